Source: an optimization exercise on an open RTL-to-GDS flow (aim: small area and a short achievable clock period). Production flows keep margins and buffers that such runs may drop.
Only simulation tests tie the RTL to the original design; equivalence was not proved.
Order is by start time. A run may have started before the one above it ended, and the first run may already hold edits.
The series may have gaps, and a smaller design here may also do less where the tests do not look.
Power figures rest on the tool's default switching activity, not on a simulated workload.

File: run.sh
#!/bin/bash
# synth_recipe.tcl (not shown) runs the flow's synth.tcl, then flattens the netlist and writes it again
# the make line also repeats each setting of config.mk as NAME=value (left out here)
make -C /OpenROAD-flow-scripts/flow DESIGN_CONFIG=/design/flow/config.mk WORK_HOME=/design/flow/orfs CLKGATE_MAP_FILE= SYNTH_SCRIPT=/design/flow/synth_recipe.tcl finish
File: config.mk
export PLATFORM = sky130hd
export DESIGN_NAME = lru_cache_4way
export DESIGN_NICKNAME = lru_cache_4way
export VERILOG_FILES = /design/flow/design.v
export SDC_FILE = /design/flow/constraint.sdc
export NUM_CORES = 4
export LEC_CHECK = 0
export CAP_MARGIN = 20
export CORE_MARGIN = 2
export CORE_UTILIZATION = 40
export SLEW_MARGIN = 20
File: constraint.sdc
create_clock -name core_clock -period 5.6 [get_ports {clk}]
set_input_delay 1.1200 -clock core_clock [delete_from_list [all_inputs] [get_ports {clk}]]
set_output_delay 1.1200 -clock core_clock [all_outputs]
set_load 0.01 [all_outputs]
File: design.v
module lru_cache_4way #(
    parameter DEPTH       = 32,     
    parameter WAYS        = 4,      
    parameter TAG_BITS    = 31,
    parameter BLOCK_SIZE  = 8
)(
    input  logic clk,
    input  logic rst_n,
    input  logic wr_en,
    input  logic rd_en,
    input  logic [31:0] addr,               
    input  logic [BLOCK_SIZE-1:0] data_in,
    output logic [BLOCK_SIZE-1:0] data_out,
    output logic [BLOCK_SIZE-1:0] data_evicted,
    output logic                  data_evict_en
);
    localparam NUM_SETS   = DEPTH / WAYS;
    localparam INDEX_BITS = $clog2(NUM_SETS);
    localparam WAY_BITS   = $clog2(WAYS);
    logic [TAG_BITS-1:0]   line_tag   [DEPTH-1:0];
    logic [BLOCK_SIZE-1:0] line_value [DEPTH-1:0];
    logic                  line_valid [DEPTH-1:0];
    logic [WAY_BITS-1:0]   line_lru   [DEPTH-1:0];   
    logic [TAG_BITS-1:0]   addr_tag;
    logic [INDEX_BITS-1:0] addr_index;
    assign addr_index = addr[0 +: INDEX_BITS];
    assign addr_tag   = addr[31 -: TAG_BITS];
    logic [TAG_BITS-1:0]   set_tag   [WAYS-1:0];
    logic [BLOCK_SIZE-1:0] set_value [WAYS-1:0];
    logic                  set_valid [WAYS-1:0];
    logic [WAY_BITS-1:0]   set_lru   [WAYS-1:0];
    always_comb begin
        for (int w = 0; w < WAYS; w++) begin
            set_tag[w]   = '0;
            set_value[w] = '0;
            set_valid[w] = 1'b0;
            set_lru[w]   = '0;
            for (int s = 0; s < NUM_SETS; s++) begin
                if (addr_index == s[INDEX_BITS-1:0]) begin
                    set_tag[w]   = line_tag[s * WAYS + w];
                    set_value[w] = line_value[s * WAYS + w];
                    set_valid[w] = line_valid[s * WAYS + w];
                    set_lru[w]   = line_lru[s * WAYS + w];
                end
            end
        end
    end
    logic hit;
    logic [WAY_BITS-1:0] hit_way;
    logic [WAY_BITS-1:0] lru_way_comb;
    logic [BLOCK_SIZE-1:0] data_out_comb;
    logic [BLOCK_SIZE-1:0] data_evicted_comb;
    logic data_evict_en_comb;
    always_comb begin
        hit = 1'b0;
        hit_way = '0;
        for (int i = 0; i < WAYS; i++) begin
            if (set_valid[i] && set_tag[i] == addr_tag) begin
                hit = 1'b1;
                hit_way = i[WAY_BITS-1:0];
            end
        end
    end
    always_comb begin
        lru_way_comb = '0;
        for (int i = 1; i < WAYS; i++) begin
            if (set_lru[i] > set_lru[lru_way_comb])
                lru_way_comb = i[WAY_BITS-1:0];
        end
    end
    always_comb begin
        data_out_comb      = '0;
        data_evicted_comb  = '0;
        data_evict_en_comb = 1'b0;
        if (wr_en) begin
            if (hit) begin
                data_out_comb = set_value[hit_way];
            end
            else begin
                if (set_valid[lru_way_comb]) begin
                    data_evicted_comb  = set_value[lru_way_comb];
                    data_evict_en_comb = 1'b1;
                end
            end
        end
        else if (rd_en && hit) begin
            data_out_comb = set_value[hit_way];
        end
    end
    always_ff @(posedge clk or negedge rst_n) begin
        if (!rst_n) begin
            for (int i = 0; i < DEPTH; i++) begin
                line_valid[i] <= 1'b0;
                line_lru[i]   <= WAY_BITS'(i % WAYS);
                line_tag[i]   <= '0;
                line_value[i] <= '0;
            end
            data_out      <= '0;
            data_evicted  <= '0;
            data_evict_en <= 1'b0;
        end
        else begin
            data_out      <= data_out_comb;
            data_evicted  <= data_evicted_comb;
            data_evict_en <= data_evict_en_comb;
            for (int s = 0; s < NUM_SETS; s++) begin
                if (addr_index == s[INDEX_BITS-1:0]) begin
                    for (int j = 0; j < WAYS; j++) begin
                        if (wr_en) begin
                            if (hit && j == int'(hit_way)) begin
                                line_value[s * WAYS + j] <= data_in;
                                line_lru[s * WAYS + j]   <= '0;
                            end
                            else if (!hit && j == int'(lru_way_comb)) begin
                                line_tag[s * WAYS + j]   <= addr_tag;
                                line_value[s * WAYS + j] <= data_in;
                                line_valid[s * WAYS + j] <= 1'b1;
                                line_lru[s * WAYS + j]   <= '0;
                            end
                            else begin
                                line_lru[s * WAYS + j] <= line_lru[s * WAYS + j] + 1'b1;
                            end
                        end
                        else if (rd_en && hit) begin
                            if (j == int'(hit_way))
                                line_lru[s * WAYS + j] <= '0;
                            else
                                line_lru[s * WAYS + j] <= line_lru[s * WAYS + j] + 1'b1;
                        end
                    end
                end
            end
        end
    end
endmodule
==> results of run 1 <==
worst max-delay path: stages:
cell and delay, ps:
buf_8 130, buf_4 220, buf_12 210, nor2b_4 760, buf_12 230, a22oi_1 100
a21o_1 250, and3_1 220, a211o_1 230, or4_1 470, nor4_4 340, buf_12 180
a21o_1 280, nor2b_1 680, mux2_2 420
worst min-delay path by stage:
stage                          startpoint              end  slack [ps]  cells after the start
after floorplan           line_tag[11][0]  line_tag[11][0]         430                      2
after global placement    line_tag[13][0]  line_tag[13][0]         440                      1
final                               rst_n  line_tag[0][18]         320                      1
after CTS                           rst_n  line_tag[4][29]         320                      1
after detailed placement   line_valid[15]   line_valid[15]         450                      1
after global routing                rst_n   line_tag[4][2]         360                      1
power groups by stage:
stage                     logic [mW]  registers, mW  clock network, mW
after floorplan                 10.1           16.0                  0
after global placement          13.9           16.6                  0
after detailed placement        14.3           16.7                  0
after CTS                       14.3           16.6               10.8
after global routing            15.4           17.2               11.2
final                           14.3           16.6               10.6
area by class of cell:
cell class              instances  share of cell area
well taps                    2189              0.0348
multi-input cells            3313               0.395
flip-flops and latches       1361               0.433
repair buffers                517              0.0678
inverters                      55             0.00272
clock buffers                 231              0.0584
diodes                          2           0.0000636
clock inverters                42             0.00852
cell families (layout without fill, tap and decap cells):
kind of cell | Yosys count | count (layout) | synth area share
fa+ha+maj | 7 | 7 | 0.00132
buf+inv | 509 | 845 | 0.0363
other cells | 0 | 2 | 0
simple gates | 804 | 804 | 0.0660
xor+xnor | 90 | 90 | 0.0119
flops | 1361 | 1361 | 0.515
mux | 1630 | 1630 | 0.291
compound gates | 782 | 782 | 0.0790
cells in the mapped netlist (69+ instances only):
cell      instances
mux2i_1         240
clkbuf_1        213
nor2b_1          78
nand2b_1         82
buf_2           156
o21ai_0         169
dfrtp_1        1329
or2_2            80
nor2_1          151
nand2_1         186
mux2_2         1215
a21oi_1         136
o22ai_1          97
mux2_1           69
mux4_2          106
sequential cells by signal, indices dropped and copies added, names as in the netlist:
register and flops:
line_tag 992, line_value 256, line_lru 64, line_valid 32
data_evicted 8, data_out 8, data_evict_en 1
cell usage in the layout, fill, tap and decap left out, drive strengths merged, types with 32 or more instances in the layout:
master | synthesis | final
o21ai | 176 | 176
buf | 241 | 496
mux2i | 240 | 240
mux4 | 106 | 106
xnor2 | 62 | 62
nand4 | 32 | 32
inv | 55 | 60
a221oi | 36 | 36
a211oi | 51 | 51
dfrtp | 1329 | 1329
mux2 | 1284 | 1284
nand2 | 187 | 187
clkbuf | 213 | 231
or2 | 81 | 81
a21oi | 138 | 138
a22oi | 59 | 59
nand2b | 82 | 82
o22ai | 97 | 97
dfstp | 32 | 32
nor2b | 78 | 78
nand3 | 47 | 47
nor2 | 164 | 164
stage by stage:
step           hold WS (ps)  worst slack, ps  area (um2)
5_1_grt                 361              195       78700
6_report                325              247       78700
3_5_place_dp            448             -367       73500
2_1_floorplan           427            -1190       67700
4_1_cts                 315              432       78700
3_3_place_gp            444             -416       73500
routing by layer:
metal | routed length [um] | share of wire | vias up | track usage
li1 | - | - | 19300 | -
met1 | 94000 | 0.47 | 23700 | 0.349
met2 | 91200 | 0.45 | 1272 | 0.368
met3 | 11300 | 0.056 | 317 | 0.0396
met4 | 4960 | 0.025 | 4 | 0.0658
met5 | 23 | 0.00011 | - | 0
==> flow_metrics.py, run 1 <==
metrics = {
    "sta": {
        "setup_violations": 0,
        "max-slew-margin-rel": 0.395,
        "fin_skew_ps": 27.6,
        "finalMaxSlewViolations": 0,
        "finalSetupTns_ps": 0,
        "fmax_mhz": 187,
        "rsz0062_at_grt": "no",
        "layout_min_cycle_time_ps": 5350,
        "fin_crit_sh": 0.956,
        "worst_pin_slew_ps": 907,
        "hold_violations": 0,
    },
    "clock_tree": {
        "cts_setup_buffers": 0,
        "cts_tree": "done",
        "post_cts_resized": 0,
        "clockRootBuffer": "clkbuf_16",
        "htreeDepth": 4,
        "clkSinkCount": 1361,
        "holdBufCountCts": 0,
        "worstSkewPairLatency_ps": 790,
        "cts_max_path_buffers": 3,
        "clk_pin_slew_ps": 60,
        "cts-buffers-inserted": 153,
    },
    "pwr": {
        "peakVddDrop_mv": 0.411,
        "leakage_nw": 34.8,
        "power.total_mw": 41.5,
        "sw_frac_of_total": 0.308,
        "p_seq_frac": 0.401,
        "share_comb_of_total_power": 0.345,
        "p_clk_frac": 0.255,
        "p_int_mw": 28.7,
        "switchingPower_mw": 12.8,
        "p_per_area_nw_per_um2": 527,
    },
    "worst_setup_path": {
        "crit_path_end": "line_value[15][2]",
        "rr_startpoint": "line_lru[8][0]",
        "critPathLaunch": "addr[0]",
        "end_kind": "flop",
        "crit_path_start_kind": "input pin",
        "worst_ep_arrival_time_ps": 6020,
        "required_ps": 6270,
        "crit_fanout": 76,
        "r2r-end": "line_value[15][2]",
        "r2r_cells": 21,
        "critPathKind": "in2reg",
        "r2r_slack_ps": 530,
    },
    "synth": {
        "synthFlopType": "dfrtp_1",
        "synth-seq-cells": 1361,
        "ys_types": 92,
        "avgSynthCellArea_um2": 12.8,
        "netlist_area_um2": 66200,
        "synth_edf_count": 0,
        "postSynthCellCount": 5183,
        "syn-num-nets": 5234,
        "yosysTopAreaCell": "dfrtp_1",
        "synth_area_leaders": "dfrtp_1 (50%), mux2_2 (21%), mux2i_1 (3.6%), mux4_2 (3.6%), o21ai_0 (1.3%)",
        "netlist.area_leader.share": 0.502,
        "synthArstFlopShare": 1.00,
        "synth-seq-area-share": 0.515,
        "ys_warn_count": 9,
    },
    "drt": {
        "wl_per_cell_um": 26.1,
        "wirelength_um": 201000,
        "postRouteAntennaNets": 0,
        "remaining_drc_errors": 0,
        "drt_pass1_iterations": 6,
        "avgViaCountPerCell": 5.78,
        "drt_iter0_markers": 3758,
        "vias": 44600,
    },
    "layout": {
        "final_nets": 5452,
        "syn2layout_area_growth_pct": 18.9,
        "drive_above_1_share": 0.417,
        "fin_cells": 7710,
        "multi_input_area_um2": 31100,
        "fillers": 14500,
        "fin_util": 0.478,
        "seq_area_um2": 34100,
    },
    "status": {
        "status": "timing/DRC/antenna clean",
    },
    "floorplan": {
        "chipWidth_um": 411,
        "die_h_um": 411,
        "io-pin-count": 61,
        "die_area_um2": 169000,
        "start_util": 0.402,
        "rows": 149,
        "core_area_um2": 165000,
    },
    "global_routing": {
        "overflow": 0,
        "grt_pass1_wl_um": 306000,
        "grt_pass1_vias": 45700,
        "antenna_found_initial": 11,
        "grt_start_max_net_pins": 149,
        "grt.total_usage": 0.240,
    },
    "worst_hold_path": {
        "holdCritPathClass": "in2async",
    },
    "place": {
        "gp_congestion": 0.911,
        "io_buffer_count": 60,
        "place_inst": 7435,
        "dpl.hpwl_um": 133000,
    },
    "run": {
        "cap_violations": 0,
    },
}
==> inputs of run 2 (changes only) <==
==> design.v (replaced) <==
module lru_cache_4way #(
    parameter DEPTH       = 32,     
    parameter WAYS        = 4,      
    parameter TAG_BITS    = 31,
    parameter BLOCK_SIZE  = 8
)(
    input  logic clk,
    input  logic rst_n,
    input  logic wr_en,
    input  logic rd_en,
    input  logic [31:0] addr,               
    input  logic [BLOCK_SIZE-1:0] data_in,
    output logic [BLOCK_SIZE-1:0] data_out,
    output logic [BLOCK_SIZE-1:0] data_evicted,
    output logic                  data_evict_en
);
    localparam NUM_SETS   = DEPTH / WAYS;    
    localparam INDEX_BITS = $clog2(NUM_SETS);
    localparam WAY_BITS   = $clog2(WAYS);
    localparam STAG_BITS  = 32 - INDEX_BITS;   
    logic [STAG_BITS-1:0]  line_tag   [NUM_SETS-1:0][WAYS-1:0];
    logic [BLOCK_SIZE-1:0] line_value [NUM_SETS-1:0][WAYS-1:0];
    logic                  line_valid [NUM_SETS-1:0][WAYS-1:0];
    logic [WAY_BITS-1:0]   line_lru   [NUM_SETS-1:0][WAYS-1:0];
    logic [INDEX_BITS-1:0] idx;
    logic [STAG_BITS-1:0]  atag;
    assign idx  = addr[INDEX_BITS-1:0];
    assign atag = addr[31:INDEX_BITS];
    logic [NUM_SETS-1:0] sdec;
    always_comb
        for (int s = 0; s < NUM_SETS; s++)
            sdec[s] = (idx == s[INDEX_BITS-1:0]);
    logic [STAG_BITS-1:0]  set_tag   [WAYS-1:0];
    logic [BLOCK_SIZE-1:0] set_value [WAYS-1:0];
    logic                  set_valid [WAYS-1:0];
    logic [WAY_BITS-1:0]   set_lru   [WAYS-1:0];
    always_comb begin
        for (int w = 0; w < WAYS; w++) begin
            set_tag[w]   = '0;
            set_value[w] = '0;
            set_valid[w] = 1'b0;
            set_lru[w]   = '0;
            for (int s = 0; s < NUM_SETS; s++) begin
                set_tag[w]   = set_tag[w]   | ({STAG_BITS{sdec[s]}}  & line_tag[s][w]);
                set_value[w] = set_value[w] | ({BLOCK_SIZE{sdec[s]}} & line_value[s][w]);
                set_valid[w] = set_valid[w] | (sdec[s] & line_valid[s][w]);
                set_lru[w]   = set_lru[w]   | ({WAY_BITS{sdec[s]}}   & line_lru[s][w]);
            end
        end
    end
    logic [WAYS-1:0] hv;
    logic hit;
    always_comb
        for (int w = 0; w < WAYS; w++)
            hv[w] = set_valid[w] && (set_tag[w] == atag);
    assign hit = |hv;
    logic [WAY_BITS-1:0] lru_way;
    always_comb begin
        lru_way = '0;
        for (int i = 1; i < WAYS; i++)
            if (set_lru[i] > set_lru[lru_way])
                lru_way = i[WAY_BITS-1:0];
    end
    logic [WAYS-1:0] lv;
    always_comb
        for (int w = 0; w < WAYS; w++)
            lv[w] = (lru_way == w[WAY_BITS-1:0]);
    logic [WAYS-1:0] sel;
    assign sel = hit ? hv : lv;
    logic [BLOCK_SIZE-1:0] sel_value;
    logic                  lru_valid;
    always_comb begin
        sel_value = '0;
        lru_valid = 1'b0;
        for (int w = 0; w < WAYS; w++) begin
            sel_value = sel_value | ({BLOCK_SIZE{sel[w]}} & set_value[w]);
            lru_valid = lru_valid | (lv[w] & set_valid[w]);
        end
    end
    logic wr, acc, evict;
    assign wr    = wr_en;
    assign acc   = wr_en | (rd_en & hit);
    assign evict = wr_en & ~hit & lru_valid;
    always_ff @(posedge clk or negedge rst_n) begin
        if (!rst_n) begin
            data_out      <= '0;
            data_evicted  <= '0;
            data_evict_en <= 1'b0;
        end else begin
            data_out      <= ((wr_en | rd_en) & hit) ? sel_value : '0;
            data_evicted  <= evict ? sel_value : '0;
            data_evict_en <= evict;
        end
    end
    always_ff @(posedge clk or negedge rst_n) begin
        if (!rst_n) begin
            for (int s = 0; s < NUM_SETS; s++)
                for (int w = 0; w < WAYS; w++) begin
                    line_valid[s][w] <= 1'b0;
                    line_lru[s][w]   <= WAY_BITS'(w);
                end
        end else begin
            for (int s = 0; s < NUM_SETS; s++)
                for (int w = 0; w < WAYS; w++)
                    if (sdec[s] && acc) begin
                        if (sel[w]) line_lru[s][w] <= '0;
                        else        line_lru[s][w] <= line_lru[s][w] + 1'b1;
                        if (wr && !hit && lv[w]) line_valid[s][w] <= 1'b1;
                    end
        end
    end
    always_ff @(posedge clk) begin
        for (int s = 0; s < NUM_SETS; s++)
            for (int w = 0; w < WAYS; w++)
                if (sdec[s] && wr) begin
                    if (sel[w]) line_value[s][w] <= data_in;
                    if (!hit && lv[w]) line_tag[s][w] <= atag;
                end
    end
endmodule
==> flow_metrics.py, run 2 <==
metrics = {
    "worst_setup_path": {
        "path_cells": "buf_8, mux2_4, a221oi_2, nor2_1, a221oi_2, ha_1, nor2b_1, o21a_2, o21a_1, ha_1, nand2_2, o21ai_4, nand2_1, o21ai_1, ha_1, nor2b_4, o21ai_4, buf_4, nand3_1, nor2_2, a21oi_2, buf_12, nor2_1",
        "end_kind": "flop",
        "crit_fanout": 11,
        "crit_path_top_delay_cell": "nor2_1",
        "crit_path_start_kind": "input pin",
        "critPathKind": "in2reg",
        "cpPeakStageDelay_ps": 490,
        "required_ps": 5980,
        "path_buf_inv": 3,
        "cp_common_cell": "ha_1",
        "worst_ep_arrival_time_ps": 5440,
        "cp_top_family": "compound AO/OA/AOI/OAI gates",
    },
    "place": {
        "place_inst": 4986,
        "gp_congestion": 0.856,
        "dpl.hpwl_um": 92900,
        "io_buffer_count": 60,
        "placed_area_um2": 58600,
    },
    "synth": {
        "synth-seq-cells": 1297,
        "yosysTopAreaCell": "edfxtp_1",
        "synth_commonest_cells": "edfxtp_1 (1184), mux2i_1 (268), a22oi_1 (159)",
        "synth_edf_count": 1184,
        "synth_most_common_cell": "edfxtp_1",
        "syn-num-nets": 3053,
        "postSynthCellCount": 3002,
        "yosys.area_share.simple": 0.0529,
        "synthArstFlopShare": 0.0871,
        "ys_types": 84,
        "synthXorXnorAreaFrac": 0.0108,
        "synth-adder-area-share": 0.00166,
        "avgSynthCellArea_um2": 17.6,
        "netlist.area_leader.share": 0.674,
        "synth-seq-area-share": 0.728,
        "synthFlopType": "edfxtp_1",
        "ys_warn_count": 9,
        "synth_top_family_by_area": "multiplexers",
        "synth_compound_area_frac": 0.0710,
        "synthMuxAreaShare": 0.114,
        "netlist_area_um2": 52800,
        "synth_area_leaders": "edfxtp_1 (67%), mux4_2 (5.1%), mux2i_1 (5.1%), dfrtp_1 (3.8%), a22oi_1 (2.3%)",
    },
    "pwr": {
        "p_per_area_nw_per_um2": 439,
        "peakVddDrop_mv": 0.407,
        "leakage_nw": 21.3,
    },
    "drt": {
        "vias": 29800,
        "drt_pass1_iterations": 6,
        "wl_per_cell_um": 27.9,
        "postRouteAntennaNets": 0,
        "remaining_drc_errors": 0,
        "wirelength_um": 146000,
        "drt_iter0_markers": 3266,
        "avgViaCountPerCell": 5.70,
    },
    "floorplan": {
        "die_h_um": 367,
        "io-pin-count": 61,
        "core_area_um2": 131000,
        "rows": 133,
        "chipWidth_um": 367,
        "die_area_um2": 135000,
        "start_util": 0.402,
    },
    "global_routing": {
        "grt_pass1_wl_um": 213000,
        "overflow": 0,
        "grt_start_max_net_pins": 102,
        "grt_pass1_vias": 29700,
        "antenna_found_initial": 7,
        "grt.total_usage": 0.217,
    },
    "sta": {
        "fmax_mhz": 198,
        "finalSetupTns_ps": 0,
        "max-slew-margin-rel": 0.262,
        "fin_skew_ps": 31.3,
        "fin_crit_sh": 0.904,
        "setup_violations": 0,
        "hold_violations": 0,
        "rsz0062_at_grt": "no",
        "finalMaxSlewViolations": 0,
        "layout_min_cycle_time_ps": 5060,
        "worst_pin_slew_ps": 1100,
    },
    "layout": {
        "fin_area_um2": 63100,
        "syn2layout_area_growth_pct": 19.6,
        "fillers": 10900,
        "final_common_cell": "edfxtp_1",
        "largest_reg_flops": 928,
        "final_cell_mix": "edfxtp_1 (1184), mux2i_1 (268), buf_4 (236)",
        "final_nets": 3420,
        "fin_cells": 5234,
        "drive_above_1_share": 0.246,
    },
    "clock_tree": {
        "holdBufCountCts": 0,
        "clk_pin_slew_ps": 60,
        "htreeDepth": 4,
        "clockRootBuffer": "clkbuf_16",
        "clkSinkCount": 1297,
        "worstSkewPairLatency_ps": 770,
        "post_cts_resized": 0,
        "cts_setup_buffers": 0,
        "cts-buffers-inserted": 135,
        "cts_max_path_buffers": 3,
        "cts_tree": "done",
    },
    "worst_hold_path": {
        "holdCritPathClass": "in2async",
    },
    "status": {
        "status": "timing/DRC/antenna clean",
    },
    "run": {
        "cap_violations": 0,
    },
}
[run 2: cell count changes in the layout (fill, tap and decap cells not counted), moves of 51 or more]
| cell | change |
|---|---|
| dfrtp_1 | -1248 |
| nand2_1 | -76 |
| o22ai_1 | -51 |
| mux2_2 | -946 |
| or2_2 | -72 |
| a21oi_1 | -109 |
| nor2_1 | -77 |
| buf_4 | -105 |
| a22oi_1 | +100 |
| nor2b_1 | -53 |
| edfxtp_1 | +1184 |
| nand2b_1 | -60 |
| o21ai_0 | -112 |
| mux2_4 | -260 |
[run 2: logic make-up (layout without fill, tap and decap cells)]
logic type | after synthesis | after routing
flip-flops | 1297 | 1297
AND/OR/NAND/NOR | 507 | 507
AO/OA/AOI/OAI | 488 | 488
multiplexers | 444 | 444
buffers and inverters | 194 | 670
XOR/XNOR | 65 | 65
adder cells (fa/ha/maj) | 7 | 7
other | 0 | 1
[run 2: area by class of cell]
class | count | area (um2) | area share
clock inverters | 66 | 706 | 0.0112
repair buffers | 386 | 4180 | 0.0662
clock buffers | 180 | 3750 | 0.0593
inverters | 38 | 144 | 0.00228
diodes | 1 | 2.50 | 0.0000396
flip-flops and latches | 1297 | 38400 | 0.609
well taps | 1755 | 2200 | 0.0348
multi-input cells | 1511 | 13700 | 0.218
[run 2: worst paths after layout]
| kind | depth (start not counted) | slack [ps] | to | start |
|---|---|---|---|---|
| max in group asynchronous | 2 | 4180 | line_lru[6][0] | rst_n |
| worst max-delay path | 23 | 540 | line_value[10][2] | addr[0] |
| worst min register to register | 1 | 460 | line_valid[14] | line_valid[14] |
| worst min-delay path | 1 | 420 | line_lru[25][0] | rst_n |
| worst max register to register | 22 | 690 | line_value[10][2] | line_lru[23][1] |
| min in group core_clock | 1 | 460 | line_valid[14] | line_valid[14] |
[run 2: through the flow]
step,power [mW],worst slack (ps),hold WS [ps],util
global route,28.7,287,435,0.481
global placement,18.8,-225,444,0.447
detailed placement,18.8,-213,447,0.447
CTS,27.8,576,393,0.481
finish,27.7,537,417,0.481
floorplan,15.9,-980,424,-
[run 2: report_power, final]
part / switching, mW / internal (mW) / leakage (nW) / total, mW
Clock: 3.71 / 5.32 / 2.16 / 9.03
Combinational: 3.78 / 2.62 / 7.19 / 6.40
Sequential: 0.434 / 11.8 / 12.0 / 12.3
Total: 7.93 / 19.8 / 21.3 / 27.7
[run 2: layer usage]
| layer | track usage | wire length, um |
|---|---|---|
| met1 | 0.309 | 64100 |
| met4 | 0.0638 | 3390 |
| met5 | 0 | 0 |
| met2 | 0.344 | 69100 |
| met3 | 0.0352 | 9250 |
==> inputs of run 3 (changes only) <==
--- a/design.v
+++ b/design.v
@@ -54,26 +54,30 @@
         for (int w = 0; w < WAYS; w++)
             hv[w] = set_valid[w] && (set_tag[w] == atag);
     assign hit = |hv;
-    logic [WAY_BITS-1:0] lru_way;
-    always_comb begin
-        lru_way = '0;
-        for (int i = 1; i < WAYS; i++)
-            if (set_lru[i] > set_lru[lru_way])
-                lru_way = i[WAY_BITS-1:0];
-    end
+    logic [WAY_BITS-1:0] L [WAYS-1:0];
+    always_comb
+        for (int w = 0; w < WAYS; w++)
+            L[w] = set_lru[w] ^ WAY_BITS'(w);
     logic [WAYS-1:0] lv;
     always_comb
-        for (int w = 0; w < WAYS; w++)
-            lv[w] = (lru_way == w[WAY_BITS-1:0]);
+        for (int w = 0; w < WAYS; w++) begin
+            lv[w] = 1'b1;
+            for (int j = 0; j < WAYS; j++) begin
+                if (j < w && !(L[w] >  L[j])) lv[w] = 1'b0;
+                if (j > w && !(L[w] >= L[j])) lv[w] = 1'b0;
+            end
+        end
     logic [WAYS-1:0] sel;
     assign sel = hit ? hv : lv;
-    logic [BLOCK_SIZE-1:0] sel_value;
+    logic [BLOCK_SIZE-1:0] hit_value, lru_value;
     logic                  lru_valid;
     always_comb begin
-        sel_value = '0;
+        hit_value = '0;
+        lru_value = '0;
         lru_valid = 1'b0;
         for (int w = 0; w < WAYS; w++) begin
-            sel_value = sel_value | ({BLOCK_SIZE{sel[w]}} & set_value[w]);
+            hit_value = hit_value | ({BLOCK_SIZE{hv[w]}} & set_value[w]);
+            lru_value = lru_value | ({BLOCK_SIZE{lv[w]}} & set_value[w]);
             lru_valid = lru_valid | (lv[w] & set_valid[w]);
         end
     end
@@ -87,8 +91,8 @@
             data_evicted  <= '0;
             data_evict_en <= 1'b0;
         end else begin
-            data_out      <= ((wr_en | rd_en) & hit) ? sel_value : '0;
-            data_evicted  <= evict ? sel_value : '0;
+            data_out      <= (wr_en | rd_en) ? hit_value : '0;
+            data_evicted  <= evict ? lru_value : '0;
             data_evict_en <= evict;
         end
     end
@@ -97,14 +101,14 @@
             for (int s = 0; s < NUM_SETS; s++)
                 for (int w = 0; w < WAYS; w++) begin
                     line_valid[s][w] <= 1'b0;
-                    line_lru[s][w]   <= WAY_BITS'(w);
+                    line_lru[s][w]   <= '0;
                 end
         end else begin
             for (int s = 0; s < NUM_SETS; s++)
                 for (int w = 0; w < WAYS; w++)
                     if (sdec[s] && acc) begin
-                        if (sel[w]) line_lru[s][w] <= '0;
-                        else        line_lru[s][w] <= line_lru[s][w] + 1'b1;
+                        if (sel[w]) line_lru[s][w] <= WAY_BITS'(w);
+                        else        line_lru[s][w] <= ((line_lru[s][w] ^ WAY_BITS'(w)) + 1'b1) ^ WAY_BITS'(w);
                         if (wr && !hit && lv[w]) line_valid[s][w] <= 1'b1;
                     end
         end
==> flow_metrics.py, run 3 <==
metrics = {
    "status": {
        "status": "timing/DRC/antenna clean",
    },
    "worst_setup_path": {
        "required_ps": 6250,
        "critPathLaunch": "addr[2]",
        "r2r-end": "line_tag[10][28]",
        "r2r_cells": 13,
        "cpPeakStageDelay_ps": 520,
        "crit_path_start_kind": "input pin",
        "critPathKind": "in2reg",
        "cp_common_cell": "buf_4",
        "worst_ep_arrival_time_ps": 5380,
        "crit_fanout": 30,
        "end_kind": "flop",
        "path_cells": "buf_8, buf_4, and3b_1, buf_4, a222oi_1, nand3_1, ha_1, o22ai_1, nand2_1, or3_1, buf_4, o21ai_0, a221o_1, nand3_2, a21oi_1",
        "crit_path_top_delay_cell": "o21ai_0",
        "crit_path_end": "data_evicted[3]",
        "r2r_slack_ps": 1420,
        "rr_startpoint": "line_tag[6][8]",
    },
    "global_routing": {
        "grt_pass1_wl_um": 208000,
        "grt.total_usage": 0.211,
        "grtUsageMet2": 0.338,
        "antenna_found_initial": 5,
        "use_met1": 0.298,
        "gr-usage-met3": 0.0320,
        "grt_pass1_vias": 29800,
        "top_usage_layer": "met2",
        "overflow": 0,
        "grt_start_max_net_pins": 63,
    },
    "clock_tree": {
        "clockRootBuffer": "clkbuf_16",
        "htreeDepth": 4,
        "clk_pin_slew_ps": 60,
        "clkSinkCount": 1297,
        "cts_setup_buffers": 0,
        "cts_max_path_buffers": 3,
        "worstSkewPairLatency_ps": 770,
        "cts-buffers-inserted": 137,
        "cts_tree": "done",
        "holdBufCountCts": 0,
        "post_cts_resized": 0,
    },
    "drt": {
        "drt_iter0_markers": 3640,
        "remaining_drc_errors": 0,
        "postRouteAntennaNets": 0,
        "wirelength_um": 143000,
        "drt_pass1_iterations": 6,
        "avgViaCountPerCell": 5.74,
        "vias": 30000,
        "wl_per_cell_um": 27.4,
    },
    "floorplan": {
        "start_util": 0.402,
        "die_area_um2": 135000,
        "chipWidth_um": 367,
        "die_h_um": 367,
        "io-pin-count": 61,
        "core_area_um2": 131000,
        "rows": 133,
    },
    "sta": {
        "layout_min_cycle_time_ps": 4720,
        "setup_violations": 0,
        "fin_crit_sh": 0.843,
        "hold_violations": 0,
        "max-slew-margin-rel": 0.263,
        "fmax_mhz": 212,
        "hold_ws_ps": 409,
        "rsz0062_at_grt": "no",
        "fin_skew_ps": 29.1,
        "fin_ws_ps": 877,
        "worst_pin_slew_ps": 1100,
        "finalMaxSlewViolations": 0,
    },
    "synth": {
        "synth-seq-area-share": 0.728,
        "netlist.area_leader.share": 0.674,
        "synth_edf_count": 1184,
        "synth-seq-cells": 1297,
        "avgSynthCellArea_um2": 17.1,
        "yosysTopAreaCell": "edfxtp_1",
        "synthFlopType": "edfxtp_1",
        "netlist_area_um2": 52700,
        "synthArstFlopShare": 0.0871,
        "syn-num-nets": 3134,
        "ys_types": 81,
        "synth_area_leaders": "edfxtp_1 (67%), dfrtp_1 (5.4%), mux2i_1 (4.9%), mux4_2 (4.9%), a22oi_1 (1.9%)",
        "synth_most_common_cell": "edfxtp_1",
        "synth_commonest_cells": "edfxtp_1 (1184), mux2i_1 (259), nor2_1 (177)",
        "postSynthCellCount": 3080,
        "ys_warn_count": 10,
    },
    "run": {
        "cap_violations": 0,
    },
    "pwr": {
        "power.total_mw": 23.8,
        "peakVddDrop_mv": 0.351,
        "p_per_area_nw_per_um2": 384,
        "leakage_nw": 20.8,
    },
    "layout": {
        "drive_above_1_share": 0.205,
        "syn2layout_area_growth_pct": 17.5,
        "fin_area_um2": 62000,
        "fillers": 11200,
        "multi_input_area_um2": 13500,
        "final_nets": 3416,
        "largest_reg_flops": 928,
        "final_common_cell": "edfxtp_1",
        "seq_area_um2": 38400,
        "final_cell_mix": "edfxtp_1 (1184), mux2i_1 (259), buf_4 (184)",
        "fin_cells": 5223,
    },
    "place": {
        "io_buffer_count": 60,
        "placed_area_um2": 57400,
        "place_ws_ps": 152,
        "place_inst": 4967,
        "dpl.hpwl_um": 90600,
        "gp_congestion": 0.921,
    },
    "worst_hold_path": {
        "holdCritPathClass": "in2async",
    },
}
[run 3: cell types whose count changed after synthesis, moves of 20 or more]
cell      previous run  this run
a211oi_1            29         9
a21oi_1             19        51
a221oi_1            34        61
a22oi_1            159       130
buf_2               33        56
dfrtp_1             81       113
dfstp_2             32         0
nand3b_1             0        22
nor2_1             103       177
o21bai_1             0        33
or2_1               27         1
[run 3: final cells by class]
| cell class | instances | area share |
|---|---|---|
| flip-flops and latches | 1297 | 0.619 |
| multi-input cells | 1579 | 0.218 |
| clock buffers | 169 | 0.0586 |
| repair buffers | 312 | 0.0553 |
| well taps | 1755 | 0.0354 |
| clock inverters | 75 | 0.0107 |
| inverters | 35 | 0.00212 |
| diodes | 1 | 0.0000404 |
[run 3: how the worst min path moves through the flow]
stage / slack (ps) / cells after the start / endpoint
global route: 460 / 1 / line_lru[15][1]
CTS: 400 / 1 / line_lru[15][0]
finish: 410 / 1 / line_lru[3][0]
floorplan: 440 / 1 / line_valid[13]
global placement: 450 / 1 / line_valid[8]
detailed placement: 460 / 1 / line_valid[11]
[run 3: worst max-delay path, delay by kind of cell]
family	cells	cell delay [ps]
adder cells (fa/ha/maj)	1	330
buffers and inverters	4	870
AND/OR/NAND/NOR	5	1360
AO/OA/AOI/OAI	5	1630
[run 3: kinds of logic after synthesis]
logic type               count (synthesis)  share of synthesized area
flip-flops                            1297                      0.728
AND/OR/NAND/NOR                        553                     0.0546
AO/OA/AOI/OAI                          509                     0.0705
multiplexers                           443                      0.113
buffers and inverters                  204                     0.0212
XOR/XNOR                                63                     0.0105
adder cells (fa/ha/maj)                 11                    0.00256
[run 3: report_power, final]
part	switching, mW	leakage (nW)	total (mW)	internal (mW)
Sequential	0.352	12.0	11.6	11.2
Combinational	2.09	6.67	3.45	1.36
Clock	3.78	2.11	8.74	4.96
Total	6.22	20.8	23.8	17.6
[run 3: metal layers]
layer,vias to the layer above,part of all wire
li1,13000,-
met1,15600,0.43
met2,1242,0.48
met3,195,0.071
met4,0,0.025
met5,-,0
[run 3: per-stage QoR]
stage / utilization / setup TNS [ps]
after CTS: 0.470 / 0
after floorplan: - / -2810
after detailed placement: 0.438 / 0
final: 0.473 / 0
after global placement: 0.437 / 0
after global routing: 0.473 / 0
==> inputs of run 4 (changes only) <==
--- a/config.mk
+++ b/config.mk
@@ -7,5 +7,6 @@
 export LEC_CHECK = 0
 export CAP_MARGIN = 20
 export CORE_MARGIN = 2
-export CORE_UTILIZATION = 40
+export CORE_UTILIZATION = 60
+export CTS_BUF_LIST = sky130_fd_sc_hd__clkbuf_4 sky130_fd_sc_hd__clkbuf_8
 export SLEW_MARGIN = 20
==> flow_metrics.py, run 4 <==
metrics = {
    "status": {
        "status": "timing/DRC/antenna clean",
    },
    "place": {
        "place_inst": 4375,
        "io_buffer_count": 60,
        "placed_area_um2": 56500,
        "place_ws_ps": 37.1,
        "dpl.hpwl_um": 89800,
        "gp_congestion": 0.955,
    },
    "global_routing": {
        "use_met1": 0.441,
        "grtUsageMet2": 0.514,
        "gr-usage-met3": 0.0554,
        "grt.total_usage": 0.318,
        "grt_pass1_wl_um": 206000,
        "antenna_found_initial": 5,
        "grt_pass1_vias": 30700,
        "top_usage_layer": "met2",
        "overflow": 0,
        "grt_start_max_net_pins": 65,
    },
    "floorplan": {
        "chipWidth_um": 300,
        "start_util": 0.607,
        "die_area_um2": 90300,
        "die_h_um": 300,
        "core_area_um2": 86900,
        "io-pin-count": 61,
        "rows": 108,
    },
    "worst_setup_path": {
        "rr_startpoint": "line_tag[24][4]",
        "required_ps": 6070,
        "crit_fanout": 34,
        "crit_path_start_kind": "input pin",
        "critPathKind": "in2reg",
        "worst_ep_arrival_time_ps": 5140,
        "end_kind": "flop",
        "critPathLaunch": "addr[0]",
    },
    "pwr": {
        "p_int_mw": 17.2,
        "power.total_mw": 23.3,
        "p_clk_frac": 0.353,
        "p_seq_frac": 0.498,
        "peakVddDrop_mv": 0.348,
        "p_per_area_nw_per_um2": 381,
        "leakage_nw": 21.0,
        "switchingPower_mw": 6.14,
        "sw_frac_of_total": 0.263,
        "share_comb_of_total_power": 0.149,
    },
    "synth": {
        "netlist.area_leader.share": 0.674,
        "netlist_area_um2": 52700,
        "avgSynthCellArea_um2": 17.1,
        "yosysTopAreaCell": "edfxtp_1",
        "synth-seq-area-share": 0.728,
        "synth-seq-cells": 1297,
        "synth_edf_count": 1184,
        "synthFlopType": "edfxtp_1",
        "synth_area_leaders": "edfxtp_1 (67%), dfrtp_1 (5.4%), mux2i_1 (4.9%), mux4_2 (4.9%), a22oi_1 (1.9%)",
        "synth_most_common_cell": "edfxtp_1",
        "synth_commonest_cells": "edfxtp_1 (1184), mux2i_1 (259), nor2_1 (177)",
        "postSynthCellCount": 3080,
        "ys_types": 81,
        "synthArstFlopShare": 0.0871,
        "syn-num-nets": 3134,
        "ys_warn_count": 10,
    },
    "sta": {
        "finalSetupTns_ps": 0,
        "fmax_mhz": 214,
        "rsz0062_at_grt": "no",
        "worst_pin_slew_ps": 1150,
        "fin_crit_sh": 0.834,
        "fin_ws_ps": 929,
        "hold_violations": 0,
        "setup_violations": 0,
        "max-slew-margin-rel": 0.231,
        "fin_skew_ps": 44.9,
        "finalMaxSlewViolations": 0,
        "layout_min_cycle_time_ps": 4670,
    },
    "run": {
        "cap_violations": 0,
    },
    "clock_tree": {
        "cts_max_path_buffers": 3,
        "clkSinkCount": 1297,
        "htreeDepth": 4,
        "cts_tree": "done",
        "clk_pin_slew_ps": 70,
        "cts_setup_buffers": 0,
        "post_cts_resized": 0,
        "clockRootBuffer": "clkbuf_8",
        "holdBufCountCts": 0,
        "worstSkewPairLatency_ps": 880,
        "cts-buffers-inserted": 200,
    },
    "layout": {
        "final_cell_mix": "edfxtp_1 (1184), mux2i_1 (259), clkbuf_8 (209)",
        "final_common_cell": "edfxtp_1",
        "syn2layout_area_growth_pct": 16.0,
        "largest_reg_flops": 928,
        "fillers": 5548,
        "fin_cells": 4762,
        "fin_area_um2": 61200,
        "final_nets": 3496,
        "drive_above_1_share": 0.239,
    },
    "drt": {
        "wl_per_cell_um": 29.8,
        "avgViaCountPerCell": 6.48,
        "postRouteAntennaNets": 0,
        "wirelength_um": 142000,
        "remaining_drc_errors": 0,
        "drt_pass1_iterations": 8,
        "vias": 30900,
        "drt_iter0_markers": 3430,
    },
    "worst_hold_path": {
        "holdCritPathClass": "in2async",
    },
}
[run 4: cell families (layout without fill, tap and decap cells)]
kind of cell,after synthesis,count (layout),synth area share
AOI/OAI and AO/OA,509,509,0.0705
buffers and inverters,204,728,0.0212
DFF,1297,1297,0.728
muxes,443,443,0.113
adders and majority gates,11,11,0.00256
other,0,3,0
xor gates and xnor gates,63,63,0.0105
and+or+nand+nor,553,553,0.0546
[run 4: per-layer routing]
layer,wire length [um],vias up
met5,0,-
met3,11600,226
met2,69000,1526
met1,57100,15900
li1,-,13200
met4,4210,0
[run 4: critical path: stages]
cell	delay [ps]
buf_8	410
buf_12	260
mux4_2	520
mux2i_1	270
xnor2_1	140
or4b_1	550
nor4b_1	340
and4b_1	550
a31oi_2	100
buf_12	170
nor2_1	640
[run 4: final timing paths]
| path | to | cells after the start | slack [ps] |
|---|---|---|---|
| worst max-delay path | line_value[4][1] | 11 | 930 |
| worst min-delay path | data_evicted[4] | 1 | 330 |
| worst max register to register | line_value[4][1] | 9 | 1600 |
| worst min register to register | line_valid[10] | 1 | 480 |
| max in group asynchronous | line_valid[28] | 2 | 4030 |
| min in group core_clock | line_valid[10] | 1 | 480 |
[run 4: power by group through the flow]
stage	clock (mW)	sequential, mW	combinational (mW)
6_report	8.23	11.6	3.48
5_1_grt	8.74	11.7	3.71
4_1_cts	8.31	11.6	3.41
3_5_place_dp	0	11.8	3.39
3_3_place_gp	0	11.8	3.31
2_1_floorplan	0	11.7	2.03
[run 4: final cells by class]
type	count	area (um2)	share of cell area
diodes	3	7.51	0.000123
clock buffers	260	3260	0.0533
clock inverters	104	938	0.0153
inverters	35	131	0.00215
multi-input cells	1579	13500	0.221
flip-flops and latches	1297	38400	0.627
well taps	1155	1450	0.0236
repair buffers	329	3510	0.0574
[run 4: metrics by stage]
stage	util	hold WS, ps
floorplan	-	437
global placement	0.650	453
detailed placement	0.650	463
CTS	0.699	309
global route	0.704	365
finish	0.704	334
==> inputs of run 5 (changes only) <==
--- a/design.v
+++ b/design.v
@@ -18,6 +18,12 @@
     localparam INDEX_BITS = $clog2(NUM_SETS);
     localparam WAY_BITS   = $clog2(WAYS);
     localparam STAG_BITS  = 32 - INDEX_BITS;   
+    function automatic logic gt2(input logic [1:0] a, input logic [1:0] b);
+        gt2 = (a[1] & ~b[1]) | ((a[1] | ~b[1]) & a[0] & ~b[0]);
+    endfunction
+    function automatic logic [1:0] inc2(input logic [1:0] a);
+        inc2 = {a[1] ^ a[0], ~a[0]};
+    endfunction
     logic [STAG_BITS-1:0]  line_tag   [NUM_SETS-1:0][WAYS-1:0];
     logic [BLOCK_SIZE-1:0] line_value [NUM_SETS-1:0][WAYS-1:0];
     logic                  line_valid [NUM_SETS-1:0][WAYS-1:0];
@@ -63,8 +69,8 @@
         for (int w = 0; w < WAYS; w++) begin
             lv[w] = 1'b1;
             for (int j = 0; j < WAYS; j++) begin
-                if (j < w && !(L[w] >  L[j])) lv[w] = 1'b0;
-                if (j > w && !(L[w] >= L[j])) lv[w] = 1'b0;
+                if (j < w && !gt2(L[w], L[j])) lv[w] = 1'b0;
+                if (j > w && gt2(L[j], L[w])) lv[w] = 1'b0;
             end
         end
     logic [WAYS-1:0] sel;
@@ -108,7 +114,7 @@
                 for (int w = 0; w < WAYS; w++)
                     if (sdec[s] && acc) begin
                         if (sel[w]) line_lru[s][w] <= WAY_BITS'(w);
-                        else        line_lru[s][w] <= ((line_lru[s][w] ^ WAY_BITS'(w)) + 1'b1) ^ WAY_BITS'(w);
+                        else        line_lru[s][w] <= inc2(line_lru[s][w] ^ WAY_BITS'(w)) ^ WAY_BITS'(w);
                         if (wr && !hit && lv[w]) line_valid[s][w] <= 1'b1;
                     end
         end
--- a/config.mk
+++ b/config.mk
@@ -8,5 +8,4 @@
 export CAP_MARGIN = 20
 export CORE_MARGIN = 2
 export CORE_UTILIZATION = 60
-export CTS_BUF_LIST = sky130_fd_sc_hd__clkbuf_4 sky130_fd_sc_hd__clkbuf_8
 export SLEW_MARGIN = 20
==> flow_metrics.py, run 5 <==
metrics = {
    "clock_tree": {
        "htreeDepth": 4,
        "cts_setup_buffers": 0,
        "clk_pin_slew_ps": 60,
        "clockRootBuffer": "clkbuf_16",
        "holdBufCountCts": 0,
        "cts-buffers-inserted": 132,
        "cts_max_path_buffers": 3,
        "cts_tree": "done",
        "clkSinkCount": 1297,
        "post_cts_resized": 0,
        "worstSkewPairLatency_ps": 730,
    },
    "floorplan": {
        "core_area_um2": 85400,
        "die_h_um": 298,
        "chipWidth_um": 298,
        "die_area_um2": 88900,
        "io-pin-count": 61,
        "rows": 107,
        "start_util": 0.608,
    },
    "run": {
        "cap_violations": 0,
    },
    "worst_hold_path": {
        "holdCritPathClass": "reg2reg",
    },
    "sta": {
        "finalMaxSlewViolations": 0,
        "fin_crit_sh": 0.914,
        "hold_violations": 0,
        "setup_violations": 0,
        "fin_skew_ps": 26.7,
        "rsz0062_at_grt": "no",
        "fmax_mhz": 195,
        "worst_pin_slew_ps": 1130,
        "max-slew-margin-rel": 0.242,
        "finalSetupTns_ps": 0,
        "hold_ws_ps": 472,
        "fin_ws_ps": 484,
        "layout_min_cycle_time_ps": 5120,
    },
    "synth": {
        "ys_types": 67,
        "syn-num-nets": 2853,
        "synthArstFlopShare": 0.0871,
        "postSynthCellCount": 2809,
        "synth-seq-cells": 1297,
        "netlist_area_um2": 51900,
        "netlist.area_leader.share": 0.685,
        "synthFlopType": "edfxtp_1",
        "synth_most_common_cell": "edfxtp_1",
        "ys_warn_count": 10,
        "avgSynthCellArea_um2": 18.5,
        "synth_commonest_cells": "edfxtp_1 (1184), mux4_2 (189), mux2i_1 (185)",
        "yosysTopAreaCell": "edfxtp_1",
        "synth_edf_count": 1184,
        "synth_area_leaders": "edfxtp_1 (68%), mux4_2 (8.2%), dfrtp_1 (5.4%), mux2i_1 (3.6%), a22oi_1 (1.4%)",
        "synth-seq-area-share": 0.739,
    },
    "worst_setup_path": {
        "r2r_slack_ps": 1270,
        "critPathKind": "in2reg",
        "worst_ep_arrival_time_ps": 5450,
        "crit_fanout": 26,
        "cpPeakStageDelay_ps": 860,
        "crit_path_start_kind": "input pin",
        "required_ps": 5940,
        "end_kind": "flop",
        "cp_common_cell": "nor2_1",
        "path_cells": "buf_8, buf_12, nor2b_1, buf_4, a22oi_1, a21oi_1, o221ai_1, or4_1, or4_1, nor2_1, nor2_1, buf_4, nor2_1",
        "crit_path_top_delay_cell": "nor2_1",
    },
    "drt": {
        "drt_iter0_markers": 3087,
        "remaining_drc_errors": 0,
        "wirelength_um": 131000,
        "vias": 28300,
        "drt_pass1_iterations": 6,
        "postRouteAntennaNets": 0,
        "avgViaCountPerCell": 6.51,
        "wl_per_cell_um": 30.0,
    },
    "place": {
        "gp_congestion": 0.884,
        "place_inst": 4106,
        "placed_area_um2": 56000,
        "io_buffer_count": 60,
        "place_ws_ps": -152,
        "dpl.hpwl_um": 80700,
    },
    "layout": {
        "n_antenna_cell": 0,
        "drive_above_1_share": 0.237,
        "syn2layout_area_growth_pct": 16.7,
        "final_nets": 3154,
        "fin_cells": 4353,
        "final_cell_mix": "edfxtp_1 (1184), buf_4 (203), mux4_2 (189)",
        "fin_area_um2": 60600,
        "final_common_cell": "edfxtp_1",
        "fin_util": 0.709,
        "largest_reg_flops": 928,
    },
    "global_routing": {
        "grt_start_max_net_pins": 73,
        "grt_pass1_wl_um": 192000,
        "gr-usage-met3": 0.0486,
        "overflow": 0,
        "top_usage_layer": "met2",
        "use_met1": 0.436,
        "grt_pass1_vias": 28700,
        "antenna_found_initial": 4,
        "grt.total_usage": 0.299,
        "grtUsageMet2": 0.474,
    },
    "pwr": {
        "leakage_nw": 20.4,
        "power.total_mw": 22.6,
        "p_per_area_nw_per_um2": 372,
        "peakVddDrop_mv": 0.406,
    },
    "status": {
        "status": "timing/DRC/antenna clean",
    },
}
==> run 5: cell types whose count changed after synthesis, moves of 14 or more <==
cell / change
o211ai_1: +29
a22oi_1: -30
nand3b_1: -20
mux4_2: +74
o21ai_1: -14
xor2_1: +33
mux2_2: -21
mux2i_1: -74
o22a_1: -17
nand2_1: -47
o22ai_1: -47
nor4_1: -32
a21oi_1: -23
==> run 5: routing by layer <==
metal  part of all wire  wire (um)
met1               0.42      55000
met5           0.000099         13
met4              0.025       3290
met2               0.48      62500
met3              0.075       9850
==> run 5: path summary, 6_finish.rpt <==
| check | cells after the start | startpoint | to |
|---|---|---|---|
| min in group asynchronous | 1 | rst_n | data_evicted[2] |
| hold reg to reg | 1 | line_valid[25] | line_valid[25] |
| hold / removal | 1 | line_valid[25] | line_valid[25] |
| max in group asynchronous | 2 | rst_n | line_valid[19] |
| setup / recovery | 13 | addr[2] | line_value[19][4] |
| setup reg to reg | 10 | line_tag[2][28] | line_value[30][4] |
==> run 5: area by class of cell <==
| type | count | area [um2] |
|---|---|---|
| flip-flops and latches | 1297 | 38400 |
| fillers | 5433 | 24800 |
| multi-input cells | 1306 | 12800 |
| clock buffers | 171 | 3640 |
| repair buffers | 335 | 3600 |
| well taps | 1144 | 1430 |
| clock inverters | 62 | 623 |
| inverters | 38 | 144 |
==> run 5: cell families (layout without fill, tap and decap cells) <==
group           count (synthesis)  after routing  share of synthesized area
compound gates                382            382                     0.0559
xor+xnor                      104            104                     0.0175
mux                           429            429                      0.130
fa+ha+maj                       5              5                   0.000964
buf+inv                       206            606                     0.0207
flops                        1297           1297                      0.739
simple gates                  386            386                     0.0361
==> run 5: where the power goes <==
group / switching [mW] / internal, mW
Sequential: 0.317 / 11.1
Combinational: 1.44 / 1.04
Clock: 3.54 / 5.16
Total: 5.29 / 17.3
==> run 5: worst max-delay path, delay by kind of cell <==
kind            cells  cell delay [ps]
simple gates        6             2890
buf+inv             4              980
compound gates      3              410
==> inputs of run 6 (changes only) <==
--- a/config.mk
+++ b/config.mk
@@ -5,7 +5,9 @@
 export SDC_FILE = /design/flow/constraint.sdc
 export NUM_CORES = 4
 export LEC_CHECK = 0
+export ABC_CLOCK_PERIOD_IN_PS = 3000
 export CAP_MARGIN = 20
 export CORE_MARGIN = 2
 export CORE_UTILIZATION = 60
+export SETUP_SLACK_MARGIN = 2.5
 export SLEW_MARGIN = 20
==> flow_metrics.py, run 6 <==
metrics = {
    "global_routing": {
        "grt.total_usage": 0.328,
        "overflow": 0,
        "grt_start_max_net_pins": 77,
        "grt_pass1_vias": 29700,
        "grt_pass1_wl_um": 208000,
        "antenna_found_initial": 4,
    },
    "sta": {
        "setup_violations": 0,
        "worst_pin_slew_ps": 1190,
        "finalMaxSlewViolations": 0,
        "fin_crit_sh": 0.780,
        "layout_min_cycle_time_ps": 4370,
        "hold_violations": 0,
        "finalSetupTns_ps": 0,
        "fin_skew_ps": 23.2,
        "max-slew-margin-rel": 0.208,
        "fmax_mhz": 229,
        "rsz0062_at_grt": "yes",
    },
    "synth": {
        "synthFlopType": "edfxtp_1",
        "synth_most_common_cell": "edfxtp_1",
        "synth_edf_count": 1184,
        "postSynthCellCount": 2809,
        "synth-seq-cells": 1297,
        "synthArstFlopShare": 0.0871,
        "avgSynthCellArea_um2": 18.5,
        "netlist_area_um2": 51900,
        "netlist.area_leader.share": 0.685,
        "synth-seq-area-share": 0.739,
        "yosysTopAreaCell": "edfxtp_1",
        "ys_types": 67,
        "synth_commonest_cells": "edfxtp_1 (1184), mux4_2 (189), mux2i_1 (185)",
        "synth_area_leaders": "edfxtp_1 (68%), mux4_2 (8.2%), dfrtp_1 (5.4%), mux2i_1 (3.6%), a22oi_1 (1.4%)",
        "syn-num-nets": 2853,
        "ys_warn_count": 10,
    },
    "drt": {
        "drt_iter0_markers": 4074,
        "postRouteAntennaNets": 0,
        "wirelength_um": 151000,
        "wl_per_cell_um": 33.0,
        "drt_pass1_iterations": 7,
        "remaining_drc_errors": 0,
        "avgViaCountPerCell": 6.73,
        "vias": 30800,
    },
    "pwr": {
        "p_seq_frac": 0.483,
        "p_clk_frac": 0.377,
        "sw_frac_of_total": 0.247,
        "leakage_nw": 22.4,
        "peakVddDrop_mv": 0.331,
        "p_per_area_nw_per_um2": 363,
        "p_int_mw": 17.8,
        "power.total_mw": 23.7,
        "switchingPower_mw": 5.85,
        "share_comb_of_total_power": 0.140,
    },
    "clock_tree": {
        "cts_tree": "done",
        "holdBufCountCts": 0,
        "cts-buffers-inserted": 134,
        "cts_max_path_buffers": 3,
        "clk_pin_slew_ps": 60,
        "clockRootBuffer": "clkbuf_16",
        "worstSkewPairLatency_ps": 740,
        "clkSinkCount": 1297,
        "htreeDepth": 4,
    },
    "worst_setup_path": {
        "critPathKind": "in2reg",
        "crit_fanout": 9,
        "rr_startpoint": "line_tag[14][23]",
        "end_kind": "flop",
        "crit_path_start_kind": "input pin",
        "required_ps": 6090,
        "critPathLaunch": "addr[0]",
        "worst_ep_arrival_time_ps": 4860,
    },
    "floorplan": {
        "die_area_um2": 88900,
        "die_h_um": 298,
        "io-pin-count": 61,
        "start_util": 0.608,
        "rows": 107,
        "core_area_um2": 85400,
        "chipWidth_um": 298,
    },
    "layout": {
        "drive_above_1_share": 0.315,
        "syn2layout_area_growth_pct": 25.7,
        "final_cell_mix": "edfxtp_1 (1184), mux4_2 (189), buf_4 (184)",
        "final_nets": 3371,
        "fin_cells": 4579,
        "largest_reg_flops": 928,
        "final_common_cell": "edfxtp_1",
    },
    "place": {
        "place_inst": 4067,
        "gp_congestion": 0.923,
        "io_buffer_count": 60,
        "dpl.hpwl_um": 82600,
    },
    "status": {
        "status": "timing/DRC/antenna clean",
    },
    "worst_hold_path": {
        "holdCritPathClass": "in2async",
    },
    "run": {
        "cap_violations": 0,
    },
}
## run 6: final timing paths
kind | end | slack [ps] | cells after the start
max | line_tag[9][24] | 1230 | 16
min | line_lru[28][0] | 270 | 1
max reg2reg | line_tag[9][24] | 1510 | 13
min reg2reg | line_valid[11] | 470 | 1
max in group asynchronous | line_valid[17] | 4170 | 3
min in group core_clock | line_valid[11] | 470 | 1
## run 6: repair_timing
| item | in CTS | in global routing |
|---|---|---|
| pin swaps | 50 | 66 |
| resized for setup | 185 | 116 |
| gates cloned | 46 | 38 |
| setup buffers | 88 | 95 |
| endpoints found under the setup margin | 1297 | 1297 |
## run 6: kinds of logic (layout without fill, tap and decap cells)
logic type / count (synthesis) / count (layout) / synth area share
other: 0 / 1 / 0
buffers and inverters: 206 / 813 / 0.0207
muxes: 429 / 429 / 0.130
adders and majority gates: 5 / 5 / 0.000964
AOI/OAI and AO/OA: 382 / 382 / 0.0559
and+or+nand+nor: 386 / 404 / 0.0361
DFF: 1297 / 1297 / 0.739
xor gates and xnor gates: 104 / 104 / 0.0175
## run 6: layout make-up
| type | count | area, um2 |
|---|---|---|
| Multi-Input combinational cell | 1324 | 13600 |
| Clock inverter | 75 | 762 |
| Antenna cell | 1 | 2.50 |
| Clock buffer | 168 | 3630 |
| Timing Repair Buffer | 532 | 7320 |
| Sequential cell | 1297 | 38400 |
| Fill cell | 4800 | 20200 |
| Inverter | 38 | 145 |
| Tap cell | 1144 | 1430 |
## run 6: power by group through the flow
stage | registers, mW | logic, mW | clock network (mW)
after global routing | 11.5 | 3.47 | 9.39
after global placement | 11.6 | 2.42 | 0
after detailed placement | 11.6 | 2.48 | 0
after CTS | 11.4 | 2.94 | 8.98
after floorplan | 11.5 | 1.59 | 0
final | 11.4 | 3.32 | 8.93
## run 6: worst max-delay path, cell delays in order
cell and delay (ps):
buf_16 160, buf_16 160, buf_12 150, mux4_2 510
mux2i_1 210, xor2_1 210, nand4_1 350, or4_4 530
or3_4 440, o2111ai_4 110, nor2_4 140, nand2_4 120
buf_12 140, buf_12 110, nor2_4 80, clkbuf_16 260
## run 6: per-stage QoR
| stage | hold slack (ps) | cell area (um2) | utilization | worst slack (ps) |
|---|---|---|---|---|
| 2_1_floorplan | 437 | 52700 | - | 1140 |
| 3_3_place_gp | 452 | 55800 | 0.653 | 36.1 |
| 3_5_place_dp | 459 | 55900 | 0.654 | -11.8 |
| 4_1_cts | 475 | 62900 | 0.736 | 1350 |
| 5_1_grt | 284 | 65300 | 0.764 | 1160 |
| 6_report | 272 | 65300 | 0.764 | 1230 |
## run 6: per-layer routing
| layer | up-vias | wire length, um | GRT usage |
|---|---|---|---|
| met3 | 312 | 15800 | 0.0507 |
| met5 | - | 0 | 0 |
| li1 | 12500 | - | - |
| met4 | 0 | 4730 | 0.0972 |
| met2 | 1964 | 73000 | 0.525 |
| met1 | 16100 | 57800 | 0.473 |
==> inputs of run 7 (changes only) <==
--- a/config.mk
+++ b/config.mk
@@ -9,5 +9,5 @@
 export CAP_MARGIN = 20
 export CORE_MARGIN = 2
 export CORE_UTILIZATION = 60
-export SETUP_SLACK_MARGIN = 2.5
+export SETUP_SLACK_MARGIN = 1.0
 export SLEW_MARGIN = 20
==> flow_metrics.py, run 7 <==
metrics = {
    "synth": {
        "yosys.area_share.simple": 0.0361,
        "synthArstFlopShare": 0.0871,
        "synthFlopType": "edfxtp_1",
        "yosysTopAreaCell": "edfxtp_1",
        "avgSynthCellArea_um2": 18.5,
        "synth_commonest_cells": "edfxtp_1 (1184), mux4_2 (189), mux2i_1 (185)",
        "synth-seq-area-share": 0.739,
        "synth_area_leaders": "edfxtp_1 (68%), mux4_2 (8.2%), dfrtp_1 (5.4%), mux2i_1 (3.6%), a22oi_1 (1.4%)",
        "synthXorXnorAreaFrac": 0.0175,
        "ys_types": 67,
        "netlist.area_leader.share": 0.685,
        "synth_edf_count": 1184,
        "synthMuxAreaShare": 0.130,
        "synth_most_common_cell": "edfxtp_1",
        "syn-num-nets": 2853,
        "synth_compound_area_frac": 0.0559,
        "ys_warn_count": 10,
        "synth-adder-area-share": 0.000964,
        "postSynthCellCount": 2809,
        "netlist_area_um2": 51900,
        "synth-seq-cells": 1297,
        "synth_top_family_by_area": "multiplexers",
    },
    "drt": {
        "drt_iter0_markers": 3538,
        "drt_pass1_iterations": 6,
        "avgViaCountPerCell": 6.53,
        "vias": 28900,
        "remaining_drc_errors": 0,
        "wirelength_um": 135000,
        "postRouteAntennaNets": 1,
        "wl_per_cell_um": 30.5,
    },
    "global_routing": {
        "antenna_found_initial": 3,
        "grt_pass1_wl_um": 198000,
        "overflow": 0,
        "grt_pass1_vias": 29200,
        "grt_start_max_net_pins": 60,
        "grt.total_usage": 0.309,
    },
    "status": {
        "check.faults": "antenna violations",
        "status": "finished with violations",
    },
    "sta": {
        "worst_pin_slew_ps": 1190,
        "max-slew-margin-rel": 0.207,
        "finalMaxSlewViolations": 0,
        "fin_crit_sh": 0.805,
        "hold_violations": 0,
        "hold_ws_ps": 456,
        "fin_skew_ps": 31.0,
        "fin_ws_ps": 1090,
        "finalSetupTns_ps": 0,
        "fmax_mhz": 222,
        "layout_min_cycle_time_ps": 4510,
        "rsz0062_at_grt": "yes",
        "setup_violations": 0,
    },
    "floorplan": {
        "io-pin-count": 61,
        "die_area_um2": 88900,
        "core_area_um2": 85400,
        "rows": 107,
        "die_h_um": 298,
        "start_util": 0.608,
        "chipWidth_um": 298,
    },
    "worst_setup_path": {
        "crit_fanout": 15,
        "path_cells": "buf_16, buf_16, buf_4, mux4_2, mux2i_2, xor2_1, nand4_1, or4_4, or3_1, o2111ai_2, nor2_4, nand2_2, buf_12, nor2_4, buf_16",
        "crit_path_start_kind": "input pin",
        "cp_common_cell": "buf_16",
        "end_kind": "flop",
        "critPathKind": "in2reg",
        "cpPeakStageDelay_ps": 650,
        "crit_path_top_delay_cell": "or4_4",
        "rr_startpoint": "line_tag[8][15]",
        "critPathLaunch": "addr[0]",
        "required_ps": 6080,
        "worst_ep_arrival_time_ps": 4990,
    },
    "clock_tree": {
        "clockRootBuffer": "clkbuf_16",
        "clkSinkCount": 1297,
        "htreeDepth": 4,
        "worstSkewPairLatency_ps": 750,
        "cts_max_path_buffers": 3,
        "clk_pin_slew_ps": 50,
        "cts-buffers-inserted": 136,
        "cts_tree": "done",
    },
    "pwr": {
        "peakVddDrop_mv": 0.325,
        "power.total_mw": 22.6,
        "leakage_nw": 20.8,
        "p_per_area_nw_per_um2": 368,
    },
    "layout": {
        "syn2layout_area_growth_pct": 18.4,
        "largest_reg_flops": 928,
        "final_cell_mix": "edfxtp_1 (1184), buf_4 (238), mux4_2 (189)",
        "final_common_cell": "edfxtp_1",
        "drive_above_1_share": 0.258,
        "fin_util": 0.720,
        "final_nets": 3220,
        "fin_area_um2": 61500,
        "fin_cells": 4432,
    },
    "place": {
        "placed_area_um2": 56900,
        "place_inst": 4167,
        "io_buffer_count": 60,
        "dpl.hpwl_um": 85500,
        "gp_congestion": 0.904,
        "place_ws_ps": -4.20,
    },
    "run": {
        "cap_violations": 0,
    },
    "worst_hold_path": {
        "holdCritPathClass": "in2async",
    },
}
## run 7: cell counts after synthesis
Identical to the previous run, type by type.
## run 7: repair_timing
action	4_1_cts	5_1_grt
setup buffers	1	7
hold buffers	0	0
endpoints found under the setup margin	350	1160
cloned	4	3
pin swaps	4	5
gates resized for setup	15	21
## run 7: path summary, 6_finish.rpt
kind / to / slack (ps) / cells after the start
max reg2reg: line_tag[2][25] / 1630 / 12
min in group core_clock: line_valid[7] / 480 / 1
min: line_lru[6][1] / 460 / 1
max: line_tag[2][25] / 1090 / 15
min reg2reg: line_valid[7] / 480 / 1
max in group asynchronous: data_out[7] / 3820 / 2
## run 7: per-layer routing
metal | vias up | GRT usage | routed length (um)
li1 | 12200 | - | -
met1 | 15100 | 0.444 | 54900
met2 | 1423 | 0.487 | 64000
met3 | 268 | 0.0497 | 11200
met4 | 2 | 0.107 | 4800
met5 | - | 0 | 16
## run 7: cells by family (layout without fill, tap and decap cells)
group,count (synthesis),count (layout)
muxes,429,429
xor gates and xnor gates,104,104
adders and majority gates,5,5
AOI/OAI and AO/OA,382,382
and+or+nand+nor,386,391
buffers and inverters,206,675
DFF,1297,1297
other,0,5
## run 7: cell type report
type	count	area (um2)
sequential	1297	38400
clock buffer	183	3710
timing repair buffer	392	4330
tap	1144	1430
antenna	5	12.5
clock inverter	62	532
multi-input combinational	1311	12900
fill	5370	24000
inverter	38	144
## run 7: critical path: cells and delay by family
family,cells,cell delay [ps]
XOR/XNOR,1,210
AO/OA/AOI/OAI,1,150
buffers and inverters,5,940
AND/OR/NAND/NOR,6,1810
multiplexers,2,680
## run 7: report_power, final
part           total [mW]  switching, mW  leakage (nW)  internal, mW
clock network        8.58           3.67          2.07          4.91
logic                2.65           1.52          6.68          1.14
registers            11.4          0.318          12.0          11.1
==> inputs of run 8 (changes only) <==
--- a/design.v
+++ b/design.v
@@ -27,7 +27,12 @@
     logic [STAG_BITS-1:0]  line_tag   [NUM_SETS-1:0][WAYS-1:0];
     logic [BLOCK_SIZE-1:0] line_value [NUM_SETS-1:0][WAYS-1:0];
     logic                  line_valid [NUM_SETS-1:0][WAYS-1:0];
-    logic [WAY_BITS-1:0]   line_lru   [NUM_SETS-1:0][WAYS-1:0];
+    logic [WAY_BITS-1:0]   line_lru   [NUM_SETS-1:0][WAYS-1:0];   
+    logic                  pend;        
+    logic [INDEX_BITS-1:0] pend_set;
+    logic [WAYS-1:0]       pend_way;    
+    logic [STAG_BITS-1:0]  pend_tag;    
+    logic [BLOCK_SIZE-1:0] pend_value;
     logic [INDEX_BITS-1:0] idx;
     logic [STAG_BITS-1:0]  atag;
     assign idx  = addr[INDEX_BITS-1:0];
@@ -54,12 +59,24 @@
             end
         end
     end
-    logic [WAYS-1:0] hv;
+    logic            pend_hit_set;
+    logic [WAYS-1:0] byp;
+    assign pend_hit_set = pend & (pend_set == idx);
+    assign byp = {WAYS{pend_hit_set}} & pend_way;
+    logic            pend_eq;
+    logic [WAYS-1:0] line_eq, hv;
     logic hit;
+    assign pend_eq = (pend_tag == atag);
+    always_comb
+        for (int w = 0; w < WAYS; w++) begin
+            line_eq[w] = (set_tag[w] == atag);
+            hv[w] = set_valid[w] && (byp[w] ? pend_eq : line_eq[w]);
+        end
+    assign hit = |hv;
+    logic [BLOCK_SIZE-1:0] eff_value [WAYS-1:0];
     always_comb
         for (int w = 0; w < WAYS; w++)
-            hv[w] = set_valid[w] && (set_tag[w] == atag);
-    assign hit = |hv;
+            eff_value[w] = byp[w] ? pend_value : set_value[w];
     logic [WAY_BITS-1:0] L [WAYS-1:0];
     always_comb
         for (int w = 0; w < WAYS; w++)
@@ -70,7 +87,7 @@
             lv[w] = 1'b1;
             for (int j = 0; j < WAYS; j++) begin
                 if (j < w && !gt2(L[w], L[j])) lv[w] = 1'b0;
-                if (j > w && gt2(L[j], L[w])) lv[w] = 1'b0;
+                if (j > w &&  gt2(L[j], L[w])) lv[w] = 1'b0;
             end
         end
     logic [WAYS-1:0] sel;
@@ -82,13 +99,12 @@
         lru_value = '0;
         lru_valid = 1'b0;
         for (int w = 0; w < WAYS; w++) begin
-            hit_value = hit_value | ({BLOCK_SIZE{hv[w]}} & set_value[w]);
-            lru_value = lru_value | ({BLOCK_SIZE{lv[w]}} & set_value[w]);
+            hit_value = hit_value | ({BLOCK_SIZE{hv[w]}} & eff_value[w]);
+            lru_value = lru_value | ({BLOCK_SIZE{lv[w]}} & eff_value[w]);
             lru_valid = lru_valid | (lv[w] & set_valid[w]);
         end
     end
-    logic wr, acc, evict;
-    assign wr    = wr_en;
+    logic acc, evict;
     assign acc   = wr_en | (rd_en & hit);
     assign evict = wr_en & ~hit & lru_valid;
     always_ff @(posedge clk or negedge rst_n) begin
@@ -109,22 +125,28 @@
                     line_valid[s][w] <= 1'b0;
                     line_lru[s][w]   <= '0;
                 end
+            pend <= 1'b0;
         end else begin
             for (int s = 0; s < NUM_SETS; s++)
                 for (int w = 0; w < WAYS; w++)
                     if (sdec[s] && acc) begin
                         if (sel[w]) line_lru[s][w] <= WAY_BITS'(w);
                         else        line_lru[s][w] <= inc2(line_lru[s][w] ^ WAY_BITS'(w)) ^ WAY_BITS'(w);
-                        if (wr && !hit && lv[w]) line_valid[s][w] <= 1'b1;
+                        if (wr_en && !hit && lv[w]) line_valid[s][w] <= 1'b1;
                     end
+            pend <= wr_en;
         end
     end
     always_ff @(posedge clk) begin
+        pend_set   <= idx;
+        pend_way   <= sel;
+        pend_tag   <= atag;
+        pend_value <= data_in;
         for (int s = 0; s < NUM_SETS; s++)
             for (int w = 0; w < WAYS; w++)
-                if (sdec[s] && wr) begin
-                    if (sel[w]) line_value[s][w] <= data_in;
-                    if (!hit && lv[w]) line_tag[s][w] <= atag;
+                if (pend && pend_set == s[INDEX_BITS-1:0] && pend_way[w]) begin
+                    line_value[s][w] <= pend_value;
+                    line_tag[s][w]   <= pend_tag;
                 end
     end
 endmodule
--- a/config.mk
+++ b/config.mk
@@ -5,9 +5,7 @@
 export SDC_FILE = /design/flow/constraint.sdc
 export NUM_CORES = 4
 export LEC_CHECK = 0
-export ABC_CLOCK_PERIOD_IN_PS = 3000
 export CAP_MARGIN = 20
 export CORE_MARGIN = 2
 export CORE_UTILIZATION = 60
-export SETUP_SLACK_MARGIN = 1.0
 export SLEW_MARGIN = 20
==> flow_metrics.py, run 8 <==
metrics = {
    "layout": {
        "syn2layout_area_growth_pct": 13.7,
        "fillers": 5805,
        "final_cell_mix": "edfxtp_1 (1184), mux2i_1 (197), buf_4 (185)",
        "final_common_cell": "edfxtp_1",
        "n_antenna_cell": 0,
        "final_nets": 3257,
        "drive_above_1_share": 0.222,
        "largest_reg_flops": 928,
    },
    "worst_hold_path": {
        "holdCritPathClass": "reg2reg",
        "hold_depth": 1,
    },
    "sta": {
        "rsz0062_at_grt": "no",
        "worst_pin_slew_ps": 1150,
        "fin_ws_ps": 153,
        "fmax_mhz": 184,
        "max-slew-margin-rel": 0.234,
        "finalMaxSlewViolations": 0,
        "fin_skew_ps": 21.4,
        "setup_violations": 0,
        "fin_crit_sh": 0.973,
        "layout_min_cycle_time_ps": 5450,
        "hold_violations": 0,
        "finalSetupTns_ps": 0,
    },
    "pwr": {
        "sw_frac_of_total": 0.239,
        "p_seq_frac": 0.502,
        "p_clk_frac": 0.396,
        "share_comb_of_total_power": 0.102,
        "switchingPower_mw": 5.61,
        "peakVddDrop_mv": 0.326,
        "leakage_nw": 20.8,
        "p_int_mw": 17.8,
        "p_per_area_nw_per_um2": 382,
    },
    "drt": {
        "avgViaCountPerCell": 6.77,
        "drt_iter0_markers": 3882,
        "vias": 30500,
        "remaining_drc_errors": 0,
        "postRouteAntennaNets": 0,
        "drt_pass1_iterations": 12,
        "wirelength_um": 155000,
        "wl_per_cell_um": 34.5,
    },
    "clock_tree": {
        "post_cts_resized": 0,
        "cts_setup_buffers": 0,
        "clkSinkCount": 1342,
        "cts_tree": "done",
        "cts_max_path_buffers": 3,
        "clockRootBuffer": "clkbuf_16",
        "cts-buffers-inserted": 138,
        "worstSkewPairLatency_ps": 760,
        "htreeDepth": 4,
        "clk_pin_slew_ps": 60,
        "holdBufCountCts": 0,
    },
    "place": {
        "gp_congestion": 0.898,
        "io_buffer_count": 60,
        "place_ws_ps": -470,
        "dpl.hpwl_um": 92400,
    },
    "synth": {
        "ys_types": 80,
        "netlist_area_um2": 54000,
        "avgSynthCellArea_um2": 18.0,
        "yosysTopAreaCell": "edfxtp_1",
        "synthFlopType": "edfxtp_1",
        "ys_warn_count": 11,
        "synth_edf_count": 1184,
        "synth_most_common_cell": "edfxtp_1",
        "synth-seq-area-share": 0.728,
        "postSynthCellCount": 3006,
        "syn-num-nets": 3050,
        "synth_area_leaders": "edfxtp_1 (66%), mux4_2 (7.1%), dfrtp_1 (5.3%), mux2i_1 (3.7%), dfxtp_1 (1.6%)",
        "synth-seq-cells": 1342,
        "netlist.area_leader.share": 0.659,
        "synth_commonest_cells": "edfxtp_1 (1184), mux2i_1 (197), mux4_2 (170)",
        "synthArstFlopShare": 0.0849,
    },
    "floorplan": {
        "die_h_um": 304,
        "core_area_um2": 89600,
        "die_area_um2": 92400,
        "chipWidth_um": 304,
        "io-pin-count": 61,
        "start_util": 0.602,
        "rows": 110,
    },
    "global_routing": {
        "grt_start_max_net_pins": 67,
        "grt.total_usage": 0.340,
        "grt_pass1_wl_um": 221000,
        "grt_pass1_vias": 30200,
        "antenna_found_initial": 1,
        "overflow": 0,
    },
    "worst_setup_path": {
        "crit_fanout": 35,
        "worst_ep_arrival_time_ps": 6080,
        "r2r_cells": 13,
        "crit_path_start_kind": "input pin",
        "critPathKind": "in2reg",
        "end_kind": "flop",
        "required_ps": 6230,
    },
    "status": {
        "status": "timing/DRC/antenna clean",
    },
    "run": {
        "cap_violations": 0,
    },
}
run 8: power groups by stage:
stage | sequential (mW) | clock [mW] | combinational, mW
5_1_grt | 11.8 | 9.75 | 2.52
2_1_floorplan | 11.9 | 0 | 1.46
3_5_place_dp | 12.0 | 0 | 2.35
6_report | 11.8 | 9.28 | 2.38
3_3_place_gp | 11.9 | 0 | 2.29
4_1_cts | 11.8 | 9.37 | 2.35
run 8: worst max-delay path, stage by stage:
cell       delay (ps)
buf_8             410
buf_4             430
mux4_2            560
mux2i_1           190
xnor2_1           170
nor4_1            960
buf_4             250
nand4_1            90
nor4_2            720
a2111oi_4         140
buf_12            220
a21oi_4           300
buf_4             190
nand4b_1          100
o21a_1            120
run 8: through the flow:
| step | total power, mW | hold slack (ps) | util | cells | area, um2 |
|---|---|---|---|---|---|
| after floorplan | 13.3 | 433 | - | 3006 | 54000 |
| after global placement | 14.2 | 444 | 0.633 | 4248 | 56800 |
| after detailed placement | 14.3 | 449 | 0.633 | 4248 | 56800 |
| after CTS | 23.5 | 462 | 0.685 | 4501 | 61300 |
| after global routing | 24.1 | 474 | 0.685 | 4502 | 61400 |
| final | 23.4 | 467 | 0.685 | 4502 | 61400 |
run 8: worst paths after layout:
path	from	endpoint	slack, ps
min	line_valid[10]	line_valid[10]	470
max in group asynchronous	rst_n	data_out[1]	3920
max reg2reg	line_tag[3][22]	line_lru[20][1]	1140
min in group asynchronous	rst_n	line_lru[4][1]	490
max	addr[0]	line_lru[20][1]	150
min reg2reg	line_valid[10]	line_valid[10]	470
run 8: cells by family after synthesis:
logic type      Yosys count  synth area share
flops                  1342             0.728
compound gates          515            0.0728
mux                     414             0.117
simple gates            353            0.0351
buf+inv                 247            0.0249
xor+xnor                130            0.0211
fa+ha+maj                 5          0.000927
run 8: area by class of cell:
class / instances / area, um2 / area share
well taps: 1176 / 1470 / 0.0240
repair buffers: 265 / 2410 / 0.0392
flip-flops and latches: 1342 / 39300 / 0.640
clock buffers: 200 / 4010 / 0.0653
clock inverters: 53 / 576 / 0.00938
multi-input cells: 1417 / 13400 / 0.219
inverters: 49 / 189 / 0.00308
run 8: per-layer routing:
layer / share of wire / track usage / vias to the layer above
met1: 0.39 / 0.474 / 16000
met5: 0 / 0 / -
met3: 0.085 / 0.0565 / 314
li1: - / - / 12500
met4: 0.037 / 0.124 / 0
met2: 0.49 / 0.548 / 1618
==> inputs of run 9 (changes only) <==
--- a/config.mk
+++ b/config.mk
@@ -8,4 +8,5 @@
 export CAP_MARGIN = 20
 export CORE_MARGIN = 2
 export CORE_UTILIZATION = 60
+export SETUP_SLACK_MARGIN = 1.2
 export SLEW_MARGIN = 20
==> flow_metrics.py, run 9 <==
metrics = {
    "drt": {
        "vias": 30700,
        "avgViaCountPerCell": 6.79,
        "wl_per_cell_um": 34.9,
        "drt_iter0_markers": 4104,
        "postRouteAntennaNets": 0,
        "drt_pass1_iterations": 6,
        "remaining_drc_errors": 0,
        "wirelength_um": 157000,
    },
    "worst_setup_path": {
        "end_kind": "flop",
        "required_ps": 6240,
        "crit_path_top_delay_cell": "clkdlybuf4s50_1",
        "cpPeakStageDelay_ps": 690,
        "crit_path_start_kind": "input pin",
        "critPathKind": "in2reg",
        "crit_fanout": 10,
        "worst_ep_arrival_time_ps": 5040,
        "path_cells": "clkdlybuf4s50_1, xnor2_1, nand4_1, nor4_1, nand4_1, nor3b_1, a41oi_2, nor2b_1, buf_4, a21oi_4, buf_4, nand3_1, o21a_1",
    },
    "sta": {
        "finalSetupTns_ps": 0,
        "setup_violations": 0,
        "fin_skew_ps": 21.4,
        "finalMaxSlewViolations": 0,
        "rsz0062_at_grt": "no",
        "hold_violations": 0,
        "worst_pin_slew_ps": 1110,
        "hold_ws_ps": 466,
        "fmax_mhz": 227,
        "fin_crit_sh": 0.786,
        "max-slew-margin-rel": 0.260,
        "fin_ws_ps": 1200,
        "layout_min_cycle_time_ps": 4400,
    },
    "status": {
        "status": "timing/DRC/antenna clean",
    },
    "place": {
        "place_ws_ps": -470,
        "placed_area_um2": 56800,
        "place_inst": 4248,
        "gp_congestion": 0.898,
        "io_buffer_count": 60,
        "dpl.hpwl_um": 92400,
    },
    "layout": {
        "drive_above_1_share": 0.231,
        "syn2layout_area_growth_pct": 14.5,
        "final_cell_mix": "edfxtp_1 (1184), mux2i_1 (196), buf_4 (187)",
        "largest_reg_flops": 928,
        "fillers": 5746,
        "fin_util": 0.690,
        "fin_cells": 4516,
        "final_nets": 3270,
        "final_common_cell": "edfxtp_1",
        "fin_area_um2": 61800,
    },
    "pwr": {
        "leakage_nw": 21.0,
        "peakVddDrop_mv": 0.324,
        "power.total_mw": 23.5,
        "p_per_area_nw_per_um2": 380,
        "p_seq_frac": 0.501,
        "sw_frac_of_total": 0.240,
        "switchingPower_mw": 5.65,
        "p_int_mw": 17.8,
        "p_clk_frac": 0.396,
        "share_comb_of_total_power": 0.104,
    },
    "synth": {
        "synth-seq-cells": 1342,
        "synth_area_leaders": "edfxtp_1 (66%), mux4_2 (7.1%), dfrtp_1 (5.3%), mux2i_1 (3.7%), dfxtp_1 (1.6%)",
        "synth-seq-area-share": 0.728,
        "yosysTopAreaCell": "edfxtp_1",
        "synth_most_common_cell": "edfxtp_1",
        "netlist_area_um2": 54000,
        "ys_types": 80,
        "synthArstFlopShare": 0.0849,
        "avgSynthCellArea_um2": 18.0,
        "syn-num-nets": 3050,
        "ys_warn_count": 11,
        "synth_edf_count": 1184,
        "netlist.area_leader.share": 0.659,
        "postSynthCellCount": 3006,
        "synthFlopType": "edfxtp_1",
        "synth_commonest_cells": "edfxtp_1 (1184), mux2i_1 (197), mux4_2 (170)",
    },
    "floorplan": {
        "die_h_um": 304,
        "core_area_um2": 89600,
        "die_area_um2": 92400,
        "start_util": 0.602,
        "io-pin-count": 61,
        "chipWidth_um": 304,
        "rows": 110,
    },
    "clock_tree": {
        "htreeDepth": 4,
        "clk_pin_slew_ps": 60,
        "holdBufCountCts": 0,
        "cts-buffers-inserted": 138,
        "worstSkewPairLatency_ps": 760,
        "clkSinkCount": 1342,
        "cts_tree": "done",
        "clockRootBuffer": "clkbuf_16",
        "cts_max_path_buffers": 3,
    },
    "global_routing": {
        "overflow": 0,
        "antenna_found_initial": 1,
        "grt.total_usage": 0.340,
        "grt_pass1_wl_um": 221000,
        "grt_pass1_vias": 30200,
        "grt_start_max_net_pins": 67,
    },
    "run": {
        "cap_violations": 0,
    },
    "worst_hold_path": {
        "holdCritPathClass": "reg2reg",
    },
}
[run 9: timing repair]
item                                    in CTS  in global routing
pin swaps                                    2                 14
endpoints found under the setup margin     117                105
setup buffers                                2                  6
resized for setup                           19                 29
gates cloned                                 0                  5
[run 9: logic make-up after synthesis]
kind of cell / synth area share
buf+inv: 0.0249
mux: 0.117
simple gates: 0.0351
flops: 0.728
xor+xnor: 0.0211
compound gates: 0.0728
fa+ha+maj: 0.000927
[run 9: power groups by stage]
stage	clock (mW)	sequential, mW	combinational, mW
after floorplan	0	11.9	1.46
after global placement	0	11.9	2.29
after detailed placement	0	12.0	2.35
after CTS	9.37	11.8	2.37
after global routing	9.75	11.8	2.58
final	9.29	11.8	2.44
[run 9: metal layers]
| layer | share of wire | routed length, um | GRT usage | vias up |
|---|---|---|---|---|
| li1 | - | - | - | 12600 |
| met5 | 0 | 0 | 0 | - |
| met2 | 0.49 | 76400 | 0.546 | 1744 |
| met1 | 0.38 | 60200 | 0.471 | 16100 |
| met4 | 0.038 | 5970 | 0.129 | 0 |
| met3 | 0.094 | 14800 | 0.0616 | 332 |
[run 9: critical path, delay by kind of cell]
family	cells	cell delay (ps)
buffers and inverters	3	1140
AOI/OAI and AO/OA	3	580
and+or+nand+nor	6	1770
xor gates and xnor gates	1	400
[run 9: final timing paths]
path                                start               to  slack (ps)  depth (start not counted)
max                               addr[5]  line_lru[16][0]        1200                         13
max reg2reg                  pend_tag[19]  line_lru[16][0]        1360                         12
min                        line_valid[10]   line_valid[10]         470                          1
min in group asynchronous           rst_n   line_lru[4][1]         500                          1
max in group asynchronous           rst_n      data_out[4]        3900                          2
min reg2reg                line_valid[10]   line_valid[10]         470                          1
[run 9: area by class of cell]
type / count / area, um2 / area share
inverter: 49 / 189 / 0.00306
antenna: 1 / 2.50 / 0.0000405
multi-input combinational: 1418 / 13600 / 0.220
sequential: 1342 / 39300 / 0.636
tap: 1176 / 1470 / 0.0238
clock inverter: 53 / 576 / 0.00931
timing repair buffer: 277 / 2670 / 0.0432
clock buffer: 200 / 4010 / 0.0648
==> inputs of run 10 (changes only) <==
--- a/config.mk
+++ b/config.mk
@@ -8,5 +8,5 @@
 export CAP_MARGIN = 20
 export CORE_MARGIN = 2
 export CORE_UTILIZATION = 60
-export SETUP_SLACK_MARGIN = 1.2
+export SETUP_SLACK_MARGIN = 2.0
 export SLEW_MARGIN = 20
==> flow_metrics.py, run 10 <==
metrics = {
    "global_routing": {
        "use_met1": 0.487,
        "grt.total_usage": 0.352,
        "overflow": 0,
        "gr-usage-met3": 0.0584,
        "top_usage_layer": "met2",
        "grt_pass1_vias": 31000,
        "antenna_found_initial": 3,
        "grtUsageMet2": 0.564,
        "grt_pass1_wl_um": 229000,
        "grt_start_max_net_pins": 75,
    },
    "place": {
        "gp_congestion": 0.897,
        "io_buffer_count": 60,
        "place_ws_ps": -112,
        "dpl.hpwl_um": 92800,
    },
    "sta": {
        "setup_violations": 0,
        "hold_violations": 0,
        "max-slew-margin-rel": 0.226,
        "fin_crit_sh": 0.738,
        "rsz0062_at_grt": "yes",
        "fmax_mhz": 242,
        "finalSetupTns_ps": 0,
        "fin_skew_ps": 28.4,
        "hold_ws_ps": 477,
        "fin_ws_ps": 1470,
        "finalMaxSlewViolations": 0,
        "worst_pin_slew_ps": 1160,
        "layout_min_cycle_time_ps": 4130,
    },
    "run": {
        "cap_violations": 0,
    },
    "worst_hold_path": {
        "holdCritPathClass": "reg2reg",
    },
    "pwr": {
        "power.total_mw": 24.2,
        "peakVddDrop_mv": 0.318,
        "leakage_nw": 22.6,
        "p_per_area_nw_per_um2": 370,
    },
    "worst_setup_path": {
        "end_kind": "flop",
        "crit_path_top_delay_cell": "a2111oi_4",
        "crit_fanout": 7,
        "crit_path_start_kind": "input pin",
        "cpPeakStageDelay_ps": 580,
        "worst_ep_arrival_time_ps": 4790,
        "critPathKind": "in2reg",
        "r2r_slack_ps": 1780,
        "path_cells": "buf_16, buf_16, mux2_4, a221o_1, a221oi_2, buf_4, a211oi_2, buf_4, nand4_1, nor4_4, a2111oi_4, buf_6, buf_6, a31oi_4, buf_12, buf_12, o2bb2ai_4, a41oi_2",
        "required_ps": 6260,
    },
    "synth": {
        "synth_area_leaders": "edfxtp_1 (66%), mux4_2 (7.1%), dfrtp_1 (5.3%), mux2i_1 (3.7%), dfxtp_1 (1.6%)",
        "synthFlopType": "edfxtp_1",
        "syn-num-nets": 3050,
        "yosys.area_share.simple": 0.0351,
        "synth_commonest_cells": "edfxtp_1 (1184), mux2i_1 (197), mux4_2 (170)",
        "synth-seq-area-share": 0.728,
        "synth_edf_count": 1184,
        "ys_types": 80,
        "netlist.area_leader.share": 0.659,
        "synth_top_family_by_area": "multiplexers",
        "postSynthCellCount": 3006,
        "synthArstFlopShare": 0.0849,
        "synthXorXnorAreaFrac": 0.0211,
        "synth_compound_area_frac": 0.0728,
        "netlist_area_um2": 54000,
        "ys_warn_count": 11,
        "avgSynthCellArea_um2": 18.0,
        "synthMuxAreaShare": 0.117,
        "synth-adder-area-share": 0.000927,
        "synth-seq-cells": 1342,
        "synth_most_common_cell": "edfxtp_1",
        "yosysTopAreaCell": "edfxtp_1",
    },
    "floorplan": {
        "die_area_um2": 92400,
        "start_util": 0.602,
        "io-pin-count": 61,
        "core_area_um2": 89600,
        "rows": 110,
        "die_h_um": 304,
        "chipWidth_um": 304,
    },
    "status": {
        "status": "timing/DRC/antenna clean",
    },
    "drt": {
        "wirelength_um": 166000,
        "postRouteAntennaNets": 0,
        "drt_pass1_iterations": 7,
        "wl_per_cell_um": 35.5,
        "avgViaCountPerCell": 6.86,
        "remaining_drc_errors": 0,
        "drt_iter0_markers": 4439,
        "vias": 32100,
    },
    "clock_tree": {
        "clockRootBuffer": "clkbuf_16",
        "holdBufCountCts": 0,
        "cts_max_path_buffers": 3,
        "worstSkewPairLatency_ps": 750,
        "clk_pin_slew_ps": 60,
        "clkSinkCount": 1342,
        "htreeDepth": 4,
        "cts-buffers-inserted": 138,
        "cts_tree": "done",
    },
    "layout": {
        "final_cell_mix": "edfxtp_1 (1184), buf_4 (259), mux2i_1 (177)",
        "final_nets": 3435,
        "drive_above_1_share": 0.314,
        "final_common_cell": "edfxtp_1",
        "multi_input_area_um2": 15100,
        "n_antenna_cell": 0,
        "fillers": 5384,
        "seq_area_um2": 39300,
        "largest_reg_flops": 928,
        "syn2layout_area_growth_pct": 21.3,
    },
}
[run 10: cell types whose count changed in the layout (fill, tap and decap cells not counted), moves of 14 or more]
cell | before | now
xnor2_1 | 85 | 67
xnor2_2 | 1 | 19
a21oi_1 | 67 | 53
a31o_4 | 0 | 33
buf_4 | 187 | 259
a31o_2 | 33 | 0
nand3_2 | 0 | 20
nand3_1 | 36 | 12
o21ai_0 | 57 | 37
buf_12 | 17 | 39
mux2i_1 | 196 | 177
buf_6 | 5 | 39
[run 10: routing by layer]
layer  vias up  wire (um)
li1      12900          -
met1     16600      61400
met2      2091      79100
met3       431      17300
met4         2       8140
met5         -         10
[run 10: cells by family after synthesis]
logic type                 count (synthesis)
adders and majority gates                  5
buffers and inverters                    247
muxes                                    414
DFF                                     1342
AOI/OAI and AO/OA                        515
and+or+nand+nor                          353
xor gates and xnor gates                 130
[run 10: critical path, delay by kind of cell]
family          cells  cell delay, ps
buf+inv             8            1390
simple gates        2             260
mux                 1             320
compound gates      7            1670
[run 10: path summary, 6_finish.rpt]
path                                      from               to  cells after the start
worst max-delay path                   addr[2]  line_lru[25][1]                     18
worst min-delay path            line_valid[22]   line_valid[22]                      1
worst max register to register    pend_tag[23]  line_lru[25][1]                     17
worst min register to register  line_valid[22]   line_valid[22]                      1
max in group asynchronous                rst_n      data_out[5]                      2
min in group asynchronous                rst_n  line_lru[31][0]                      1
[run 10: power breakdown]
part	switching (mW)	leakage, nW	internal, mW
Combinational	1.86	7.92	1.39
Sequential	0.391	12.4	11.4
Clock	3.79	2.21	5.39
Total	6.04	22.6	18.2
[run 10: what timing repair did]
| item | 4_1_cts | 5_1_grt |
|---|---|---|
| gates resized for setup | 181 | 202 |
| buffers inserted | 67 | 49 |
| pin swaps | 34 | 94 |
| gates cloned | 16 | 15 |
| endpoints found under the setup margin | 117 | 117 |
[run 10: stage by stage]
step | cells | cell area, um2 | utilization
finish | 4676 | 65500 | 0.731
global route | 4676 | 65500 | 0.731
CTS | 4612 | 63600 | 0.710
detailed placement | 4280 | 57200 | 0.639
global placement | 4280 | 57200 | 0.639
floorplan | 3006 | 54400 | -
[run 10: area by class of cell]
class                   instances  share of cell area
repair buffers                437              0.0739
flip-flops and latches       1342               0.600
clock buffers                 184              0.0594
clock inverters                65             0.00975
well taps                    1176              0.0225
multi-input cells            1423               0.231
inverters                      49             0.00310
==> inputs of run 11 (changes only) <==
--- a/config.mk
+++ b/config.mk
@@ -8,5 +8,7 @@
 export CAP_MARGIN = 20
 export CORE_MARGIN = 2
 export CORE_UTILIZATION = 60
+export CTS_CLUSTER_DIAMETER = 100
+export CTS_CLUSTER_SIZE = 30
 export SETUP_SLACK_MARGIN = 2.0
 export SLEW_MARGIN = 20
==> flow_metrics.py, run 11 <==
metrics = {
    "status": {
        "status": "timing/DRC/antenna clean",
    },
    "worst_setup_path": {
        "end_kind": "flop",
        "worst_ep_arrival_time_ps": 4690,
        "crit_fanout": 7,
        "critPathKind": "in2reg",
        "crit_path_start_kind": "input pin",
        "required_ps": 6180,
    },
    "synth": {
        "avgSynthCellArea_um2": 18.0,
        "netlist_area_um2": 54000,
        "postSynthCellCount": 3006,
        "syn-num-nets": 3050,
        "synth_most_common_cell": "edfxtp_1",
        "netlist.area_leader.share": 0.659,
        "synth-seq-cells": 1342,
        "synth_commonest_cells": "edfxtp_1 (1184), mux2i_1 (197), mux4_2 (170)",
        "synth_edf_count": 1184,
        "ys_warn_count": 11,
        "synthFlopType": "edfxtp_1",
        "yosysTopAreaCell": "edfxtp_1",
        "synth-seq-area-share": 0.728,
        "synthArstFlopShare": 0.0849,
        "synth_area_leaders": "edfxtp_1 (66%), mux4_2 (7.1%), dfrtp_1 (5.3%), mux2i_1 (3.7%), dfxtp_1 (1.6%)",
        "ys_types": 80,
    },
    "pwr": {
        "switchingPower_mw": 5.15,
        "sw_frac_of_total": 0.263,
        "p_seq_frac": 0.599,
        "leakage_nw": 20.9,
        "share_comb_of_total_power": 0.159,
        "peakVddDrop_mv": 0.285,
        "p_int_mw": 14.4,
        "p_per_area_nw_per_um2": 315,
        "p_clk_frac": 0.241,
    },
    "floorplan": {
        "chipWidth_um": 304,
        "die_h_um": 304,
        "die_area_um2": 92400,
        "rows": 110,
        "start_util": 0.602,
        "core_area_um2": 89600,
        "io-pin-count": 61,
    },
    "layout": {
        "drive_above_1_share": 0.286,
        "n_antenna_cell": 0,
        "final_cell_mix": "edfxtp_1 (1184), buf_4 (231), mux2i_1 (175)",
        "seq_area_um2": 39300,
        "fillers": 5772,
        "largest_reg_flops": 928,
        "final_nets": 3325,
        "multi_input_area_um2": 15000,
        "final_common_cell": "edfxtp_1",
        "syn2layout_area_growth_pct": 15.0,
    },
    "run": {
        "cap_violations": 0,
    },
    "worst_hold_path": {
        "holdCritPathClass": "reg2reg",
    },
    "place": {
        "io_buffer_count": 60,
        "gp_congestion": 0.897,
        "dpl.hpwl_um": 92800,
        "place_ws_ps": -112,
    },
    "sta": {
        "fin_ws_ps": 1490,
        "fin_crit_sh": 0.734,
        "max-slew-margin-rel": 0.219,
        "fin_skew_ps": 42.5,
        "layout_min_cycle_time_ps": 4110,
        "hold_ws_ps": 476,
        "fmax_mhz": 243,
        "setup_violations": 0,
        "worst_pin_slew_ps": 1170,
        "finalMaxSlewViolations": 0,
        "rsz0062_at_grt": "yes",
        "hold_violations": 0,
    },
    "global_routing": {
        "grt_pass1_vias": 30200,
        "grt_pass1_wl_um": 224000,
        "grt_start_max_net_pins": 75,
        "grtUsageMet2": 0.562,
        "use_met1": 0.478,
        "grt.total_usage": 0.344,
        "top_usage_layer": "met2",
        "overflow": 0,
        "gr-usage-met3": 0.0491,
        "antenna_found_initial": 3,
    },
    "clock_tree": {
        "htreeDepth": 2,
        "clkSinkCount": 1342,
        "cts_tree": "done",
        "cts-buffers-inserted": 51,
        "cts_max_path_buffers": 3,
        "clockRootBuffer": "clkbuf_16",
        "worstSkewPairLatency_ps": 700,
        "clk_pin_slew_ps": 110,
    },
    "drt": {
        "wl_per_cell_um": 35.9,
        "drt_iter0_markers": 4207,
        "remaining_drc_errors": 0,
        "wirelength_um": 162000,
        "drt_pass1_iterations": 6,
        "postRouteAntennaNets": 0,
        "vias": 31000,
        "avgViaCountPerCell": 6.90,
    },
}
## run 11: cell counts after synthesis
No cell type changed its count.
## run 11: per-stage QoR
stage | area, um2 | cells | TNS (ps) | power (mW) | utilization
2_1_floorplan | 54400 | 3006 | 0 | 13.4 | -
3_3_place_gp | 57200 | 4280 | -7910 | 14.3 | 0.639
3_5_place_dp | 57200 | 4280 | -380 | 14.4 | 0.639
4_1_cts | 60800 | 4449 | 0 | 19.2 | 0.678
5_1_grt | 62100 | 4493 | 0 | 20.1 | 0.693
6_report | 62100 | 4493 | 0 | 19.6 | 0.693
## run 11: final timing paths
check                      cells past startpoint      startpoint              end  slack [ps]
max reg2reg                                   14     pend_tag[5]  line_lru[25][1]        1600
max                                           15        addr[16]  line_lru[25][1]        1490
max in group asynchronous                      2           rst_n   line_valid[19]        3890
min in group asynchronous                      1           rst_n  line_lru[29][1]         580
min                                            1  line_valid[10]   line_valid[10]         480
min reg2reg                                    1  line_valid[10]   line_valid[10]         480
## run 11: kinds of logic after synthesis
kind of cell,count (synthesis),synth area share
AO/OA/AOI/OAI,515,0.0728
XOR/XNOR,130,0.0211
adder cells (fa/ha/maj),5,0.000927
buffers and inverters,247,0.0249
flip-flops,1342,0.728
multiplexers,414,0.117
AND/OR/NAND/NOR,353,0.0351
## run 11: area by class of cell
cell class | count | area share
Clock buffer | 83 | 0.0225
Clock inverter | 6 | 0.000887
Inverter | 49 | 0.00333
Multi-Input combinational cell | 1422 | 0.242
Sequential cell | 1342 | 0.633
Tap cell | 1176 | 0.0237
Timing Repair Buffer | 415 | 0.0745
## run 11: power groups by stage
| stage | clock network (mW) | registers [mW] | logic [mW] |
|---|---|---|---|
| final | 4.72 | 11.7 | 3.12 |
| after global routing | 5.06 | 11.8 | 3.25 |
| after CTS | 4.75 | 11.7 | 2.73 |
| after detailed placement | 0 | 11.9 | 2.46 |
| after global placement | 0 | 11.9 | 2.41 |
| after floorplan | 0 | 11.9 | 1.56 |
## run 11: routing by layer
layer,vias to the layer above,part of all wire
met1,16300,0.38
met5,-,0.00017
met2,1820,0.49
li1,12600,-
met3,349,0.091
met4,4,0.045
## run 11: timing repair
action                                  CTS  global route
setup buffers                            64            33
hold buffers                              0             0
gates resized for setup                 223           161
pin swaps                                71            67
endpoints found under the setup margin  117           117
cloned                                   16            11
## run 11: worst max-delay path, cell delays in order
cell and delay [ps]:
clkdlybuf4s50_1 530, xor2_2 440, nor4_1 140, nand4_1 170
buf_6 180, nor3_1 80, or3_4 430, a2111oi_4 530
buf_6 260, buf_12 130, a31oi_4 80, buf_12 160
buf_12 150, o2bb2ai_2 120, a41oi_2 170
==> inputs of run 12 (changes only) <==
--- a/design.v
+++ b/design.v
@@ -29,6 +29,8 @@
     logic                  line_valid [NUM_SETS-1:0][WAYS-1:0];
     logic [WAY_BITS-1:0]   line_lru   [NUM_SETS-1:0][WAYS-1:0];   
     logic                  pend;        
+    logic                  pend_miss;   
+    logic                  pend_acc;    
     logic [INDEX_BITS-1:0] pend_set;
     logic [WAYS-1:0]       pend_way;    
     logic [STAG_BITS-1:0]  pend_tag;    
@@ -63,6 +65,18 @@
     logic [WAYS-1:0] byp;
     assign pend_hit_set = pend & (pend_set == idx);
     assign byp = {WAYS{pend_hit_set}} & pend_way;
+    logic                lk_valid [WAYS-1:0];
+    logic [WAY_BITS-1:0] lk_lru   [WAYS-1:0];
+    logic                lru_byp;
+    assign lru_byp = pend_acc & (pend_set == idx);
+    always_comb
+        for (int w = 0; w < WAYS; w++) begin
+            lk_valid[w] = set_valid[w] | (byp[w] & pend_miss);
+            if (lru_byp)
+                lk_lru[w] = pend_way[w] ? WAY_BITS'(w) : inc2(set_lru[w] ^ WAY_BITS'(w)) ^ WAY_BITS'(w);
+            else
+                lk_lru[w] = set_lru[w];
+        end
     logic            pend_eq;
     logic [WAYS-1:0] line_eq, hv;
     logic hit;
@@ -70,7 +84,7 @@
     always_comb
         for (int w = 0; w < WAYS; w++) begin
             line_eq[w] = (set_tag[w] == atag);
-            hv[w] = set_valid[w] && (byp[w] ? pend_eq : line_eq[w]);
+            hv[w] = lk_valid[w] && (byp[w] ? pend_eq : line_eq[w]);
         end
     assign hit = |hv;
     logic [BLOCK_SIZE-1:0] eff_value [WAYS-1:0];
@@ -80,7 +94,7 @@
     logic [WAY_BITS-1:0] L [WAYS-1:0];
     always_comb
         for (int w = 0; w < WAYS; w++)
-            L[w] = set_lru[w] ^ WAY_BITS'(w);
+            L[w] = lk_lru[w] ^ WAY_BITS'(w);
     logic [WAYS-1:0] lv;
     always_comb
         for (int w = 0; w < WAYS; w++) begin
@@ -101,7 +115,7 @@
         for (int w = 0; w < WAYS; w++) begin
             hit_value = hit_value | ({BLOCK_SIZE{hv[w]}} & eff_value[w]);
             lru_value = lru_value | ({BLOCK_SIZE{lv[w]}} & eff_value[w]);
-            lru_valid = lru_valid | (lv[w] & set_valid[w]);
+            lru_valid = lru_valid | (lv[w] & lk_valid[w]);
         end
     end
     logic acc, evict;
@@ -125,16 +139,22 @@
                     line_valid[s][w] <= 1'b0;
                     line_lru[s][w]   <= '0;
                 end
-            pend <= 1'b0;
+            pend      <= 1'b0;
+            pend_miss <= 1'b0;
+            pend_acc  <= 1'b0;
         end else begin
             for (int s = 0; s < NUM_SETS; s++)
                 for (int w = 0; w < WAYS; w++)
-                    if (sdec[s] && acc) begin
-                        if (sel[w]) line_lru[s][w] <= WAY_BITS'(w);
-                        else        line_lru[s][w] <= inc2(line_lru[s][w] ^ WAY_BITS'(w)) ^ WAY_BITS'(w);
-                        if (wr_en && !hit && lv[w]) line_valid[s][w] <= 1'b1;
+                    if (pend_set == s[INDEX_BITS-1:0]) begin
+                        if (pend_acc) begin
+                            if (pend_way[w]) line_lru[s][w] <= WAY_BITS'(w);
+                            else             line_lru[s][w] <= inc2(line_lru[s][w] ^ WAY_BITS'(w)) ^ WAY_BITS'(w);
+                        end
+                        if (pend_miss && pend_way[w]) line_valid[s][w] <= 1'b1;
                     end
-            pend <= wr_en;
+            pend      <= wr_en;
+            pend_miss <= wr_en & ~hit;
+            pend_acc  <= acc;
         end
     end
     always_ff @(posedge clk) begin
--- a/config.mk
+++ b/config.mk
@@ -8,7 +8,7 @@
 export CAP_MARGIN = 20
 export CORE_MARGIN = 2
 export CORE_UTILIZATION = 60
-export CTS_CLUSTER_DIAMETER = 100
-export CTS_CLUSTER_SIZE = 30
+export CTS_CLUSTER_DIAMETER = 80
+export CTS_CLUSTER_SIZE = 25
 export SETUP_SLACK_MARGIN = 2.0
 export SLEW_MARGIN = 20
==> flow_metrics.py, run 12 <==
metrics = {
    "place": {
        "io_buffer_count": 60,
        "dpl.hpwl_um": 91300,
        "gp_congestion": 0.901,
    },
    "synth": {
        "synth_edf_count": 1184,
        "synth-seq-cells": 1344,
        "synth_area_leaders": "edfxtp_1 (66%), mux4_2 (7.1%), dfrtp_1 (5.4%), mux2i_1 (3.6%), dfxtp_1 (1.6%)",
        "synth_commonest_cells": "edfxtp_1 (1184), mux2i_1 (197), mux4_2 (171)",
        "avgSynthCellArea_um2": 17.9,
        "synth-seq-area-share": 0.726,
        "ys_warn_count": 13,
        "ys_types": 100,
        "netlist_area_um2": 54200,
        "postSynthCellCount": 3022,
        "synthFlopType": "edfxtp_1",
        "synth_most_common_cell": "edfxtp_1",
        "yosysTopAreaCell": "edfxtp_1",
        "synthArstFlopShare": 0.0863,
        "syn-num-nets": 3066,
        "netlist.area_leader.share": 0.656,
    },
    "clock_tree": {
        "cts_tree": "done",
        "clk_pin_slew_ps": 100,
        "holdBufCountCts": 0,
        "htreeDepth": 2,
        "cts_max_path_buffers": 3,
        "clkSinkCount": 1344,
        "clockRootBuffer": "clkbuf_16",
        "cts-buffers-inserted": 61,
        "worstSkewPairLatency_ps": 730,
    },
    "layout": {
        "syn2layout_area_growth_pct": 10.6,
        "drive_above_1_share": 0.206,
        "fillers": 6082,
        "multi_input_area_um2": 14200,
        "final_common_cell": "edfxtp_1",
        "seq_area_um2": 39300,
        "largest_reg_flops": 928,
        "final_cell_mix": "edfxtp_1 (1184), mux2i_1 (188), mux4_2 (171)",
        "final_nets": 3214,
    },
    "worst_setup_path": {
        "crit_path_start_kind": "input pin",
        "worst_ep_arrival_time_ps": 4350,
        "crit_fanout": 28,
        "critPathKind": "in2reg",
        "end_kind": "flop",
        "required_ps": 6220,
    },
    "sta": {
        "worst_pin_slew_ps": 1150,
        "hold_violations": 0,
        "finalSetupTns_ps": 0,
        "fin_crit_sh": 0.665,
        "fin_skew_ps": 26.1,
        "max-slew-margin-rel": 0.231,
        "setup_violations": 0,
        "fmax_mhz": 268,
        "layout_min_cycle_time_ps": 3730,
        "finalMaxSlewViolations": 0,
        "rsz0062_at_grt": "yes",
    },
    "pwr": {
        "leakage_nw": 20.1,
        "p_seq_frac": 0.595,
        "power.total_mw": 19.7,
        "peakVddDrop_mv": 0.280,
        "p_clk_frac": 0.273,
        "p_int_mw": 14.7,
        "share_comb_of_total_power": 0.132,
        "sw_frac_of_total": 0.253,
        "p_per_area_nw_per_um2": 328,
        "switchingPower_mw": 4.98,
    },
    "floorplan": {
        "start_util": 0.604,
        "die_h_um": 304,
        "rows": 110,
        "core_area_um2": 89700,
        "io-pin-count": 61,
        "chipWidth_um": 304,
        "die_area_um2": 92700,
    },
    "global_routing": {
        "grt.total_usage": 0.336,
        "grt_start_max_net_pins": 66,
        "grt_pass1_wl_um": 219000,
        "overflow": 0,
        "antenna_found_initial": 2,
        "grt_pass1_vias": 29400,
    },
    "drt": {
        "avgViaCountPerCell": 6.88,
        "drt_iter0_markers": 4089,
        "drt_pass1_iterations": 5,
        "postRouteAntennaNets": 0,
        "remaining_drc_errors": 0,
        "wirelength_um": 157000,
        "vias": 30200,
        "wl_per_cell_um": 35.7,
    },
    "worst_hold_path": {
        "holdCritPathClass": "reg2reg",
    },
    "run": {
        "cap_violations": 0,
    },
    "status": {
        "status": "timing/DRC/antenna clean",
    },
}
run 12: cell count changes in the layout (fill, tap and decap cells not counted), sizes merged, moves of 25 or more:
cell   delta
a21oi    -31
and2     -25
and3     +28
buf     -149
inv      -41
nor3     +37
o22ai    +28
run 12: cell type report:
| cell class | instances | area share |
|---|---|---|
| Antenna cell | 1 | 0.0000418 |
| Clock buffer | 105 | 0.0289 |
| Sequential cell | 1344 | 0.657 |
| Timing Repair Buffer | 267 | 0.0492 |
| Multi-Input combinational cell | 1486 | 0.237 |
| Clock inverter | 10 | 0.00257 |
| Inverter | 10 | 0.000982 |
| Tap cell | 1176 | 0.0246 |
run 12: what timing repair did:
item	4_1_cts	5_1_grt
endpoints found under the setup margin	23	23
gates resized for setup	65	50
pin swaps	12	19
gates cloned	11	8
buffers inserted	10	36
run 12: metrics by stage:
step | setup slack, ps | instances | instance area (um2) | hold WS [ps] | util
6_report | 1870 | 4399 | 59900 | 478 | 0.668
5_1_grt | 1830 | 4398 | 59900 | 487 | 0.668
4_1_cts | 2000 | 4353 | 59200 | 479 | 0.659
3_5_place_dp | 352 | 4217 | 56500 | 457 | 0.630
3_3_place_gp | 335 | 4217 | 56500 | 451 | 0.630
2_1_floorplan | 1700 | 3022 | 54300 | 437 | -
run 12: final timing paths:
check / from / to / slack [ps] / cells past startpoint
hold reg to reg: line_valid[25] / line_valid[25] / 480 / 1
max in group asynchronous: rst_n / pend / 3820 / 2
setup reg to reg: pend_tag[25] / data_out[3] / 2110 / 10
hold / removal: line_valid[25] / line_valid[25] / 480 / 1
setup / recovery: addr[2] / data_evicted[2] / 1870 / 11
min in group asynchronous: rst_n / line_lru[27][1] / 500 / 1
run 12: power groups by stage:
stage / logic (mW) / registers, mW / clock network [mW]
after floorplan: 1.57 / 11.8 / 0
after global placement: 2.36 / 11.9 / 0
after detailed placement: 2.40 / 11.9 / 0
after CTS: 2.49 / 11.7 / 5.40
after global routing: 2.73 / 11.8 / 5.72
final: 2.59 / 11.7 / 5.37
run 12: kinds of logic after synthesis:
logic type	count (synthesis)	share of synthesized area
buffers and inverters	194	0.0203
muxes	419	0.118
adders and majority gates	1	0.000185
and+or+nand+nor	426	0.0415
xor gates and xnor gates	140	0.0226
AOI/OAI and AO/OA	498	0.0706
DFF	1344	0.726
run 12: critical path, cell delays in order:
cell,delay (ps)
clkbuf_16,250
mux2_2,400
a221oi_1,360
o221a_2,310
mux2_2,370
or2_2,310
maj3_1,400
a211oi_2,260
a2111oi_4,90
buf_4,230
a211oi_2,220
run 12: routing by layer:
layer	wire [um]	track usage
met2	76400	0.548
met3	14000	0.0505
met1	61000	0.474
met4	5440	0.106
met5	11	0
==> inputs of run 13 (changes only) <==
--- a/config.mk
+++ b/config.mk
@@ -10,5 +10,5 @@
 export CORE_UTILIZATION = 60
 export CTS_CLUSTER_DIAMETER = 80
 export CTS_CLUSTER_SIZE = 25
-export SETUP_SLACK_MARGIN = 2.0
+export SETUP_SLACK_MARGIN = 3.0
 export SLEW_MARGIN = 20
==> flow_metrics.py, run 13 <==
metrics = {
    "worst_setup_path": {
        "end_kind": "flop",
        "required_ps": 6250,
        "crit_path_top_delay_cell": "mux4_2",
        "cpPeakStageDelay_ps": 540,
        "path_cells": "buf_16, buf_12, buf_16, buf_12, mux4_2, mux2i_4, xnor2_2, nor2_2, nand4_1, nor4_4, a41o_1, a2bb2oi_1, a21oi_2",
        "crit_fanout": 7,
        "critPathKind": "in2reg",
        "crit_path_start_kind": "input pin",
        "worst_ep_arrival_time_ps": 4190,
        "path_buf_inv": 4,
        "cp_top_family": "simple AND/OR/NAND/NOR gates",
    },
    "clock_tree": {
        "clockRootBuffer": "clkbuf_16",
        "cts_tree": "done",
        "clkSinkCount": 1344,
        "cts_max_path_buffers": 3,
        "clk_pin_slew_ps": 110,
        "cts-buffers-inserted": 61,
        "htreeDepth": 2,
        "worstSkewPairLatency_ps": 730,
    },
    "layout": {
        "multi_input_area_um2": 14800,
        "final_common_cell": "edfxtp_1",
        "fin_area_um2": 61000,
        "n_antenna_cell": 0,
        "final_nets": 3274,
        "seq_area_um2": 39400,
        "drive_above_1_share": 0.242,
        "syn2layout_area_growth_pct": 12.6,
        "largest_reg_flops": 928,
        "final_cell_mix": "edfxtp_1 (1184), buf_4 (182), mux2i_1 (177)",
        "fillers": 5952,
    },
    "sta": {
        "fin_skew_ps": 24.6,
        "finalSetupTns_ps": 0,
        "worst_pin_slew_ps": 1110,
        "hold_violations": 0,
        "fin_crit_sh": 0.632,
        "layout_min_cycle_time_ps": 3540,
        "setup_violations": 0,
        "max-slew-margin-rel": 0.261,
        "rsz0062_at_grt": "yes",
        "fmax_mhz": 282,
        "finalMaxSlewViolations": 0,
    },
    "worst_hold_path": {
        "holdCritPathClass": "in2async",
    },
    "synth": {
        "synth-adder-area-share": 0.000185,
        "synth_most_common_cell": "edfxtp_1",
        "syn-num-nets": 3066,
        "netlist_area_um2": 54200,
        "yosysTopAreaCell": "edfxtp_1",
        "ys_types": 100,
        "synth_edf_count": 1184,
        "synth_area_leaders": "edfxtp_1 (66%), mux4_2 (7.1%), dfrtp_1 (5.4%), mux2i_1 (3.6%), dfxtp_1 (1.6%)",
        "synth_commonest_cells": "edfxtp_1 (1184), mux2i_1 (197), mux4_2 (171)",
        "synthXorXnorAreaFrac": 0.0226,
        "postSynthCellCount": 3022,
        "yosys.area_share.simple": 0.0415,
        "netlist.area_leader.share": 0.656,
        "synthFlopType": "edfxtp_1",
        "ys_warn_count": 13,
        "synth-seq-area-share": 0.726,
        "synthArstFlopShare": 0.0863,
        "synth_top_family_by_area": "multiplexers",
        "avgSynthCellArea_um2": 17.9,
        "synthMuxAreaShare": 0.118,
        "synth_compound_area_frac": 0.0706,
        "synth-seq-cells": 1344,
    },
    "global_routing": {
        "grt_start_max_net_pins": 61,
        "overflow": 0,
        "grt_pass1_wl_um": 229000,
        "antenna_found_initial": 5,
        "grt_pass1_vias": 30300,
        "grt.total_usage": 0.354,
    },
    "place": {
        "io_buffer_count": 60,
        "dpl.hpwl_um": 93200,
        "placed_area_um2": 56600,
        "gp_congestion": 0.874,
    },
    "floorplan": {
        "rows": 110,
        "io-pin-count": 61,
        "core_area_um2": 89700,
        "die_area_um2": 92700,
        "start_util": 0.604,
        "chipWidth_um": 304,
        "die_h_um": 304,
    },
    "drt": {
        "remaining_drc_errors": 0,
        "drt_pass1_iterations": 6,
        "wirelength_um": 165000,
        "vias": 31300,
        "avgViaCountPerCell": 7.02,
        "wl_per_cell_um": 37.0,
        "drt_iter0_markers": 4165,
        "postRouteAntennaNets": 0,
    },
    "pwr": {
        "switchingPower_mw": 5.17,
        "share_comb_of_total_power": 0.146,
        "sw_frac_of_total": 0.260,
        "p_int_mw": 14.7,
        "p_per_area_nw_per_um2": 326,
        "p_seq_frac": 0.588,
        "p_clk_frac": 0.265,
        "leakage_nw": 20.6,
        "peakVddDrop_mv": 0.307,
    },
    "status": {
        "status": "timing/DRC/antenna clean",
    },
    "run": {
        "cap_violations": 0,
    },
}
run 13: cell counts after synthesis:
Identical to the previous run, type by type.
run 13: layout make-up:
| type | instances | area share |
|---|---|---|
| Clock buffer | 106 | 0.0284 |
| Clock inverter | 7 | 0.00162 |
| Inverter | 10 | 0.000882 |
| Multi-Input combinational cell | 1492 | 0.243 |
| Sequential cell | 1344 | 0.645 |
| Tap cell | 1176 | 0.0241 |
| Timing Repair Buffer | 321 | 0.0566 |
run 13: worst reg2reg max path: cells and delay by family (launching register included):
kind / cells / cell delay (ps)
AOI/OAI and AO/OA: 5 / 850
and+or+nand+nor: 3 / 1160
buffers and inverters: 2 / 350
DFF: 1 / 900
run 13: repair_timing:
item | CTS | global route
setup endpoints to repair | 656 | 390
hold buffers | 0 | 0
gates cloned | 23 | 2
gates resized for setup | 248 | 56
pin swaps | 55 | 20
buffers inserted | 60 | 25
endpoints found under the hold margin | 0 | 0
run 13: logic make-up after synthesis:
group,Yosys count
flops,1344
compound gates,498
simple gates,426
mux,419
buf+inv,194
xor+xnor,140
fa+ha+maj,1
run 13: per-stage QoR:
stage | utilization | instances | worst slack, ps | power, mW | hold WS, ps
2_1_floorplan | - | 3022 | 1700 | 13.4 | 437
3_3_place_gp | 0.631 | 4232 | 432 | 14.3 | 450
3_5_place_dp | 0.631 | 4232 | 347 | 14.4 | 453
4_1_cts | 0.675 | 4428 | 2220 | 19.8 | 479
5_1_grt | 0.680 | 4456 | 2070 | 20.4 | 497
6_report | 0.680 | 4456 | 2060 | 19.9 | 462
run 13: metal layers:
layer	wire length, um	GRT usage
met1	61700	0.493
met2	79600	0.570
met3	16000	0.0572
met4	7430	0.136
met5	26	0
run 13: power by group through the flow:
stage / sequential, mW / combinational, mW / clock [mW]
2_1_floorplan: 11.8 / 1.57 / 0
3_3_place_gp: 11.9 / 2.42 / 0
3_5_place_dp: 11.9 / 2.47 / 0
4_1_cts: 11.7 / 2.79 / 5.30
5_1_grt: 11.7 / 3.03 / 5.63
6_report: 11.7 / 2.91 / 5.28
run 13: final timing paths:
path | start | end | slack (ps) | cells after the start
min reg2reg | line_valid[20] | line_valid[20] | 480 | 1
max in group asynchronous | rst_n | data_evicted[5] | 4090 | 2
min | rst_n | line_lru[5][1] | 460 | 1
max reg2reg | pend | data_out[1] | 2250 | 10
max | addr[0] | data_out[7] | 2060 | 13
min in group core_clock | line_valid[20] | line_valid[20] | 480 | 1
==> inputs of run 14 (changes only) <==
==> flow/run.sh (new file) <==
#!/bin/bash
# Standard ORFS layout with two resizer settings changed: the port buffers are
# buf_4 cells, and timing repair may swap a cell for one of another footprint.
set -euo pipefail
cd "$(dirname "$0")/.."
bash standard.sh synth > synth.log 2>&1
bash standard.sh MATCH_CELL_FOOTPRINT=0 "BUFFER_PORTS_ARGS=-buffer_cell sky130_fd_sc_hd__buf_4" finish > layout.log 2>&1
==> standard.sh (new file) <==
#!/bin/bash
# synth_recipe.tcl (not shown) runs the flow's synth.tcl, then flattens the netlist and writes it again
# the make line also repeats each setting of config.mk as NAME=value (left out here)
make -C /OpenROAD-flow-scripts/flow DESIGN_CONFIG=/design/flow/config.mk WORK_HOME=/design/flow/orfs CLKGATE_MAP_FILE= SYNTH_SCRIPT=/design/flow/synth_recipe.tcl "${@:-finish}"
--- a/config.mk
+++ b/config.mk
@@ -10,5 +10,5 @@
 export CORE_UTILIZATION = 60
 export CTS_CLUSTER_DIAMETER = 80
 export CTS_CLUSTER_SIZE = 25
-export SETUP_SLACK_MARGIN = 3.0
+export SETUP_SLACK_MARGIN = 2.0
 export SLEW_MARGIN = 20
removed: run.sh
==> flow_metrics.py, run 14 <==
metrics = {
    "layout": {
        "seq_area_um2": 39400,
        "largest_reg_flops": 928,
        "n_antenna_cell": 0,
        "final_nets": 3189,
        "syn2layout_area_growth_pct": 10.1,
        "drive_above_1_share": 0.222,
        "final_cell_mix": "edfxtp_1 (1184), buf_4 (191), mux2i_1 (188)",
        "multi_input_area_um2": 14300,
        "final_common_cell": "edfxtp_1",
        "fillers": 6101,
        "fin_area_um2": 59600,
    },
    "sta": {
        "layout_min_cycle_time_ps": 3610,
        "hold_violations": 0,
        "finalMaxSlewViolations": 0,
        "rsz0062_at_grt": "yes",
        "worst_pin_slew_ps": 1200,
        "setup_violations": 0,
        "max-slew-margin-rel": 0.202,
        "fin_skew_ps": 29.0,
        "finalSetupTns_ps": 0,
        "fin_crit_sh": 0.645,
        "fmax_mhz": 277,
    },
    "floorplan": {
        "chipWidth_um": 304,
        "rows": 110,
        "start_util": 0.604,
        "die_h_um": 304,
        "die_area_um2": 92700,
        "core_area_um2": 89700,
        "io-pin-count": 61,
    },
    "worst_setup_path": {
        "worst_ep_arrival_time_ps": 4220,
        "path_buf_inv": 4,
        "required_ps": 6210,
        "path_cells": "clkbuf_16, buf_12, mux4_2, mux2i_1, xnor2_1, nor4_4, nand4_1, o41ai_4, buf_6, buf_4, nand2_1, o21ai_1, o22a_1",
        "end_kind": "flop",
        "crit_path_start_kind": "input pin",
        "critPathKind": "in2reg",
        "crit_path_top_delay_cell": "mux4_2",
        "crit_fanout": 22,
        "cp_top_family": "buffers and inverters",
        "cpPeakStageDelay_ps": 530,
    },
    "place": {
        "gp_congestion": 0.910,
        "dpl.hpwl_um": 92700,
        "placed_area_um2": 56400,
        "io_buffer_count": 60,
    },
    "global_routing": {
        "antenna_found_initial": 4,
        "use_met1": 0.486,
        "grt_pass1_vias": 29800,
        "gr-usage-met3": 0.0436,
        "overflow": 0,
        "grt_pass1_wl_um": 221000,
        "top_usage_layer": "met2",
        "grtUsageMet2": 0.546,
        "grt_start_max_net_pins": 62,
        "grt.total_usage": 0.338,
    },
    "drt": {
        "postRouteAntennaNets": 0,
        "remaining_drc_errors": 0,
        "wirelength_um": 156000,
        "vias": 30400,
        "wl_per_cell_um": 35.6,
        "drt_iter0_markers": 4034,
        "avgViaCountPerCell": 6.95,
        "drt_pass1_iterations": 6,
    },
    "worst_hold_path": {
        "holdCritPathClass": "reg2reg",
    },
    "clock_tree": {
        "clkSinkCount": 1344,
        "cts_tree": "done",
        "cts_max_path_buffers": 3,
        "htreeDepth": 3,
        "cts-buffers-inserted": 66,
        "holdBufCountCts": 0,
        "clockRootBuffer": "clkbuf_16",
        "worstSkewPairLatency_ps": 680,
        "clk_pin_slew_ps": 90,
    },
    "synth": {
        "syn-num-nets": 3066,
        "synth_area_leaders": "edfxtp_1 (66%), mux4_2 (7.1%), dfrtp_1 (5.4%), mux2i_1 (3.6%), dfxtp_1 (1.6%)",
        "synth_most_common_cell": "edfxtp_1",
        "synthArstFlopShare": 0.0863,
        "netlist.area_leader.share": 0.656,
        "synthFlopType": "edfxtp_1",
        "synth_edf_count": 1184,
        "postSynthCellCount": 3022,
        "netlist_area_um2": 54200,
        "ys_types": 100,
        "ys_warn_count": 13,
        "synth-seq-area-share": 0.726,
        "synth-seq-cells": 1344,
        "synth_commonest_cells": "edfxtp_1 (1184), mux2i_1 (197), mux4_2 (171)",
        "avgSynthCellArea_um2": 17.9,
        "yosysTopAreaCell": "edfxtp_1",
    },
    "status": {
        "status": "timing/DRC/antenna clean",
    },
    "pwr": {
        "peakVddDrop_mv": 0.271,
        "p_per_area_nw_per_um2": 334,
        "leakage_nw": 20.0,
    },
    "run": {
        "cap_violations": 0,
    },
}
## run 14: changes by cell type in the layout (fill, tap and decap cells not counted), sizes merged, moves of 2 or more
cell / change
clkbuf: +10
dlygate4sd2: -25
bufbuf: -7
clkdlybuf4s50: -28
clkinv: +3
dlymetal6s2s: -2
and3: -6
buf: -27
## run 14: path summary, 6_finish.rpt
check	start	end	slack, ps	cells past startpoint
setup / recovery	addr[0]	data_out[1]	1990	13
hold / removal	line_valid[22]	line_valid[22]	470	1
min in group asynchronous	rst_n	line_lru[23][0]	530	1
hold reg to reg	line_valid[22]	line_valid[22]	470	1
max in group asynchronous	rst_n	pend	3770	2
setup reg to reg	pend_tag[28]	data_out[1]	2050	12
## run 14: cell families (layout without fill, tap and decap cells)
| group | Yosys count | in the layout | synth area share |
|---|---|---|---|
| DFF | 1344 | 1344 | 0.726 |
| xor gates and xnor gates | 140 | 140 | 0.0226 |
| buffers and inverters | 194 | 367 | 0.0203 |
| and+or+nand+nor | 426 | 427 | 0.0415 |
| muxes | 419 | 419 | 0.118 |
| adders and majority gates | 1 | 1 | 0.000185 |
| AOI/OAI and AO/OA | 498 | 498 | 0.0706 |
## run 14: timing repair
item / in CTS / in global routing
buffers inserted: 18 / 10
hold endpoints to repair: 0 / 0
pin swaps: 12 / 12
cloned: 10 / 1
gates resized for setup: 79 / 56
endpoints found under the setup margin: 23 / 23
## run 14: worst reg2reg max path, stage by stage, from the launching register on
cell	delay (ps)
dfxtp_1	310
buf_4	230
xnor2_1	450
nand4_1	350
nor4_1	290
nand4_1	480
or3_1	660
o41ai_4	100
buf_6	200
buf_4	140
nand2_1	50
o21ai_1	100
o22a_1	150
## run 14: area by class of cell
| type | instances | share of cell area |
|---|---|---|
| repair buffers | 238 | 0.0397 |
| inverters | 10 | 0.000818 |
| clock inverters | 10 | 0.00172 |
| well taps | 1176 | 0.0247 |
| flip-flops and latches | 1344 | 0.660 |
| clock buffers | 109 | 0.0327 |
| multi-input cells | 1485 | 0.240 |
## run 14: per-stage QoR
step,setup slack (ps),instances,power [mW],util,hold slack (ps)
floorplan,1700,3022,13.4,-,437
global placement,422,4214,14.3,0.628,445
detailed placement,350,4214,14.3,0.628,455
CTS,2000,4361,19.9,0.661,477
global route,1970,4372,20.5,0.665,489
finish,1990,4372,19.9,0.665,475
## run 14: report_power, final
group          switching [mW]  internal (mW)
clock network            3.15           2.45
registers               0.361           11.3
logic                    1.58           1.06
## run 14: layer usage
metal  vias up  part of all wire
met2      1605              0.49
met4         2             0.035
met5         -          0.000090
met1     16100              0.39
met3       248             0.087
li1      12400                 -
==> inputs of run 15 (changes only) <==
--- a/design.v
+++ b/design.v
@@ -47,19 +47,17 @@
     logic [BLOCK_SIZE-1:0] set_value [WAYS-1:0];
     logic                  set_valid [WAYS-1:0];
     logic [WAY_BITS-1:0]   set_lru   [WAYS-1:0];
-    always_comb begin
-        for (int w = 0; w < WAYS; w++) begin
-            set_tag[w]   = '0;
-            set_value[w] = '0;
-            set_valid[w] = 1'b0;
-            set_lru[w]   = '0;
-            for (int s = 0; s < NUM_SETS; s++) begin
-                set_tag[w]   = set_tag[w]   | ({STAG_BITS{sdec[s]}}  & line_tag[s][w]);
-                set_value[w] = set_value[w] | ({BLOCK_SIZE{sdec[s]}} & line_value[s][w]);
-                set_valid[w] = set_valid[w] | (sdec[s] & line_valid[s][w]);
-                set_lru[w]   = set_lru[w]   | ({WAY_BITS{sdec[s]}}   & line_lru[s][w]);
-            end
+    localparam LINE_BITS = WAY_BITS + 1 + BLOCK_SIZE + STAG_BITS;
+    for (genvar w = 0; w < WAYS; w++) begin : g_read
+        logic [NUM_SETS*LINE_BITS-1:0] lines;
+        logic [LINE_BITS-1:0]          rd;
+        for (genvar s = 0; s < NUM_SETS; s++) begin : g_set
+            assign lines[s*LINE_BITS +: LINE_BITS] =
+                {line_lru[s][w], line_valid[s][w], line_value[s][w], line_tag[s][w]};
         end
+        lru_cache_onehot_mux #(.N(NUM_SETS), .W(LINE_BITS)) u_mux (
+            .sel(sdec), .d(lines), .y(rd));
+        assign {set_lru[w], set_valid[w], set_value[w], set_tag[w]} = rd;
     end
     logic            pend_hit_set;
     logic [WAYS-1:0] byp;
@@ -170,3 +168,17 @@
                 end
     end
 endmodule
+module lru_cache_onehot_mux #(
+    parameter N = 8,
+    parameter W = 40
+)(
+    input  logic [N-1:0]   sel,
+    input  logic [N*W-1:0] d,
+    output logic [W-1:0]   y
+);
+    always_comb begin
+        y = '0;
+        for (int i = 0; i < N; i++)
+            y = y | ({W{sel[i]}} & d[i*W +: W]);
+    end
+endmodule
==> run.sh (new file) <==
#!/bin/bash
# synth_recipe.tcl (not shown) runs the flow's synth.tcl, then flattens the netlist and writes it again
# the make line also repeats each setting of config.mk as NAME=value (left out here)
make -C /OpenROAD-flow-scripts/flow DESIGN_CONFIG=/design/flow/config.mk WORK_HOME=/design/flow/orfs CLKGATE_MAP_FILE= SYNTH_SCRIPT=/design/flow/synth_recipe.tcl finish
--- a/config.mk
+++ b/config.mk
@@ -10,5 +10,6 @@
 export CORE_UTILIZATION = 60
 export CTS_CLUSTER_DIAMETER = 80
 export CTS_CLUSTER_SIZE = 25
-export SETUP_SLACK_MARGIN = 2.0
+export SETUP_SLACK_MARGIN = 3.0
 export SLEW_MARGIN = 20
+export SYNTH_HIERARCHICAL = 1
removed: flow/run.sh
removed: standard.sh
==> flow_metrics.py, run 15 <==
metrics = {
    "sta": {
        "fin_crit_sh": 0.696,
        "fin_skew_ps": 36.6,
        "worst_pin_slew_ps": 1110,
        "max-slew-margin-rel": 0.259,
        "finalMaxSlewViolations": 0,
        "layout_min_cycle_time_ps": 3900,
        "fmax_mhz": 256,
        "hold_violations": 0,
        "rsz0062_at_grt": "yes",
        "finalSetupTns_ps": 0,
        "setup_violations": 0,
    },
    "clock_tree": {
        "htreeDepth": 3,
        "clk_pin_slew_ps": 100,
        "cts_tree": "done",
        "worstSkewPairLatency_ps": 670,
        "clockRootBuffer": "clkbuf_16",
        "cts-buffers-inserted": 66,
        "clkSinkCount": 1344,
        "holdBufCountCts": 0,
        "cts_max_path_buffers": 3,
    },
    "synth": {
        "yosysTopAreaCell": "edfxtp_1",
        "ys_types": 78,
        "syn-num-nets": 3113,
        "synth-adder-area-share": 0.000194,
        "synthMuxAreaShare": 0.0110,
        "synth_most_common_cell": "edfxtp_1",
        "yosys.area_share.simple": 0.0575,
        "synth_edf_count": 1184,
        "avgSynthCellArea_um2": 16.8,
        "postSynthCellCount": 3069,
        "ys_warn_count": 20,
        "synth_area_leaders": "edfxtp_1 (69%), a22oi_1 (9.3%), dfrtp_1 (5.6%), nand4_1 (2.3%), xnor2_1 (2.0%)",
        "synth_commonest_cells": "edfxtp_1 (1184), a22oi_1 (637), nand4_1 (192)",
        "netlist.area_leader.share": 0.690,
        "synthArstFlopShare": 0.0863,
        "synthFlopType": "edfxtp_1",
        "synthXorXnorAreaFrac": 0.0256,
        "synth-seq-cells": 1344,
        "synth-seq-area-share": 0.763,
        "synth_top_family_by_area": "compound AO/OA/AOI/OAI gates",
        "synth_compound_area_frac": 0.119,
        "netlist_area_um2": 51500,
    },
    "place": {
        "dpl.hpwl_um": 93600,
        "io_buffer_count": 60,
        "gp_congestion": 0.913,
        "place_inst": 4243,
    },
    "floorplan": {
        "rows": 107,
        "die_h_um": 297,
        "die_area_um2": 88200,
        "io-pin-count": 61,
        "core_area_um2": 85100,
        "chipWidth_um": 297,
        "start_util": 0.605,
    },
    "layout": {
        "drive_above_1_share": 0.178,
        "final_nets": 3314,
        "fin_util": 0.687,
        "final_common_cell": "edfxtp_1",
        "syn2layout_area_growth_pct": 13.5,
        "fin_cells": 4472,
        "largest_reg_flops": 928,
        "final_cell_mix": "edfxtp_1 (1184), a22oi_1 (613), nand4_1 (192)",
    },
    "run": {
        "cap_violations": 0,
    },
    "global_routing": {
        "grt_pass1_wl_um": 234000,
        "grt_pass1_vias": 30500,
        "grt_start_max_net_pins": 65,
        "overflow": 0,
        "antenna_found_initial": 7,
        "grt.total_usage": 0.377,
    },
    "worst_setup_path": {
        "required_ps": 6150,
        "crit_path_start_kind": "input pin",
        "worst_ep_arrival_time_ps": 4450,
        "critPathKind": "in2reg",
        "end_kind": "flop",
        "crit_fanout": 11,
    },
    "drt": {
        "drt_pass1_iterations": 5,
        "drt_iter0_markers": 5084,
        "wl_per_cell_um": 37.4,
        "remaining_drc_errors": 0,
        "vias": 31900,
        "avgViaCountPerCell": 7.14,
        "postRouteAntennaNets": 0,
        "wirelength_um": 167000,
    },
    "pwr": {
        "power.total_mw": 19.7,
        "peakVddDrop_mv": 0.340,
        "p_per_area_nw_per_um2": 337,
        "leakage_nw": 19.1,
    },
    "worst_hold_path": {
        "holdCritPathClass": "reg2reg",
    },
    "status": {
        "status": "timing/DRC/antenna clean",
    },
}
-- run 15: critical path: stages --
cell	delay (ps)
buf_12	130
buf_4	150
nor3_4	240
buf_4	230
bufbuf_16	340
a22oi_1	110
nand4_1	130
xnor2_1	130
nand4_1	360
nor4_1	350
buf_4	150
nand4_1	240
and4b_2	400
and2_4	170
a21o_1	160
-- run 15: timing repair --
action                                  in CTS  in global routing
endpoints found under the setup margin     638                265
pin swaps                                   78                 20
setup buffers                               75                  5
gates resized for setup                    209                 24
cloned                                      22                  1
-- run 15: cells by family (layout without fill, tap and decap cells) --
logic type	after synthesis	after routing
AOI/OAI and AO/OA	809	809
buffers and inverters	208	457
adders and majority gates	1	1
muxes	53	53
and+or+nand+nor	506	512
xor gates and xnor gates	148	148
DFF	1344	1344
other	0	4
-- run 15: final cells by class --
type | count | area, um2
multi-input combinational | 1523 | 11900
timing repair buffer | 331 | 3730
sequential | 1344 | 39400
fill | 5712 | 26700
tap | 1144 | 1430
antenna | 4 | 10.0
inverter | 4 | 15.0
clock inverter | 13 | 163
clock buffer | 109 | 1860
-- run 15: per-stage QoR --
step	setup WS [ps]	instance area, um2	hold WS (ps)
global placement	76.3	54100	455
detailed placement	150	54100	464
floorplan	1550	51700	442
global route	1720	58500	504
finish	1700	58500	488
CTS	1900	58300	488
-- run 15: path summary, 6_finish.rpt --
| check | startpoint | end | slack, ps | cells after the start |
|---|---|---|---|---|
| worst max-delay path | addr[0] | pend_way[2] | 1700 | 15 |
| worst min register to register | line_valid[2] | line_valid[2] | 490 | 1 |
| worst min-delay path | line_valid[2] | line_valid[2] | 490 | 1 |
| max in group asynchronous | rst_n | data_evicted[2] | 3720 | 2 |
| min in group asynchronous | rst_n | line_lru[24][0] | 570 | 1 |
| worst max register to register | pend_tag[16] | pend_way[2] | 2200 | 9 |
-- run 15: report_power, final --
part | switching, mW | leakage (nW) | total, mW | internal (mW)
Combinational | 1.54 | 5.67 | 2.52 | 0.979
Clock | 3.18 | 0.959 | 5.54 | 2.36
Sequential | 0.371 | 12.4 | 11.7 | 11.3
Total | 5.09 | 19.1 | 19.7 | 14.7
-- run 15: layer usage --
metal / vias to the layer above / GRT usage / wire (um)
li1: 12900 / - / -
met1: 16500 / 0.535 / 63800
met2: 2111 / 0.569 / 75600
met3: 385 / 0.0806 / 19100
met4: 10 / 0.169 / 8720
met5: - / 0 / 48
==> inputs of run 16 (changes only) <==
==> flow/run.sh (new file) <==
#!/bin/bash
# Standard ORFS layout with two resizer settings changed: the port buffers are
# buf_4 cells, and timing repair may swap a cell for one of another footprint.
set -euo pipefail
cd "$(dirname "$0")/.."
bash standard.sh synth > synth.log 2>&1
bash standard.sh MATCH_CELL_FOOTPRINT=0 "BUFFER_PORTS_ARGS=-buffer_cell sky130_fd_sc_hd__buf_4" finish > layout.log 2>&1
==> standard.sh (new file) <==
#!/bin/bash
# synth_recipe.tcl (not shown) runs the flow's synth.tcl, then flattens the netlist and writes it again
# the make line also repeats each setting of config.mk as NAME=value (left out here)
make -C /OpenROAD-flow-scripts/flow DESIGN_CONFIG=/design/flow/config.mk WORK_HOME=/design/flow/orfs CLKGATE_MAP_FILE= SYNTH_SCRIPT=/design/flow/synth_recipe.tcl "${@:-finish}"
removed: run.sh
==> flow_metrics.py, run 16 <==
metrics = {
    "status": {
        "status": "timing/DRC/antenna clean",
    },
    "floorplan": {
        "core_area_um2": 85100,
        "chipWidth_um": 297,
        "die_area_um2": 88200,
        "start_util": 0.605,
        "rows": 107,
        "io-pin-count": 61,
        "die_h_um": 297,
    },
    "synth": {
        "synth_edf_count": 1184,
        "netlist.area_leader.share": 0.690,
        "ys_warn_count": 20,
        "synthArstFlopShare": 0.0863,
        "avgSynthCellArea_um2": 16.8,
        "netlist_area_um2": 51500,
        "syn-num-nets": 3113,
        "synthXorXnorAreaFrac": 0.0256,
        "ys_types": 78,
        "yosysTopAreaCell": "edfxtp_1",
        "synth-seq-cells": 1344,
        "postSynthCellCount": 3069,
        "synth_compound_area_frac": 0.119,
        "synth_top_family_by_area": "compound AO/OA/AOI/OAI gates",
        "synth-adder-area-share": 0.000194,
        "synth-seq-area-share": 0.763,
        "synthFlopType": "edfxtp_1",
        "synth_most_common_cell": "edfxtp_1",
        "synth_commonest_cells": "edfxtp_1 (1184), a22oi_1 (637), nand4_1 (192)",
        "synth_area_leaders": "edfxtp_1 (69%), a22oi_1 (9.3%), dfrtp_1 (5.6%), nand4_1 (2.3%), xnor2_1 (2.0%)",
        "synthMuxAreaShare": 0.0110,
        "yosys.area_share.simple": 0.0575,
    },
    "layout": {
        "largest_reg_flops": 928,
        "final_common_cell": "edfxtp_1",
        "fin_cells": 4487,
        "seq_area_um2": 39400,
        "fillers": 5764,
        "multi_input_area_um2": 12000,
        "syn2layout_area_growth_pct": 13.0,
        "final_nets": 3332,
        "drive_above_1_share": 0.195,
        "final_cell_mix": "edfxtp_1 (1184), a22oi_1 (603), buf_4 (254)",
    },
    "clock_tree": {
        "clk_pin_slew_ps": 100,
        "worstSkewPairLatency_ps": 710,
        "cts-buffers-inserted": 60,
        "cts_tree": "done",
        "clockRootBuffer": "clkbuf_16",
        "htreeDepth": 2,
        "cts_max_path_buffers": 3,
        "clkSinkCount": 1344,
    },
    "sta": {
        "worst_pin_slew_ps": 1070,
        "layout_min_cycle_time_ps": 3620,
        "max-slew-margin-rel": 0.286,
        "finalSetupTns_ps": 0,
        "setup_violations": 0,
        "fin_crit_sh": 0.646,
        "finalMaxSlewViolations": 0,
        "fin_skew_ps": 39.9,
        "hold_violations": 0,
        "fin_ws_ps": 1980,
        "rsz0062_at_grt": "yes",
        "fmax_mhz": 276,
    },
    "place": {
        "dpl.hpwl_um": 92300,
        "gp_congestion": 0.875,
        "place_inst": 4213,
        "io_buffer_count": 60,
        "place_ws_ps": 667,
    },
    "worst_setup_path": {
        "crit_fanout": 18,
        "worst_ep_arrival_time_ps": 4200,
        "required_ps": 6180,
        "rr_startpoint": "pend_tag[13]",
        "critPathKind": "in2reg",
        "r2r_cells": 8,
        "r2r_slack_ps": 2190,
        "r2r-end": "pend_way[0]",
        "crit_path_start_kind": "input pin",
        "end_kind": "flop",
    },
    "pwr": {
        "p_clk_frac": 0.265,
        "switchingPower_mw": 4.94,
        "sw_frac_of_total": 0.256,
        "peakVddDrop_mv": 0.272,
        "p_per_area_nw_per_um2": 332,
        "share_comb_of_total_power": 0.132,
        "leakage_nw": 19.0,
        "power.total_mw": 19.3,
        "p_seq_frac": 0.603,
        "p_int_mw": 14.4,
    },
    "global_routing": {
        "gr-usage-met3": 0.0719,
        "grt_start_max_net_pins": 77,
        "grt_pass1_wl_um": 234000,
        "grtUsageMet2": 0.583,
        "top_usage_layer": "met2",
        "antenna_found_initial": 9,
        "use_met1": 0.534,
        "grt.total_usage": 0.376,
        "grt_pass1_vias": 30700,
        "overflow": 0,
    },
    "drt": {
        "postRouteAntennaNets": 0,
        "avgViaCountPerCell": 7.19,
        "wirelength_um": 168000,
        "vias": 32300,
        "wl_per_cell_um": 37.5,
        "drt_iter0_markers": 4950,
        "remaining_drc_errors": 0,
        "drt_pass1_iterations": 8,
    },
    "run": {
        "cap_violations": 0,
    },
    "worst_hold_path": {
        "hold_depth": 1,
        "holdCritPathClass": "reg2reg",
        "hp-start": "line_valid[26]",
        "min_to": "line_valid[26]",
    },
}
-- run 16: cell counts after synthesis --
No cell type changed its count.
-- run 16: area by class of cell --
class / count / share of cell area
Antenna cell: 5 / 0.000215
Clock buffer: 106 / 0.0289
Clock inverter: 6 / 0.00129
Inverter: 4 / 0.000258
Multi-Input combinational cell: 1529 / 0.205
Sequential cell: 1344 / 0.676
Tap cell: 1144 / 0.0246
Timing Repair Buffer: 349 / 0.0637
-- run 16: metal layers --
layer,share of wire,vias up
li1,-,13000
met1,0.37,16600
met2,0.46,2291
met3,0.12,379
met4,0.047,0
met5,0,-
-- run 16: logic make-up after synthesis --
logic type / Yosys count
AO/OA/AOI/OAI: 809
buffers and inverters: 208
multiplexers: 53
flip-flops: 1344
AND/OR/NAND/NOR: 506
XOR/XNOR: 148
adder cells (fa/ha/maj): 1
-- run 16: worst max path at each step --
stage | startpoint | to | slack, ps | depth (start not counted)
after CTS | addr[0] | pend_way[0] | 2170 | 15
after global routing | addr[2] | data_evicted[6] | 2000 | 14
after detailed placement | addr[0] | pend_way[0] | 670 | 13
after floorplan | addr[1] | data_evicted[0] | 1550 | 13
after global placement | addr[2] | pend_way[0] | 700 | 13
final | addr[0] | pend_way[0] | 1980 | 15
-- run 16: stage by stage --
| step | util | hold slack (ps) | instance area (um2) |
|---|---|---|---|
| after floorplan | - | 442 | 51700 |
| after global placement | 0.631 | 451 | 53700 |
| after detailed placement | 0.631 | 455 | 53700 |
| after CTS | 0.679 | 477 | 57900 |
| after global routing | 0.684 | 498 | 58200 |
| final | 0.684 | 478 | 58200 |
-- run 16: worst max-delay path, stage by stage --
cell	delay (ps)
clkbuf_16	150
nor3b_4	340
buf_12	210
buf_4	160
buf_8	190
a22oi_1	120
nand4_1	110
xnor2_1	130
nand4_1	270
nor4_1	450
nand4_1	150
buf_4	200
and4b_2	260
and2_4	160
a21o_1	150
-- run 16: what timing repair did --
item / CTS / global route
hold buffers: 0 / 0
buffers inserted: 105 / 15
resized for setup: 184 / 34
cloned: 34 / 3
pin swaps: 44 / 24
setup endpoints to repair: 732 / 321
endpoints found under the hold margin: 0 / 0
-- run 16: power groups by stage --
stage | logic (mW) | clock network [mW] | registers (mW)
after global placement | 2.10 | 0 | 11.8
after CTS | 2.45 | 5.14 | 11.6
after floorplan | 1.35 | 0 | 11.8
after global routing | 2.66 | 5.46 | 11.7
final | 2.55 | 5.12 | 11.6
after detailed placement | 2.15 | 0 | 11.9
==> inputs of run 17 (changes only) <==
--- a/design.v
+++ b/design.v
@@ -160,12 +160,18 @@
         pend_way   <= sel;
         pend_tag   <= atag;
         pend_value <= data_in;
-        for (int s = 0; s < NUM_SETS; s++)
-            for (int w = 0; w < WAYS; w++)
-                if (pend && pend_set == s[INDEX_BITS-1:0] && pend_way[w]) begin
-                    line_value[s][w] <= pend_value;
-                    line_tag[s][w]   <= pend_tag;
-                end
+    end
+    for (genvar s = 0; s < NUM_SETS; s++) begin : g_wset
+        for (genvar w = 0; w < WAYS; w++) begin : g_wway
+            logic wen;
+            logic [BLOCK_SIZE+STAG_BITS-1:0] nxt;
+            assign wen = pend && (pend_set == s[INDEX_BITS-1:0]) && pend_way[w];
+            lru_cache_hold #(.W(BLOCK_SIZE+STAG_BITS)) u_hold (
+                .q({line_value[s][w], line_tag[s][w]}), .d({pend_value, pend_tag}),
+                .en(wen), .en_n(~wen), .y(nxt));
+            always_ff @(posedge clk)
+                {line_value[s][w], line_tag[s][w]} <= nxt;
+        end
     end
 endmodule
 module lru_cache_onehot_mux #(
@@ -182,3 +188,14 @@
             y = y | ({W{sel[i]}} & d[i*W +: W]);
     end
 endmodule
+module lru_cache_hold #(
+    parameter W = 37
+)(
+    input  logic [W-1:0] q,
+    input  logic [W-1:0] d,
+    input  logic         en,
+    input  logic         en_n,
+    output logic [W-1:0] y
+);
+    assign y = (q & {W{en_n}}) | (d & {W{en}});
+endmodule
==> flow_metrics.py, run 17 <==
metrics = {
    "status": {
        "status": "timing/DRC/antenna clean",
    },
    "worst_setup_path": {
        "crit_path_start_kind": "input pin",
        "cp_common_cell": "buf_4",
        "path_cells": "buf_12, nor3b_4, buf_6, buf_8, a22oi_2, nand4_1, buf_4, buf_4, buf_4, nor3_1, mux2i_1, o2bb2ai_4, or3b_4, o22a_1, a311oi_4, buf_4, o31a_1",
        "r2r_slack_ps": 2030,
        "crit_fanout": 12,
        "end_kind": "flop",
        "r2r-end": "data_evicted[7]",
        "rr_startpoint": "pend_acc",
        "crit_path_top_delay_cell": "or3b_4",
        "required_ps": 6250,
        "worst_ep_arrival_time_ps": 4350,
        "cpPeakStageDelay_ps": 410,
        "critPathLaunch": "addr[2]",
        "r2r_cells": 9,
        "critPathKind": "in2reg",
        "crit_path_end": "data_evicted[7]",
    },
    "synth": {
        "avgSynthCellArea_um2": 11.7,
        "synthXorXnorAreaFrac": 0.0246,
        "syn-num-nets": 4578,
        "synth_compound_area_frac": 0.317,
        "synth_area_leaders": "dfxtp_1 (46%), a22o_1 (16%), a22oi_1 (9.0%), buf_6 (6.2%), dfrtp_1 (5.5%)",
        "postSynthCellCount": 4534,
        "synthArstFlopShare": 0.0863,
        "synth-adder-area-share": 0,
        "synth-seq-cells": 1344,
        "synthMuxAreaShare": 0.0104,
        "synth_top_family_by_area": "compound AO/OA/AOI/OAI gates",
        "synthFlopType": "dfxtp_1",
        "netlist_area_um2": 52900,
        "yosysTopAreaCell": "dfxtp_1",
        "synth_edf_count": 0,
        "netlist.area_leader.share": 0.464,
        "ys_warn_count": 20,
        "ys_types": 62,
        "synth-seq-area-share": 0.519,
        "yosys.area_share.simple": 0.0504,
        "synth_commonest_cells": "dfxtp_1 (1228), a22o_1 (960), a22oi_1 (632)",
        "synth_most_common_cell": "dfxtp_1",
    },
    "pwr": {
        "p_per_area_nw_per_um2": 495,
        "leakage_nw": 21.8,
        "peakVddDrop_mv": 0.403,
    },
    "sta": {
        "layout_min_cycle_time_ps": 3700,
        "fin_skew_ps": 20.8,
        "worst_pin_slew_ps": 1130,
        "setup_violations": 0,
        "hold_violations": 0,
        "finalSetupTns_ps": 0,
        "max-slew-margin-rel": 0.247,
        "hold_ws_ps": 479,
        "fin_crit_sh": 0.661,
        "rsz0062_at_grt": "yes",
        "finalMaxSlewViolations": 0,
        "fmax_mhz": 270,
    },
    "drt": {
        "remaining_drc_errors": 0,
        "vias": 41600,
        "avgViaCountPerCell": 7.35,
        "wirelength_um": 186000,
        "drt_iter0_markers": 5165,
        "drt_pass1_iterations": 6,
        "wl_per_cell_um": 32.8,
        "postRouteAntennaNets": 0,
    },
    "layout": {
        "fin_cells": 5657,
        "fillers": 6902,
        "largest_reg_flops": 928,
        "final_common_cell": "dfxtp_1",
        "drive_above_1_share": 0.183,
        "syn2layout_area_growth_pct": 6.52,
        "final_cell_mix": "dfxtp_1 (1223), a22o_1 (960), a22oi_1 (605)",
        "final_nets": 4529,
    },
    "floorplan": {
        "die_h_um": 301,
        "core_area_um2": 87200,
        "rows": 108,
        "chipWidth_um": 301,
        "io-pin-count": 61,
        "die_area_um2": 90600,
        "start_util": 0.607,
    },
    "clock_tree": {
        "clk_pin_slew_ps": 110,
        "clkSinkCount": 1344,
        "cts_tree": "done",
        "cts-buffers-inserted": 60,
        "holdBufCountCts": 0,
        "clockRootBuffer": "clkbuf_16",
        "worstSkewPairLatency_ps": 710,
        "cts_max_path_buffers": 3,
        "htreeDepth": 2,
    },
    "global_routing": {
        "antenna_found_initial": 2,
        "grt.total_usage": 0.393,
        "grt_pass1_wl_um": 268000,
        "overflow": 0,
        "grt_pass1_vias": 38800,
        "grt_start_max_net_pins": 77,
    },
    "place": {
        "io_buffer_count": 60,
        "dpl.hpwl_um": 107000,
        "gp_congestion": 0.909,
        "place_inst": 5473,
    },
    "worst_hold_path": {
        "holdCritPathClass": "reg2reg",
    },
    "run": {
        "cap_violations": 0,
    },
}
==> run 17: cell type report <==
type                       instances  area, um2  area share
clock inverter                     7       77.6     0.00138
tap                             1155       1450      0.0256
timing repair inverter             2       15.0    0.000266
timing repair buffer             341       3580      0.0635
sequential                      1344      27500       0.488
multi-input combinational       2698      22000       0.389
clock buffer                      69       1590      0.0282
inverter                          38        218     0.00386
antenna                            3       7.51    0.000133
==> run 17: logic make-up (layout without fill, tap and decap cells) <==
logic type	count (synthesis)	after routing
AOI/OAI and AO/OA	1997	1997
xor gates and xnor gates	148	148
buffers and inverters	494	457
DFF	1344	1344
muxes	54	54
other	0	3
and+or+nand+nor	497	499
==> run 17: critical path, delay by kind of cell <==
family	cells	cell delay, ps
buffers and inverters	7	1080
and+or+nand+nor	4	990
AOI/OAI and AO/OA	5	980
muxes	1	160
==> run 17: repair_timing <==
action	in CTS	in global routing
buffers inserted	63	22
setup endpoints to repair	989	544
pin swaps	29	34
gates resized for setup	91	92
gates cloned	12	8
==> run 17: where the power goes <==
part	internal, mW	switching [mW]
clock	2.06	3.09
combinational	4.31	2.78
sequential	13.4	2.26
total	19.8	8.14
==> run 17: how the worst min path moves through the flow <==
stage                              start        endpoint  slack (ps)  cells after the start
after global placement     line_valid[8]   line_valid[8]         450                      1
after floorplan           line_valid[10]  line_valid[10]         440                      1
after global routing      line_valid[21]  line_valid[21]         490                      1
after CTS                 line_valid[21]  line_valid[21]         480                      1
after detailed placement  line_valid[21]  line_valid[21]         460                      1
final                     line_valid[28]  line_valid[28]         480                      1
==> run 17: metrics by stage <==
stage | area [um2] | total power, mW | util | setup WS, ps
after detailed placement | 52700 | 22.4 | 0.605 | 64.0
after floorplan | 53100 | 20.7 | - | 1190
final | 56400 | 27.9 | 0.647 | 1900
after CTS | 55600 | 27.6 | 0.638 | 2010
after global placement | 52700 | 22.2 | 0.604 | 66.9
after global routing | 56400 | 29.1 | 0.647 | 1820
==> run 17: metal layers <==
layer / wire length (um) / vias to the layer above / GRT usage
met1: 75600 / 21000 / 0.547
met3: 19800 / 439 / 0.0722
met4: 8560 / 0 / 0.158
li1: - / 17700 / -
met2: 81600 / 2551 / 0.604
met5: 0 / - / 0
==> inputs of run 18 (changes only) <==
--- a/design.v
+++ b/design.v
@@ -55,8 +55,10 @@
             assign lines[s*LINE_BITS +: LINE_BITS] =
                 {line_lru[s][w], line_valid[s][w], line_value[s][w], line_tag[s][w]};
         end
+        logic [NUM_SETS-1:0] wdec;    
+        lru_cache_dec #(.N(INDEX_BITS)) u_dec (.a(idx), .y(wdec));
         lru_cache_onehot_mux #(.N(NUM_SETS), .W(LINE_BITS)) u_mux (
-            .sel(sdec), .d(lines), .y(rd));
+            .sel(wdec), .d(lines), .y(rd));
         assign {set_lru[w], set_valid[w], set_value[w], set_tag[w]} = rd;
     end
     logic            pend_hit_set;
@@ -199,3 +201,13 @@
 );
     assign y = (q & {W{en_n}}) | (d & {W{en}});
 endmodule
+module lru_cache_dec #(
+    parameter N = 3
+)(
+    input  logic [N-1:0]      a,
+    output logic [(1<<N)-1:0] y
+);
+    always_comb
+        for (int i = 0; i < (1 << N); i++)
+            y[i] = (a == i[N-1:0]);
+endmodule
==> flow_metrics.py, run 18 <==
metrics = {
    "place": {
        "gp_congestion": 0.907,
        "io_buffer_count": 60,
        "dpl.hpwl_um": 108000,
    },
    "worst_setup_path": {
        "path_buf_inv": 5,
        "end_kind": "flop",
        "critPathLaunch": "addr[0]",
        "r2r_cells": 7,
        "rr_startpoint": "pend_set[1]",
        "required_ps": 6170,
        "worst_ep_arrival_time_ps": 4060,
        "crit_path_start_kind": "input pin",
        "cpPeakStageDelay_ps": 600,
        "path_cells": "clkbuf_16, buf_4, nor3b_4, buf_12, a22oi_2, nand4_1, buf_6, nand2b_1, nand2b_1, o311a_4, o31a_1, nor3_4, buf_6, a222oi_1, a2111oi_4",
        "cp_num_cells": 15,
        "crit_fanout": 8,
        "cp_top_family": "compound AO/OA/AOI/OAI gates",
        "crit_path_top_delay_cell": "a222oi_1",
        "critPathKind": "in2reg",
    },
    "synth": {
        "yosysTopAreaCell": "dfxtp_1",
        "synthArstFlopShare": 0.0863,
        "synth-seq-area-share": 0.514,
        "synth_commonest_cells": "dfxtp_1 (1228), a22o_1 (961), a22oi_1 (632)",
        "avgSynthCellArea_um2": 11.8,
        "syn-num-nets": 4594,
        "synth-seq-cells": 1344,
        "ys_warn_count": 21,
        "yosys.area_share.simple": 0.0555,
        "synth_compound_area_frac": 0.316,
        "synth_most_common_cell": "dfxtp_1",
        "synthXorXnorAreaFrac": 0.0256,
        "ys_types": 75,
        "synth-adder-area-share": 0.000421,
        "postSynthCellCount": 4550,
        "netlist_area_um2": 53500,
        "synth_area_leaders": "dfxtp_1 (46%), a22o_1 (16%), a22oi_1 (8.9%), buf_6 (6.1%), dfrtp_1 (5.4%)",
        "synthMuxAreaShare": 0.0108,
        "synth_top_family_by_area": "compound AO/OA/AOI/OAI gates",
        "synthFlopType": "dfxtp_1",
        "netlist.area_leader.share": 0.460,
        "synth_edf_count": 0,
    },
    "layout": {
        "syn2layout_area_growth_pct": 9.61,
        "drive_above_1_share": 0.226,
        "fillers": 6831,
        "final_common_cell": "dfxtp_1",
        "final_nets": 4631,
        "final_cell_mix": "dfxtp_1 (1214), a22o_1 (960), a22oi_1 (585)",
        "fin_util": 0.663,
        "largest_reg_flops": 928,
    },
    "clock_tree": {
        "cts-buffers-inserted": 61,
        "worstSkewPairLatency_ps": 720,
        "clockRootBuffer": "clkbuf_16",
        "cts_tree": "done",
        "cts_max_path_buffers": 3,
        "clk_pin_slew_ps": 100,
        "htreeDepth": 2,
        "clkSinkCount": 1344,
    },
    "sta": {
        "finalSetupTns_ps": 0,
        "finalMaxSlewViolations": 0,
        "fin_skew_ps": 42.4,
        "layout_min_cycle_time_ps": 3490,
        "fin_crit_sh": 0.624,
        "max-slew-margin-rel": 0.381,
        "rsz0062_at_grt": "yes",
        "setup_violations": 0,
        "hold_violations": 0,
        "worst_pin_slew_ps": 928,
        "fmax_mhz": 286,
    },
    "global_routing": {
        "grt_start_max_net_pins": 65,
        "grt_pass1_vias": 39500,
        "grt.total_usage": 0.414,
        "grt_pass1_wl_um": 281000,
        "antenna_found_initial": 4,
        "overflow": 0,
    },
    "drt": {
        "postRouteAntennaNets": 0,
        "avgViaCountPerCell": 7.37,
        "vias": 42600,
        "remaining_drc_errors": 0,
        "wirelength_um": 197000,
        "drt_iter0_markers": 5459,
        "drt_pass1_iterations": 9,
        "wl_per_cell_um": 34.0,
    },
    "floorplan": {
        "core_area_um2": 88400,
        "start_util": 0.605,
        "rows": 109,
        "die_area_um2": 91500,
        "io-pin-count": 61,
        "chipWidth_um": 303,
        "die_h_um": 303,
    },
    "pwr": {
        "peakVddDrop_mv": 0.420,
        "leakage_nw": 22.5,
        "p_per_area_nw_per_um2": 466,
        "power.total_mw": 27.3,
    },
    "worst_hold_path": {
        "hp-start": "line_valid[14]",
        "holdCritPathClass": "reg2reg",
        "hold_depth": 1,
    },
    "status": {
        "status": "timing/DRC/antenna clean",
    },
    "run": {
        "cap_violations": 0,
    },
}
[run 18: final cells by class]
| cell class | instances | area, um2 | area share |
|---|---|---|---|
| clock inverters | 7 | 68.8 | 0.00117 |
| repair buffers | 414 | 4570 | 0.0779 |
| diodes | 3 | 7.51 | 0.000128 |
| inverters | 42 | 248 | 0.00423 |
| multi-input cells | 2720 | 23100 | 0.394 |
| flip-flops and latches | 1344 | 27500 | 0.469 |
| well taps | 1165 | 1460 | 0.0249 |
| clock buffers | 76 | 1670 | 0.0284 |
| repair inverters | 4 | 30.0 | 0.000512 |
[run 18: stage by stage]
stage          cells  instance area, um2  setup slack (ps)  hold slack, ps
2_1_floorplan   4550               54000              1800             442
3_3_place_gp    5493               53300               703             449
3_5_place_dp    5493               53300               636             457
4_1_cts         5736               57900              2240             477
5_1_grt         5772               58600              2040             485
6_report        5775               58600              2110             479
[run 18: timing repair]
| action | 4_1_cts | 5_1_grt |
|---|---|---|
| setup endpoints to repair | 1056 | 238 |
| hold buffers | 0 | 0 |
| pin swaps | 122 | 28 |
| setup buffers | 114 | 27 |
| gates resized for setup | 236 | 42 |
| cloned | 46 | 9 |
[run 18: worst paths after layout]
path | to | slack, ps
max in group asynchronous | line_valid[14] | 4080
worst min-delay path | line_valid[14] | 480
worst max register to register | data_evicted[5] | 2320
worst min register to register | line_valid[14] | 480
worst max-delay path | data_evicted[5] | 2110
min in group asynchronous | line_valid[29] | 520
[run 18: power breakdown]
part           leakage (nW)  switching, mW  internal, mW  total, mW
logic                  10.1           2.90          4.14       7.04
clock network         0.847           3.15          2.11       5.26
registers              11.6           2.05          13.0       15.0
[run 18: logic make-up after synthesis]
group	count (synthesis)
compound gates	1994
mux	53
fa+ha+maj	2
xor+xnor	151
buf+inv	491
simple gates	515
flops	1344
[run 18: routing by layer]
metal / global-route usage / wire length (um)
met4: 0.217 / 12000
met1: 0.580 / 80500
met2: 0.583 / 80100
met3: 0.110 / 23900
met5: 0 / 23
==> inputs of run 19 (changes only) <==
--- a/design.v
+++ b/design.v
@@ -24,6 +24,18 @@
     function automatic logic [1:0] inc2(input logic [1:0] a);
         inc2 = {a[1] ^ a[0], ~a[0]};
     endfunction
+    function automatic logic [3:0] lru_onehot(input logic [1:0] c0, input logic [1:0] c1,
+                                              input logic [1:0] c2, input logic [1:0] c3);
+        logic [1:0] L [4];
+        L[0] = c0; L[1] = c1 ^ 2'd1; L[2] = c2 ^ 2'd2; L[3] = c3 ^ 2'd3;
+        for (int w = 0; w < 4; w++) begin
+            lru_onehot[w] = 1'b1;
+            for (int j = 0; j < 4; j++) begin
+                if (j < w && !gt2(L[w], L[j])) lru_onehot[w] = 1'b0;
+                if (j > w &&  gt2(L[j], L[w])) lru_onehot[w] = 1'b0;
+            end
+        end
+    endfunction
     logic [STAG_BITS-1:0]  line_tag   [NUM_SETS-1:0][WAYS-1:0];
     logic [BLOCK_SIZE-1:0] line_value [NUM_SETS-1:0][WAYS-1:0];
     logic                  line_valid [NUM_SETS-1:0][WAYS-1:0];
@@ -55,28 +67,18 @@
             assign lines[s*LINE_BITS +: LINE_BITS] =
                 {line_lru[s][w], line_valid[s][w], line_value[s][w], line_tag[s][w]};
         end
-        logic [NUM_SETS-1:0] wdec;    
-        lru_cache_dec #(.N(INDEX_BITS)) u_dec (.a(idx), .y(wdec));
         lru_cache_onehot_mux #(.N(NUM_SETS), .W(LINE_BITS)) u_mux (
-            .sel(wdec), .d(lines), .y(rd));
+            .sel(sdec), .d(lines), .y(rd));
         assign {set_lru[w], set_valid[w], set_value[w], set_tag[w]} = rd;
     end
     logic            pend_hit_set;
     logic [WAYS-1:0] byp;
     assign pend_hit_set = pend & (pend_set == idx);
     assign byp = {WAYS{pend_hit_set}} & pend_way;
-    logic                lk_valid [WAYS-1:0];
-    logic [WAY_BITS-1:0] lk_lru   [WAYS-1:0];
-    logic                lru_byp;
-    assign lru_byp = pend_acc & (pend_set == idx);
-    always_comb
-        for (int w = 0; w < WAYS; w++) begin
+    logic lk_valid [WAYS-1:0];
+    always_comb
+        for (int w = 0; w < WAYS; w++)
             lk_valid[w] = set_valid[w] | (byp[w] & pend_miss);
-            if (lru_byp)
-                lk_lru[w] = pend_way[w] ? WAY_BITS'(w) : inc2(set_lru[w] ^ WAY_BITS'(w)) ^ WAY_BITS'(w);
-            else
-                lk_lru[w] = set_lru[w];
-        end
     logic            pend_eq;
     logic [WAYS-1:0] line_eq, hv;
     logic hit;
@@ -91,19 +93,20 @@
     always_comb
         for (int w = 0; w < WAYS; w++)
             eff_value[w] = byp[w] ? pend_value : set_value[w];
-    logic [WAY_BITS-1:0] L [WAYS-1:0];
-    always_comb
-        for (int w = 0; w < WAYS; w++)
-            L[w] = lk_lru[w] ^ WAY_BITS'(w);
-    logic [WAYS-1:0] lv;
+    logic [WAY_BITS-1:0] pset_lru [WAYS-1:0];    
     always_comb
         for (int w = 0; w < WAYS; w++) begin
-            lv[w] = 1'b1;
-            for (int j = 0; j < WAYS; j++) begin
-                if (j < w && !gt2(L[w], L[j])) lv[w] = 1'b0;
-                if (j > w &&  gt2(L[j], L[w])) lv[w] = 1'b0;
-            end
-        end
+            pset_lru[w] = '0;
+            for (int s = 0; s < NUM_SETS; s++)
+                if (pend_set == s[INDEX_BITS-1:0]) pset_lru[w] = line_lru[s][w];
+            pset_lru[w] = pend_way[w] ? WAY_BITS'(w) : inc2(pset_lru[w] ^ WAY_BITS'(w)) ^ WAY_BITS'(w);
+        end
+    logic [WAYS-1:0] pend_lv, set_lv, lv;
+    logic            lru_byp;
+    assign pend_lv = lru_onehot(pset_lru[0], pset_lru[1], pset_lru[2], pset_lru[3]);
+    assign set_lv  = lru_onehot(set_lru[0], set_lru[1], set_lru[2], set_lru[3]);
+    assign lru_byp = pend_acc & (pend_set == idx);
+    assign lv = lru_byp ? pend_lv : set_lv;
     logic [WAYS-1:0] sel;
     assign sel = hit ? hv : lv;
     logic [BLOCK_SIZE-1:0] hit_value, lru_value;
@@ -201,13 +204,3 @@
 );
     assign y = (q & {W{en_n}}) | (d & {W{en}});
 endmodule
-module lru_cache_dec #(
-    parameter N = 3
-)(
-    input  logic [N-1:0]      a,
-    output logic [(1<<N)-1:0] y
-);
-    always_comb
-        for (int i = 0; i < (1 << N); i++)
-            y[i] = (a == i[N-1:0]);
-endmodule
==> flow_metrics.py, run 19 <==
metrics = {
    "worst_setup_path": {
        "required_ps": 6210,
        "end_kind": "flop",
        "r2r-end": "data_evicted[5]",
        "crit_path_start_kind": "input pin",
        "r2r_cells": 11,
        "r2r_slack_ps": 1840,
        "critPathKind": "in2reg",
        "crit_fanout": 7,
        "rr_startpoint": "pend_tag[28]",
        "worst_ep_arrival_time_ps": 4400,
    },
    "layout": {
        "fillers": 7053,
        "fin_util": 0.651,
        "syn2layout_area_growth_pct": 7.33,
        "fin_cells": 5773,
        "multi_input_area_um2": 22500,
        "seq_area_um2": 27500,
        "final_cell_mix": "dfxtp_1 (1221), a22o_1 (960), a22oi_1 (602)",
        "n_antenna_cell": 0,
        "fin_area_um2": 57500,
        "largest_reg_flops": 928,
        "final_nets": 4638,
        "drive_above_1_share": 0.185,
        "final_common_cell": "dfxtp_1",
    },
    "synth": {
        "postSynthCellCount": 4610,
        "synthFlopType": "dfxtp_1",
        "synth_edf_count": 0,
        "synthArstFlopShare": 0.0863,
        "ys_types": 76,
        "yosysTopAreaCell": "dfxtp_1",
        "netlist.area_leader.share": 0.459,
        "synth-seq-cells": 1344,
        "avgSynthCellArea_um2": 11.6,
        "synth_most_common_cell": "dfxtp_1",
        "ys_warn_count": 21,
        "syn-num-nets": 4654,
        "synth_area_leaders": "dfxtp_1 (46%), a22o_1 (16%), a22oi_1 (8.9%), buf_6 (6.1%), dfrtp_1 (5.4%)",
        "synth_commonest_cells": "dfxtp_1 (1228), a22o_1 (960), a22oi_1 (633)",
        "netlist_area_um2": 53600,
        "synth-seq-area-share": 0.513,
    },
    "place": {
        "dpl.hpwl_um": 105000,
        "io_buffer_count": 60,
        "place_inst": 5549,
        "gp_congestion": 0.873,
        "placed_area_um2": 53300,
        "place_ws_ps": -139,
    },
    "clock_tree": {
        "cts_max_path_buffers": 3,
        "clockRootBuffer": "clkbuf_16",
        "holdBufCountCts": 0,
        "htreeDepth": 2,
        "cts-buffers-inserted": 61,
        "cts_tree": "done",
        "clkSinkCount": 1344,
        "worstSkewPairLatency_ps": 730,
        "clk_pin_slew_ps": 100,
    },
    "global_routing": {
        "grt_pass1_vias": 39700,
        "grt_start_max_net_pins": 67,
        "grt.total_usage": 0.397,
        "antenna_found_initial": 5,
        "overflow": 0,
        "grt_pass1_wl_um": 274000,
    },
    "floorplan": {
        "io-pin-count": 61,
        "chipWidth_um": 303,
        "die_area_um2": 91700,
        "die_h_um": 303,
        "rows": 109,
        "start_util": 0.606,
        "core_area_um2": 88400,
    },
    "sta": {
        "finalMaxSlewViolations": 0,
        "hold_violations": 0,
        "fin_crit_sh": 0.677,
        "max-slew-margin-rel": 0.205,
        "fin_ws_ps": 1810,
        "hold_ws_ps": 394,
        "finalSetupTns_ps": 0,
        "layout_min_cycle_time_ps": 3790,
        "setup_violations": 0,
        "fmax_mhz": 264,
        "worst_pin_slew_ps": 1190,
        "fin_skew_ps": 25.8,
        "rsz0062_at_grt": "yes",
    },
    "drt": {
        "postRouteAntennaNets": 0,
        "drt_iter0_markers": 5360,
        "drt_pass1_iterations": 6,
        "wirelength_um": 188000,
        "remaining_drc_errors": 0,
        "avgViaCountPerCell": 7.35,
        "wl_per_cell_um": 32.5,
        "vias": 42400,
    },
    "worst_hold_path": {
        "holdCritPathClass": "in2async",
    },
    "status": {
        "status": "timing/DRC/antenna clean",
    },
    "pwr": {
        "peakVddDrop_mv": 0.442,
        "leakage_nw": 22.6,
        "power.total_mw": 28.7,
        "p_per_area_nw_per_um2": 500,
    },
    "run": {
        "cap_violations": 0,
    },
}
==> run 19: cell count changes after synthesis, sizes merged, moves of 11 or more <==
cell    before  now
a31o        25    1
mux2i       15   57
nor2        56   86
xor2        13   94
mux2        38    8
xnor2      138   54
nand4      197  180
o21bai       8   33
nor3b       27    7
nor4        17   29
a21oi       15   29
nand2b      34    9
o22ai        2   35
and3b       13    2
==> run 19: worst max-delay path by stage <==
stage                            endpoint  slack [ps]  startpoint  depth (start not counted)
after floorplan           data_evicted[0]        1810     addr[1]                         14
after global placement    data_evicted[0]        -160     addr[2]                         15
after global routing      data_evicted[5]        1770     addr[1]                         17
after CTS                 data_evicted[5]        1900     addr[1]                         16
after detailed placement  data_evicted[5]        -140     addr[2]                         15
final                     data_evicted[5]        1810     addr[0]                         17
==> run 19: metal layers <==
metal | global-route usage | routed length [um]
met3 | 0.0636 | 18500
met5 | 0 | 64
met4 | 0.172 | 9340
met1 | 0.566 | 78100
met2 | 0.597 | 81700
==> run 19: cells by family after synthesis <==
family,Yosys count,synth area share
AO/OA/AOI/OAI,2032,0.317
buffers and inverters,503,0.0787
XOR/XNOR,148,0.0242
flip-flops,1344,0.513
adder cells (fa/ha/maj),2,0.000374
AND/OR/NAND/NOR,510,0.0514
multiplexers,71,0.0153
==> run 19: report_power, final <==
part	switching, mW	internal [mW]	leakage, nW
clock network	3.15	2.07	0.834
logic	2.90	4.52	10.2
registers	2.45	13.6	11.6
==> run 19: final cells by class <==
class	instances	area share
sequential	1344	0.478
timing repair buffer	373	0.0708
clock buffer	70	0.0282
clock inverter	7	0.00135
multi-input combinational	2765	0.391
timing repair inverter	6	0.000740
tap	1165	0.0253
inverter	43	0.00392
==> run 19: timing repair <==
| action | 4_1_cts | 5_1_grt |
|---|---|---|
| cloned | 28 | 6 |
| gates resized for setup | 130 | 73 |
| buffers inserted | 77 | 36 |
| pin swaps | 21 | 32 |
| setup endpoints to repair | 1221 | 762 |
==> run 19: critical path: stages <==
cell	delay [ps]
buf_16	100
nor3_4	40
buf_8	130
clkbuf_16	190
buf_16	180
buf_6	130
a22oi_2	140
nand4_1	170
xor2_2	250
nor4_4	410
nand4_1	310
nor4_4	510
a21oi_2	120
and4_4	200
and2_4	180
o31ai_4	90
nor2_1	100
==> inputs of run 20 (changes only) <==
==> design.v: back to that of run 18 <==
--- a/config.mk
+++ b/config.mk
@@ -13,3 +13,4 @@
 export SETUP_SLACK_MARGIN = 3.0
 export SLEW_MARGIN = 20
 export SYNTH_HIERARCHICAL = 1
+export TNS_END_PERCENT = 0
==> flow_metrics.py, run 20 <==
metrics = {
    "status": {
        "status": "timing/DRC/antenna clean",
    },
    "synth": {
        "ys_warn_count": 21,
        "postSynthCellCount": 4550,
        "netlist.area_leader.share": 0.460,
        "synth-seq-area-share": 0.514,
        "synth_most_common_cell": "dfxtp_1",
        "synth_edf_count": 0,
        "syn-num-nets": 4594,
        "yosysTopAreaCell": "dfxtp_1",
        "synthFlopType": "dfxtp_1",
        "netlist_area_um2": 53500,
        "ys_types": 75,
        "synth_area_leaders": "dfxtp_1 (46%), a22o_1 (16%), a22oi_1 (8.9%), buf_6 (6.1%), dfrtp_1 (5.4%)",
        "synth_commonest_cells": "dfxtp_1 (1228), a22o_1 (961), a22oi_1 (632)",
        "avgSynthCellArea_um2": 11.8,
        "synth-seq-cells": 1344,
        "synthArstFlopShare": 0.0863,
    },
    "pwr": {
        "sw_frac_of_total": 0.295,
        "p_per_area_nw_per_um2": 482,
        "leakage_nw": 21.6,
        "p_clk_frac": 0.193,
        "switchingPower_mw": 7.98,
        "p_int_mw": 19.0,
        "p_seq_frac": 0.555,
        "share_comb_of_total_power": 0.252,
        "power.total_mw": 27.0,
        "peakVddDrop_mv": 0.490,
    },
    "layout": {
        "syn2layout_area_growth_pct": 4.82,
        "fin_util": 0.634,
        "drive_above_1_share": 0.180,
        "fillers": 7086,
        "final_cell_mix": "dfxtp_1 (1219), a22o_1 (960), a22oi_1 (624)",
        "largest_reg_flops": 928,
        "fin_area_um2": 56100,
        "final_common_cell": "dfxtp_1",
        "final_nets": 4519,
    },
    "floorplan": {
        "die_area_um2": 91500,
        "io-pin-count": 61,
        "start_util": 0.605,
        "core_area_um2": 88400,
        "die_h_um": 303,
        "rows": 109,
        "chipWidth_um": 303,
    },
    "drt": {
        "postRouteAntennaNets": 0,
        "wl_met2_um": 79800,
        "wirelength_um": 190000,
        "wl_met3_um": 23800,
        "vias": 41500,
        "drt_pass1_iterations": 6,
        "drt_iter0_markers": 5805,
        "remaining_drc_errors": 0,
        "wl_per_cell_um": 33.6,
        "top_layer": "met5",
        "avgViaCountPerCell": 7.34,
        "met1_length_um": 78300,
    },
    "sta": {
        "fin_crit_sh": 0.648,
        "worst_pin_slew_ps": 1070,
        "finalSetupTns_ps": 0,
        "hold_violations": 0,
        "finalMaxSlewViolations": 0,
        "fin_ws_ps": 1970,
        "fin_skew_ps": 33.0,
        "layout_min_cycle_time_ps": 3630,
        "setup_violations": 0,
        "rsz0062_at_grt": "yes",
        "max-slew-margin-rel": 0.280,
        "fmax_mhz": 276,
    },
    "clock_tree": {
        "worstSkewPairLatency_ps": 720,
        "htreeDepth": 2,
        "cts-buffers-inserted": 61,
        "cts_tree": "done",
        "cts_max_path_buffers": 3,
        "clkSinkCount": 1344,
        "clockRootBuffer": "clkbuf_16",
        "clk_pin_slew_ps": 100,
    },
    "worst_setup_path": {
        "worst_ep_arrival_time_ps": 4220,
        "required_ps": 6190,
        "crit_fanout": 15,
        "crit_path_start_kind": "input pin",
        "end_kind": "flop",
        "critPathKind": "in2reg",
    },
    "place": {
        "dpl.hpwl_um": 109000,
        "gp_congestion": 0.982,
        "place_ws_ps": 554,
        "io_buffer_count": 60,
        "placed_area_um2": 53100,
    },
    "global_routing": {
        "grt_pass1_vias": 39000,
        "grt.total_usage": 0.405,
        "antenna_found_initial": 8,
        "grt_pass1_wl_um": 275000,
        "grt_start_max_net_pins": 65,
        "overflow": 0,
    },
    "run": {
        "cap_violations": 0,
    },
    "worst_hold_path": {
        "holdCritPathClass": "reg2reg",
    },
}
==> run 20: cell count changes after synthesis, sizes merged, moves of 14 or more <==
cell    change
xnor2      +84
mux2       +30
nor2       -30
nor3b      +20
o21bai     -25
a21oi      -14
mux2i      -42
nand2b     +25
o22ai      -33
xor2       -81
a31o       +24
nand4      +17
==> run 20: metal layers <==
layer  track usage  vias up
li1              -    17700
met1         0.568    21000
met2         0.584     2461
met3         0.114      379
met4         0.170        6
met5             0        -
==> run 20: cell type report <==
cell class / count / area [um2] / area share
Clock inverter: 7 / 72.6 / 0.00129
Multi-Input combinational cell: 2718 / 22500 / 0.401
Inverter: 42 / 161 / 0.00288
Clock buffer: 76 / 1640 / 0.0292
Antenna cell: 2 / 5.00 / 0.0000893
Tap cell: 1165 / 1460 / 0.0260
Timing Repair Buffer: 308 / 2780 / 0.0496
Sequential cell: 1344 / 27500 / 0.490
==> run 20: cells by family (layout without fill, tap and decap cells) <==
logic type	Yosys count	count (layout)	share of synthesized area
multiplexers	53	53	0.0108
flip-flops	1344	1344	0.514
AO/OA/AOI/OAI	1994	1994	0.316
other	0	2	0
XOR/XNOR	151	151	0.0256
AND/OR/NAND/NOR	515	518	0.0555
adder cells (fa/ha/maj)	2	2	0.000421
buffers and inverters	491	433	0.0774
==> run 20: worst max-delay path: stages <==
cell and delay, ps:
clkbuf_16 170, buf_6 180, buf_4 170, and3b_4 230, buf_12 140, buf_4 150, a22oi_1 160, nand4_1 120
xnor2_1 180, nand4_1 160, nor4_1 60, buf_4 150, nand3_2 140, o31a_1 360, nand4_1 210, buf_12 210
a2111oi_2 290
==> run 20: path summary, 6_finish.rpt <==
path,from,end,slack [ps],depth (start not counted)
worst min-delay path,line_valid[22],line_valid[22],480,1
max in group asynchronous,rst_n,line_valid[28],3750,2
min in group asynchronous,rst_n,data_evict_en,530,1
worst max register to register,pend_set[0],line_tag[30][3],2150,6
worst min register to register,line_valid[22],line_valid[22],480,1
worst max-delay path,addr[0],data_evicted[0],1970,17
==> run 20: per-stage QoR <==
step,hold WS [ps],std cells
floorplan,442,4550
global placement,451,5510
detailed placement,460,5510
CTS,478,5644
global route,491,5660
finish,483,5662
==> run 20: what timing repair did <==
item | CTS | global route
buffers inserted | 42 | 14
pin swaps | 28 | 25
gates cloned | 9 | 2
setup endpoints to repair | 939 | 1161
hold buffers | 0 | 0
gates resized for setup | 79 | 30
==> run 20: power groups by stage <==
stage | registers (mW) | logic, mW | clock network (mW)
after floorplan | 14.6 | 5.14 | 0
after global placement | 15.0 | 6.26 | 0
after detailed placement | 15.1 | 6.42 | 0
final | 15.0 | 6.81 | 5.22
after CTS | 14.9 | 6.62 | 5.23
after global routing | 15.3 | 7.28 | 5.53
==> inputs of run 21 (changes only) <==
--- a/config.mk
+++ b/config.mk
@@ -10,6 +10,7 @@
 export CORE_UTILIZATION = 60
 export CTS_CLUSTER_DIAMETER = 80
 export CTS_CLUSTER_SIZE = 25
+export PLACE_DENSITY = 0.75
 export SETUP_SLACK_MARGIN = 3.0
 export SLEW_MARGIN = 20
 export SYNTH_HIERARCHICAL = 1
==> flow_metrics.py, run 21 <==
metrics = {
    "place": {
        "dpl.hpwl_um": 102000,
        "io_buffer_count": 60,
        "gp_congestion": 0.970,
    },
    "run": {
        "cap_violations": 0,
    },
    "worst_setup_path": {
        "crit_fanout": 13,
        "worst_ep_arrival_time_ps": 4160,
        "required_ps": 6130,
        "crit_path_start_kind": "input pin",
        "critPathKind": "in2reg",
        "end_kind": "flop",
    },
    "drt": {
        "wirelength_um": 181000,
        "postRouteAntennaNets": 0,
        "wl_per_cell_um": 32.0,
        "vias": 41900,
        "drt_iter0_markers": 5920,
        "remaining_drc_errors": 0,
        "drt_pass1_iterations": 7,
        "avgViaCountPerCell": 7.42,
    },
    "global_routing": {
        "overflow": 0,
        "antenna_found_initial": 3,
        "grt_start_max_net_pins": 67,
        "grt_pass1_wl_um": 260000,
        "grt_pass1_vias": 39400,
        "grt.total_usage": 0.376,
    },
    "status": {
        "status": "timing/DRC/antenna clean",
    },
    "sta": {
        "finalSetupTns_ps": 0,
        "rsz0062_at_grt": "yes",
        "max-slew-margin-rel": 0.261,
        "setup_violations": 0,
        "finalMaxSlewViolations": 0,
        "fin_crit_sh": 0.647,
        "layout_min_cycle_time_ps": 3620,
        "fmax_mhz": 276,
        "hold_violations": 0,
        "worst_pin_slew_ps": 1110,
        "fin_skew_ps": 40.5,
    },
    "pwr": {
        "leakage_nw": 21.5,
        "p_seq_frac": 0.556,
        "p_per_area_nw_per_um2": 483,
        "switchingPower_mw": 7.84,
        "sw_frac_of_total": 0.291,
        "peakVddDrop_mv": 0.484,
        "power.total_mw": 26.9,
        "share_comb_of_total_power": 0.250,
        "p_int_mw": 19.1,
        "p_clk_frac": 0.194,
    },
    "floorplan": {
        "chipWidth_um": 303,
        "die_area_um2": 91500,
        "rows": 109,
        "io-pin-count": 61,
        "die_h_um": 303,
        "start_util": 0.605,
        "core_area_um2": 88400,
    },
    "clock_tree": {
        "clkSinkCount": 1344,
        "clockRootBuffer": "clkbuf_16",
        "cts-buffers-inserted": 61,
        "holdBufCountCts": 0,
        "htreeDepth": 2,
        "cts_max_path_buffers": 3,
        "worstSkewPairLatency_ps": 690,
        "clk_pin_slew_ps": 100,
        "cts_tree": "done",
    },
    "synth": {
        "postSynthCellCount": 4550,
        "synth-seq-cells": 1344,
        "avgSynthCellArea_um2": 11.8,
        "synthArstFlopShare": 0.0863,
        "synthFlopType": "dfxtp_1",
        "ys_warn_count": 21,
        "synth-seq-area-share": 0.514,
        "netlist_area_um2": 53500,
        "yosysTopAreaCell": "dfxtp_1",
        "synth_edf_count": 0,
        "syn-num-nets": 4594,
        "synth_most_common_cell": "dfxtp_1",
        "netlist.area_leader.share": 0.460,
        "synth_area_leaders": "dfxtp_1 (46%), a22o_1 (16%), a22oi_1 (8.9%), buf_6 (6.1%), dfrtp_1 (5.4%)",
        "synth_commonest_cells": "dfxtp_1 (1228), a22o_1 (961), a22oi_1 (632)",
        "ys_types": 75,
    },
    "layout": {
        "drive_above_1_share": 0.174,
        "syn2layout_area_growth_pct": 4.22,
        "final_cell_mix": "dfxtp_1 (1220), a22o_1 (960), a22oi_1 (628)",
        "final_nets": 4501,
        "largest_reg_flops": 928,
        "final_common_cell": "dfxtp_1",
    },
    "worst_hold_path": {
        "holdCritPathClass": "reg2reg",
    },
}
[run 21: power groups by stage]
stage | logic (mW) | registers [mW] | clock network, mW
floorplan | 5.14 | 14.6 | 0
global placement | 6.16 | 15.0 | 0
detailed placement | 6.36 | 15.0 | 0
CTS | 6.49 | 14.9 | 5.22
global route | 7.16 | 15.3 | 5.55
finish | 6.74 | 15.0 | 5.22
[run 21: cell type report]
type / instances / area (um2)
Tap cell: 1165 / 1460
Fill cell: 7000 / 32600
Multi-Input combinational cell: 2725 / 22400
Clock inverter: 8 / 92.6
Antenna cell: 1 / 2.50
Inverter: 42 / 165
Sequential cell: 1344 / 27500
Clock buffer: 76 / 1670
Timing Repair Buffer: 283 / 2460
[run 21: per-layer routing]
metal / global-route usage / share of wire / vias to the layer above
met4: 0.181 / 0.055 / 0
met1: 0.530 / 0.40 / 20900
li1: - / - / 17700
met2: 0.537 / 0.41 / 2841
met3: 0.0952 / 0.13 / 498
met5: 0 / 0 / -
[run 21: worst paths after layout]
| check | start | to | slack (ps) | depth (start not counted) |
|---|---|---|---|---|
| min in group asynchronous | rst_n | data_out[3] | 540 | 1 |
| max in group asynchronous | rst_n | line_lru[16][0] | 3820 | 2 |
| setup reg to reg | pend_set[0] | line_tag[3][2] | 2000 | 6 |
| hold / removal | line_valid[7] | line_valid[7] | 480 | 1 |
| setup / recovery | addr[1] | data_evicted[5] | 1980 | 14 |
| hold reg to reg | line_valid[7] | line_valid[7] | 480 | 1 |
[run 21: kinds of logic (layout without fill, tap and decap cells)]
family          count (synthesis)  in the layout  synth area share
fa+ha+maj                       2              2          0.000421
simple gates                  515            525            0.0555
flops                        1344           1344             0.514
mux                            53             53            0.0108
other cells                     0              1                 0
buf+inv                       491            409            0.0774
xor+xnor                      151            151            0.0256
compound gates               1994           1994             0.316
[run 21: critical path, cell delays in order]
cell,delay (ps)
buf_16,140
buf_8,190
nor3_4,60
buf_4,210
a22oi_2,210
nand4_1,260
buf_4,230
or2_2,310
and3_1,190
o2111ai_2,290
a211oi_4,100
buf_4,190
a222oi_1,490
a2111oi_4,140
[run 21: timing repair]
action | CTS | global route
setup endpoints to repair | 946 | 1170
cloned | 8 | 15
gates resized for setup | 49 | 48
setup buffers | 25 | 24
pin swaps | 28 | 33
[run 21: per-stage QoR]
stage / cells / hold WS (ps) / setup slack, ps / cell area, um2 / utilization
finish: 5644 / 481 / 1980 / 55700 / 0.631
detailed placement: 5487 / 455 / 668 / 52900 / 0.598
CTS: 5604 / 479 / 2050 / 55200 / 0.624
global placement: 5487 / 451 / 691 / 52900 / 0.598
floorplan: 4550 / 442 / 1760 / 53500 / -
global route: 5643 / 499 / 1950 / 55700 / 0.631
==> inputs of run 22 (changes only) <==
--- a/config.mk
+++ b/config.mk
@@ -10,7 +10,7 @@
 export CORE_UTILIZATION = 60
 export CTS_CLUSTER_DIAMETER = 80
 export CTS_CLUSTER_SIZE = 25
-export PLACE_DENSITY = 0.75
+export PLACE_DENSITY = 0.85
 export SETUP_SLACK_MARGIN = 3.0
 export SLEW_MARGIN = 20
 export SYNTH_HIERARCHICAL = 1
==> flow_metrics.py, run 22 <==
metrics = {
    "sta": {
        "rsz0062_at_grt": "yes",
        "fin_ws_ps": 2010,
        "fin_crit_sh": 0.641,
        "fmax_mhz": 278,
        "worst_pin_slew_ps": 1140,
        "max-slew-margin-rel": 0.241,
        "hold_violations": 0,
        "setup_violations": 0,
        "finalSetupTns_ps": 0,
        "finalMaxSlewViolations": 0,
        "layout_min_cycle_time_ps": 3590,
        "fin_skew_ps": 66.1,
    },
    "global_routing": {
        "grt.total_usage": 0.375,
        "grt_pass1_wl_um": 261000,
        "grt_start_max_net_pins": 73,
        "overflow": 0,
        "antenna_found_initial": 9,
        "grt_pass1_vias": 40700,
    },
    "drt": {
        "postRouteAntennaNets": 0,
        "wl_met3_um": 28000,
        "wl_met2_um": 73500,
        "remaining_drc_errors": 0,
        "avgViaCountPerCell": 7.54,
        "wl_per_cell_um": 31.8,
        "met1_length_um": 67300,
        "drt_iter0_markers": 7457,
        "top_layer": "met5",
        "drt_pass1_iterations": 7,
        "wirelength_um": 180000,
        "vias": 42800,
    },
    "synth": {
        "synth_top_family_by_area": "compound AO/OA/AOI/OAI gates",
        "netlist.area_leader.share": 0.460,
        "synthFlopType": "dfxtp_1",
        "synth-seq-cells": 1344,
        "synth_area_leaders": "dfxtp_1 (46%), a22o_1 (16%), a22oi_1 (8.9%), buf_6 (6.1%), dfrtp_1 (5.4%)",
        "synth_compound_area_frac": 0.316,
        "synth-seq-area-share": 0.514,
        "synthMuxAreaShare": 0.0108,
        "synthArstFlopShare": 0.0863,
        "synth_commonest_cells": "dfxtp_1 (1228), a22o_1 (961), a22oi_1 (632)",
        "ys_types": 75,
        "yosysTopAreaCell": "dfxtp_1",
        "ys_warn_count": 21,
        "netlist_area_um2": 53500,
        "synthXorXnorAreaFrac": 0.0256,
        "synth_edf_count": 0,
        "postSynthCellCount": 4550,
        "yosys.area_share.simple": 0.0555,
        "synth_most_common_cell": "dfxtp_1",
        "synth-adder-area-share": 0.000421,
        "avgSynthCellArea_um2": 11.8,
        "syn-num-nets": 4594,
    },
    "pwr": {
        "sw_frac_of_total": 0.295,
        "p_per_area_nw_per_um2": 481,
        "share_comb_of_total_power": 0.251,
        "p_clk_frac": 0.191,
        "switchingPower_mw": 7.94,
        "p_int_mw": 19.0,
        "leakage_nw": 21.6,
        "peakVddDrop_mv": 0.413,
        "p_seq_frac": 0.557,
    },
    "place": {
        "gp_congestion": 0.971,
        "dpl.hpwl_um": 101000,
        "io_buffer_count": 60,
        "place_ws_ps": 657,
        "placed_area_um2": 52900,
    },
    "layout": {
        "fin_area_um2": 56000,
        "seq_area_um2": 27500,
        "drive_above_1_share": 0.173,
        "multi_input_area_um2": 22300,
        "final_nets": 4521,
        "syn2layout_area_growth_pct": 4.64,
        "largest_reg_flops": 928,
        "final_common_cell": "dfxtp_1",
        "final_cell_mix": "dfxtp_1 (1226), a22o_1 (961), a22oi_1 (622)",
        "fillers": 6674,
    },
    "clock_tree": {
        "clkSinkCount": 1344,
        "clk_pin_slew_ps": 110,
        "worstSkewPairLatency_ps": 720,
        "cts_max_path_buffers": 3,
        "cts-buffers-inserted": 61,
        "cts_tree": "done",
        "clockRootBuffer": "clkbuf_16",
        "htreeDepth": 2,
    },
    "floorplan": {
        "core_area_um2": 88400,
        "start_util": 0.605,
        "chipWidth_um": 303,
        "die_h_um": 303,
        "die_area_um2": 91500,
        "io-pin-count": 61,
        "rows": 109,
    },
    "status": {
        "status": "timing/DRC/antenna clean",
    },
    "worst_setup_path": {
        "worst_ep_arrival_time_ps": 4180,
        "end_kind": "flop",
        "critPathKind": "in2reg",
        "required_ps": 6190,
        "crit_fanout": 9,
        "crit_path_start_kind": "input pin",
    },
    "worst_hold_path": {
        "holdCritPathClass": "reg2reg",
    },
    "run": {
        "cap_violations": 0,
    },
}
[run 22: cell types whose count changed in the layout (fill, tap and decap cells not counted), sizes merged]
cell      delta
buf         +18
diode       +10
inv          +5
clkinv       -3
clkinvlp     -2
and3         +1
and3b        -1
bufinv       -1
o31a         +1
[run 22: area by class of cell]
cell class,count,area share
Sequential cell,1344,0.491
Multi-Input combinational cell,2726,0.399
Timing Repair Buffer,302,0.0499
Clock buffer,75,0.0292
Tap cell,1165,0.0260
Inverter,42,0.00288
Clock inverter,7,0.00127
Antenna cell,11,0.000492
[run 22: timing repair]
| action | in CTS | in global routing |
|---|---|---|
| hold buffers | 0 | 0 |
| pin swaps | 28 | 19 |
| setup buffers | 34 | 18 |
| gates resized for setup | 58 | 34 |
| endpoints found under the setup margin | 701 | 1002 |
| cloned | 24 | 7 |
[run 22: worst max-delay path, stage by stage]
cell	delay [ps]
clkbuf_16	170
buf_6	140
and3b_4	240
a22oi_2	140
nand4_1	380
nand2b_4	290
o311a_4	410
maj3_2	370
buf_4	150
nor4_2	240
a2111oi_4	100
buf_6	170
a2111oi_1	260
[run 22: metrics by stage]
step,power (mW),hold slack (ps),std cells,utilization
after floorplan,19.7,442,4550,-
after global placement,21.1,450,5496,0.599
after detailed placement,21.4,454,5496,0.599
after CTS,26.5,476,5636,0.629
after global routing,27.9,484,5661,0.633
final,26.9,479,5672,0.633
[run 22: worst paths after layout]
check / depth (start not counted) / end / slack [ps] / start
hold / removal: 1 / line_valid[24] / 480 / line_valid[24]
max in group asynchronous: 2 / line_lru[29][0] / 3810 / rst_n
hold reg to reg: 1 / line_valid[24] / 480 / line_valid[24]
setup reg to reg: 8 / line_value[14][3] / 2080 / pend_set[2]
setup / recovery: 13 / data_evicted[3] / 2010 / addr[0]
min in group asynchronous: 1 / data_out[2] / 550 / rst_n
[run 22: logic make-up (layout without fill, tap and decap cells)]
| family | after synthesis | count (layout) |
|---|---|---|
| buffers and inverters | 491 | 426 |
| adder cells (fa/ha/maj) | 2 | 2 |
| multiplexers | 53 | 53 |
| AND/OR/NAND/NOR | 515 | 525 |
| other | 0 | 11 |
| flip-flops | 1344 | 1344 |
| AO/OA/AOI/OAI | 1994 | 1995 |
| XOR/XNOR | 151 | 151 |
[run 22: per-layer routing]
layer / vias to the layer above / track usage
met3: 697 / 0.132
met1: 21100 / 0.498
li1: 17700 / -
met5: - / 0.00932
met4: 9 / 0.207
met2: 3251 / 0.529
[run 22: power by group through the flow]
stage | Clock [mW] | Combinational, mW | Sequential (mW)
floorplan | 0 | 5.14 | 14.6
global placement | 0 | 6.15 | 14.9
detailed placement | 0 | 6.37 | 15.1
CTS | 5.12 | 6.51 | 14.9
global route | 5.47 | 7.13 | 15.3
finish | 5.15 | 6.76 | 15.0
==> inputs of run 23 (changes only) <==
--- a/config.mk
+++ b/config.mk
@@ -7,10 +7,10 @@
 export LEC_CHECK = 0
 export CAP_MARGIN = 20
 export CORE_MARGIN = 2
-export CORE_UTILIZATION = 60
+export CORE_UTILIZATION = 65
 export CTS_CLUSTER_DIAMETER = 80
 export CTS_CLUSTER_SIZE = 25
-export PLACE_DENSITY = 0.85
+export PLACE_DENSITY = 0.75
 export SETUP_SLACK_MARGIN = 3.0
 export SLEW_MARGIN = 20
 export SYNTH_HIERARCHICAL = 1
==> flow_metrics.py, run 23 <==
metrics = {
    "status": {
        "status": "timing/DRC/antenna clean",
    },
    "global_routing": {
        "grt_pass1_vias": 40200,
        "overflow": 0,
        "grt_start_max_net_pins": 48,
        "antenna_found_initial": 12,
        "grt.total_usage": 0.418,
        "grt_pass1_wl_um": 268000,
    },
    "drt": {
        "remaining_drc_errors": 0,
        "wirelength_um": 186000,
        "wl_per_cell_um": 33.3,
        "drt_iter0_markers": 5926,
        "avgViaCountPerCell": 7.62,
        "drt_pass1_iterations": 8,
        "postRouteAntennaNets": 0,
        "vias": 42600,
    },
    "clock_tree": {
        "clockRootBuffer": "clkbuf_16",
        "cts_max_path_buffers": 3,
        "holdBufCountCts": 0,
        "htreeDepth": 2,
        "cts-buffers-inserted": 60,
        "cts_tree": "done",
        "clkSinkCount": 1344,
        "worstSkewPairLatency_ps": 720,
        "clk_pin_slew_ps": 110,
    },
    "layout": {
        "syn2layout_area_growth_pct": 4.72,
        "fin_util": 0.685,
        "final_cell_mix": "dfxtp_1 (1220), a22o_1 (960), a22oi_1 (625)",
        "fillers": 6239,
        "drive_above_1_share": 0.177,
        "fin_cells": 5585,
        "largest_reg_flops": 928,
        "fin_area_um2": 56000,
        "final_common_cell": "dfxtp_1",
        "final_nets": 4530,
    },
    "pwr": {
        "p_int_mw": 19.0,
        "switchingPower_mw": 7.91,
        "leakage_nw": 21.6,
        "p_clk_frac": 0.190,
        "sw_frac_of_total": 0.294,
        "p_seq_frac": 0.557,
        "share_comb_of_total_power": 0.253,
        "peakVddDrop_mv": 0.352,
        "p_per_area_nw_per_um2": 480,
        "power.total_mw": 26.9,
    },
    "floorplan": {
        "die_area_um2": 84600,
        "die_h_um": 291,
        "start_util": 0.655,
        "io-pin-count": 61,
        "rows": 105,
        "core_area_um2": 81700,
        "chipWidth_um": 291,
    },
    "synth": {
        "synth-seq-cells": 1344,
        "synth_commonest_cells": "dfxtp_1 (1228), a22o_1 (961), a22oi_1 (632)",
        "synth-seq-area-share": 0.514,
        "synthFlopType": "dfxtp_1",
        "synth_most_common_cell": "dfxtp_1",
        "ys_types": 75,
        "ys_warn_count": 21,
        "yosysTopAreaCell": "dfxtp_1",
        "synth_area_leaders": "dfxtp_1 (46%), a22o_1 (16%), a22oi_1 (8.9%), buf_6 (6.1%), dfrtp_1 (5.4%)",
        "synth_edf_count": 0,
        "netlist_area_um2": 53500,
        "syn-num-nets": 4594,
        "synthArstFlopShare": 0.0863,
        "netlist.area_leader.share": 0.460,
        "avgSynthCellArea_um2": 11.8,
        "postSynthCellCount": 4550,
    },
    "place": {
        "placed_area_um2": 52700,
        "place_inst": 5390,
        "place_ws_ps": 572,
        "gp_congestion": 0.973,
        "dpl.hpwl_um": 101000,
        "io_buffer_count": 60,
    },
    "worst_setup_path": {
        "crit_path_start_kind": "input pin",
        "required_ps": 6180,
        "worst_ep_arrival_time_ps": 4180,
        "end_kind": "flop",
        "critPathKind": "in2reg",
        "crit_fanout": 15,
    },
    "sta": {
        "setup_violations": 0,
        "finalMaxSlewViolations": 0,
        "rsz0062_at_grt": "yes",
        "finalSetupTns_ps": 0,
        "fin_skew_ps": 59.7,
        "max-slew-margin-rel": 0.267,
        "hold_ws_ps": 446,
        "worst_pin_slew_ps": 1090,
        "layout_min_cycle_time_ps": 3600,
        "fmax_mhz": 278,
        "fin_crit_sh": 0.643,
        "hold_violations": 0,
        "fin_ws_ps": 2000,
    },
    "run": {
        "cap_violations": 0,
    },
    "worst_hold_path": {
        "holdCritPathClass": "in2async",
    },
}
run 23: cell type report:
cell class	instances	area, um2	area share
antenna	9	22.5	0.000402
clock buffer	77	1610	0.0287
clock inverter	5	46.3	0.000827
inverter	42	168	0.00299
multi-input combinational	2726	22400	0.400
sequential	1344	27500	0.491
tap	1070	1340	0.0239
timing repair buffer	312	2940	0.0524
run 23: repair_timing:
action	CTS	global route
pin swaps	29	25
resized for setup	66	41
cloned	24	12
setup endpoints to repair	815	1137
buffers inserted	41	27
endpoints found under the hold margin	0	0
run 23: logic make-up (layout without fill, tap and decap cells):
group,Yosys count,in the layout,share of synthesized area
AO/OA/AOI/OAI,1994,1995,0.316
XOR/XNOR,151,151,0.0256
adder cells (fa/ha/maj),2,2,0.000421
buffers and inverters,491,436,0.0774
flip-flops,1344,1344,0.514
multiplexers,53,53,0.0108
other,0,9,0
AND/OR/NAND/NOR,515,525,0.0555
run 23: final timing paths:
check                                from               to  slack, ps  cells past startpoint
min in group core_clock    line_valid[24]   line_valid[24]        480                      1
min reg2reg                line_valid[24]   line_valid[24]        480                      1
max reg2reg                   pend_set[2]  line_tag[19][5]       2070                      7
min                                 rst_n        pend_miss        450                      1
max in group asynchronous           rst_n  line_lru[22][0]       4120                      2
max                               addr[2]  data_evicted[3]       2000                     12
run 23: power by group through the flow:
stage          registers [mW]  logic, mW  clock network [mW]
6_report                 15.0       6.80                5.10
5_1_grt                  15.3       7.23                5.41
4_1_cts                  14.9       6.55                5.08
3_5_place_dp             15.0       6.38                   0
3_3_place_gp             15.0       6.19                   0
2_1_floorplan            14.6       5.14                   0
run 23: worst max-delay path, stage by stage:
cell and delay, ps:
clkbuf_16 170, and3b_1 890, a22oi_1 290, nand4_1 170
xnor2_1 80, nand4_1 140, nor4_1 80, nand3_1 120
o31a_2 350, nand4_1 190, buf_6 210, a2111oi_1 340
run 23: routing by layer:
layer | routed length (um) | vias up | track usage
met1 | 71600 | 21300 | 0.564
met2 | 76800 | 2916 | 0.601
met5 | 135 | - | 0
li1 | - | 17800 | -
met4 | 10800 | 16 | 0.213
met3 | 26600 | 602 | 0.135
==> inputs of run 24 (changes only) <==
--- a/config.mk
+++ b/config.mk
@@ -7,9 +7,10 @@
 export LEC_CHECK = 0
 export CAP_MARGIN = 20
 export CORE_MARGIN = 2
-export CORE_UTILIZATION = 65
+export CORE_UTILIZATION = 60
 export CTS_CLUSTER_DIAMETER = 80
 export CTS_CLUSTER_SIZE = 25
+export GPL_ROUTABILITY_DRIVEN = 0
 export PLACE_DENSITY = 0.75
 export SETUP_SLACK_MARGIN = 3.0
 export SLEW_MARGIN = 20
==> flow_metrics.py, run 24 <==
metrics = {
    "status": {
        "status": "timing/DRC/antenna clean",
    },
    "place": {
        "io_buffer_count": 60,
        "place_ws_ps": 618,
        "placed_area_um2": 53000,
        "dpl.hpwl_um": 100000,
        "place_inst": 5478,
    },
    "floorplan": {
        "die_area_um2": 91500,
        "core_area_um2": 88400,
        "start_util": 0.605,
        "rows": 109,
        "die_h_um": 303,
        "io-pin-count": 61,
        "chipWidth_um": 303,
    },
    "pwr": {
        "peakVddDrop_mv": 0.450,
        "sw_frac_of_total": 0.293,
        "leakage_nw": 21.4,
        "p_int_mw": 19.0,
        "p_per_area_nw_per_um2": 482,
        "share_comb_of_total_power": 0.250,
        "switchingPower_mw": 7.90,
        "p_clk_frac": 0.193,
        "p_seq_frac": 0.557,
    },
    "worst_setup_path": {
        "cpPeakStageDelay_ps": 490,
        "crit_path_top_delay_cell": "a222oi_1",
        "crit_path_start_kind": "input pin",
        "cp_num_cells": 13,
        "r2r_slack_ps": 2130,
        "critPathKind": "in2reg",
        "path_buf_inv": 3,
        "r2r_cells": 8,
        "cp_top_family": "compound AO/OA/AOI/OAI gates",
        "crit_fanout": 10,
        "end_kind": "flop",
        "worst_ep_arrival_time_ps": 4080,
        "path_cells": "clkbuf_16, nor3b_2, a22oi_2, nand4_1, buf_4, nor2b_1, o21ai_0, a31oi_2, a22o_4, nor3_4, buf_6, a222oi_1, a2111oi_4",
        "required_ps": 6150,
    },
    "sta": {
        "fin_skew_ps": 26.8,
        "hold_violations": 0,
        "fin_crit_sh": 0.630,
        "fin_ws_ps": 2070,
        "finalSetupTns_ps": 0,
        "setup_violations": 0,
        "max-slew-margin-rel": 0.268,
        "finalMaxSlewViolations": 0,
        "rsz0062_at_grt": "yes",
        "worst_pin_slew_ps": 1090,
        "hold_ws_ps": 481,
        "fmax_mhz": 283,
        "layout_min_cycle_time_ps": 3530,
    },
    "drt": {
        "drt_pass1_iterations": 9,
        "postRouteAntennaNets": 0,
        "remaining_drc_errors": 0,
        "avgViaCountPerCell": 7.50,
        "vias": 42200,
        "wirelength_um": 181000,
        "wl_per_cell_um": 32.2,
        "drt_iter0_markers": 6158,
    },
    "synth": {
        "yosysTopAreaCell": "dfxtp_1",
        "netlist_area_um2": 53500,
        "synth-seq-area-share": 0.514,
        "syn-num-nets": 4594,
        "synthFlopType": "dfxtp_1",
        "synthArstFlopShare": 0.0863,
        "synth_most_common_cell": "dfxtp_1",
        "synth-seq-cells": 1344,
        "ys_warn_count": 21,
        "synth_area_leaders": "dfxtp_1 (46%), a22o_1 (16%), a22oi_1 (8.9%), buf_6 (6.1%), dfrtp_1 (5.4%)",
        "synth_commonest_cells": "dfxtp_1 (1228), a22o_1 (961), a22oi_1 (632)",
        "postSynthCellCount": 4550,
        "netlist.area_leader.share": 0.460,
        "synth_edf_count": 0,
        "ys_types": 75,
        "avgSynthCellArea_um2": 11.8,
    },
    "layout": {
        "syn2layout_area_growth_pct": 4.55,
        "final_common_cell": "dfxtp_1",
        "largest_reg_flops": 928,
        "fin_cells": 5633,
        "fillers": 6980,
        "fin_area_um2": 55900,
        "seq_area_um2": 27500,
        "drive_above_1_share": 0.173,
        "multi_input_area_um2": 22400,
        "final_cell_mix": "dfxtp_1 (1219), a22o_1 (960), a22oi_1 (627)",
        "final_nets": 4488,
    },
    "clock_tree": {
        "cts-buffers-inserted": 61,
        "cts_tree": "done",
        "worstSkewPairLatency_ps": 700,
        "clk_pin_slew_ps": 110,
        "htreeDepth": 2,
        "cts_max_path_buffers": 3,
        "clkSinkCount": 1344,
        "clockRootBuffer": "clkbuf_16",
    },
    "global_routing": {
        "overflow": 0,
        "antenna_found_initial": 7,
        "grt_pass1_wl_um": 264000,
        "grt_start_max_net_pins": 74,
        "grt.total_usage": 0.382,
        "grt_pass1_vias": 39600,
    },
    "worst_hold_path": {
        "hold_depth": 1,
        "holdCritPathClass": "reg2reg",
    },
    "run": {
        "cap_violations": 0,
    },
}
[run 24: cell counts after synthesis]
No cell type changed its count.
[run 24: final cells by class]
class / count / share of cell area
Sequential cell: 1344 / 0.492
Clock buffer: 80 / 0.0301
Antenna cell: 1 / 0.0000447
Clock inverter: 6 / 0.00123
Timing Repair Buffer: 274 / 0.0475
Multi-Input combinational cell: 2721 / 0.400
Tap cell: 1165 / 0.0261
Inverter: 42 / 0.00309
[run 24: logic make-up after synthesis]
logic type      share of synthesized area
fa+ha+maj                        0.000421
simple gates                       0.0555
buf+inv                            0.0774
compound gates                      0.316
mux                                0.0108
xor+xnor                           0.0256
flops                               0.514
[run 24: metrics by stage]
stage	power [mW]	util
finish	26.9	0.633
global route	28.0	0.633
CTS	26.6	0.629
detailed placement	21.4	0.599
global placement	21.1	0.599
floorplan	19.7	-
[run 24: metal layers]
| metal | GRT usage | wire length (um) | vias to the layer above |
|---|---|---|---|
| met1 | 0.542 | 72000 | 21000 |
| li1 | - | - | 17700 |
| met4 | 0.188 | 10300 | 6 |
| met3 | 0.101 | 25600 | 579 |
| met5 | 0 | 46 | - |
| met2 | 0.539 | 73500 | 2981 |
[run 24: power by group through the flow]
stage	Clock [mW]	Combinational, mW	Sequential, mW
6_report	5.20	6.74	15.0
5_1_grt	5.54	7.14	15.4
4_1_cts	5.21	6.51	14.9
3_5_place_dp	0	6.34	15.1
3_3_place_gp	0	6.13	15.0
2_1_floorplan	0	5.14	14.6
[run 24: final timing paths]
check	from	endpoint
min in group asynchronous	rst_n	data_out[1]
worst max register to register	pend_set[2]	line_tag[5][1]
worst min-delay path	line_valid[27]	line_valid[27]
max in group asynchronous	rst_n	line_lru[5][0]
worst min register to register	line_valid[27]	line_valid[27]
worst max-delay path	addr[2]	data_evicted[1]
[run 24: timing repair]
action                                  in CTS  in global routing
hold buffers                                 0                  0
gates resized for setup                     65                 33
gates cloned                                19                  6
pin swaps                                   26                 23
setup buffers                               36                  7
endpoints found under the setup margin     999               1166
[run 24: worst register-to-register path: cells and delay by family (launching register included)]
kind            cells  cell delay, ps
simple gates        4            1280
flops               1             720
compound gates      1             240
buf+inv             3            1190
==> inputs of run 25 (changes only) <==
--- a/config.mk
+++ b/config.mk
@@ -7,7 +7,7 @@
 export LEC_CHECK = 0
 export CAP_MARGIN = 20
 export CORE_MARGIN = 2
-export CORE_UTILIZATION = 60
+export CORE_UTILIZATION = 55
 export CTS_CLUSTER_DIAMETER = 80
 export CTS_CLUSTER_SIZE = 25
 export GPL_ROUTABILITY_DRIVEN = 0
==> flow_metrics.py, run 25 <==
metrics = {
    "sta": {
        "fmax_mhz": 270,
        "setup_violations": 0,
        "hold_ws_ps": 476,
        "fin_crit_sh": 0.661,
        "max-slew-margin-rel": 0.265,
        "fin_ws_ps": 1900,
        "finalSetupTns_ps": 0,
        "hold_violations": 0,
        "rsz0062_at_grt": "yes",
        "layout_min_cycle_time_ps": 3700,
        "fin_skew_ps": 40.3,
        "finalMaxSlewViolations": 0,
        "worst_pin_slew_ps": 1100,
    },
    "synth": {
        "synthArstFlopShare": 0.0863,
        "ys_warn_count": 21,
        "synth_commonest_cells": "dfxtp_1 (1228), a22o_1 (961), a22oi_1 (632)",
        "avgSynthCellArea_um2": 11.8,
        "synth-seq-cells": 1344,
        "netlist.area_leader.share": 0.460,
        "synth_most_common_cell": "dfxtp_1",
        "netlist_area_um2": 53500,
        "ys_types": 75,
        "yosysTopAreaCell": "dfxtp_1",
        "synth-seq-area-share": 0.514,
        "syn-num-nets": 4594,
        "synthFlopType": "dfxtp_1",
        "synth_edf_count": 0,
        "synth_area_leaders": "dfxtp_1 (46%), a22o_1 (16%), a22oi_1 (8.9%), buf_6 (6.1%), dfrtp_1 (5.4%)",
        "postSynthCellCount": 4550,
    },
    "worst_setup_path": {
        "path_buf_inv": 4,
        "crit_path_start_kind": "input pin",
        "critPathLaunch": "addr[1]",
        "required_ps": 6140,
        "rr_startpoint": "pend_tag[7]",
        "path_cells": "buf_16, and3b_4, buf_4, a22oi_1, nand4_1, xnor2_2, nand4_1, nor4_1, buf_4, nand3_1, o31a_1, nand4_1, buf_6, o21ai_0",
        "crit_fanout": 12,
        "cpPeakStageDelay_ps": 330,
        "cp_top_family": "simple AND/OR/NAND/NOR gates",
        "end_kind": "flop",
        "cp_common_cell": "nand4_1",
        "critPathKind": "in2reg",
        "crit_path_top_delay_cell": "xnor2_2",
        "worst_ep_arrival_time_ps": 4240,
    },
    "clock_tree": {
        "cts_max_path_buffers": 3,
        "holdBufCountCts": 0,
        "cts-buffers-inserted": 66,
        "htreeDepth": 3,
        "clk_pin_slew_ps": 100,
        "cts_tree": "done",
        "clkSinkCount": 1344,
        "clockRootBuffer": "clkbuf_16",
        "worstSkewPairLatency_ps": 680,
    },
    "floorplan": {
        "chipWidth_um": 316,
        "die_area_um2": 99800,
        "die_h_um": 316,
        "start_util": 0.554,
        "rows": 114,
        "io-pin-count": 61,
        "core_area_um2": 96600,
    },
    "pwr": {
        "p_per_area_nw_per_um2": 483,
        "leakage_nw": 21.6,
        "peakVddDrop_mv": 0.220,
    },
    "status": {
        "status": "timing/DRC/antenna clean",
    },
    "drt": {
        "remaining_drc_errors": 0,
        "avgViaCountPerCell": 7.34,
        "drt_iter0_markers": 6347,
        "wirelength_um": 183000,
        "postRouteAntennaNets": 0,
        "wl_per_cell_um": 31.6,
        "drt_pass1_iterations": 6,
        "vias": 42400,
    },
    "layout": {
        "n_antenna_cell": 0,
        "final_cell_mix": "dfxtp_1 (1224), a22o_1 (960), a22oi_1 (628)",
        "drive_above_1_share": 0.175,
        "final_common_cell": "dfxtp_1",
        "final_nets": 4519,
        "largest_reg_flops": 928,
        "syn2layout_area_growth_pct": 5.13,
        "fin_area_um2": 56200,
    },
    "place": {
        "io_buffer_count": 60,
        "placed_area_um2": 53200,
        "place_ws_ps": 506,
        "dpl.hpwl_um": 103000,
    },
    "worst_hold_path": {
        "hp-start": "line_valid[27]",
        "holdCritPathClass": "reg2reg",
    },
    "global_routing": {
        "overflow": 0,
        "grt_pass1_wl_um": 268000,
        "grt_start_max_net_pins": 75,
        "antenna_found_initial": 6,
        "grt_pass1_vias": 40200,
        "grt.total_usage": 0.356,
    },
    "run": {
        "cap_violations": 0,
    },
}
## run 25: what timing repair did
action,in CTS,in global routing
setup endpoints to repair,768,1093
gates cloned,19,0
pin swaps,30,6
setup buffers,51,2
gates resized for setup,92,5
endpoints found under the hold margin,0,0
## run 25: worst paths after layout
check / slack [ps] / depth (start not counted) / endpoint
max: 1900 / 14 / pend_way[1]
min: 480 / 1 / line_valid[27]
max reg2reg: 1910 / 9 / pend_way[1]
min reg2reg: 480 / 1 / line_valid[27]
max in group asynchronous: 3820 / 2 / line_lru[22][0]
min in group asynchronous: 590 / 1 / data_out[1]
## run 25: power by group
| part | internal [mW] | switching [mW] | total, mW |
|---|---|---|---|
| logic | 3.94 | 2.79 | 6.73 |
| clock network | 2.25 | 3.19 | 5.44 |
| registers | 13.0 | 2.00 | 15.0 |
| total | 19.2 | 7.99 | 27.1 |
## run 25: logic make-up (layout without fill, tap and decap cells)
kind of cell	after synthesis	after routing	share of synthesized area
muxes	53	53	0.0108
and+or+nand+nor	515	520	0.0555
adders and majority gates	2	2	0.000421
xor gates and xnor gates	151	151	0.0256
buffers and inverters	491	433	0.0774
AOI/OAI and AO/OA	1994	1995	0.316
DFF	1344	1344	0.514
## run 25: cell type report
| class | count | area, um2 |
|---|---|---|
| flip-flops and latches | 1344 | 27500 |
| multi-input cells | 2721 | 22400 |
| clock buffers | 78 | 1720 |
| well taps | 1276 | 1600 |
| repair buffers | 300 | 2720 |
| fillers | 7923 | 40300 |
| clock inverters | 13 | 161 |
| inverters | 42 | 158 |
## run 25: metal layers
layer,GRT usage,vias up,part of all wire
met4,0.182,10,0.059
met1,0.488,21100,0.40
li1,-,17800,-
met2,0.502,2913,0.41
met3,0.112,566,0.14
met5,0,-,0.00038
## run 25: through the flow
| step | total power [mW] | instances | util |
|---|---|---|---|
| after floorplan | 19.7 | 4550 | - |
| after global placement | 21.1 | 5609 | 0.550 |
| after detailed placement | 21.4 | 5610 | 0.550 |
| after CTS | 26.9 | 5771 | 0.582 |
| after global routing | 28.3 | 5774 | 0.582 |
| final | 27.1 | 5774 | 0.582 |

separate check: timing with driven ports:
Ports are ideal in the flow. The routed layouts listed here were re-timed in OpenROAD.
Step 1, drivers: a clkbuf_16 drives clk and a buf_2 each remaining input, both assumed.
Step 2, shift: input delay + t, output delay - t, t = (earliest + latest rising clock arrival at the registers) / 2. This alone moves slack from input paths to output paths.
Slacks: ideal ports / drivers / drivers and shift; pairs: ideal ports / drivers.
run	t (ns)	setup WS [ns]	worst hold slack (ns)
run 1	0.857	0.247 / 0.284 / -0.573	0.325 / 0.336 / 0.459
run 2	0.817	0.537 / 0.426 / -0.391	0.417 / 0.380 / 0.462
run 3	0.827	0.877 / 0.876 / 0.050	0.409 / 0.367 / 0.470
run 4	0.917	0.929 / 0.937 / 0.019	0.334 / 0.303 / 0.479
run 5	0.784	0.484 / 0.499 / -0.286	0.472 / 0.472 / 0.472
run 6	0.809	1.232 / 1.104 / 0.294	0.272 / 0.220 / 0.474
run 7	0.807	1.091 / 0.941 / 0.134	0.456 / 0.411 / 0.475
run 8	0.820	0.153 / 0.171 / -0.649	0.467 / 0.443 / 0.467
run 9	0.821	1.199 / 1.049 / 0.228	0.466 / 0.448 / 0.466
run 10	0.804	1.469 / 1.196 / 0.392	0.477 / 0.477 / 0.477
run 11	0.752	1.489 / 1.195 / 0.444	0.476 / 0.476 / 0.476
run 12	0.788	1.873 / 1.708 / 0.921	0.478 / 0.451 / 0.478
run 13	0.787	2.060 / 1.757 / 0.971	0.462 / 0.416 / 0.482
run 14	0.731	1.990 / 1.713 / 0.982	0.475 / 0.475 / 0.475
run 15	0.726	1.700 / 1.721 / 0.996	0.488 / 0.488 / 0.488
run 16	0.760	1.982 / 1.916 / 1.155	0.478 / 0.478 / 0.478
run 17	0.778	1.896 / 1.841 / 1.064	0.479 / 0.467 / 0.479
run 18	0.778	2.107 / 1.888 / 1.110	0.479 / 0.445 / 0.479
run 19	0.791	1.807 / 1.727 / 0.936	0.394 / 0.365 / 0.486
run 20	0.786	1.973 / 1.794 / 1.008	0.483 / 0.459 / 0.483
run 21	0.746	1.976 / 1.764 / 1.017	0.481 / 0.481 / 0.481
run 22	0.760	2.008 / 1.688 / 0.928	0.479 / 0.479 / 0.479
run 23	0.763	1.998 / 1.654 / 0.891	0.446 / 0.397 / 0.479
run 24	0.758	2.072 / 1.864 / 1.107	0.481 / 0.481 / 0.481
run 25	0.728	1.899 / 1.610 / 0.882	0.476 / 0.476 / 0.476
Met with ideal ports but missed after step 2: setup timing in run 1, run 2, run 5 and run 8. The setup slack of run 23, which loses most, moves by -0.344 ns with the drivers and by -1.107 ns with both steps.
